What follows belongs to an exercise in optimizing a design on an open flow for small area, a short achievable clock period and few clock cycles; a production flow would make more cautious choices. In this exercise RTL edits were held to simulation tests only and were not proved equivalent to the original. Runs are listed by start time; runs that overlapped did not see each other's results, and the first one shown may already differ from the original design. Not every run is shown, and edits may drop behaviour that the tests do not exercise. The clock port is modelled as an ideal driver; clocking choices that lean on that would not hold on a real chip. No activity file was given, so power comes from the tool's default toggle rates.

### design.v
module CHIP(clk,
            rst_n,
            mem_wen_D,
            mem_addr_D,
            mem_wdata_D,
            mem_rdata_D,
            mem_addr_I,
            mem_rdata_I
    );
    input         clk, rst_n ;
    output        mem_wen_D  ;
    output [31:0] mem_addr_D ;
    output [31:0] mem_wdata_D;
    input  [31:0] mem_rdata_D;
    output [31:0] mem_addr_I ;
    input  [31:0] mem_rdata_I;
    reg    [31:0] PC          ;              
    reg   [31:0] PC_nxt      ;              
    wire          regWrite    ;              
    wire   [ 4:0] rs1, rs2, rd;              
    wire   [31:0] rs1_data    ;              
    wire   [31:0] rs2_data    ;              
    reg   [31:0] rd_data     ;              
    reg [4:0] state, state_nxt;
    reg [2:0] sub_state, sub_state_nxt;
    reg readInstr,nextReadInstr, updatePC;
    wire branch;
    reg regShouldWrite;
    reg aluValid,mulWaiting;
    reg [1:0] aluMode;
    reg [31:0] in_A,in_B;
    wire aluReady;
    wire [63:0] aluOut;
    reg [11:0] immtest;
    reg [31:0] ex_result;  
    parameter IDLE = 5'd0;
    parameter AUIPC  = 5'd1;
    parameter JAL  = 5'd2;
    parameter JALR = 5'd3;
    parameter BEQ = 5'd4;
    parameter LW  = 5'd5;
    parameter SW  = 5'd6;
    parameter ADDI  = 5'd7;
    parameter SLTI  = 5'd8;
    parameter ADD  = 5'd9;
    parameter SUB  = 5'd10;
    parameter XOR  = 5'd11;
    parameter MUL  = 5'd12;
    parameter ID = 3'd0;
    parameter EX = 3'd1;
    parameter MEM = 3'd2;
    parameter WB = 3'd3;
    parameter BUFFER = 3'd4;
    reg_file reg0(                           
        .clk(clk),                           
        .rst_n(rst_n),                       
        .wen(regWrite),                      
        .a1(rs1),                            
        .a2(rs2),                            
        .aw(rd),                             
        .d(rd_data),                         
        .q1(rs1_data),                       
        .q2(rs2_data));                      
    mulDiv alu0(
        .clk(clk),
        .rst_n(rst_n),
        .valid(aluValid),
        .ready(aluReady),
        .mode(aluMode),
        .in_A(in_A),
        .in_B(in_B),
        .out(aluOut)
    );
    assign rs1 = mem_rdata_I[19:15];
    assign rs2 = mem_rdata_I[24:20];
    assign rd = mem_rdata_I[11:7];
    assign mem_addr_I = PC;
    assign mem_addr_D = (state == LW)? $signed(rs1_data) + $signed(mem_rdata_I[31:20]):$signed(rs1_data) + $signed({mem_rdata_I[31:25],mem_rdata_I[11:7]});
    assign mem_wen_D = (state == SW && sub_state==EX)? 1'd1:1'd0;
    assign mem_wdata_D = rs2_data;
    assign regWrite = regShouldWrite&&(sub_state==WB);
    assign branch = (state==JAL||state==JALR||state==BEQ);
    always @(*)begin
        if(!readInstr)begin
            state_nxt = state;
        end
        else begin
            state_nxt = IDLE;
            case (mem_rdata_I[6:0])
                7'b0010011:begin 
                    case (mem_rdata_I[14:12])
                        3'b000:begin 
                            state_nxt = ADDI;
                        end
                        3'b010:state_nxt = SLTI; 
                    endcase
                end
                7'b0110011:begin 
                    case ({mem_rdata_I[31:25],mem_rdata_I[14:12]})
                        10'd0:state_nxt=ADD; 
                        10'h100:state_nxt=SUB; 
                        10'h4:state_nxt=XOR; 
                        10'h8:state_nxt=MUL; 
                    endcase
                end
                7'b0000011:begin 
                    case (mem_rdata_I[14:12])
                        3'b010:state_nxt=LW; 
                    endcase
                end
                7'b0100011:begin 
                    case (mem_rdata_I[14:12])
                        3'b010:state_nxt=SW; 
                    endcase
                end
                7'b1100011:begin 
                    case (mem_rdata_I[14:12])
                        3'b000:state_nxt=BEQ; 
                    endcase
                end
                7'b0010111:begin 
                    state_nxt=AUIPC;
                end
                7'b1101111:begin
                    state_nxt = JAL;
                end
                7'b1100111:begin
                    state_nxt = JALR;
                end
                default:state_nxt=IDLE;
            endcase
        end
    end
    always @(*)begin
        mulWaiting = 1'd0;
        in_A = 32'd0;
        in_B = 32'd0;
        aluMode = 2'd1;
        aluValid = 1'd0;
        regShouldWrite = 1'd0;
        immtest=12'd0;
        updatePC = 1'd0;
        aluValid = 1'd0;
        sub_state_nxt = ID;
        if(state!=MUL&&sub_state!=EX)begin
            mulWaiting = 1'd0;
            aluMode = 2'd0;
            aluValid = 1'd0;
            in_A = 32'd0;
            in_B = 32'd0;
        end
        case (sub_state)
            ID:begin
                rd_data = 32'd0;
                sub_state_nxt = EX;
                updatePC = 1'd0;
                regShouldWrite = 1'd0;
            end
            EX:begin
                rd_data = 32'd0;
                sub_state_nxt = WB;
                updatePC=1'd0;
                regShouldWrite = 1'd0;
                case (state)
                    ADDI:begin
                        rd_data = $signed(mem_rdata_I[31:20])+$signed(rs1_data);
                    end
                    SLTI:begin
                         rd_data =32'd0;
                         immtest=mem_rdata_I[31:20];
                         if($signed(rs1_data)<$signed(mem_rdata_I[31:20]))begin
                            rd_data = 32'd1;
                         end
                    end
                    ADD: rd_data = $signed(rs1_data)+$signed(rs2_data);
                    SUB: rd_data = $signed(rs1_data)-$signed(rs2_data);
                    XOR: rd_data = rs1_data^rs2_data;
                    MUL:begin
                        if(!mulWaiting)begin
                            aluValid = 1'd1;
                        end
                        else aluValid = 1'd0;
                        in_A = rs1_data;
                        in_B = rs2_data;
                        aluMode = 2'd0;
                        mulWaiting=1'd1;
                        sub_state_nxt = EX;
                        rd_data = aluOut[31:0];
                        if(aluReady)begin
                            sub_state_nxt = WB;
                            mulWaiting = 1'd0;
                        end
                    end
                    LW:begin 
                    end
                    SW:begin
                    end
                    AUIPC:rd_data = {mem_rdata_I[31:12],12'd0} + PC;
                    JAL:rd_data = PC+32'd4;
                    JALR:rd_data = PC+32'd4;
                    BEQ:rd_data = 32'd0;
                endcase
            end
            WB:begin
                regShouldWrite = 1'd0;
                updatePC = 1'd1;
                sub_state_nxt = ID;
                rd_data = ex_result;
                case (state)
                    ADDI:regShouldWrite = 1'd1;
                    SLTI: regShouldWrite = 1'd1;
                    ADD: regShouldWrite = 1'd1;
                    SUB: regShouldWrite = 1'd1;
                    XOR: regShouldWrite = 1'd1;
                    MUL:regShouldWrite = 1'd1;
                    LW: begin
                        regShouldWrite = 1'd1;
                        rd_data = mem_rdata_D;
                    end
                    AUIPC:regShouldWrite = 1'd1;
                    JAL:regShouldWrite = 1'd1;
                    JALR:regShouldWrite = 1'd1;
                endcase
            end
            default: rd_data = 32'd0;
        endcase
    end
    always @(*)begin
        PC_nxt = PC;
        nextReadInstr = 1'd0;
        if(updatePC)begin
            nextReadInstr=1'd1;
            PC_nxt = PC+32'd4;
            if(branch)begin
                if(state==JAL)begin
                    PC_nxt = $signed({mem_rdata_I[31],mem_rdata_I[19:12],mem_rdata_I[20],mem_rdata_I[30:21],1'd0})+$signed(PC);
                end
                else if(state==JALR)begin
                    PC_nxt = $signed(rs1_data)+$signed(mem_rdata_I[31:20]);
                end
                else if(state==BEQ) begin
                    if(rs1_data==rs2_data)begin
                        PC_nxt = $signed({mem_rdata_I[31],mem_rdata_I[7],mem_rdata_I[30:25],mem_rdata_I[11:8],1'd0})+$signed(PC);
                    end
                end            
            end
        end
    end
    always @(posedge clk or negedge rst_n) begin
        if (!rst_n) begin
            PC <= 32'h00400000;  
            state <=IDLE;
            sub_state <=ID;
            readInstr <= 1'd1;
            ex_result <= 32'd0;
        end
        else begin
            PC <= PC_nxt;
            state <= state_nxt;
            sub_state<=sub_state_nxt;
            readInstr <=nextReadInstr;
            if (sub_state == EX) ex_result <= rd_data;
        end
    end
endmodule
module reg_file(clk, rst_n, wen, a1, a2, aw, d, q1, q2);
    parameter BITS = 32;
    parameter word_depth = 32;
    parameter addr_width = 5;  
    input clk, rst_n, wen;  
    input [BITS-1:0] d;
    input [addr_width-1:0] a1, a2, aw;
    output [BITS-1:0] q1, q2;
    reg [BITS-1:0] mem [0:word_depth-1];
    reg [BITS-1:0] mem_nxt [0:word_depth-1];
    integer i;
    assign q1 = mem[a1];
    assign q2 = mem[a2];
    always @(*) begin
        for (i=0; i<word_depth; i=i+1)
            mem_nxt[i] = (wen && (aw == i)) ? d : mem[i];
    end
    always @(posedge clk or negedge rst_n) begin
        if (!rst_n) begin
            mem[0] <= 0;  
            for (i=1; i<word_depth; i=i+1) begin
                case(i)
                    32'd2: mem[i] <= 32'h7fffeffc;  
                    32'd3: mem[i] <= 32'h10008000;  
                    default: mem[i] <= 32'h0;
                endcase
            end
        end
        else begin
            mem[0] <= 0;
            for (i=1; i<word_depth; i=i+1)
                mem[i] <= mem_nxt[i];
        end
    end
endmodule
module mulDiv(clk, rst_n, valid, ready, mode, in_A, in_B, out);
    input         clk, rst_n;
    input         valid;
    input  [1:0]  mode;  
    output        ready;
    input  [31:0] in_A, in_B;
    output [63:0] out;
    parameter IDLE = 3'd0;
    parameter MUL  = 3'd1;
    parameter DIV  = 3'd2;
    parameter SHIFT = 3'd3;
    parameter AVG = 3'd4;
    parameter OUT  = 3'd5;
    reg  [ 2:0] state, state_nxt;
    reg  [ 4:0] counter, counter_nxt;
    reg  [63:0] shreg, shreg_nxt;
    reg  [31:0] alu_in, alu_in_nxt;
    reg  [32:0] alu_out;
    assign ready = (state == OUT);
    assign out = ready? shreg : 64'd0;
    always @(*) begin
        case(state)
            IDLE: begin
                if(!valid)state_nxt = IDLE;
                else begin
                    case(mode)
                        2'd0 : state_nxt = MUL;
                        2'd1 : state_nxt = DIV;
                        2'd2 : state_nxt = SHIFT;
                        2'd3 : state_nxt = AVG;
                        default: state_nxt = IDLE;
                    endcase
                end
            end
            MUL : state_nxt = counter<31 ? MUL:OUT;
            DIV : state_nxt = counter<31 ? DIV:OUT;
            SHIFT : state_nxt = OUT;
            AVG : state_nxt = OUT;
            OUT : state_nxt = IDLE;
            default : state_nxt = IDLE;
        endcase
    end
    always @(*) begin
        if(state == MUL || state == DIV)
            counter_nxt = counter + 5'd1;
        else
            counter_nxt = 5'd0;
    end
    always @(*) begin
        case(state)
            IDLE: begin
                if (valid) alu_in_nxt = in_B;
                else       alu_in_nxt = 0;
            end
            OUT : alu_in_nxt = 0;
            default: alu_in_nxt = alu_in;
        endcase
    end
    always @(*)begin
        case(state)
            MUL : 
                alu_out = shreg[0]? alu_in + shreg[63:32] : shreg[63:32];
            DIV : 
                alu_out = (shreg[62:31] >= alu_in)? {1'd1, shreg[62:31]-alu_in}:{1'd0, shreg[62:31]}; 
            SHIFT :
                alu_out = shreg[31:0]>>alu_in[2:0];
            AVG :  
                alu_out = (shreg[31:0] + alu_in)>>1;
            default:
                alu_out = 33'd0;
        endcase
    end    
    always @(*)begin
        shreg_nxt = shreg; 
        case(state)
            IDLE : begin
                shreg_nxt = 64'd0;
                if(valid) shreg_nxt[31:0] = in_A;
                else ;
            end
            MUL : begin
                shreg_nxt = shreg>>1;
                shreg_nxt[63:31] = alu_out;
            end
            DIV : begin
                shreg_nxt = shreg<<1;
                shreg_nxt[63:32]= alu_out[31:0]; 
                shreg_nxt[0] = alu_out[32];
            end
            SHIFT : 
                shreg_nxt = {32'd0, alu_out[31:0]};
            AVG : 
                shreg_nxt = {32'd0, alu_out[31:0]};
            default:
                shreg_nxt = 64'd0;
        endcase
    end
    always @(posedge clk or negedge rst_n) begin
        if (!rst_n) begin
            state <= IDLE;
            shreg <=64'd0;
            alu_in <=32'd0;
            counter <= 5'd0;
        end
        else begin
            state <= state_nxt;
            shreg <=shreg_nxt;
            alu_in <=alu_in_nxt;
            counter <= counter_nxt;
        end
    end
endmodule
### run.sh
#!/bin/bash
# synth_recipe.tcl (not shown) runs the flow's synth.tcl, then flattens the netlist and writes it again
# the make line also repeats each setting of config.mk as NAME=value (left out here)
make -C /OpenROAD-flow-scripts/flow DESIGN_CONFIG=/design/flow/config.mk WORK_HOME=/design/flow/orfs CLKGATE_MAP_FILE= SYNTH_SCRIPT=/design/flow/synth_recipe.tcl finish
### constraint.sdc
create_clock -name core_clock -period 10.0 [get_ports {clk}]
set_input_delay 2.0000 -clock core_clock [delete_from_list [all_inputs] [get_ports {clk}]]
set_output_delay 2.0000 -clock core_clock [all_outputs]
set_load 0.01 [all_outputs]
### config.mk
export PLATFORM = sky130hd
export DESIGN_NAME = CHIP
export DESIGN_NICKNAME = CHIP
export VERILOG_FILES = /design/flow/design.v
export SDC_FILE = /design/flow/constraint.sdc
export NUM_CORES = 4
export LEC_CHECK = 0
export CAP_MARGIN = 20
export CORE_MARGIN = 2
export CORE_UTILIZATION = 30
export PLACE_DENSITY = 0.45
export SETUP_SLACK_MARGIN = 0.3
export SLEW_MARGIN = 20
==> run summary, run 1 <==
status timing/DRC/antenna clean; IO Pins 163; combinational family with the most area after synthesis compound AO/OA/AOI/OAI gates; Synth top area share 0.3821; skew final 0.08173 ns; total CTS buffers 148; initial antenna violation count 19; hold_buf cts 0; fin. max-slew vios 0; Port Buffer Count 162; Die W 501.7 um; Post-Synth Simple-Gate Area 0.1675; Pleak 38.02 nW; FF/Latch Area 0.02925 mm2; VDD IR max 0.1331 mV; adder-cell area share of the yosys netlist 0.05167; pin count of the biggest net entering global routing 162; CP max stage cell or4b_4; design area 0.08845 mm2; post-DP HPWL 331300 um; DIE AREA 0.2517 mm2; highest clock rate 0.1055 GHz; gr ovfl total 0; Syn Area/Cell 8.467 um2; CP required 8.00 ns; # fillers 25460; type of origin of the critical path input port; EDFF count, synth 0; worst-margin pin slew 1.194 ns; max incr delay on CP 0.54 ns; core box area 0.2462 mm2; Initial Utilization 0.3019; Top FF cell, synth dfrtp_1; Synth Warn # 5; RSZ-0062 raised after global routing false; reg-to-reg startpoint reg0.mem[31][1]; WL per Instance 37.55 um; clock root buffer clkbuf_16; first-pass GRT wire length 637900 um; Netlist Area Pre-Place 0.07432 mm2; hold-critical path depth 1; Logic pwr share 0.322; clock latency on the worst-skew pair 0.85 ns; area grow syn2layout 19.01%; crit path from mem_rdata_I[16]; Via Count 78240; ratio of cells with drive above 1 in the final layout 0.1332; class of the worst hold path register to register; worst r2r path cells 23; Avg Vias per Cell 6.266; # placed instances 12190; critical path fanouts, max 14; crit path time final 9.476 ns; DRT iter0 DRCs 11950; Crit path max-delay family compound AO/OA/AOI/OAI gates; DRC Markers 0; drt total wl 468800 um; most frequent cells in the layout 1131 x dfrtp_1, 1059 x nand2_1, 792 x o21ai_0, 774 x a21oi_1, 746 x nor2_1; Rows 182; Placer Congestion 1.022; Synth async-reset ratio 1.000; Crit path depth 25; Die Y 501.7 um; number of global-route vias before repair 74550; Max-Cap Viols 0; final worst path period share 0.9476; Post-Synthesis Cells 8778; Clock Sinks 1167; switch share 0.3939; CTS tree yes; Flop pwr share 0.332; CP Class input port to primary output; setup TNS 0 ns; commonest non-fill, non-tap cell in the layout dfrtp_1; arrival time worst endpoint 7.48 ns; Cell Pwr Density 184.2 mW/mm2; mux cell area share after synthesis 0.02126; Synth area leader dfrtp_1; Layout Nets 9393; Initial DRT Pass Iterations 10; Rel. slew slack 0.2024; post-synthesis xor/xnor area fraction 0.03273; synth unique cells 117; worst path bufs/invs 6; ANT nets after route 0; CTS max path bufs 3; Seq cells post-synth 1167; GRT Util Overall 0.3632; Critical Path End Type primary output; H-Tree Depth 4; Post-DP Area 0.08324 mm2; top post-synthesis cells by area dfrtp_1 38%, nand2_1 5.4%, o21ai_0 5.4%; clock group share of total power 0.345; switching power 6.416 mW; multi-input combinational cell area 0.04232 mm2; Hold Startpoint ex_result[12]; Compound-Gate Fraction of Synth Area 0.2857; register area share after synthesis 0.3935; Final Core Density 0.3593; final setup violating endpoints 0; CTS clk-pin slew, worst paths 0.05 ns; Hold Violations, Final 0; Internal Power 9.872 mW; Post-Layout Cell Count 12490
==> cell families after synthesis <==
kind of cell,after synthesis
AND/OR/NAND/NOR,2758
XOR/XNOR,276
flip-flops,1167
multiplexers,132
buffers and inverters,898
AO/OA/AOI/OAI,3244
adder cells (fa/ha/maj),303
==> power by group through the flow <==
| stage | clock (mW) | combinational (mW) | sequential [mW] |
|---|---|---|---|
| after floorplan | 0 | 2.75 | 5.29 |
| after global placement | 0 | 5.07 | 5.48 |
| after detailed placement | 0 | 5.08 | 5.48 |
| after CTS | 5.69 | 5.10 | 5.39 |
| after global routing | 5.88 | 5.50 | 5.43 |
| final | 5.62 | 5.25 | 5.42 |
==> per-stage QoR <==
step | worst slack [ns] | total power, mW | hold slack, ns
2_1_floorplan | 1.082 | 8.040 | 0.4080
3_3_place_gp | -0.2634 | 10.55 | 0.4579
3_5_place_dp | -0.2375 | 10.56 | 0.4622
4_1_cts | 0.2134 | 16.19 | 0.4785
5_1_grt | 0.3137 | 16.81 | 0.4916
6_report | 0.5238 | 16.29 | 0.4786
==> layer usage <==
| metal | routed length, um | vias to the layer above | global-route usage |
|---|---|---|---|
| met5 | 110 | - | 0.001158 |
| met3 | 47640 | 1337 | 0.09787 |
| met4 | 31980 | 14 | 0.2067 |
| li1 | - | 32870 | - |
| met2 | 200900 | 5098 | 0.5464 |
| met1 | 188200 | 38910 | 0.4681 |
==> path summary, 6_finish.rpt <==
check                                    to  slack (ns)
min reg2reg                   ex_result[12]        0.48
max reg2reg                 reg0.mem[3][17]        3.26
min                           ex_result[12]        0.48
max in group asynchronous            PC[29]        6.66
max                          mem_addr_D[30]        0.52
min in group asynchronous  reg0.mem[24][14]        1.18
==> repair_timing <==
action / in CTS / in global routing
pin swaps: 8 / 12
endpoints found under the setup margin: 21 / 21
gates resized for setup: 34 / 18
setup buffers: 4 / 2
==> area by class of cell <==
class | count | area share
timing repair buffer | 807 | 0.07821
sequential | 1167 | 0.3307
antenna | 15 | 0.0004244
clock buffer | 229 | 0.04962
multi-input combinational | 6713 | 0.4784
tap | 3312 | 0.04685
clock inverter | 45 | 0.007327
inverter | 198 | 0.008473
==> Yosys cell counts, types with 30 or more instances <==
| cell | number |
|---|---|
| dfrtp_1 | 1135 |
| nand2_1 | 1079 |
| nor2_1 | 822 |
| o21ai_0 | 800 |
| a21oi_1 | 781 |
| clkbuf_1 | 580 |
| a22oi_1 | 510 |
| ha_1 | 282 |
| a221oi_1 | 206 |
| inv_1 | 190 |
| xnor2_1 | 190 |
| nand3_1 | 183 |
| a22o_1 | 181 |
| nand4_1 | 140 |
| a21o_1 | 110 |
| mux2i_1 | 96 |
| and3_1 | 94 |
| xor2_1 | 84 |
| nor3_1 | 82 |
| a31oi_1 | 75 |
| a222oi_1 | 59 |
| o21bai_1 | 58 |
| buf_1 | 55 |
| o21ai_1 | 52 |
| a211oi_1 | 50 |
| o22ai_1 | 49 |
| nor2b_1 | 48 |
| nand2b_1 | 45 |
| nor4_1 | 43 |
| or3_1 | 42 |
| buf_2 | 39 |
| dfstp_2 | 32 |
| o21ai_2 | 32 |
| o221ai_1 | 30 |
==> flip-flops by register name, indices dropped and copies added (netlist names) <==
| name | flops |
|---|---|
| PC | 32 |
| alu0.alu_in | 32 |
| alu0.counter | 5 |
| alu0.state | 3 |
| ex_result | 32 |
| sub_state | 2 |
| reg0.mem | 992 |
| state | 4 |
| readInstr | 1 |
| alu0.shreg | 64 |
Testbench counts, summed over its fixed seeds: cycles 121,836.
==> run 2: changes to the inputs <==
==> design.v (replaced) <==
module CHIP(clk,
            rst_n,
            mem_wen_D,
            mem_addr_D,
            mem_wdata_D,
            mem_rdata_D,
            mem_addr_I,
            mem_rdata_I
    );
    input         clk, rst_n ;
    output        mem_wen_D  ;
    output [31:0] mem_addr_D ;
    output [31:0] mem_wdata_D;
    input  [31:0] mem_rdata_D;
    output [31:0] mem_addr_I ;
    input  [31:0] mem_rdata_I;
    reg  [31:2] pc;
    reg         ex_valid;
    reg  [4:0]  ex_rd;
    reg         ex_wb, ex_inv, ex_ld, ex_sw, ex_beq, ex_jalr, ex_mul, ex_xor, ex_slt, ex_pcx, ex_pred;
    reg  [31:0] opA, opB, sdata;
    reg  [31:2] ex_pcx_v;
    reg  [31:0] mS, mC;
    reg         mul_fin;
    wire [31:0] inst = mem_rdata_I;
    wire [4:0]  rs1 = inst[19:15];
    wire [4:0]  rs2 = inst[24:20];
    wire [4:0]  rd  = inst[11:7];
    wire i_opimm = ~inst[6] & ~inst[5] &  inst[4] & ~inst[2];
    wire i_op    = ~inst[6] &  inst[5] &  inst[4];
    wire i_load  = ~inst[6] & ~inst[5] & ~inst[4];
    wire i_store = ~inst[6] &  inst[5] & ~inst[4];
    wire i_auipc = ~inst[6] &  inst[4] &  inst[2];
    wire i_beq   =  inst[6] & ~inst[2];
    wire i_jalr  =  inst[6] &  inst[2] & ~inst[3];
    wire i_jal   =  inst[6] &  inst[3];
    wire i_slti  = i_opimm & inst[13];
    wire i_mul   = i_op & inst[25];
    wire i_xor   = i_op & inst[14];
    wire i_sub   = i_op & inst[30];
    wire [31:0] immI = {{20{inst[31]}}, inst[31:20]};
    wire [31:0] immS = {{20{inst[31]}}, inst[31:25], inst[11:7]};
    wire [31:2] immBJ = inst[3] ? {{12{inst[31]}}, inst[19:12], inst[20], inst[30:22]}
                                : {{20{inst[31]}}, inst[7], inst[30:25], inst[11:9]};
    wire [31:2] pc4    = pc + 30'd1;
    wire [31:2] tgt_if = pc + immBJ;
    wire [31:2] pcU    = {pc[31:12] + inst[31:12], pc[11:2]};
    wire        pred   = i_jal | (i_beq & (inst[31] | (rs1 == rs2)));
    reg  [31:0] rf [1:31];
    reg  [31:1] rfv;           
    function [31:0] rf_init;
        input [4:0] a;
        begin
            case (a)
                5'd2:    rf_init = 32'h7fffeffc;
                5'd3:    rf_init = 32'h10008000;
                default: rf_init = 32'h0;
            endcase
        end
    endfunction
    wire [31:0] rd1_raw = (rs1 == 5'd0) ? 32'd0 : rf[rs1];
    wire [31:0] rd2_raw = (rs2 == 5'd0) ? 32'd0 : rf[rs2];
    wire        v1 = (rs1 == 5'd0) ? 1'b0 : rfv[rs1];
    wire        v2 = (rs2 == 5'd0) ? 1'b0 : rfv[rs2];
    wire [31:0] rd1 = v1 ? rd1_raw : rf_init(rs1);
    wire [31:0] rd2 = v2 ? rd2_raw : rf_init(rs2);
    wire        stall   = ex_valid & ex_mul & ~mul_fin;
    wire [31:0] sum     = opA + opB + {31'd0, ex_inv};
    wire        slt     = (opA[31] == opB[31]) ? opA[31] : sum[31];
    wire [31:0] result  = ex_ld  ? mem_rdata_D :
                          ex_xor ? (opA ^ opB) :
                          ex_slt ? {31'd0, slt} :
                          ex_pcx ? {ex_pcx_v, 2'b00} : sum;
    wire        we      = ex_valid & ex_wb & ~stall;
    wire        taken   = (opA == opB);
    wire        redirect = ex_valid & (ex_jalr | (ex_beq & (taken != ex_pred)));
    wire [31:2] redir_pc = ex_jalr ? sum[31:2] : ex_pcx_v;
    assign mem_addr_I  = {pc, 2'b00};
    assign mem_addr_D  = sum;
    assign mem_wdata_D = sdata;
    assign mem_wen_D   = ex_valid & ex_sw;
    wire [31:0] rs1v = (we && ex_rd == rs1) ? result : rd1;
    wire [31:0] rs2v = (we && ex_rd == rs2) ? result : rd2;
    wire        use_immI = ~inst[6] & ~inst[5] | (inst[6] & inst[2]);    
    wire        inv_if   = i_sub | i_slti;
    wire [31:0] opB_sel  = i_store ? immS : use_immI ? immI : rs2v;
    function [63:0] csa;    
        input [31:0] a, b, c;
        reg   [31:0] s, k;
        begin
            s = a ^ b ^ c;
            k = (a & b) | (a & c) | (b & c);
            csa = {k[30:0], 1'b0, s};
        end
    endfunction
    wire [31:0] pp0 = opB[0] ? opA        : 32'd0;
    wire [31:0] pp1 = opB[1] ? {opA[30:0], 1'b0} : 32'd0;
    wire [31:0] pp2 = opB[2] ? {opA[29:0], 2'b0} : 32'd0;
    wire [31:0] pp3 = opB[3] ? {opA[28:0], 3'b0} : 32'd0;
    wire [63:0] l1a = csa(mS, mC, pp0);
    wire [63:0] l1b = csa(pp1, pp2, pp3);
    wire [63:0] l2  = csa(l1a[31:0], l1a[63:32], l1b[31:0]);
    wire [63:0] l3  = csa(l2[31:0], l2[63:32], l1b[63:32]);
    wire        mul_last = (opB[31:4] == 28'd0);
    always @(posedge clk or negedge rst_n) begin
        if (!rst_n) begin
            pc       <= 30'h00100000;
            ex_valid <= 1'b0;
            mul_fin  <= 1'b0;
            rfv      <= 31'd0;
        end else begin
            mul_fin <= stall & mul_last;
            if (we) rfv[ex_rd] <= 1'b1;
            if (redirect)       pc <= redir_pc;
            else if (!stall)    pc <= pred ? tgt_if : pc4;
            if (!stall)         ex_valid <= ~redirect;
        end
    end
    always @(posedge clk) begin
        if (we) rf[ex_rd] <= result;
        if (stall) begin
            mS <= mul_last ? 32'd0 : l3[31:0];
            mC <= mul_last ? 32'd0 : l3[63:32];
            opA <= mul_last ? l3[31:0]  : {opA[27:0], 4'd0};
            opB <= mul_last ? l3[63:32] : {4'd0, opB[31:4]};
        end else begin
            mS <= 32'd0;
            mC <= 32'd0;
            opA <= rs1v;
            opB <= inv_if ? ~opB_sel : opB_sel;
            sdata <= rs2v;
            ex_rd   <= rd;
            ex_wb   <= ~(i_store | i_beq) & (rd != 5'd0);
            ex_inv  <= inv_if;
            ex_ld   <= i_load;
            ex_sw   <= i_store;
            ex_beq  <= i_beq;
            ex_jalr <= i_jalr;
            ex_mul  <= i_mul;
            ex_xor  <= i_xor;
            ex_slt  <= i_slti;
            ex_pcx  <= i_auipc | i_jal | i_jalr;
            ex_pred <= pred;
            ex_pcx_v <= i_auipc ? pcU : (pred | ~i_beq) ? pc4 : tgt_if;
        end
    end
endmodule
==> run summary, run 2 <==
setup repair bufs after CTS 0 (was 4); Internal Power 12.54 mW (was 9.872 mW); most frequent cell after synthesis edfxtp_1 (was dfrtp_1); Cell Pwr Density 255.1 mW/mm2 (was 184.2 mW/mm2); Tot Pwr 20.05 mW (was 16.29 mW); WL per Instance 31.33 um (was 37.55 um); largest register by flop count rf (was reg0.mem); RSZ-0062 raised after global routing false (unchanged); layer with the highest usage met2 (unchanged); CTS max path bufs 3 (unchanged); M3 GR Usage 0.02847 (was 0.09787); clock latency on the worst-skew pair 0.82 ns (was 0.85 ns); max reg flops 992 (unchanged); post-DP HPWL 158800 um (was 331300 um); hold-critical path depth 1 (unchanged); Max-Cap Viols 0 (unchanged); Port Buffer Count 158 (was 162); top post-synthesis cells by area edfxtp_1 47%, mux4_2 18%, dfxtp_1 3.6% (was dfrtp_1 38%, nand2_1 5.4%, o21ai_0 5.4%); synth unique cells 108 (was 117); Logic pwr share 0.349 (was 0.322); hold_buf cts 0 (unchanged); FF/Latch Area 0.03621 mm2 (was 0.02925 mm2); CP Class register to primary output (was input port to primary output); Rows 175 (was 182); multi-input combinational cell area 0.03076 mm2 (was 0.04232 mm2); Netlist Area Pre-Place 0.06890 mm2 (was 0.07432 mm2); Synth top area share 0.4663 (was 0.3821); Rel. slew slack 0.1536 (was 0.2024); Critical Path End Type primary output (unchanged); register area share after synthesis 0.5255 (was 0.3935); number of global-route vias before repair 45330 (was 74550); Synth async-reset ratio 0.05008 (was 1.000); setup TNS 0 ns (unchanged); GRT Util Overall 0.2102 (was 0.3632); clock root buffer clkbuf_16 (unchanged); skew final 0.03688 ns (was 0.08173 ns); most frequent cells after synthesis 1070 x edfxtp_1, 564 x mux4_2, 282 x nor2_1 (was 1135 x dfrtp_1, 1079 x nand2_1, 822 x nor2_1); Syn Area/Cell 14.47 um2 (was 8.467 um2); commonest non-fill, non-tap cell in the layout edfxtp_1 (was dfrtp_1); Post-Synthesis Cells 4763 (was 8778); Post-CTS Resized 0 (was 34); EDFF count, synth 1070 (was 0); status timing/DRC/antenna clean (unchanged); CP required 8.00 ns (about the same); DRT iter0 DRCs 4677 (was 11950); most frequent cells in the layout 1070 x edfxtp_1, 564 x mux4_2, 245 x nor2_1, 216 x a21oi_1, 212 x nand2_1 (was 1131 x dfrtp_1, 1059 x nand2_1, 792 x o21ai_0, 774 x a21oi_1, 746 x nor2_1); Top FF cell, synth edfxtp_1 (was dfrtp_1); Flop pwr share 0.392 (was 0.332); met1 track demand over resource 0.2847 (was 0.4681); class of the worst hold path register to register (unchanged); M2 GR Usage 0.3487 (was 0.5464); Seq cells post-synth 1258 (was 1167); Die W 483.2 um (was 501.7 um); DRC Markers 0 (unchanged); switching power 7.507 mW (was 6.416 mW); Initial DRT Pass Iterations 6 (was 10); Clock Sinks 1258 (was 1167); crit path time final 7.443 ns (was 9.476 ns); CTS clk-pin slew, worst paths 0.07 ns (was 0.05 ns); drt total wl 249900 um (was 468800 um); Final Core Density 0.3448 (was 0.3593); Avg Vias per Cell 5.654 (was 6.266); worst r2r path cells 14 (was 23); Synth area leader edfxtp_1 (was dfrtp_1); pin count of the biggest net entering global routing 126 (was 162); area grow syn2layout 14.05% (was 19.01%); Synth Warn # 1 (was 5); Initial Utilization 0.3023 (was 0.3019); initial antenna violation count 11 (was 19); type of origin of the critical path register (was input port); H-Tree Depth 4 (unchanged); ratio of cells with drive above 1 in the final layout 0.2052 (was 0.1332); Placer Congestion 0.9112 (was 1.022); DIE AREA 0.2335 mm2 (was 0.2517 mm2); CTS tree yes (unchanged); Pleak 26.83 nW (was 38.02 nW); worst-margin pin slew 1.260 ns (was 1.194 ns); switch share 0.3744 (was 0.3939); IO Pins 163 (unchanged); VDD IR max 0.1799 mV (was 0.1331 mV); fin. max-slew vios 0 (unchanged); clock group share of total power 0.260 (was 0.345); # fillers 21850 (was 25460); ANT nets after route 0 (unchanged); Die Y 483.2 um (was 501.7 um); Via Count 45100 (was 78240); Hold Violations, Final 0 (unchanged); first-pass GRT wire length 352600 um (was 637900 um); core box area 0.2279 mm2 (was 0.2462 mm2); total CTS buffers 144 (was 148); highest clock rate 0.1343 GHz (was 0.1055 GHz); gr ovfl total 0 (unchanged); critical path fanouts, max 30 (was 14); final worst path period share 0.7443 (was 0.9476); arrival time worst endpoint 5.44 ns (was 7.48 ns); Layout Nets 5143 (was 9393); final setup violating endpoints 0 (unchanged)
run 2: worst paths after layout:
check | start | endpoint | slack, ns
max | opB[2] | mem_addr_D[25] | 2.56
min | rfv[2] | rfv[2] | 0.48
max reg2reg | opB[0] | opB[26] | 4.78
min reg2reg | rfv[2] | rfv[2] | 0.48
max in group asynchronous | rst_n | rfv[25] | 7.98
min in group asynchronous | rst_n | pc[9] | 1.35
run 2: layer usage:
layer,vias up,routed length [um]
li1,18960,-
met1,24040,107100
met2,1700,120800
met3,386,14090
met4,2,7865
met5,-,13
run 2: cell families after synthesis:
kind of cell	after synthesis	synth area share
mux	773	0.2151
fa+ha+maj	223	0.05335
compound gates	869	0.08553
buf+inv	537	0.03407
xor+xnor	131	0.01676
flops	1258	0.5255
other cells	1	0.00005442
simple gates	971	0.06966
run 2: power by group through the flow:
stage                     sequential [mW]  clock (mW)  combinational (mW)
after CTS                            7.84        5.32                6.98
after global placement               7.94           0                6.90
after detailed placement             7.94           0                6.95
after global routing                 7.89        5.50                7.50
after floorplan                      7.64           0                4.02
final                                7.85        5.20                7.00
run 2: worst max-delay path, stage by stage, from the launching register on:
cell and delay [ns]:
dfxtp_1 0.30, buf_4 0.25, ha_1 0.55, o211ai_1 0.16, o21ai_2 0.33, o211ai_1 0.22, o31ai_4 0.53, a21oi_2 0.18
o21bai_1 0.26, a21oi_1 0.12, xnor2_1 1.00, clkdlybuf4s50_1 0.72
run 2: final cells by class:
class / count / area share
diodes: 1 / 0.00003184
clock buffers: 180 / 0.04864
clock inverters: 78 / 0.008868
inverters: 197 / 0.009473
multi-input cells: 2969 / 0.3915
flip-flops and latches: 1258 / 0.4608
well taps: 3009 / 0.04791
repair buffers: 284 / 0.03281
run 2: metrics by stage:
step                hold slack, ns  cells  setup slack, ns  area [um2]
finish                      0.4751   7976            2.557       78590
global route                0.4985   7976            2.428       78590
CTS                         0.4713   7975            2.614       78580
floorplan                   0.4387   4764            4.159       68910
global placement            0.4564   7717            2.947       74060
detailed placement          0.4614   7717            2.888       74060
Testbench counts for the RTL of run 2, summed over its fixed seeds: cycles 38,577.
==> run 3: changes to the inputs <==
--- a/design.v
+++ b/design.v
@@ -23,4 +23,5 @@
     reg  [31:0] mS, mC;
     reg         mul_fin;
+    reg         ex_st;
     wire [31:0] inst = mem_rdata_I;
     wire [4:0]  rs1 = inst[19:15];
@@ -46,5 +47,5 @@
     wire [31:2] tgt_if = pc + immBJ;
     wire [31:2] pcU    = {pc[31:12] + inst[31:12], pc[11:2]};
-    wire        pred   = i_jal | (i_beq & (inst[31] | (rs1 == rs2)));
+    wire        pred_b = i_jal | (i_beq & (inst[31] | (rs1 == rs2)));
     reg  [31:0] rf [1:31];
     reg  [31:1] rfv;           
@@ -59,10 +60,28 @@
         end
     endfunction
-    wire [31:0] rd1_raw = (rs1 == 5'd0) ? 32'd0 : rf[rs1];
-    wire [31:0] rd2_raw = (rs2 == 5'd0) ? 32'd0 : rf[rs2];
-    wire        v1 = (rs1 == 5'd0) ? 1'b0 : rfv[rs1];
-    wire        v2 = (rs2 == 5'd0) ? 1'b0 : rfv[rs2];
+    wire [31:0] dec1 = 32'd1 << rs1;
+    wire [31:0] dec2 = 32'd1 << rs2;
+    reg  [31:0] rd1_raw, rd2_raw;
+    integer k;
+    always @(*) begin
+        rd1_raw = 32'd0;
+        rd2_raw = 32'd0;
+        for (k = 1; k < 32; k = k + 1) begin
+            rd1_raw = rd1_raw | ({32{dec1[k]}} & rf[k]);
+            rd2_raw = rd2_raw | ({32{dec2[k]}} & rf[k]);
+        end
+    end
+    wire        v1  = |(dec1[31:1] & rfv);
+    wire        v2  = |(dec2[31:1] & rfv);
     wire [31:0] rd1 = v1 ? rd1_raw : rf_init(rs1);
     wire [31:0] rd2 = v2 ? rd2_raw : rf_init(rs2);
+    wire        ex_w1   = we && (ex_rd == rs1);
+    wire        jb_ex   = ex_w1 & ex_pcx;
+    wire        jb_x1   = (rs1 == 5'd1) & ~ex_w1;
+    wire        jr_ok   = i_jalr & (jb_ex | jb_x1);
+    wire [31:0] jbase   = jb_ex ? {ex_pcx_v, 2'b00} : (rfv[1] ? rf[1] : 32'd0);
+    wire [31:0] jtgt    = jbase + immI;
+    wire        pred    = pred_b | jr_ok;
+    wire [31:2] pred_pc = i_jalr ? jtgt[31:2] : tgt_if;
     wire        stall   = ex_valid & ex_mul & ~mul_fin;
     wire [31:0] sum     = opA + opB + {31'd0, ex_inv};
@@ -74,10 +93,10 @@
     wire        we      = ex_valid & ex_wb & ~stall;
     wire        taken   = (opA == opB);
-    wire        redirect = ex_valid & (ex_jalr | (ex_beq & (taken != ex_pred)));
+    wire        redirect = ex_valid & ((ex_jalr & ~ex_pred) | (ex_beq & (taken != ex_pred)));
     wire [31:2] redir_pc = ex_jalr ? sum[31:2] : ex_pcx_v;
     assign mem_addr_I  = {pc, 2'b00};
     assign mem_addr_D  = sum;
     assign mem_wdata_D = sdata;
-    assign mem_wen_D   = ex_valid & ex_sw;
+    assign mem_wen_D   = ex_st;
     wire [31:0] rs1v = (we && ex_rd == rs1) ? result : rd1;
     wire [31:0] rs2v = (we && ex_rd == rs2) ? result : rd2;
@@ -109,11 +128,17 @@
             mul_fin  <= 1'b0;
             rfv      <= 31'd0;
+            ex_st    <= 1'b0;
         end else begin
             mul_fin <= stall & mul_last;
             if (we) rfv[ex_rd] <= 1'b1;
             if (redirect)       pc <= redir_pc;
-            else if (!stall)    pc <= pred ? tgt_if : pc4;
+            else if (!stall)    pc <= pred ? pred_pc : pc4;
             if (!stall)         ex_valid <= ~redirect;
+            ex_st <= ~stall & ~redirect & i_store;
         end
+    end
+    always @(posedge clk) begin
+        sdata    <= rs2v;
+        ex_pcx_v <= i_auipc ? pcU : (pred | ~i_beq) ? pc4 : tgt_if;
     end
     always @(posedge clk) begin
@@ -129,5 +154,4 @@
             opA <= rs1v;
             opB <= inv_if ? ~opB_sel : opB_sel;
-            sdata <= rs2v;
             ex_rd   <= rd;
             ex_wb   <= ~(i_store | i_beq) & (rd != 5'd0);
@@ -142,5 +166,4 @@
             ex_pcx  <= i_auipc | i_jal | i_jalr;
             ex_pred <= pred;
-            ex_pcx_v <= i_auipc ? pcU : (pred | ~i_beq) ? pc4 : tgt_if;
         end
     end
==> run summary, run 3 <==
max incr delay on CP 0.90 ns (was 1.00 ns); GRT Util Overall 0.3119 (was 0.2102); Max-Cap Viols 0 (unchanged); Rel. slew slack 0.1532 (was 0.1536); Seq cells post-synth 1258 (unchanged); RSZ-0062 raised after global routing false (unchanged); CP cell instances ha_1 > a211o_1 > a21o_1 > nor3_2 > o21ai_1 > a311oi_2 > nor2_1 > o21a_1 > and2_1 > xnor2_1 > clkdlybuf4s50_1 (was buf_4 > ha_1 > o211ai_1 > o21ai_2 > o211ai_1 > o31ai_4 > a21oi_2 > o21bai_1 > a21oi_1 > xnor2_1 > clkdlybuf4s50_1); IO Pins 163 (unchanged); Cell Pwr Density 280.1 mW/mm2 (was 255.1 mW/mm2); Post-Layout Cell Count 8899 (was 7976); critical path fanouts, max 7 (was 30); fin. max-slew vios 0 (unchanged); Via Count 57860 (was 45100); Hold Violations, Final 0 (unchanged); setup repair bufs after CTS 0 (unchanged); Netlist Area Pre-Place 0.06494 mm2 (was 0.06890 mm2); Synth Warn # 1 (unchanged); commonest non-fill, non-tap cell in the layout edfxtp_1 (unchanged); Pleak 27.10 nW (was 26.83 nW); Synth async-reset ratio 0.05087 (was 0.05008); max reg flops 992 (unchanged); arrival time worst endpoint 5.43 ns (was 5.44 ns); final setup violating endpoints 0 (unchanged); pin count of the biggest net entering global routing 59 (was 126); Tot Pwr 21.16 mW (was 20.05 mW); Rows 170 (was 175); Die Y 469.3 um (was 483.2 um); type of origin of the critical path register (unchanged); ratio of cells with drive above 1 in the final layout 0.09333 (was 0.2052); Critical Path End Type primary output (unchanged); Clock Sinks 1258 (unchanged); CTS max path bufs 3 (unchanged); Syn Area/Cell 11.16 um2 (was 14.47 um2); EDFF count, synth 1007 (was 1070); first-pass GRT wire length 476100 um (was 352600 um); Post-Synthesis Cells 5818 (was 4763); most frequent cells after synthesis 1007 x edfxtp_1, 916 x a22oi_1, 568 x nand2_1 (was 1070 x edfxtp_1, 564 x mux4_2, 282 x nor2_1); register area share after synthesis 0.5480 (was 0.5255); CP required 8.00 ns (about the same); core box area 0.2148 mm2 (was 0.2279 mm2); CTS clk-pin slew, worst paths 0.06 ns (was 0.07 ns); number of global-route vias before repair 54280 (was 45330); CP Class register to primary output (unchanged); DRT iter0 DRCs 10920 (was 4677); worst-margin pin slew 1.257 ns (was 1.260 ns); class of the worst hold path register to register (unchanged); # fillers 21270 (was 21850); clock root buffer clkbuf_16 (unchanged); skew final 0.07662 ns (was 0.03688 ns); Layout Nets 6246 (was 5143); Port Buffer Count 158 (unchanged); crit path time final 7.434 ns (was 7.443 ns); most frequent cells in the layout 1007 x edfxtp_1, 916 x a22oi_1, 566 x nand2_1, 219 x nor2_1, 218 x inv_1 (was 1070 x edfxtp_1, 564 x mux4_2, 245 x nor2_1, 216 x a21oi_1, 212 x nand2_1); Top FF cell, synth edfxtp_1 (unchanged); final worst path period share 0.7434 (was 0.7443); ANT nets after route 0 (unchanged); Placer Congestion 0.9469 (was 0.9112); post-DP HPWL 219400 um (was 158800 um); drt total wl 356600 um (was 249900 um); hold_buf cts 0 (unchanged); highest clock rate 0.1345 GHz (was 0.1343 GHz); Synth top area share 0.4656 (was 0.4663); Die W 469.3 um (was 483.2 um); largest register by flop count rf (unchanged); H-Tree Depth 4 (unchanged); synth unique cells 98 (was 108); status timing/DRC/antenna clean (unchanged); CP max stage cell xnor2_1 (unchanged); setup TNS 0 ns (unchanged); Avg Vias per Cell 6.502 (was 5.654); most frequent cell after synthesis edfxtp_1 (unchanged); design area 0.07554 mm2 (was 0.07859 mm2); gr ovfl total 0 (unchanged); Initial DRT Pass Iterations 9 (was 6); initial antenna violation count 31 (was 11); top post-synthesis cells by area edfxtp_1 47%, a22oi_1 11%, dfxtp_1 5.8% (was edfxtp_1 47%, mux4_2 18%, dfxtp_1 3.6%); # placed instances 8629 (was 7717); Post-DP Area 0.07087 mm2 (was 0.07406 mm2); DIE AREA 0.2202 mm2 (was 0.2335 mm2); Initial Utilization 0.3023 (about the same); clock latency on the worst-skew pair 0.85 ns (was 0.82 ns); VDD IR max 0.1732 mV (was 0.1799 mV); Final Core Density 0.3516 (was 0.3448); WL per Instance 40.07 um (was 31.33 um); area grow syn2layout 16.32% (was 14.05%); total CTS buffers 141 (was 144); Post-CTS Resized 0 (unchanged); CTS tree yes (unchanged); Synth area leader edfxtp_1 (unchanged); DRC Markers 0 (unchanged)
[run 3: report_power, final]
part | leakage, nW | switching (mW) | internal [mW]
logic | 13.4 | 5.37 | 2.49
clock network | 2.25 | 2.39 | 2.93
registers | 11.5 | 0.803 | 7.17
total | 27.1 | 8.56 | 12.6
[run 3: cell type report]
type                    count  area [um2]  share of cell area
diodes                      7       17.52           0.0002319
clock buffers             180        3705             0.04904
clock inverters            82       907.1             0.01201
inverters                 222       833.3             0.01103
multi-input cells        3959       27870              0.3690
flip-flops and latches   1258       35590              0.4711
well taps                2838        3551             0.04701
repair buffers            353        3070             0.04065
[run 3: cells by family after synthesis]
group | count (synthesis) | share of synthesized area
buffers and inverters | 602 | 0.03555
XOR/XNOR | 157 | 0.02117
multiplexers | 65 | 0.01013
flip-flops | 1258 | 0.5480
other | 1 | 0.00005775
AO/OA/AOI/OAI | 1795 | 0.1977
adder cells (fa/ha/maj) | 246 | 0.06102
AND/OR/NAND/NOR | 1694 | 0.1264
[run 3: per-layer routing]
layer | vias up | track usage | routed length (um)
li1 | 22710 | - | -
met1 | 29240 | 0.4015 | 135300
met2 | 4795 | 0.4658 | 151300
met3 | 1090 | 0.1122 | 49040
met4 | 24 | 0.1447 | 20750
met5 | - | 0 | 143
[run 3: worst paths after layout]
kind	from	to	slack, ns	cells past startpoint
min in group asynchronous	rst_n	pc[15]	1.13	1
worst min-delay path	rfv[13]	rfv[13]	0.53	1
worst min register to register	rfv[13]	rfv[13]	0.53	1
max in group asynchronous	rst_n	rfv[18]	7.91	2
worst max-delay path	opA[6]	mem_addr_D[29]	2.57	11
worst max register to register	opB[0]	opA[12]	4.41	15
[run 3: through the flow]
step                setup slack [ns]  hold slack (ns)
floorplan                      3.869           0.4410
global placement               2.557           0.5111
detailed placement             2.499           0.5080
CTS                            2.726           0.5185
global route                   2.549           0.5412
finish                         2.566           0.5291
[run 3: worst max-delay path: cells and delay by family (launching register included)]
family                   cells  cell delay [ns]
buffers and inverters        1             0.72
AO/OA/AOI/OAI                5             1.40
flip-flops                   1             0.62
adder cells (fa/ha/maj)      1             0.41
AND/OR/NAND/NOR              3             0.56
XOR/XNOR                     1             0.90
Testbench counts for the RTL of run 3, summed over its fixed seeds: cycles 37,510.
==> run 4: changes to the inputs <==
==> design.v (replaced) <==
module CHIP(clk,
            rst_n,
            mem_wen_D,
            mem_addr_D,
            mem_wdata_D,
            mem_rdata_D,
            mem_addr_I,
            mem_rdata_I
    );
    input         clk, rst_n ;
    output        mem_wen_D  ;
    output [31:0] mem_addr_D ;
    output [31:0] mem_wdata_D;
    input  [31:0] mem_rdata_D;
    output [31:0] mem_addr_I ;
    input  [31:0] mem_rdata_I;
    reg  [31:2] pc;
    reg         ex_valid;
    reg  [4:0]  ex_rd;
    reg         ex_wb, ex_inv, ex_imm_en, ex_ld, ex_st, ex_beq, ex_jalr, ex_mul, ex_xor, ex_slt, ex_lnk, ex_pred, ex_aui;
    reg  [19:0] ex_imm;
    reg  [31:0] opA, opB;
    reg  [31:2] ex_pcx_v;
    reg  [31:0] mS, mC;
    reg         mul_fin;
    reg         m_wb, m_ld, m_st;
    reg  [4:0]  m_rd;
    reg  [31:0] m_res, m_sdata;
    reg  [31:0] rf [1:31];
    reg  [31:1] rfv;           
    wire [31:0] inst = mem_rdata_I;
    wire [4:0]  rs1 = inst[19:15];
    wire [4:0]  rs2 = inst[24:20];
    wire [4:0]  rd  = inst[11:7];
    wire i_opimm = ~inst[6] & ~inst[5] &  inst[4] & ~inst[2];
    wire i_op    = ~inst[6] &  inst[5] &  inst[4];
    wire i_load  = ~inst[6] & ~inst[5] & ~inst[4];
    wire i_store = ~inst[6] &  inst[5] & ~inst[4];
    wire i_auipc = ~inst[6] &  inst[4] &  inst[2];
    wire i_beq   =  inst[6] & ~inst[2];
    wire i_jalr  =  inst[6] &  inst[2] & ~inst[3];
    wire i_jal   =  inst[6] &  inst[3];
    wire i_slti  = i_opimm & inst[13];
    wire i_mul   = i_op & inst[25];
    wire i_xor   = i_op & inst[14];
    wire i_sub   = i_op & inst[30];
    wire use_rs1 = ~(inst[2] & (inst[3] | inst[4]));
    wire use_rs2 = inst[5] & ~inst[2];
    wire [31:0] immI = {{20{inst[31]}}, inst[31:20]};
    wire [31:2] immBJ = inst[3] ? {{12{inst[31]}}, inst[19:12], inst[20], inst[30:22]}
                                : {{20{inst[31]}}, inst[7], inst[30:25], inst[11:9]};
    wire [31:2] pc4    = pc + 30'd1;
    wire [31:2] tgt_if = pc + immBJ;
    function [31:0] rf_init;
        input [4:0] a;
        begin
            case (a)
                5'd2:    rf_init = 32'h7fffeffc;
                5'd3:    rf_init = 32'h10008000;
                default: rf_init = 32'h0;
            endcase
        end
    endfunction
    wire [31:0] dec1 = 32'd1 << rs1;
    wire [31:0] dec2 = 32'd1 << rs2;
    reg  [31:0] rd1_raw, rd2_raw;
    integer k;
    always @(*) begin
        rd1_raw = 32'd0;
        rd2_raw = 32'd0;
        for (k = 1; k < 32; k = k + 1) begin
            rd1_raw = rd1_raw | ({32{dec1[k]}} & rf[k]);
            rd2_raw = rd2_raw | ({32{dec2[k]}} & rf[k]);
        end
    end
    wire        v1  = |(dec1[31:1] & rfv);
    wire        v2  = |(dec2[31:1] & rfv);
    wire [31:0] rd1 = v1 ? rd1_raw : rf_init(rs1);
    wire [31:0] rd2 = v2 ? rd2_raw : rf_init(rs2);
    wire        stall_ex = ex_valid & ex_mul & ~mul_fin;
    wire [31:0] immx    = ex_aui ? {ex_imm, 12'd0} :
                          ex_imm_en ? {{20{ex_imm[11]}}, ex_imm[11:0]} : opB;
    wire [31:0] bop     = ex_inv ? ~immx : immx;
    wire [31:0] aop     = ex_aui ? {ex_pcx_v, 2'b00} : opA;
    wire [31:0] sum     = aop + bop + {31'd0, ex_inv};
    wire        slt     = (opA[31] == bop[31]) ? opA[31] : sum[31];
    wire [31:0] ex_res  = ex_xor ? (opA ^ opB) :
                          ex_slt ? {31'd0, slt} :
                          ex_lnk ? {ex_pcx_v, 2'b00} : sum;
    wire        e_we    = ex_valid & ex_wb;           
    wire        taken   = (opA == opB);
    wire        redirect = ex_valid & (ex_jalr | (ex_beq & (taken != ex_pred)));
    wire [31:2] redir_pc = ex_jalr ? sum[31:2] : ex_pcx_v;
    wire [31:0] m_result = m_ld ? mem_rdata_D : m_res;
    assign mem_addr_I  = {pc, 2'b00};
    assign mem_addr_D  = m_res;
    assign mem_wdata_D = m_sdata;
    assign mem_wen_D   = m_st;
    wire        f1e = e_we && (ex_rd == rs1);
    wire        f2e = e_we && (ex_rd == rs2);
    wire        f1m = m_wb && (m_rd == rs1);
    wire        f2m = m_wb && (m_rd == rs2);
    wire [31:0] rs1v = f1e ? ex_res : f1m ? m_result : rd1;
    wire [31:0] rs2v = f2e ? ex_res : f2m ? m_result : rd2;
    wire        hazard = ex_ld & ((f1e & use_rs1) | (f2e & use_rs2));
    wire        stall_if = stall_ex | hazard;
    wire        pred_b  = i_jal | (i_beq & (inst[31] | (rs1 == rs2)));
    wire        pred    = pred_b;
    wire [31:2] pred_pc = tgt_if;
    function [63:0] csa;    
        input [31:0] a, b, c;
        reg   [31:0] s, q;
        begin
            s = a ^ b ^ c;
            q = (a & b) | (a & c) | (b & c);
            csa = {q[30:0], 1'b0, s};
        end
    endfunction
    wire [31:0] pp0 = opB[0] ? opA        : 32'd0;
    wire [31:0] pp1 = opB[1] ? {opA[30:0], 1'b0} : 32'd0;
    wire [31:0] pp2 = opB[2] ? {opA[29:0], 2'b0} : 32'd0;
    wire [31:0] pp3 = opB[3] ? {opA[28:0], 3'b0} : 32'd0;
    wire [63:0] l1a = csa(mS, mC, pp0);
    wire [63:0] l1b = csa(pp1, pp2, pp3);
    wire [63:0] l2  = csa(l1a[31:0], l1a[63:32], l1b[31:0]);
    wire [63:0] l3  = csa(l2[31:0], l2[63:32], l1b[63:32]);
    wire        mul_last = (opB[31:4] == 28'd0);
    always @(posedge clk or negedge rst_n) begin
        if (!rst_n) begin
            pc       <= 30'h00100000;
            ex_valid <= 1'b0;
            mul_fin  <= 1'b0;
            m_wb     <= 1'b0;
            m_st     <= 1'b0;
            rfv      <= 31'd0;
        end else begin
            mul_fin <= stall_ex & mul_last;
            if (m_wb) rfv[m_rd] <= 1'b1;
            if (redirect)        pc <= redir_pc;
            else if (!stall_if)  pc <= pred ? pred_pc : pc4;
            if (!stall_ex)       ex_valid <= ~redirect & ~hazard;
            m_wb <= e_we & ~stall_ex;
            m_st <= ex_valid & ex_st & ~stall_ex;
        end
    end
    always @(posedge clk) begin
        if (m_wb) rf[m_rd] <= m_result;
        m_ld    <= ex_ld;
        m_rd    <= ex_rd;
        m_res   <= ex_res;
        m_sdata <= opB;
        ex_pcx_v <= i_auipc ? pc : (pred | ~i_beq) ? pc4 : tgt_if;
        ex_imm  <= i_auipc ? inst[31:12] : {8'd0, i_store ? {inst[31:25], inst[11:7]} : inst[31:20]};
        if (stall_ex) begin
            mS <= mul_last ? 32'd0 : l3[31:0];
            mC <= mul_last ? 32'd0 : l3[63:32];
            opA <= mul_last ? l3[31:0]  : {opA[27:0], 4'd0};
            opB <= mul_last ? l3[63:32] : {4'd0, opB[31:4]};
        end else begin
            mS <= 32'd0;
            mC <= 32'd0;
            opA <= rs1v;
            opB <= rs2v;
            ex_rd     <= rd;
            ex_wb     <= ~(i_store | i_beq) & (rd != 5'd0);
            ex_inv    <= i_sub | i_slti;
            ex_imm_en <= ~i_op & ~i_beq;
            ex_ld     <= i_load;
            ex_st     <= i_store;
            ex_beq    <= i_beq;
            ex_jalr   <= i_jalr;
            ex_mul    <= i_mul;
            ex_xor    <= i_xor;
            ex_slt    <= i_slti;
            ex_lnk    <= i_jal | i_jalr;
            ex_aui    <= i_auipc;
            ex_pred   <= pred;
        end
    end
endmodule
--- a/config.mk
+++ b/config.mk
@@ -8,6 +8,6 @@
 export CAP_MARGIN = 20
 export CORE_MARGIN = 2
-export CORE_UTILIZATION = 30
-export PLACE_DENSITY = 0.45
-export SETUP_SLACK_MARGIN = 0.3
+export CORE_UTILIZATION = 40
+export PLACE_DENSITY = 0.5
+export SETUP_SLACK_MARGIN = 5.0
 export SLEW_MARGIN = 20
==> run summary, run 4 <==
status timing/DRC/antenna clean (unchanged); Via Count 57490 (was 57860); clock root buffer clkbuf_16 (unchanged); Placer Congestion 0.9690 (was 0.9469); # fillers 14840 (was 21270); skew final 0.05288 ns (was 0.07662 ns); # placed instances 7890 (was 8629); crit path time final 5.165 ns (was 7.434 ns); commonest non-fill, non-tap cell in the layout edfxtp_1 (unchanged); DRC Markers 0 (unchanged); Critical Path End Type register (was primary output); class of the worst hold path register to register (unchanged); Layout Nets 6209 (was 6246); most frequent cells after synthesis 1010 x edfxtp_1, 862 x a22oi_1, 453 x nand2_1 (was 1007 x edfxtp_1, 916 x a22oi_1, 568 x nand2_1); WL per Instance 40.48 um (was 40.07 um); DP Worst Slack 2.445 ns (was 2.499 ns); post-DP HPWL 196700 um (was 219400 um); Clock Sinks 1320 (was 1258); Top FF cell, synth edfxtp_1 (unchanged); Initial Utilization 0.4030 (was 0.3023); drt total wl 334100 um (was 356600 um); H-Tree Depth 4 (unchanged); Syn Area/Cell 11.34 um2 (was 11.16 um2); clock latency on the worst-skew pair 0.82 ns (was 0.85 ns); most frequent cell after synthesis edfxtp_1 (unchanged); pin count of the biggest net entering global routing 87 (was 59); worst r2r path cells 16 (was 15); total CTS buffers 145 (was 141); final setup margin 4.835 ns (was 2.566 ns); highest clock rate 0.1936 GHz (was 0.1345 GHz); Setup crit end opA[12] (was mem_addr_D[29]); number of global-route vias before repair 53920 (was 54280); Max-Cap Viols 0 (unchanged); fin. max-slew vios 0 (unchanged); Rows 148 (was 170); Seq cells post-synth 1320 (was 1258); most frequent cells in the layout 1010 x edfxtp_1, 862 x a22oi_1, 449 x nand2_1, 244 x dfxtp_1, 227 x inv_1 (was 1007 x edfxtp_1, 916 x a22oi_1, 566 x nand2_1, 219 x nor2_1, 218 x inv_1); worst-margin pin slew 1.222 ns (was 1.257 ns); CP Class input port to register (was register to primary output); CP required 10.75 ns (was 8.00 ns); CTS clk-pin slew, worst paths 0.06 ns (about the same); setup TNS 0 ns (unchanged); gr ovfl total 0 (unchanged); hold_buf cts 0 (unchanged); largest register by flop count rf (unchanged); initial antenna violation count 23 (was 31); first-pass GRT wire length 448800 um (was 476100 um); Synth async-reset ratio 0.04924 (was 0.05087); r2r setup slk 5.09 ns (was 4.41 ns); Die W 409.0 um (was 469.3 um); CTS tree yes (unchanged); ratio of cells with drive above 1 in the final layout 0.1230 (was 0.09333); DIE AREA 0.1672 mm2 (was 0.2202 mm2); area grow syn2layout 16.69% (was 16.32%); register area share after synthesis 0.5619 (was 0.5480); VDD IR max 0.2548 mV (was 0.1732 mV); final worst path period share 0.5165 (was 0.7434); top post-synthesis cells by area edfxtp_1 46%, a22oi_1 9.9%, dfxtp_1 7.5% (was edfxtp_1 47%, a22oi_1 11%, dfxtp_1 5.8%); Post-Synthesis Cells 5787 (was 5818); Cell Pwr Density 268.8 mW/mm2 (was 280.1 mW/mm2); critical path fanouts, max 20 (was 7); FF-to-FF End opA[21] (was opA[12]); synth unique cells 89 (was 98); Tot Pwr 20.58 mW (was 21.16 mW); DRT iter0 DRCs 10300 (was 10920); Die Y 409.0 um (was 469.3 um); final setup violating endpoints 0 (unchanged); Pleak 27.60 nW (was 27.10 nW); hold-critical path depth 0 (was 1); CTS max path bufs 3 (unchanged); Initial DRT Pass Iterations 11 (was 9); Port Buffer Count 158 (unchanged); RSZ-0062 raised after global routing true (was false); Synth top area share 0.4623 (was 0.4656); reg-to-reg startpoint ex_imm_en (was opB[0]); IO Pins 163 (unchanged); Hold Violations, Final 0 (unchanged); ANT nets after route 0 (unchanged); type of origin of the critical path input port (was register); Synth Warn # 1 (unchanged); core box area 0.1628 mm2 (was 0.2148 mm2); crit path from mem_rdata_I[18] (was opA[6]); arrival time worst endpoint 5.91 ns (was 5.43 ns); Rel. slew slack 0.1623 (was 0.1532); Avg Vias per Cell 6.966 (was 6.502); Synth area leader edfxtp_1 (unchanged); max reg flops 992 (unchanged); GRT Util Overall 0.3869 (was 0.3119); EDFF count, synth 1010 (was 1007); Netlist Area Pre-Place 0.06560 mm2 (was 0.06494 mm2); Post-Layout Cell Count 8253 (was 8899)
-- run 4: where the power goes --
group	internal (mW)	switching, mW	total, mW
Sequential	7.10	0.902	8.01
Combinational	2.25	4.77	7.02
Clock	3.14	2.41	5.55
Total	12.5	8.08	20.6
-- run 4: logic make-up after synthesis --
kind of cell / share of synthesized area
DFF: 0.5619
xor gates and xnor gates: 0.02003
muxes: 0.02129
AOI/OAI and AO/OA: 0.1889
buffers and inverters: 0.03811
adders and majority gates: 0.05085
other: 0.00005717
and+or+nand+nor: 0.1188
-- run 4: stage by stage --
step	instance area, um2	util	hold slack, ns
3_3_place_gp	70420	0.4326	0.4375
4_1_cts	75880	0.4662	0.4521
6_report	76540	0.4703	0.4557
2_1_floorplan	65620	-	0.3665
5_1_grt	76510	0.4701	0.4595
3_5_place_dp	70420	0.4326	0.4329
-- run 4: how the worst min path moves through the flow --
stage,end,start
floorplan,m_sdata[3],opB[3]
global placement,m_ld,ex_ld
detailed placement,m_rd[3],ex_rd[3]
CTS,m_ld,ex_ld
global route,m_ld,ex_ld
finish,m_ld,ex_ld
-- run 4: critical path, cell delays in order --
cell	delay, ns
clkdlybuf4s50_1	0.39
buf_4	0.22
nand3b_1	0.21
buf_4	0.19
nor2_4	0.57
buf_4	0.63
a22oi_1	0.18
nand4_1	0.18
nor2_1	0.07
a21boi_0	0.51
mux2i_1	0.32
mux2i_1	0.23
a21o_1	0.13
-- run 4: layout make-up --
class	instances	area [um2]	share of cell area
multi-input cells	3827	27390	0.3579
clock inverters	87	964.7	0.01260
inverters	231	875.8	0.01144
flip-flops and latches	1320	36860	0.4816
diodes	14	35.03	0.0004577
repair buffers	420	3822	0.04994
clock buffers	178	3865	0.05049
repair inverters	1	5.005	0.00006538
well taps	2175	2721	0.03555
-- run 4: repair_timing --
item                       4_1_cts  5_1_grt
setup endpoints to repair       95       75
gates resized for setup         70       85
buffers inserted                48       34
gates cloned                     0        2
pin swaps                       22       18
-- run 4: metal layers --
| metal | track usage | up-vias | part of all wire |
|---|---|---|---|
| met2 | 0.5896 | 4987 | 0.44 |
| li1 | - | 22660 | - |
| met3 | 0.1359 | 1454 | 0.13 |
| met1 | 0.4640 | 28350 | 0.35 |
| met4 | 0.2495 | 40 | 0.081 |
| met5 | 0.002874 | - | 0.0017 |
Testbench counts for the RTL of run 4, summed over its fixed seeds: cycles 38,827.
==> run 5: changes to the inputs <==
--- a/design.v
+++ b/design.v
@@ -18,8 +18,8 @@
     reg         ex_valid;
     reg  [4:0]  ex_rd;
-    reg         ex_wb, ex_inv, ex_imm_en, ex_ld, ex_st, ex_beq, ex_jalr, ex_mul, ex_xor, ex_slt, ex_lnk, ex_pred, ex_aui;
+    reg         ex_wb, ex_inv, ex_imm_en, ex_ld, ex_st, ex_beq, ex_jalr, ex_mul, ex_xor, ex_slt, ex_lnk, ex_pred, ex_aui, ex_pcs;
     reg  [19:0] ex_imm;
     reg  [31:0] opA, opB;
-    reg  [31:2] ex_pcx_v;
+    reg  [31:2] ex_pc;
     reg  [31:0] mS, mC;
     reg         mul_fin;
@@ -80,16 +80,18 @@
     wire        stall_ex = ex_valid & ex_mul & ~mul_fin;
     wire [31:0] immx    = ex_aui ? {ex_imm, 12'd0} :
+                          ex_beq ? {{19{ex_imm[11]}}, ex_imm[11:0], 1'b0} :
                           ex_imm_en ? {{20{ex_imm[11]}}, ex_imm[11:0]} : opB;
     wire [31:0] bop     = ex_inv ? ~immx : immx;
-    wire [31:0] aop     = ex_aui ? {ex_pcx_v, 2'b00} : opA;
+    wire [31:0] aop     = ex_pcs ? {ex_pc, 2'b00} : opA;
+    wire [31:2] ex_pc4  = ex_pc + 30'd1;
     wire [31:0] sum     = aop + bop + {31'd0, ex_inv};
     wire        slt     = (opA[31] == bop[31]) ? opA[31] : sum[31];
     wire [31:0] ex_res  = ex_xor ? (opA ^ opB) :
                           ex_slt ? {31'd0, slt} :
-                          ex_lnk ? {ex_pcx_v, 2'b00} : sum;
+                          ex_lnk ? {ex_pc4, 2'b00} : sum;
     wire        e_we    = ex_valid & ex_wb;           
     wire        taken   = (opA == opB);
     wire        redirect = ex_valid & (ex_jalr | (ex_beq & (taken != ex_pred)));
-    wire [31:2] redir_pc = ex_jalr ? sum[31:2] : ex_pcx_v;
+    wire [31:2] redir_pc = (ex_beq & ex_pred) ? ex_pc4 : sum[31:2];
     wire [31:0] m_result = m_ld ? mem_rdata_D : m_res;
     assign mem_addr_I  = {pc, 2'b00};
@@ -150,6 +152,8 @@
         m_res   <= ex_res;
         m_sdata <= opB;
-        ex_pcx_v <= i_auipc ? pc : (pred | ~i_beq) ? pc4 : tgt_if;
-        ex_imm  <= i_auipc ? inst[31:12] : {8'd0, i_store ? {inst[31:25], inst[11:7]} : inst[31:20]};
+        ex_pc   <= pc;
+        ex_imm  <= i_auipc ? inst[31:12] :
+                   {8'd0, i_store ? {inst[31:25], inst[11:7]} :
+                          i_beq   ? {inst[31], inst[7], inst[30:25], inst[11:8]} : inst[31:20]};
         if (stall_ex) begin
             mS <= mul_last ? 32'd0 : l3[31:0];
@@ -175,4 +179,5 @@
             ex_lnk    <= i_jal | i_jalr;
             ex_aui    <= i_auipc;
+            ex_pcs    <= i_auipc | i_beq;
             ex_pred   <= pred;
         end
==> flow/run.sh (new file) <==
#!/bin/bash
set -euo pipefail
bash standard.sh SETUP_SLACK_MARGIN=6.0 finish > standard.log 2>&1
==> standard.sh (new file) <==
#!/bin/bash
# synth_recipe.tcl (not shown) runs the flow's synth.tcl, then flattens the netlist and writes it again
# the make line also repeats each setting of config.mk as NAME=value (left out here)
make -C /OpenROAD-flow-scripts/flow DESIGN_CONFIG=/design/flow/config.mk WORK_HOME=/design/flow/orfs CLKGATE_MAP_FILE= SYNTH_SCRIPT=/design/flow/synth_recipe.tcl "${@:-finish}"
removed: run.sh
==> run summary, run 5 <==
status timing/DRC/antenna clean (unchanged); Setup crit end pc[31] (was opA[12]); Logic pwr share 0.395 (was 0.341); most frequent cells in the layout 1011 x edfxtp_1, 868 x a22oi_1, 422 x nand2_1, 310 x buf_4, 242 x dfxtp_1 (was 1010 x edfxtp_1, 862 x a22oi_1, 449 x nand2_1, 244 x dfxtp_1, 227 x inv_1); Synth async-reset ratio 0.04921 (was 0.04924); DIE AREA 0.1651 mm2 (was 0.1672 mm2); final setup margin 5.046 ns (was 4.835 ns); Synth Warn # 1 (unchanged); highest clock rate 0.2019 GHz (was 0.1936 GHz); # fillers 14170 (was 14840); Internal Power 13.66 mW (was 12.50 mW); most frequent cells after synthesis 1011 x edfxtp_1, 875 x a22oi_1, 436 x nand2_1 (was 1010 x edfxtp_1, 862 x a22oi_1, 453 x nand2_1); initial antenna violation count 16 (was 23); Clock Sinks 1321 (was 1320); clock latency on the worst-skew pair 0.80 ns (was 0.82 ns); Post-Synthesis Cells 5597 (was 5787); IO Pins 163 (unchanged); worst-margin pin slew 1.204 ns (was 1.222 ns); Placer Congestion 0.9810 (was 0.9690); ratio of cells with drive above 1 in the final layout 0.2147 (was 0.1230); fin. max-slew vios 0 (unchanged); ANT nets after route 0 (unchanged); register area share after synthesis 0.5697 (was 0.5619); top post-synthesis cells by area edfxtp_1 47%, a22oi_1 10%, dfxtp_1 7.6% (was edfxtp_1 46%, a22oi_1 9.9%, dfxtp_1 7.5%); Via Count 58090 (was 57490); final setup violating endpoints 0 (unchanged); Post-Layout Cell Count 8329 (was 8253); Initial DRT Pass Iterations 13 (was 11); Avg Vias per Cell 6.974 (was 6.966); Post-DP Area 0.06977 mm2 (was 0.07042 mm2); gr ovfl total 0 (unchanged); GRT Util Overall 0.4123 (was 0.3869); synth unique cells 85 (was 89); EDFF count, synth 1011 (was 1010); post-DP HPWL 197900 um (was 196700 um); class of the worst hold path register to register (unchanged); r2r setup slk 5.72 ns (was 5.09 ns); FF-to-FF End pc[31] (was opA[21]); first-pass GRT wire length 463400 um (was 448800 um); H-Tree Depth 4 (unchanged); setup TNS 0 ns (unchanged); multi-input combinational cell area 0.02914 mm2 (was 0.02739 mm2); total CTS buffers 147 (was 145); clock group share of total power 0.250 (was 0.270); arrival time worst endpoint 5.62 ns (was 5.91 ns); DP Worst Slack 2.430 ns (was 2.445 ns); CP required 10.67 ns (was 10.75 ns); Flop pwr share 0.355 (was 0.389); Max-Cap Viols 0 (unchanged); final worst path period share 0.4954 (was 0.5165); Critical Path End Type register (unchanged); Die W 406.4 um (was 409.0 um); switching power 8.765 mW (was 8.080 mW); final hold slack 0.4152 ns (was 0.4557 ns); FF/Latch Area 0.03690 mm2 (was 0.03686 mm2); Final Core Density 0.5094 (was 0.4703); Seq cells post-synth 1321 (was 1320); pin count of the biggest net entering global routing 94 (was 87); # placed instances 7713 (was 7890); most frequent cell after synthesis edfxtp_1 (unchanged); CP Class input port to register (unchanged); Cell Pwr Density 273.8 mW/mm2 (was 268.8 mW/mm2); Top FF cell, synth edfxtp_1 (unchanged); skew final 0.02737 ns (was 0.05288 ns); Netlist Area Pre-Place 0.06476 mm2 (was 0.06560 mm2); crit path from mem_rdata_I[20] (was mem_rdata_I[18]); commonest non-fill, non-tap cell in the layout edfxtp_1 (unchanged); CTS clk-pin slew, worst paths 0.06 ns (about the same); Hold Violations, Final 0 (unchanged); DRC Markers 0 (unchanged); RSZ-0062 raised after global routing true (unchanged); reg-to-reg startpoint opB[3] (was ex_imm_en); Synth top area share 0.4688 (was 0.4623); clock root buffer clkbuf_16 (unchanged); crit path time final 4.954 ns (was 5.165 ns); hold_buf cts 0 (unchanged); Port Buffer Count 158 (unchanged); hold-critical path depth 0 (unchanged); Initial Utilization 0.4029 (was 0.4030); DRT iter0 DRCs 11060 (was 10300); Layout Nets 6303 (was 6209); area grow syn2layout 26.45% (was 16.69%); type of origin of the critical path input port (unchanged); Synth area leader edfxtp_1 (unchanged); Die Y 406.4 um (was 409.0 um); number of global-route vias before repair 54720 (was 53920); core box area 0.1608 mm2 (was 0.1628 mm2); WL per Instance 42.11 um (was 40.48 um); drt total wl 350700 um (was 334100 um); largest register by flop count rf (unchanged); Rel. slew slack 0.1889 (was 0.1623); VDD IR max 0.1854 mV (was 0.2548 mV); CTS max path bufs 3 (unchanged); max reg flops 992 (unchanged); switch share 0.3909 (was 0.3927); Syn Area/Cell 11.57 um2 (was 11.34 um2); worst r2r path cells 13 (was 16); design area 0.08189 mm2 (was 0.07654 mm2); Rows 147 (was 148); CTS tree yes (unchanged); Tot Pwr 22.42 mW (was 20.58 mW); critical path fanouts, max 5 (was 20); Pleak 29.91 nW (was 27.60 nW)
## run 5: cell types whose count changed in the layout (fill, tap and decap cells not counted), moves of 65 or more
cell and change:
buf_4 +86, buf_6 +74, a21oi_1 -79, nand3_1 -92, o21ai_0 -149, buf_12 +65
## run 5: critical path, stage by stage
cell and delay (ns):
buf_6 0.10, buf_12 0.14, xor2_4 0.22, nor3_2 0.06
a31oi_1 0.16, nor2_1 0.06, o21a_2 0.24, nand2_4 0.12
inv_8 0.05, a21oi_4 0.23, a21oi_4 0.07, ha_4 0.33
a21oi_2 0.05, o211a_1 0.22, or3_4 0.36, o2111a_2 0.17
a21o_1 0.19, o21ai_2 0.15, a21oi_2 0.07, xnor2_1 0.14
or3_1 0.31, and3b_1 0.17
## run 5: timing repair
action	CTS	global route
gates cloned	15	6
hold endpoints to repair	0	0
buffers inserted	234	83
pin swaps	183	186
gates resized for setup	661	265
setup endpoints to repair	118	137
## run 5: final cells by class
cell class | count | share of cell area
diodes | 13 | 0.0003973
clock buffers | 182 | 0.04753
clock inverters | 83 | 0.01164
inverters | 216 | 0.01001
multi-input cells | 3677 | 0.3559
flip-flops and latches | 1321 | 0.4505
well taps | 2160 | 0.03300
repair buffers | 677 | 0.09099
## run 5: how the worst min path moves through the flow
| stage | from | endpoint | slack (ns) |
|---|---|---|---|
| 6_report | ex_ld | m_ld | 0.42 |
| 5_1_grt | ex_ld | m_ld | 0.44 |
| 4_1_cts | ex_ld | m_ld | 0.39 |
| 3_5_place_dp | ex_ld | m_ld | 0.38 |
| 3_3_place_gp | ex_ld | m_ld | 0.38 |
| 2_1_floorplan | ex_ld | m_ld | 0.34 |
## run 5: cell families (layout without fill, tap and decap cells)
group                    count (synthesis)  in the layout  share of synthesized area
adder cells (fa/ha/maj)                197            197                    0.05151
multiplexers                           109            109                    0.01754
other                                    1             15                 0.00005791
AND/OR/NAND/NOR                       1554           1558                     0.1186
XOR/XNOR                               180            180                    0.02434
AO/OA/AOI/OAI                         1630           1631                     0.1813
buffers and inverters                  605           1158                    0.03692
flip-flops                            1321           1321                     0.5697
## run 5: power by group through the flow
stage / clock network, mW / registers, mW / logic, mW
CTS: 5.61 / 7.91 / 7.99
global route: 5.84 / 7.96 / 9.22
global placement: 0 / 8.01 / 6.74
detailed placement: 0 / 8.00 / 6.76
floorplan: 0 / 7.62 / 3.78
finish: 5.61 / 7.96 / 8.86
## run 5: per-layer routing
| layer | track usage | vias to the layer above | share of wire |
|---|---|---|---|
| li1 | - | 22470 | - |
| met1 | 0.4815 | 28490 | 0.33 |
| met2 | 0.6153 | 5385 | 0.42 |
| met3 | 0.1503 | 1731 | 0.14 |
| met4 | 0.3192 | 17 | 0.10 |
| met5 | 0 | - | 0.00048 |
Testbench counts for the RTL of run 5, summed over its fixed seeds: cycles 38,827.
==> run 6: changes to the inputs <==
--- a/design.v
+++ b/design.v
@@ -16,5 +16,5 @@
     input  [31:0] mem_rdata_I;
     reg  [31:2] pc;
-    reg         ex_valid;
+    reg         ex_valid, ex_replay;
     reg  [4:0]  ex_rd;
     reg         ex_wb, ex_inv, ex_imm_en, ex_ld, ex_st, ex_beq, ex_jalr, ex_mul, ex_xor, ex_slt, ex_lnk, ex_pred, ex_aui, ex_pcs;
@@ -50,5 +50,14 @@
     wire [31:2] immBJ = inst[3] ? {{12{inst[31]}}, inst[19:12], inst[20], inst[30:22]}
                                 : {{20{inst[31]}}, inst[7], inst[30:25], inst[11:9]};
-    wire [31:2] pc4    = pc + 30'd1;
+    function [29:0] inc30;
+        input [29:0] x;
+        integer j;
+        begin
+            inc30[0] = ~x[0];
+            for (j = 1; j < 30; j = j + 1)
+                inc30[j] = x[j] ^ (&(x | ~((30'd1 << j) - 30'd1)));
+        end
+    endfunction
+    wire [31:2] pc4    = inc30(pc);
     wire [31:2] tgt_if = pc + immBJ;
     function [31:0] rf_init;
@@ -64,18 +73,16 @@
     wire [31:0] dec1 = 32'd1 << rs1;
     wire [31:0] dec2 = 32'd1 << rs2;
-    reg  [31:0] rd1_raw, rd2_raw;
+    wire [31:1] sel1 = dec1[31:1] & rfv;
+    wire [31:1] sel2 = dec2[31:1] & rfv;
+    reg  [31:0] rd1, rd2;
     integer k;
     always @(*) begin
-        rd1_raw = 32'd0;
-        rd2_raw = 32'd0;
+        rd1 = ({32{dec1[2] & ~rfv[2]}} & rf_init(5'd2)) | ({32{dec1[3] & ~rfv[3]}} & rf_init(5'd3));
+        rd2 = ({32{dec2[2] & ~rfv[2]}} & rf_init(5'd2)) | ({32{dec2[3] & ~rfv[3]}} & rf_init(5'd3));
         for (k = 1; k < 32; k = k + 1) begin
-            rd1_raw = rd1_raw | ({32{dec1[k]}} & rf[k]);
-            rd2_raw = rd2_raw | ({32{dec2[k]}} & rf[k]);
+            rd1 = rd1 | ({32{sel1[k]}} & rf[k]);
+            rd2 = rd2 | ({32{sel2[k]}} & rf[k]);
         end
     end
-    wire        v1  = |(dec1[31:1] & rfv);
-    wire        v2  = |(dec2[31:1] & rfv);
-    wire [31:0] rd1 = v1 ? rd1_raw : rf_init(rs1);
-    wire [31:0] rd2 = v2 ? rd2_raw : rf_init(rs2);
     wire        stall_ex = ex_valid & ex_mul & ~mul_fin;
     wire [31:0] immx    = ex_aui ? {ex_imm, 12'd0} :
@@ -92,6 +99,6 @@
     wire        e_we    = ex_valid & ex_wb;           
     wire        taken   = (opA == opB);
-    wire        redirect = ex_valid & (ex_jalr | (ex_beq & (taken != ex_pred)));
-    wire [31:2] redir_pc = (ex_beq & ex_pred) ? ex_pc4 : sum[31:2];
+    wire        redirect = ex_replay | (ex_valid & (ex_jalr | (ex_beq & (taken != ex_pred))));
+    wire [31:2] redir_pc = ex_replay ? ex_pc : (ex_beq & ex_pred) ? ex_pc4 : sum[31:2];
     wire [31:0] m_result = m_ld ? mem_rdata_D : m_res;
     assign mem_addr_I  = {pc, 2'b00};
@@ -106,5 +113,4 @@
     wire [31:0] rs2v = f2e ? ex_res : f2m ? m_result : rd2;
     wire        hazard = ex_ld & ((f1e & use_rs1) | (f2e & use_rs2));
-    wire        stall_if = stall_ex | hazard;
     wire        pred_b  = i_jal | (i_beq & (inst[31] | (rs1 == rs2)));
     wire        pred    = pred_b;
@@ -132,4 +138,5 @@
             pc       <= 30'h00100000;
             ex_valid <= 1'b0;
+            ex_replay <= 1'b0;
             mul_fin  <= 1'b0;
             m_wb     <= 1'b0;
@@ -140,6 +147,9 @@
             if (m_wb) rfv[m_rd] <= 1'b1;
             if (redirect)        pc <= redir_pc;
-            else if (!stall_if)  pc <= pred ? pred_pc : pc4;
-            if (!stall_ex)       ex_valid <= ~redirect & ~hazard;
+            else if (!stall_ex)  pc <= pred ? pred_pc : pc4;
+            if (!stall_ex) begin
+                ex_valid  <= ~redirect & ~hazard;
+                ex_replay <= ~redirect & hazard;
+            end
             m_wb <= e_we & ~stall_ex;
             m_st <= ex_valid & ex_st & ~stall_ex;
==> run.sh (new file) <==
#!/bin/bash
# synth_recipe.tcl (not shown) runs the flow's synth.tcl, then flattens the netlist and writes it again
# the make line also repeats each setting of config.mk as NAME=value (left out here)
make -C /OpenROAD-flow-scripts/flow DESIGN_CONFIG=/design/flow/config.mk WORK_HOME=/design/flow/orfs CLKGATE_MAP_FILE= SYNTH_SCRIPT=/design/flow/synth_recipe.tcl finish
removed: flow/run.sh
removed: standard.sh
==> run summary, run 6 <==
ANT nets after route 0 (unchanged); most frequent cells after synthesis 1011 x edfxtp_1, 406 x a22oi_1, 345 x clkbuf_1 (was 1011 x edfxtp_1, 875 x a22oi_1, 436 x nand2_1); ratio of cells with drive above 1 in the final layout 0.1120 (was 0.2147); Critical Path End Type register (unchanged); post-synthesis xor/xnor area fraction 0.02483 (was 0.02434); multi-input combinational cell area 0.02574 mm2 (was 0.02914 mm2); Synth top area share 0.4728 (was 0.4688); WL per Instance 42.84 um (was 42.11 um); Post-Synthesis Cells 5285 (was 5597); Tot Pwr 20.24 mW (was 22.42 mW); routed wl met2 139200 um (was 147600 um); EDFF count, synth 1011 (unchanged); clock root buffer clkbuf_16 (unchanged); # fillers 14520 (was 14170); Initial Utilization 0.4013 (was 0.4029); combinational family with the most area after synthesis compound AO/OA/AOI/OAI gates (unchanged); commonest non-fill, non-tap cell in the layout edfxtp_1 (unchanged); arrival time worst endpoint 5.87 ns (was 5.62 ns); Layout Nets 5603 (was 6303); CTS clk-pin slew, worst paths 0.06 ns (about the same); highest clock rate 0.1942 GHz (was 0.2019 GHz); mux cell area share after synthesis 0.02013 (was 0.01754); Post-Layout Cell Count 7538 (was 8329); critical path fanouts, max 19 (was 5); number of global-route vias before repair 51080 (was 54720); synth unique cells 83 (was 85); Synth area leader edfxtp_1 (unchanged); Hold Violations, Final 0 (unchanged); GRT Util Overall 0.3843 (was 0.4123); FF/Latch Area 0.03692 mm2 (was 0.03690 mm2); top post-synthesis cells by area edfxtp_1 47%, dfxtp_1 7.6%, a22oi_1 4.7% (was edfxtp_1 47%, a22oi_1 10%, dfxtp_1 7.6%); Netlist Area Pre-Place 0.06421 mm2 (was 0.06476 mm2); final hold slack 0.3866 ns (was 0.4152 ns); Post-Synth Simple-Gate Area 0.09636 (was 0.1186); Clock Sinks 1322 (was 1321); final worst path period share 0.5149 (was 0.4954); Rel. slew slack 0.2117 (was 0.1889); Syn Area/Cell 12.15 um2 (was 11.57 um2); total CTS buffers 145 (was 147); first-pass GRT wire length 432400 um (was 463400 um); pin count of the biggest net entering global routing 75 (was 94); area grow syn2layout 14.58% (was 26.45%); Pleak 26.52 nW (was 29.91 nW); DRC Markers 0 (unchanged); register area share after synthesis 0.5750 (was 0.5697); worst-margin pin slew 1.182 ns (was 1.204 ns); crit path time final 5.149 ns (was 4.954 ns); Die Y 404.7 um (was 406.4 um); Via Count 54340 (was 58090); Cell Pwr Density 275.2 mW/mm2 (was 273.8 mW/mm2); core box area 0.1600 mm2 (was 0.1608 mm2); Placer Congestion 0.9550 (was 0.9810); status timing/DRC/antenna clean (unchanged); hold_buf cts 0 (unchanged); Seq cells post-synth 1322 (was 1321); final setup violating endpoints 0 (unchanged); most frequent cells in the layout 1011 x edfxtp_1, 405 x a22oi_1, 267 x a221oi_1, 264 x a22o_1, 244 x dfxtp_1 (was 1011 x edfxtp_1, 868 x a22oi_1, 422 x nand2_1, 310 x buf_4, 242 x dfxtp_1); initial antenna violation count 17 (was 16); CTS tree yes (unchanged); class of the worst hold path register to register (unchanged); type of origin of the critical path input port (unchanged); H-Tree Depth 4 (unchanged); clock latency on the worst-skew pair 0.81 ns (was 0.80 ns); Avg Vias per Cell 7.209 (was 6.974); most frequent cell after synthesis edfxtp_1 (unchanged); fin. max-slew vios 0 (unchanged); CTS max path bufs 3 (unchanged); DRT iter0 DRCs 10490 (was 11060); final setup margin 4.851 ns (was 5.046 ns); gr ovfl total 0 (unchanged); Synth Warn # 1 (unchanged); CP required 10.72 ns (was 10.67 ns); Metal-1 WL 113800 um (was 116800 um); largest register by flop count rf (unchanged); setup TNS 0 ns (unchanged); IO Pins 163 (unchanged); RSZ-0062 raised after global routing true (unchanged); # placed instances 7266 (was 7713); post-DP HPWL 190400 um (was 197900 um); Rows 147 (unchanged); Max-Cap Viols 0 (unchanged); Initial DRT Pass Iterations 12 (was 13); CP Class input port to register (unchanged); Top FF cell, synth edfxtp_1 (unchanged); Port Buffer Count 158 (unchanged); VDD IR max 0.1992 mV (was 0.1854 mV); adder-cell area share of the yosys netlist 0.05293 (was 0.05151); Die W 404.7 um (was 406.4 um); drt total wl 322900 um (was 350700 um); DR top layer met5 (unchanged); Synth async-reset ratio 0.04992 (was 0.04921); DIE AREA 0.1637 mm2 (was 0.1651 mm2); met3 wire length 44150 um (was 50070 um); max reg flops 992 (unchanged); DP Worst Slack 3.419 ns (was 2.430 ns); Compound-Gate Fraction of Synth Area 0.1933 (was 0.1813); skew final 0.03510 ns (was 0.02737 ns)
==> run 6: kinds of logic (layout without fill, tap and decap cells) <==
logic type / count (synthesis) / in the layout
AO/OA/AOI/OAI: 1634 / 1634
other: 1 / 8
flip-flops: 1322 / 1322
AND/OR/NAND/NOR: 1195 / 1195
XOR/XNOR: 182 / 182
buffers and inverters: 627 / 787
adder cells (fa/ha/maj): 202 / 202
multiplexers: 122 / 122
==> run 6: per-stage QoR <==
stage	cell area, um2	util
3_5_place_dp	68370	0.4273
6_report	73570	0.4597
3_3_place_gp	68340	0.4271
4_1_cts	73200	0.4575
2_1_floorplan	64230	-
5_1_grt	73550	0.4597
==> run 6: per-layer routing <==
layer	track usage	up-vias
met5	0	-
met4	0.2272	16
met3	0.1299	1418
met2	0.5822	4928
met1	0.4761	27040
li1	-	20940
==> run 6: timing repair <==
item	CTS	global route
pin swaps	2	12
endpoints found under the setup margin	79	57
buffers inserted	0	7
resized for setup	61	64
==> run 6: path summary, 6_finish.rpt <==
kind	startpoint	cells past startpoint	to	slack, ns
setup reg to reg	opB[0]	14	opB[16]	5.13
max in group asynchronous	rst_n	1	pc[27]	8.05
setup / recovery	mem_rdata_I[24]	13	opB[14]	4.85
min in group asynchronous	rst_n	1	rfv[8]	1.33
hold / removal	ex_ld	0	m_ld	0.39
hold reg to reg	ex_ld	0	m_ld	0.39
==> run 6: area by class of cell <==
cell class	count	share of cell area
Inverter	209	0.01070
Timing Repair Buffer	320	0.03912
Clock buffer	183	0.05323
Sequential cell	1322	0.5018
Multi-Input combinational cell	3337	0.3499
Antenna cell	6	0.0002041
Tap cell	2086	0.03548
Clock inverter	75	0.009558
==> run 6: power breakdown <==
part	switching (mW)	leakage [nW]	internal, mW
sequential	0.917	12.1	7.11
combinational	4.60	12.2	2.26
clock	2.34	2.25	3.02
total	7.86	26.5	12.4
==> run 6: worst max-delay path: stages <==
cell             delay, ns
clkdlybuf4s50_1       0.39
buf_4                 0.19
nor2_1                0.44
and2_1                0.26
and3_2                0.46
buf_4                 0.62
buf_4                 0.38
a22oi_1               0.12
nand4_1               0.15
nor4_1                0.08
nor3_1                0.47
a21oi_1               0.08
a21oi_1               0.17
Testbench counts for the RTL of run 6, summed over its fixed seeds: cycles 39,029.
==> run 7: changes to the inputs <==
--- a/design.v
+++ b/design.v
@@ -17,4 +17,5 @@
     reg  [31:2] pc;
     reg         ex_valid, ex_replay;
+    reg         ex_fa1, ex_fa2, ex_fb1, ex_fb2;    
     reg  [4:0]  ex_rd;
     reg         ex_wb, ex_inv, ex_imm_en, ex_ld, ex_st, ex_beq, ex_jalr, ex_mul, ex_xor, ex_slt, ex_lnk, ex_pred, ex_aui, ex_pcs;
@@ -27,4 +28,5 @@
     reg  [4:0]  m_rd;
     reg  [31:0] m_res, m_sdata;
+    reg  [31:0] w_res;         
     reg  [31:0] rf [1:31];
     reg  [31:1] rfv;           
@@ -45,6 +47,4 @@
     wire i_xor   = i_op & inst[14];
     wire i_sub   = i_op & inst[30];
-    wire use_rs1 = ~(inst[2] & (inst[3] | inst[4]));
-    wire use_rs2 = inst[5] & ~inst[2];
     wire [31:0] immI = {{20{inst[31]}}, inst[31:20]};
     wire [31:2] immBJ = inst[3] ? {{12{inst[31]}}, inst[19:12], inst[20], inst[30:22]}
@@ -85,21 +85,23 @@
         end
     end
+    wire [31:0] m_result = m_ld ? mem_rdata_D : m_res;
+    wire [31:0] A = ex_fa1 ? m_res : ex_fa2 ? w_res : opA;
+    wire [31:0] B = ex_fb1 ? m_res : ex_fb2 ? w_res : opB;
     wire        stall_ex = ex_valid & ex_mul & ~mul_fin;
     wire [31:0] immx    = ex_aui ? {ex_imm, 12'd0} :
                           ex_beq ? {{19{ex_imm[11]}}, ex_imm[11:0], 1'b0} :
-                          ex_imm_en ? {{20{ex_imm[11]}}, ex_imm[11:0]} : opB;
+                          ex_imm_en ? {{20{ex_imm[11]}}, ex_imm[11:0]} : B;
     wire [31:0] bop     = ex_inv ? ~immx : immx;
-    wire [31:0] aop     = ex_pcs ? {ex_pc, 2'b00} : opA;
+    wire [31:0] aop     = ex_pcs ? {ex_pc, 2'b00} : A;
     wire [31:2] ex_pc4  = ex_pc + 30'd1;
     wire [31:0] sum     = aop + bop + {31'd0, ex_inv};
-    wire        slt     = (opA[31] == bop[31]) ? opA[31] : sum[31];
-    wire [31:0] ex_res  = ex_xor ? (opA ^ opB) :
+    wire        slt     = (A[31] == bop[31]) ? A[31] : sum[31];
+    wire [31:0] ex_res  = ex_xor ? (A ^ B) :
                           ex_slt ? {31'd0, slt} :
                           ex_lnk ? {ex_pc4, 2'b00} : sum;
     wire        e_we    = ex_valid & ex_wb;           
-    wire        taken   = (opA == opB);
+    wire        taken   = (A == B);
     wire        redirect = ex_replay | (ex_valid & (ex_jalr | (ex_beq & (taken != ex_pred))));
     wire [31:2] redir_pc = ex_replay ? ex_pc : (ex_beq & ex_pred) ? ex_pc4 : sum[31:2];
-    wire [31:0] m_result = m_ld ? mem_rdata_D : m_res;
     assign mem_addr_I  = {pc, 2'b00};
     assign mem_addr_D  = m_res;
@@ -110,7 +112,5 @@
     wire        f1m = m_wb && (m_rd == rs1);
     wire        f2m = m_wb && (m_rd == rs2);
-    wire [31:0] rs1v = f1e ? ex_res : f1m ? m_result : rd1;
-    wire [31:0] rs2v = f2e ? ex_res : f2m ? m_result : rd2;
-    wire        hazard = ex_ld & ((f1e & use_rs1) | (f2e & use_rs2));
+    wire        hazard = ex_ld & (f1e | f2e);
     wire        pred_b  = i_jal | (i_beq & (inst[31] | (rs1 == rs2)));
     wire        pred    = pred_b;
@@ -125,13 +125,13 @@
         end
     endfunction
-    wire [31:0] pp0 = opB[0] ? opA        : 32'd0;
-    wire [31:0] pp1 = opB[1] ? {opA[30:0], 1'b0} : 32'd0;
-    wire [31:0] pp2 = opB[2] ? {opA[29:0], 2'b0} : 32'd0;
-    wire [31:0] pp3 = opB[3] ? {opA[28:0], 3'b0} : 32'd0;
+    wire [31:0] pp0 = B[0] ? A               : 32'd0;
+    wire [31:0] pp1 = B[1] ? {A[30:0], 1'b0} : 32'd0;
+    wire [31:0] pp2 = B[2] ? {A[29:0], 2'b0} : 32'd0;
+    wire [31:0] pp3 = B[3] ? {A[28:0], 3'b0} : 32'd0;
     wire [63:0] l1a = csa(mS, mC, pp0);
     wire [63:0] l1b = csa(pp1, pp2, pp3);
     wire [63:0] l2  = csa(l1a[31:0], l1a[63:32], l1b[31:0]);
     wire [63:0] l3  = csa(l2[31:0], l2[63:32], l1b[63:32]);
-    wire        mul_last = (opB[31:4] == 28'd0);
+    wire        mul_last = (B[31:4] == 28'd0);
     always @(posedge clk or negedge rst_n) begin
         if (!rst_n) begin
@@ -161,5 +161,6 @@
         m_rd    <= ex_rd;
         m_res   <= ex_res;
-        m_sdata <= opB;
+        m_sdata <= B;
+        w_res   <= m_result;
         ex_pc   <= pc;
         ex_imm  <= i_auipc ? inst[31:12] :
@@ -169,11 +170,19 @@
             mS <= mul_last ? 32'd0 : l3[31:0];
             mC <= mul_last ? 32'd0 : l3[63:32];
-            opA <= mul_last ? l3[31:0]  : {opA[27:0], 4'd0};
-            opB <= mul_last ? l3[63:32] : {4'd0, opB[31:4]};
+            opA <= mul_last ? l3[31:0]  : {A[27:0], 4'd0};
+            opB <= mul_last ? l3[63:32] : {4'd0, B[31:4]};
+            ex_fa1 <= 1'b0;
+            ex_fa2 <= 1'b0;
+            ex_fb1 <= 1'b0;
+            ex_fb2 <= 1'b0;
         end else begin
             mS <= 32'd0;
             mC <= 32'd0;
-            opA <= rs1v;
-            opB <= rs2v;
+            opA <= rd1;
+            opB <= rd2;
+            ex_fa1 <= f1e;
+            ex_fa2 <= f1m;
+            ex_fb1 <= f2e;
+            ex_fb2 <= f2m;
             ex_rd     <= rd;
             ex_wb     <= ~(i_store | i_beq) & (rd != 5'd0);
==> flow/run.sh (new file) <==
#!/bin/bash
set -euo pipefail
bash standard.sh SETUP_SLACK_MARGIN=6.2 finish > standard.log 2>&1
==> standard.sh (new file) <==
#!/bin/bash
# synth_recipe.tcl (not shown) runs the flow's synth.tcl, then flattens the netlist and writes it again
# the make line also repeats each setting of config.mk as NAME=value (left out here)
make -C /OpenROAD-flow-scripts/flow DESIGN_CONFIG=/design/flow/config.mk WORK_HOME=/design/flow/orfs CLKGATE_MAP_FILE= SYNTH_SCRIPT=/design/flow/synth_recipe.tcl "${@:-finish}"
--- a/config.mk
+++ b/config.mk
@@ -12,2 +12,3 @@
 export SETUP_SLACK_MARGIN = 5.0
 export SLEW_MARGIN = 20
+export TNS_END_PERCENT = 5
removed: run.sh
==> run summary, run 7 <==
status timing/DRC/antenna clean (unchanged); combinational family with the most area after synthesis compound AO/OA/AOI/OAI gates (unchanged); M3 GR Usage 0.1376 (was 0.1299); arrival time worst endpoint 5.09 ns (was 5.87 ns); fin. max-slew vios 0 (unchanged); number of global-route vias before repair 53300 (was 51080); Synth async-reset ratio 0.04860 (was 0.04992); Clock Sinks 1358 (was 1322); Post-Layout Cell Count 8056 (was 7538); synth unique cells 93 (was 83); first-pass GRT wire length 450000 um (was 432400 um); worst-margin pin slew 1.226 ns (was 1.182 ns); Syn Area/Cell 12.03 um2 (was 12.15 um2); final setup violating endpoints 0 (unchanged); clock latency on the worst-skew pair 0.83 ns (was 0.81 ns); Via Count 56720 (was 54340); Placer Congestion 0.9313 (was 0.9550); max incr delay on CP 0.41 ns (was 0.62 ns); final hold slack 0.4540 ns (was 0.3866 ns); area grow syn2layout 21.62% (was 14.58%); core box area 0.1628 mm2 (was 0.1600 mm2); Hold Violations, Final 0 (unchanged); Final Core Density 0.4898 (was 0.4597); M2 GR Usage 0.5834 (was 0.5822); Layout Nets 6016 (was 5603); EDFF count, synth 1011 (unchanged); Max-Cap Viols 0 (unchanged); CTS clk-pin slew, worst paths 0.06 ns (about the same); Post-Synth Simple-Gate Area 0.09357 (was 0.09636); met1 track demand over resource 0.4773 (was 0.4761); most frequent cells after synthesis 1011 x edfxtp_1, 361 x a22oi_1, 353 x nor2_1 (was 1011 x edfxtp_1, 406 x a22oi_1, 345 x clkbuf_1); Die W 408.8 um (was 404.7 um); # placed instances 7554 (was 7266); Avg Vias per Cell 7.041 (was 7.209); top post-synthesis cells by area edfxtp_1 46%, dfxtp_1 8.6%, a22oi_1 4.1% (was edfxtp_1 47%, dfxtp_1 7.6%, a22oi_1 4.7%); gr ovfl total 0 (unchanged); Initial DRT Pass Iterations 7 (was 12); Pleak 28.44 nW (was 26.52 nW); Synth top area share 0.4632 (was 0.4728); highest clock rate 0.2263 GHz (was 0.1942 GHz); Seq cells post-synth 1358 (was 1322); CTS tree yes (unchanged); crit path time final 4.419 ns (was 5.149 ns); initial antenna violation count 23 (was 17); drt total wl 338200 um (was 322900 um); post-synthesis xor/xnor area fraction 0.02539 (was 0.02483); Rel. slew slack 0.1829 (was 0.2117); CTS max path bufs 3 (unchanged); Post-DP Area 0.07018 mm2 (was 0.06837 mm2); Initial Utilization 0.4027 (was 0.4013); RSZ-0062 raised after global routing true (unchanged); post-DP HPWL 194500 um (was 190400 um); H-Tree Depth 4 (unchanged); Top FF cell, synth edfxtp_1 (unchanged); Port Buffer Count 158 (unchanged); skew final 0.04578 ns (was 0.03510 ns); Compound-Gate Fraction of Synth Area 0.1882 (was 0.1933); clock root buffer clkbuf_16 (unchanged); CP required 10.67 ns (was 10.72 ns); DRC Markers 0 (unchanged); critical path fanouts, max 7 (was 19); Critical Path End Type register (unchanged); pin count of the biggest net entering global routing 67 (was 75); ANT nets after route 0 (unchanged); adder-cell area share of the yosys netlist 0.05184 (was 0.05293); WL per Instance 41.98 um (was 42.84 um); Rows 148 (was 147); CP Class register to register (was input port to register); mux cell area share after synthesis 0.02949 (was 0.02013); setup TNS 0 ns (unchanged); Post-Synthesis Cells 5449 (was 5285); most frequent cell after synthesis edfxtp_1 (unchanged); largest register by flop count rf (unchanged); layer with the highest usage met2 (unchanged); Tot Pwr 22.13 mW (was 20.24 mW); DRT iter0 DRCs 10420 (was 10490); VDD IR max 0.2094 mV (was 0.1992 mV); commonest non-fill, non-tap cell in the layout edfxtp_1 (unchanged); Synth Warn # 1 (unchanged); final setup margin 5.581 ns (was 4.851 ns); final worst path period share 0.4419 (was 0.5149); total CTS buffers 147 (was 145); Netlist Area Pre-Place 0.06555 mm2 (was 0.06421 mm2); CP cell instances buf_12 > buf_4 > buf_12 > mux2_2 > mux2i_4 > inv_1 > a21oi_1 > o21ai_0 > xor2_1 > ha_1 > nand3_2 > nand2b_4 > a211oi_4 > o211ai_1 > buf_4 > or2_4 > o211ai_1 > a21oi_2 > xnor2_2 > a221o_1 (was clkdlybuf4s50_1 > buf_4 > nor2_1 > and2_1 > and3_2 > buf_4 > buf_4 > a22oi_1 > nand4_1 > nor4_1 > nor3_1 > a21oi_1 > a21oi_1); type of origin of the critical path register (was input port); GRT Util Overall 0.3903 (was 0.3843); DIE AREA 0.1671 mm2 (was 0.1637 mm2); register area share after synthesis 0.5742 (was 0.5750); DP Worst Slack 3.730 ns (was 3.419 ns); CP max stage cell a221o_1 (was buf_4); ratio of cells with drive above 1 in the final layout 0.1829 (was 0.1120); class of the worst hold path register to register (unchanged); most frequent cells in the layout 1011 x edfxtp_1, 361 x a22oi_1, 320 x nor2_1, 293 x a22o_1, 282 x buf_4 (was 1011 x edfxtp_1, 405 x a22oi_1, 267 x a221oi_1, 264 x a22o_1, 244 x dfxtp_1); Cell Pwr Density 277.6 mW/mm2 (was 275.2 mW/mm2); IO Pins 163 (unchanged); Synth area leader edfxtp_1 (unchanged); max reg flops 992 (unchanged); design area 0.07972 mm2 (was 0.07357 mm2); Die Y 408.8 um (was 404.7 um)
==> run 7: cell count changes in the layout (fill, tap and decap cells not counted), sizes merged, moves of 33 or more <==
cell	change
and3	-66
dfxtp	+36
and2	-50
o221ai	-47
a22oi	-45
a22o	+33
nor3	+34
nor2	+142
buf	+238
a21oi	+50
==> run 7: timing repair <==
item	in CTS	in global routing
cloned	12	5
buffers inserted	148	55
pin swaps	87	59
resized for setup	435	188
setup endpoints to repair	251	256
hold buffers	0	0
==> run 7: report_power, final <==
part	leakage (nW)	internal, mW	total (mW)	switching (mW)
logic	13.7	3.08	8.51	5.42
registers	12.4	7.31	8.03	0.724
clock network	2.36	3.13	5.59	2.47
total	28.4	13.5	22.1	8.61
==> run 7: cells by family (layout without fill, tap and decap cells) <==
group | Yosys count | after routing
AO/OA/AOI/OAI | 1654 | 1654
XOR/XNOR | 190 | 190
adder cells (fa/ha/maj) | 202 | 202
buffers and inverters | 626 | 1040
flip-flops | 1358 | 1358
multiplexers | 170 | 170
other | 1 | 16
AND/OR/NAND/NOR | 1248 | 1251
==> run 7: final timing paths <==
check	start	end	slack [ns]	cells after the start
min in group asynchronous	rst_n	rfv[1]	1.33	1
worst min-delay path	ex_rd[4]	m_rd[4]	0.45	0
worst min register to register	ex_rd[4]	m_rd[4]	0.45	0
worst max-delay path	ex_fb2	m_res[30]	5.58	20
max in group asynchronous	rst_n	pc[21]	8.00	1
worst max register to register	ex_fb2	m_res[30]	5.58	20
==> run 7: routing by layer <==
| metal | wire [um] | vias to the layer above | share of wire |
|---|---|---|---|
| met5 | 181 | - | 0.00054 |
| li1 | - | 21870 | - |
| met4 | 28530 | 18 | 0.084 |
| met1 | 118800 | 28280 | 0.35 |
| met3 | 46660 | 1533 | 0.14 |
| met2 | 144100 | 5018 | 0.43 |
==> run 7: cell type report <==
class | count | area (um2)
clock inverter | 77 | 825.8
inverter | 205 | 770.7
timing repair buffer | 567 | 6010
multi-input combinational | 3469 | 27690
clock buffer | 191 | 4018
tap | 2175 | 2721
sequential | 1358 | 37650
fill | 14500 | 83050
antenna | 14 | 35.03
==> run 7: worst max-delay path: cells and delay by family (launching register included) <==
family	cells	cell delay [ns]
buf+inv	5	0.65
fa+ha+maj	1	0.35
mux	2	0.54
flops	1	0.37
simple gates	3	0.58
xor+xnor	2	0.37
compound gates	7	1.41
Testbench counts for the RTL of run 7, summed over its fixed seeds: cycles 39,055.
==> run 8: changes to the inputs <==
==> run.sh (new file) <==
#!/bin/bash
# synth_recipe.tcl (not shown) runs the flow's synth.tcl, then flattens the netlist and writes it again
# the make line also repeats each setting of config.mk as NAME=value (left out here)
make -C /OpenROAD-flow-scripts/flow DESIGN_CONFIG=/design/flow/config.mk WORK_HOME=/design/flow/orfs CLKGATE_MAP_FILE= SYNTH_SCRIPT=/design/flow/synth_recipe.tcl finish
--- a/config.mk
+++ b/config.mk
@@ -12,3 +12,2 @@
 export SETUP_SLACK_MARGIN = 5.0
 export SLEW_MARGIN = 20
-export TNS_END_PERCENT = 5
removed: flow/run.sh
removed: standard.sh
==> run summary, run 8 <==
post-synthesis xor/xnor area fraction 0.02539 (unchanged); type of origin of the critical path input port (was register); Synth top area share 0.4632 (unchanged); Pleak 26.79 nW (was 28.44 nW); Post-Synthesis Cells 5449 (unchanged); Rel. slew slack 0.1977 (was 0.1829); Internal Power 12.98 mW (was 13.52 mW); area grow syn2layout 15.47% (was 21.62%); worst-margin pin slew 1.204 ns (was 1.226 ns); fin. max-slew vios 0 (unchanged); Netlist Area Pre-Place 0.06555 mm2 (unchanged); number of global-route vias before repair 52020 (was 53300); most frequent cells after synthesis 1011 x edfxtp_1, 361 x a22oi_1, 353 x nor2_1 (unchanged); switching power 8.188 mW (was 8.614 mW); Placer Congestion 0.9638 (was 0.9313); H-Tree Depth 4 (unchanged); top post-synthesis cells by area edfxtp_1 46%, dfxtp_1 8.6%, a22oi_1 4.1% (unchanged); register area share after synthesis 0.5742 (unchanged); Die Y 408.8 um (unchanged); status timing/DRC/antenna clean (unchanged); Avg Vias per Cell 7.044 (was 7.041); CTS clk-pin slew, worst paths 0.07 ns (was 0.06 ns); mux cell area share after synthesis 0.02949 (unchanged); final hold slack 0.4234 ns (was 0.4540 ns); critical path fanouts, max 14 (was 7); CTS tree yes (unchanged); class of the worst hold path register to register (unchanged); Max-Cap Viols 0 (unchanged); final setup violating endpoints 0 (unchanged); Hold Violations, Final 0 (unchanged); most frequent cells in the layout 1011 x edfxtp_1, 361 x a22oi_1, 327 x nor2_1, 297 x a22o_1, 286 x a221oi_1 (was 1011 x edfxtp_1, 361 x a22oi_1, 320 x nor2_1, 293 x a22o_1, 282 x buf_4); max reg flops 992 (unchanged); design area 0.07569 mm2 (was 0.07972 mm2); max incr delay on CP 0.63 ns (was 0.41 ns); hold_buf cts 0 (unchanged); largest register by flop count rf (unchanged); IO Pins 163 (unchanged); commonest non-fill, non-tap cell in the layout edfxtp_1 (unchanged); clock root buffer clkbuf_16 (unchanged); first-pass GRT wire length 438600 um (was 450000 um); Synth area leader edfxtp_1 (unchanged); setup TNS 0 ns (unchanged); skew final 0.02859 ns (was 0.04578 ns); CP cell instances dlygate4sd2_1 > nor2b_1 > nor2b_1 > and3_4 > buf_4 > buf_4 > a221oi_1 > nand4_1 > nor3_1 > a31oi_1 (was buf_12 > buf_4 > buf_12 > mux2_2 > mux2i_4 > inv_1 > a21oi_1 > o21ai_0 > xor2_1 > ha_1 > nand3_2 > nand2b_4 > a211oi_4 > o211ai_1 > buf_4 > or2_4 > o211ai_1 > a21oi_2 > xnor2_2 > a221o_1); pin count of the biggest net entering global routing 67 (unchanged); DRC Markers 0 (unchanged); crit path time final 5.175 ns (was 4.419 ns); final worst path period share 0.5175 (was 0.4419); highest clock rate 0.1932 GHz (was 0.2263 GHz); core box area 0.1628 mm2 (unchanged); Top FF cell, synth edfxtp_1 (unchanged); Post-DP Area 0.07002 mm2 (was 0.07018 mm2); Logic pwr share 0.356 (was 0.384); gr ovfl total 0 (unchanged); synth unique cells 93 (unchanged); Die W 408.8 um (unchanged); CP required 10.61 ns (was 10.67 ns); Compound-Gate Fraction of Synth Area 0.1882 (unchanged); DRT iter0 DRCs 10750 (was 10420); adder-cell area share of the yosys netlist 0.05184 (unchanged); Seq cells post-synth 1358 (unchanged); most frequent cell after synthesis edfxtp_1 (unchanged); Port Buffer Count 158 (unchanged); EDFF count, synth 1011 (unchanged); Initial DRT Pass Iterations 10 (was 7); Synth Warn # 1 (unchanged); post-DP HPWL 193400 um (was 194500 um); Synth async-reset ratio 0.04860 (unchanged); clock latency on the worst-skew pair 0.80 ns (was 0.83 ns); total CTS buffers 147 (unchanged); CTS max path bufs 3 (unchanged); Via Count 55280 (was 56720); VDD IR max 0.2316 mV (was 0.2094 mV); drt total wl 328500 um (was 338200 um); ANT nets after route 0 (unchanged); switch share 0.3868 (was 0.3893); ratio of cells with drive above 1 in the final layout 0.1297 (was 0.1829); Rows 148 (unchanged); Layout Nets 5811 (was 6016); GRT Util Overall 0.3802 (was 0.3903); CP Class input port to register (was register to register); WL per Instance 41.86 um (was 41.98 um); Post-Synth Simple-Gate Area 0.09357 (unchanged); clock group share of total power 0.266 (was 0.253); Clock Sinks 1358 (unchanged); Critical Path End Type register (unchanged); Initial Utilization 0.4027 (unchanged); initial antenna violation count 21 (was 23); combinational family with the most area after synthesis compound AO/OA/AOI/OAI gates (unchanged); arrival time worst endpoint 5.79 ns (was 5.09 ns); RSZ-0062 raised after global routing true (unchanged); CP max stage cell dlygate4sd2_1 (was a221o_1); Flop pwr share 0.378 (was 0.363); Syn Area/Cell 12.03 um2 (unchanged); DIE AREA 0.1671 mm2 (unchanged); Cell Pwr Density 279.7 mW/mm2 (was 277.6 mW/mm2)
## run 8: cell types whose count changed in the layout (fill, tap and decap cells not counted), sizes merged
cell           before  now
diode              14   12
clkinv             57   58
clkdlybuf4s15       0    4
and3               85   84
bufbuf              7    0
buf               402  203
bufinv             10   13
clkbuf            201  186
clkdlybuf4s50     138  150
dlymetal6s2s        4    0
inv               209  210
clkinvlp            6    9
dlygate4sd2         6    2
## run 8: repair_timing
item	4_1_cts	5_1_grt
buffers inserted	9	12
pin swaps	4	5
hold endpoints to repair	0	0
gates cloned	2	1
resized for setup	77	64
setup endpoints to repair	160	57
## run 8: power groups by stage
stage	logic, mW	clock network (mW)	registers, mW
2_1_floorplan	3.99	0	7.83
3_3_place_gp	7.08	0	8.09
3_5_place_dp	7.09	0	8.10
4_1_cts	7.23	5.65	7.99
5_1_grt	7.93	5.86	8.06
6_report	7.53	5.64	8.00
## run 8: routing by layer
layer  track usage  vias up  part of all wire
li1              -    21440                 -
met2        0.5693     4775              0.43
met3        0.1534     1444              0.14
met5      0.004023        -           0.00089
met1        0.4629    27600              0.35
met4        0.2176       22             0.074
## run 8: cell families (layout without fill, tap and decap cells)
group / Yosys count / count (layout)
compound gates: 1654 / 1654
buf+inv: 626 / 835
other cells: 1 / 14
mux: 170 / 170
fa+ha+maj: 202 / 202
simple gates: 1248 / 1250
xor+xnor: 190 / 190
flops: 1358 / 1358
## run 8: path summary, 6_finish.rpt
| kind | start | end | slack, ns | cells after the start |
|---|---|---|---|---|
| worst max-delay path | mem_rdata_I[17] | opA[29] | 4.83 | 10 |
| worst min-delay path | ex_ld | m_ld | 0.42 | 0 |
| worst max register to register | ex_fb2 | opA[13] | 4.99 | 10 |
| worst min register to register | ex_ld | m_ld | 0.42 | 0 |
| max in group asynchronous | rst_n | pc[28] | 8.03 | 1 |
| min in group asynchronous | rst_n | rfv[1] | 1.31 | 1 |
## run 8: through the flow
stage                       util  worst slack, ns  instances  total power, mW
after detailed placement  0.4302            3.461       7545            15.19
after global routing      0.4649            4.930       7837            21.85
after global placement    0.4301            3.489       7545            15.17
after CTS                 0.4623            4.968       7823            20.88
after floorplan                -            5.008       5450            11.83
final                     0.4650            4.825       7848            21.17
## run 8: layout make-up
type / instances / area (um2)
Fill cell: 14640 / 87080
Sequential cell: 1358 / 37650
Multi-Input combinational cell: 3468 / 26420
Clock buffer: 182 / 4028
Timing Repair Buffer: 363 / 3217
Tap cell: 2175 / 2721
Clock inverter: 85 / 857.1
Inverter: 205 / 770.7
Antenna cell: 12 / 30.03
## run 8: critical path: cells and delay by family
family,cells,cell delay (ns)
AND/OR/NAND/NOR,5,1.50
buffers and inverters,3,1.50
AO/OA/AOI/OAI,2,0.73
==> run 9: changes to the inputs <==
--- a/design.v
+++ b/design.v
@@ -48,6 +48,24 @@
     wire i_sub   = i_op & inst[30];
     wire [31:0] immI = {{20{inst[31]}}, inst[31:20]};
-    wire [31:2] immBJ = inst[3] ? {{12{inst[31]}}, inst[19:12], inst[20], inst[30:22]}
-                                : {{20{inst[31]}}, inst[7], inst[30:25], inst[11:9]};
+    wire [31:2] immJ  = {{12{inst[31]}}, inst[19:12], inst[20], inst[30:22]};
+    wire [31:2] immB  = {{20{inst[31]}}, inst[7], inst[30:25], inst[11:9]};
+    function [29:0] ks_add30;
+        input [29:0] x, y;
+        reg   [29:0] g, p, g2, p2;
+        integer j, d;
+        begin
+            g = x & y;
+            p = x ^ y;
+            for (d = 1; d < 30; d = d * 2) begin
+                g2 = g; p2 = p;
+                for (j = d; j < 30; j = j + 1) begin
+                    g2[j] = g[j] | (p[j] & g[j-d]);
+                    p2[j] = p[j] & p[j-d];
+                end
+                g = g2; p = p2;
+            end
+            ks_add30 = (x ^ y) ^ {g[28:0], 1'b0};
+        end
+    endfunction
     function [29:0] inc30;
         input [29:0] x;
@@ -60,5 +78,7 @@
     endfunction
     wire [31:2] pc4    = inc30(pc);
-    wire [31:2] tgt_if = pc + immBJ;
+    wire [31:2] tgt_j  = ks_add30(pc, immJ);
+    wire [31:2] tgt_b  = ks_add30(pc, immB);
+    wire [31:2] tgt_if = inst[3] ? tgt_j : tgt_b;
     function [31:0] rf_init;
         input [4:0] a;
==> flow/run.sh (new file) <==
#!/bin/bash
set -euo pipefail
bash standard.sh 'BUFFER_PORTS_ARGS=-buffer_cell sky130_fd_sc_hd__buf_2' SETUP_SLACK_MARGIN=6.2 finish > standard.log 2>&1
==> standard.sh (new file) <==
#!/bin/bash
# synth_recipe.tcl (not shown) runs the flow's synth.tcl, then flattens the netlist and writes it again
# the make line also repeats each setting of config.mk as NAME=value (left out here)
make -C /OpenROAD-flow-scripts/flow DESIGN_CONFIG=/design/flow/config.mk WORK_HOME=/design/flow/orfs CLKGATE_MAP_FILE= SYNTH_SCRIPT=/design/flow/synth_recipe.tcl "${@:-finish}"
--- a/config.mk
+++ b/config.mk
@@ -12,2 +12,3 @@
 export SETUP_SLACK_MARGIN = 5.0
 export SLEW_MARGIN = 20
+export TNS_END_PERCENT = 5
removed: run.sh
==> run summary, run 9 <==
clock root buffer clkbuf_16 (unchanged); gr ovfl total 0 (unchanged); total CTS buffers 145 (was 147); top post-synthesis cells by area edfxtp_1 46%, dfxtp_1 8.5%, a22o_1 4.1% (was edfxtp_1 46%, dfxtp_1 8.6%, a22oi_1 4.1%); DIE AREA 0.1689 mm2 (was 0.1671 mm2); most frequent cells in the layout 1011 x edfxtp_1, 315 x nand2_1, 312 x a22oi_1, 309 x a22o_1, 307 x nor2_1 (was 1011 x edfxtp_1, 361 x a22oi_1, 327 x nor2_1, 297 x a22o_1, 286 x a221oi_1); register area share after synthesis 0.5680 (was 0.5742); CTS clk-pin slew, worst paths 0.06 ns (was 0.07 ns); Die W 411.0 um (was 408.8 um); setup TNS 0 ns (unchanged); Synth Warn # 1 (unchanged); Rel. slew slack 0.2126 (was 0.1977); Synth area leader edfxtp_1 (unchanged); Rows 149 (was 148); fin. max-slew vios 0 (unchanged); Syn Area/Cell 11.96 um2 (was 12.03 um2); Clock Sinks 1358 (unchanged); switching power 8.859 mW (was 8.188 mW); first-pass GRT wire length 447800 um (was 438600 um); number of global-route vias before repair 53060 (was 52020); Post-DP Area 0.07010 mm2 (was 0.07002 mm2); max incr delay on CP 0.59 ns (was 0.63 ns); status timing/DRC/antenna clean (unchanged); Via Count 56970 (was 55280); CP Class input port to register (unchanged); commonest non-fill, non-tap cell in the layout edfxtp_1 (unchanged); critical path fanouts, max 26 (was 14); final setup margin 5.391 ns (was 4.825 ns); skew final 0.03727 ns (was 0.02859 ns); crit path time final 4.609 ns (was 5.175 ns); final worst path period share 0.4609 (was 0.5175); Placer Congestion 0.9722 (was 0.9638); Netlist Area Pre-Place 0.06626 mm2 (was 0.06555 mm2); Pleak 28.02 nW (was 26.79 nW); arrival time worst endpoint 5.33 ns (was 5.79 ns); multi-input combinational cell area 0.02773 mm2 (was 0.02642 mm2); switch share 0.4008 (was 0.3868); VDD IR max 0.3081 mV (was 0.2316 mV); Port Buffer Count 158 (unchanged); Top FF cell, synth edfxtp_1 (unchanged); Post-Synthesis Cells 5539 (was 5449); Initial Utilization 0.4021 (was 0.4027); clock group share of total power 0.242 (was 0.266); max reg flops 992 (unchanged); Seq cells post-synth 1358 (unchanged); CTS max path bufs 3 (unchanged); EDFF count, synth 1011 (unchanged); ANT nets after route 0 (unchanged); synth unique cells 95 (was 93); DRT iter0 DRCs 11340 (was 10750); class of the worst hold path register to register (unchanged); Internal Power 13.24 mW (was 12.98 mW); design area 0.07694 mm2 (was 0.07569 mm2); hold_buf cts 0 (unchanged); Synth async-reset ratio 0.04860 (unchanged); final setup violating endpoints 0 (unchanged); Flop pwr share 0.365 (was 0.378); FF/Latch Area 0.03765 mm2 (about the same); WL per Instance 42.17 um (was 41.86 um); Logic pwr share 0.392 (was 0.356); worst-margin pin slew 1.181 ns (was 1.204 ns); DP Worst Slack 4.426 ns (was 3.461 ns); most frequent cells after synthesis 1011 x edfxtp_1, 366 x clkbuf_1, 336 x nor2_1 (was 1011 x edfxtp_1, 361 x a22oi_1, 353 x nor2_1); Hold Violations, Final 0 (unchanged); largest register by flop count rf (unchanged); CP max stage cell and3_2 (was dlygate4sd2_1); CTS tree yes (unchanged); Avg Vias per Cell 7.105 (was 7.044); DRC Markers 0 (unchanged); RSZ-0062 raised after global routing true (unchanged); pin count of the biggest net entering global routing 113 (was 67); drt total wl 338100 um (was 328500 um); ratio of cells with drive above 1 in the final layout 0.1737 (was 0.1297); highest clock rate 0.2170 GHz (was 0.1932 GHz); initial antenna violation count 25 (was 21); most frequent cell after synthesis edfxtp_1 (unchanged); Die Y 411.0 um (was 408.8 um); # fillers 15070 (was 14640); Max-Cap Viols 0 (unchanged); CP required 10.72 ns (was 10.61 ns); GRT Util Overall 0.3855 (was 0.3802); area grow syn2layout 16.11% (was 15.47%); Critical Path End Type register (unchanged); IO Pins 163 (unchanged); post-DP HPWL 195200 um (was 193400 um); CP cell instances buf_2 > nand2_1 > nor2_1 > and3_2 > buf_6 > a222oi_1 > nand4_1 > nor3_1 > a21oi_1 > a31o_2 (was dlygate4sd2_1 > nor2b_1 > nor2b_1 > and3_4 > buf_4 > buf_4 > a221oi_1 > nand4_1 > nor3_1 > a31oi_1); Cell Pwr Density 287.3 mW/mm2 (was 279.7 mW/mm2); Layout Nets 5987 (was 5811); type of origin of the critical path input port (unchanged); Initial DRT Pass Iterations 12 (was 10); H-Tree Depth 4 (unchanged); Synth top area share 0.4582 (was 0.4632); clock latency on the worst-skew pair 0.80 ns (about the same); core box area 0.1648 mm2 (was 0.1628 mm2)
## run 9: final cells by class
| type | instances | area share |
|---|---|---|
| well taps | 2189 | 0.03560 |
| inverters | 190 | 0.009302 |
| repair buffers | 444 | 0.04544 |
| flip-flops and latches | 1358 | 0.4893 |
| clock inverters | 69 | 0.007676 |
| diodes | 10 | 0.0003252 |
| multi-input cells | 3567 | 0.3604 |
| clock buffers | 191 | 0.05193 |
## run 9: power groups by stage
stage          sequential (mW)  clock (mW)  combinational [mW]
2_1_floorplan             7.89           0                4.35
3_3_place_gp              8.14           0                7.47
3_5_place_dp              8.15           0                7.49
4_1_cts                   8.05        5.36                8.08
5_1_grt                   8.12        5.55                9.10
6_report                  8.08        5.36                8.67
## run 9: worst max-delay path, delay by kind of cell
family,cells,cell delay (ns)
AND/OR/NAND/NOR,5,1.43
buffers and inverters,2,0.94
AO/OA/AOI/OAI,3,0.87
## run 9: timing repair
item / CTS / global route
gates resized for setup: 172 / 84
pin swaps: 51 / 34
endpoints found under the setup margin: 199 / 157
endpoints found under the hold margin: 0 / 0
gates cloned: 4 / 6
buffers inserted: 60 / 26
## run 9: logic make-up after synthesis
group	Yosys count	share of synthesized area
DFF	1358	0.5680
buffers and inverters	617	0.03656
muxes	164	0.02936
AOI/OAI and AO/OA	1660	0.1875
and+or+nand+nor	1322	0.09800
adders and majority gates	215	0.05385
xor gates and xnor gates	202	0.02670
other	1	0.00005659
## run 9: per-stage QoR
step | util | cells | hold WS (ns) | total power [mW]
floorplan | - | 5540 | 0.3414 | 12.23
detailed placement | 0.4253 | 7651 | 0.4347 | 15.64
finish | 0.4669 | 8018 | 0.4567 | 22.10
global placement | 0.4253 | 7650 | 0.4325 | 15.60
global route | 0.4667 | 8008 | 0.4657 | 22.77
CTS | 0.4622 | 7975 | 0.4589 | 21.48
## run 9: routing by layer
layer / track usage / share of wire / vias up
met5: 0.001696 / 0.00056 / -
met4: 0.2611 / 0.089 / 22
met3: 0.1327 / 0.14 / 1584
met2: 0.5830 / 0.43 / 5071
met1: 0.4640 / 0.35 / 28250
li1: - / - / 22040
## run 9: path summary, 6_finish.rpt
path / end / cells after the start / slack, ns / from
max: opA[0] / 10 / 5.39 / mem_rdata_I[15]
min: m_ld / 0 / 0.46 / ex_ld
max reg2reg: m_res[21] / 21 / 5.56 / ex_fb2
min reg2reg: m_ld / 0 / 0.46 / ex_ld
max in group asynchronous: mul_fin / 1 / 8.03 / rst_n
min in group asynchronous: rfv[1] / 1 / 1.35 / rst_n
Testbench counts for the RTL of run 9, summed over its fixed seeds: cycles 39,055.
==> run 10: changes to the inputs <==
--- a/config.mk
+++ b/config.mk
@@ -9,4 +9,5 @@
 export CORE_MARGIN = 2
 export CORE_UTILIZATION = 40
+export CTS_BUF_LIST = sky130_fd_sc_hd__clkbuf_8
 export PLACE_DENSITY = 0.5
 export SETUP_SLACK_MARGIN = 5.0
==> run summary, run 10 <==
status timing/DRC/antenna clean (unchanged); Pleak 28.37 nW (was 28.02 nW); largest register by flop count rf (unchanged); multi-input combinational cell area 0.02751 mm2 (was 0.02773 mm2); DRC Markers 0 (unchanged); Layout Nets 6074 (was 5987); VDD IR max 0.2999 mV (was 0.3081 mV); class of the worst hold path register to register (unchanged); most frequent cell after synthesis edfxtp_1 (unchanged); most frequent cells in the layout 1011 x edfxtp_1, 317 x nand2_1, 311 x a22oi_1, 310 x a22o_1, 309 x nor2_1 (was 1011 x edfxtp_1, 315 x nand2_1, 312 x a22oi_1, 309 x a22o_1, 307 x nor2_1); arrival time worst endpoint 5.56 ns (was 5.33 ns); Port Buffer Count 158 (unchanged); Rel. slew slack 0.1594 (was 0.2126); RSZ-0062 raised after global routing true (unchanged); top post-synthesis cells by area edfxtp_1 46%, dfxtp_1 8.5%, a22o_1 4.1% (unchanged); switch share 0.4083 (was 0.4008); EDFF count, synth 1011 (unchanged); total CTS buffers 218 (was 145); Synth Warn # 1 (unchanged); CTS max path bufs 3 (unchanged); Initial Utilization 0.4021 (unchanged); Avg Vias per Cell 7.011 (was 7.105); design area 0.07668 mm2 (was 0.07694 mm2); r2r setup slk 5.50 ns (was 5.56 ns); H-Tree Depth 4 (unchanged); Clock Sinks 1358 (unchanged); pin count of the biggest net entering global routing 113 (unchanged); Netlist Area Pre-Place 0.06626 mm2 (unchanged); Rows 149 (unchanged); Synth top area share 0.4582 (unchanged); Post-Synthesis Cells 5539 (unchanged); GRT Util Overall 0.3896 (was 0.3855); core box area 0.1648 mm2 (unchanged); Flop pwr share 0.375 (was 0.365); synth unique cells 95 (unchanged); number of global-route vias before repair 53990 (was 53060); Synth async-reset ratio 0.04860 (unchanged); CTS clk-pin slew, worst paths 0.07 ns (was 0.06 ns); Critical Path End Type register (unchanged); ANT nets after route 0 (unchanged); CTS tree yes (unchanged); # placed instances 7651 (unchanged); max reg flops 992 (unchanged); # fillers 15140 (was 15070); Die Y 411.0 um (unchanged); FF/Latch Area 0.03765 mm2 (unchanged); final setup violating endpoints 0 (unchanged); crit path time final 4.613 ns (was 4.609 ns); Via Count 57330 (was 56970); area grow syn2layout 15.73% (was 16.11%); initial antenna violation count 26 (was 25); final worst path period share 0.4613 (was 0.4609); post-DP HPWL 195200 um (unchanged); hold_buf cts 0 (unchanged); CP Class input port to register (unchanged); Internal Power 12.76 mW (was 13.24 mW); DRT iter0 DRCs 10770 (was 11340); switching power 8.801 mW (was 8.859 mW); Post-Layout Cell Count 8178 (was 8018); Post-DP Area 0.07010 mm2 (unchanged); skew final 0.06732 ns (was 0.03727 ns); Initial DRT Pass Iterations 10 (was 12); Max-Cap Viols 0 (unchanged); type of origin of the critical path input port (unchanged); WL per Instance 41.49 um (was 42.17 um); fin. max-slew vios 0 (unchanged); Synth area leader edfxtp_1 (unchanged); setup TNS 0 ns (unchanged); most frequent cells after synthesis 1011 x edfxtp_1, 366 x clkbuf_1, 336 x nor2_1 (unchanged); ratio of cells with drive above 1 in the final layout 0.1815 (was 0.1737); Hold Violations, Final 0 (unchanged); critical path fanouts, max 19 (was 26); Syn Area/Cell 11.96 um2 (unchanged); IO Pins 163 (unchanged); Die W 411.0 um (unchanged); register area share after synthesis 0.5680 (unchanged); Placer Congestion 0.9722 (unchanged); gr ovfl total 0 (unchanged); commonest non-fill, non-tap cell in the layout edfxtp_1 (unchanged); Logic pwr share 0.399 (was 0.392); worst-margin pin slew 1.251 ns (was 1.181 ns); Top FF cell, synth edfxtp_1 (unchanged); DIE AREA 0.1689 mm2 (unchanged); highest clock rate 0.2168 GHz (was 0.2170 GHz); CP required 10.94 ns (was 10.72 ns); Seq cells post-synth 1358 (unchanged); first-pass GRT wire length 452700 um (was 447800 um); clock latency on the worst-skew pair 1.01 ns (was 0.80 ns); clock root buffer clkbuf_8 (was clkbuf_16); Cell Pwr Density 281.1 mW/mm2 (was 287.3 mW/mm2); drt total wl 339300 um (was 338100 um); clock group share of total power 0.226 (was 0.242)
[run 10: changes by cell type in the layout (fill, tap and decap cells not counted), sizes merged]
cell and delta:
bufbuf +5, and3 +1, clkbuf +59, clkinvlp -3, or4 +1, inv +83
diode +2, bufinv +1, buf +11
[run 10: final cells by class]
type,count,area share
well taps,2189,0.03572
repair buffers,456,0.04828
flip-flops and latches,1358,0.4909
clock buffers,254,0.04559
clock inverters,150,0.01100
diodes,12,0.0003916
inverters,190,0.009333
multi-input cells,3569,0.3587
[run 10: stage by stage]
stage,total power [mW],worst slack (ns),utilization,hold WS [ns]
floorplan,12.23,5.708,-,0.3414
global placement,15.60,4.408,0.4253,0.4325
detailed placement,15.64,4.426,0.4253,0.4347
CTS,21.17,5.575,0.4625,0.4509
global route,22.31,5.514,0.4652,0.4575
finish,21.56,5.387,0.4653,0.4449
[run 10: power by group through the flow]
stage | Combinational, mW | Sequential (mW) | Clock [mW]
after floorplan | 4.35 | 7.89 | 0
after global placement | 7.47 | 8.14 | 0
after detailed placement | 7.49 | 8.15 | 0
after CTS | 8.24 | 8.05 | 4.88
after global routing | 9.07 | 8.13 | 5.11
final | 8.60 | 8.08 | 4.88
[run 10: worst max-delay path, stage by stage]
cell and delay, ns:
buf_2 0.27, inv_4 0.09, nor2_1 0.55, and3_2 0.99, buf_4 0.67, a22o_1 0.25
a221oi_1 0.06, nand4_1 0.16, nor4_2 0.08, buf_4 0.26, a21oi_1 0.12
[run 10: final timing paths]
kind,startpoint,end,cells past startpoint
min,ex_ld,m_ld,0
min reg2reg,ex_ld,m_ld,0
max reg2reg,ex_fa1,opA[12],11
max in group asynchronous,rst_n,pc[25],1
max,mem_rdata_I[23],opB[11],11
min in group asynchronous,rst_n,rfv[1],1
[run 10: repair_timing]
item                                    in CTS  in global routing
endpoints found under the setup margin     206                160
resized for setup                          155                 81
pin swaps                                   43                 24
gates cloned                                11                  2
setup buffers                               83                 15
[run 10: kinds of logic (layout without fill, tap and decap cells)]
group | after synthesis | count (layout) | share of synthesized area
AND/OR/NAND/NOR | 1322 | 1326 | 0.09800
other | 1 | 14 | 0.00005659
buffers and inverters | 617 | 1050 | 0.03656
AO/OA/AOI/OAI | 1660 | 1660 | 0.1875
flip-flops | 1358 | 1358 | 0.5680
XOR/XNOR | 202 | 202 | 0.02670
multiplexers | 164 | 164 | 0.02936
adder cells (fa/ha/maj) | 215 | 215 | 0.05385
[run 10: per-layer routing]
layer,GRT usage,share of wire,vias to the layer above
met5,0.0008479,0.00086,-
met4,0.2700,0.087,30
met3,0.1458,0.14,1645
met2,0.5852,0.43,5042
met1,0.4623,0.35,28360
li1,-,-,22250
==> run 11: changes to the inputs <==
--- a/design.v
+++ b/design.v
@@ -17,8 +17,9 @@
     reg  [31:2] pc;
     reg         ex_valid, ex_replay;
-    reg         ex_fa1, ex_fa2, ex_fb1, ex_fb2;    
+    reg         fa_m, fa_w, fa_r, fb_m, fb_w, fb_r;
+    reg         sa_m, sa_w, sa_r, sa_p, sb_m, sb_w, sb_r, sb_i;
     reg  [4:0]  ex_rd;
-    reg         ex_wb, ex_inv, ex_imm_en, ex_ld, ex_st, ex_beq, ex_jalr, ex_mul, ex_xor, ex_slt, ex_lnk, ex_pred, ex_aui, ex_pcs;
-    reg  [19:0] ex_imm;
+    reg         ex_wb, ex_sub, ex_cin, ex_ld, ex_st, ex_beq, ex_jalr, ex_mul, ex_xor, ex_slt, ex_lnk, ex_pred;
+    reg  [31:0] ex_immv;       
     reg  [31:0] opA, opB;
     reg  [31:2] ex_pc;
@@ -50,4 +51,23 @@
     wire [31:2] immJ  = {{12{inst[31]}}, inst[19:12], inst[20], inst[30:22]};
     wire [31:2] immB  = {{20{inst[31]}}, inst[7], inst[30:25], inst[11:9]};
+    function [31:0] ks_add32;
+        input [31:0] x, y;
+        input        c;
+        reg   [32:0] g, p, g2, p2;
+        integer j, d;
+        begin
+            g = {x & y, c};
+            p = {x ^ y, 1'b0};
+            for (d = 1; d < 33; d = d * 2) begin
+                g2 = g; p2 = p;
+                for (j = d; j < 33; j = j + 1) begin
+                    g2[j] = g[j] | (p[j] & g[j-d]);
+                    p2[j] = p[j] & p[j-d];
+                end
+                g = g2; p = p2;
+            end
+            ks_add32 = (x ^ y) ^ g[31:0];
+        end
+    endfunction
     function [29:0] ks_add30;
         input [29:0] x, y;
@@ -106,14 +126,13 @@
     end
     wire [31:0] m_result = m_ld ? mem_rdata_D : m_res;
-    wire [31:0] A = ex_fa1 ? m_res : ex_fa2 ? w_res : opA;
-    wire [31:0] B = ex_fb1 ? m_res : ex_fb2 ? w_res : opB;
+    wire [31:0] A = ({32{fa_m}} & m_res) | ({32{fa_w}} & w_res) | ({32{fa_r}} & opA);
+    wire [31:0] B = ({32{fb_m}} & m_res) | ({32{fb_w}} & w_res) | ({32{fb_r}} & opB);
     wire        stall_ex = ex_valid & ex_mul & ~mul_fin;
-    wire [31:0] immx    = ex_aui ? {ex_imm, 12'd0} :
-                          ex_beq ? {{19{ex_imm[11]}}, ex_imm[11:0], 1'b0} :
-                          ex_imm_en ? {{20{ex_imm[11]}}, ex_imm[11:0]} : B;
-    wire [31:0] bop     = ex_inv ? ~immx : immx;
-    wire [31:0] aop     = ex_pcs ? {ex_pc, 2'b00} : A;
+    wire [31:0] aop     = ({32{sa_m}} & m_res) | ({32{sa_w}} & w_res) | ({32{sa_r}} & opA) |
+                          ({32{sa_p}} & {ex_pc, 2'b00});
+    wire [31:0] bop     = (({32{sb_m}} & m_res) | ({32{sb_w}} & w_res) | ({32{sb_r}} & opB) |
+                           ({32{sb_i}} & ex_immv)) ^ {32{ex_sub}};
     wire [31:2] ex_pc4  = ex_pc + 30'd1;
-    wire [31:0] sum     = aop + bop + {31'd0, ex_inv};
+    wire [31:0] sum     = ks_add32(aop, bop, ex_cin);
     wire        slt     = (A[31] == bop[31]) ? A[31] : sum[31];
     wire [31:0] ex_res  = ex_xor ? (A ^ B) :
@@ -133,4 +152,6 @@
     wire        f2m = m_wb && (m_rd == rs2);
     wire        hazard = ex_ld & (f1e | f2e);
+    wire        pcs_if = i_auipc | i_beq;    
+    wire        imm_if = ~i_op;              
     wire        pred_b  = i_jal | (i_beq & (inst[31] | (rs1 == rs2)));
     wire        pred    = pred_b;
@@ -184,7 +205,8 @@
         w_res   <= m_result;
         ex_pc   <= pc;
-        ex_imm  <= i_auipc ? inst[31:12] :
-                   {8'd0, i_store ? {inst[31:25], inst[11:7]} :
-                          i_beq   ? {inst[31], inst[7], inst[30:25], inst[11:8]} : inst[31:20]};
+        ex_immv <= i_auipc ? {inst[31:12], 12'd0} :
+                   i_store ? {{20{inst[31]}}, inst[31:25], inst[11:7]} :
+                   i_beq   ? {{19{inst[31]}}, inst[31], inst[7], inst[30:25], inst[11:8], 1'b0} :
+                   i_slti  ? ~immI : immI;
         if (stall_ex) begin
             mS <= mul_last ? 32'd0 : l3[31:0];
@@ -192,8 +214,8 @@
             opA <= mul_last ? l3[31:0]  : {A[27:0], 4'd0};
             opB <= mul_last ? l3[63:32] : {4'd0, B[31:4]};
-            ex_fa1 <= 1'b0;
-            ex_fa2 <= 1'b0;
-            ex_fb1 <= 1'b0;
-            ex_fb2 <= 1'b0;
+            {fa_m, fa_w, fa_r} <= 3'b001;
+            {fb_m, fb_w, fb_r} <= 3'b001;
+            {sa_m, sa_w, sa_r, sa_p} <= 4'b0010;
+            {sb_m, sb_w, sb_r, sb_i} <= 4'b0010;
         end else begin
             mS <= 32'd0;
@@ -201,12 +223,12 @@
             opA <= rd1;
             opB <= rd2;
-            ex_fa1 <= f1e;
-            ex_fa2 <= f1m;
-            ex_fb1 <= f2e;
-            ex_fb2 <= f2m;
+            {fa_m, fa_w, fa_r} <= {f1e, ~f1e & f1m, ~f1e & ~f1m};
+            {fb_m, fb_w, fb_r} <= {f2e, ~f2e & f2m, ~f2e & ~f2m};
+            {sa_m, sa_w, sa_r, sa_p} <= {f1e & ~pcs_if, ~f1e & f1m & ~pcs_if, ~f1e & ~f1m & ~pcs_if, pcs_if};
+            {sb_m, sb_w, sb_r, sb_i} <= {f2e & ~imm_if, ~f2e & f2m & ~imm_if, ~f2e & ~f2m & ~imm_if, imm_if};
             ex_rd     <= rd;
             ex_wb     <= ~(i_store | i_beq) & (rd != 5'd0);
-            ex_inv    <= i_sub | i_slti;
-            ex_imm_en <= ~i_op & ~i_beq;
+            ex_sub    <= i_sub;
+            ex_cin    <= i_sub | i_slti;
             ex_ld     <= i_load;
             ex_st     <= i_store;
@@ -217,6 +239,4 @@
             ex_slt    <= i_slti;
             ex_lnk    <= i_jal | i_jalr;
-            ex_aui    <= i_auipc;
-            ex_pcs    <= i_auipc | i_beq;
             ex_pred   <= pred;
         end
--- a/config.mk
+++ b/config.mk
@@ -9,5 +9,4 @@
 export CORE_MARGIN = 2
 export CORE_UTILIZATION = 40
-export CTS_BUF_LIST = sky130_fd_sc_hd__clkbuf_8
 export PLACE_DENSITY = 0.5
 export SETUP_SLACK_MARGIN = 5.0
==> run summary, run 11 <==
GRT Util Overall 0.4069 (was 0.3896); Placer Congestion 1.040 (was 0.9722); top post-synthesis cells by area edfxtp_1 46%, dfxtp_1 9.2%, a22o_1 4.7% (was edfxtp_1 46%, dfxtp_1 8.5%, a22o_1 4.1%); Crit path max-delay family simple AND/OR/NAND/NOR gates (unchanged); most frequent cells after synthesis 1009 x edfxtp_1, 361 x clkbuf_1, 352 x a22o_1 (was 1011 x edfxtp_1, 366 x clkbuf_1, 336 x nor2_1); CP max stage cell nor2_1 (was and3_2); max incr delay on CP 0.54 ns (was 0.99 ns); WL per Instance 44.57 um (was 41.49 um); drt total wl 353900 um (was 339300 um); setup TNS 0 ns (unchanged); Layout Nets 5897 (was 6074); DIE AREA 0.1681 mm2 (was 0.1689 mm2); pin count of the biggest net entering global routing 142 (was 113); Final Core Density 0.4708 (was 0.4653); DRC Markers 0 (unchanged); CP Class input port to register (unchanged); Hold Violations, Final 0 (unchanged); Rel. slew slack 0.2010 (was 0.1594); clock latency on the worst-skew pair 0.81 ns (was 1.01 ns); Pleak 28.57 nW (was 28.37 nW); ANT nets after route 0 (unchanged); Port Buffer Count 158 (unchanged); Cell Pwr Density 290.1 mW/mm2 (was 281.1 mW/mm2); CP required 10.68 ns (was 10.94 ns); Synth area leader edfxtp_1 (unchanged); Synth async-reset ratio 0.04790 (was 0.04860); Max-Cap Viols 0 (unchanged); max reg flops 992 (unchanged); CP cell instances buf_2 > nor2_1 > nand2_1 > nor2_4 > buf_6 > a222oi_1 > a32oi_1 (was buf_2 > inv_4 > nor2_1 > and3_2 > buf_4 > a22o_1 > a221oi_1 > nand4_1 > nor4_2 > buf_4 > a21oi_1); CTS clk-pin slew, worst paths 0.06 ns (was 0.07 ns); core box area 0.1644 mm2 (was 0.1648 mm2); Via Count 57800 (was 57330); status timing/DRC/antenna clean (unchanged); Top FF cell, synth edfxtp_1 (unchanged); EDFF count, synth 1009 (was 1011); worst-margin pin slew 1.198 ns (was 1.251 ns); post-DP HPWL 205200 um (was 195200 um); final setup violating endpoints 0 (unchanged); initial antenna violation count 22 (was 26); area grow syn2layout 17.38% (was 15.73%); Rows 149 (unchanged); DRT iter0 DRCs 12060 (was 10770); final worst path period share 0.4395 (was 0.4613); skew final 0.03926 ns (was 0.06732 ns); ratio of cells with drive above 1 in the final layout 0.1809 (was 0.1815); first-pass GRT wire length 467400 um (was 452700 um); Synth Warn # 1 (unchanged); largest register by flop count rf (unchanged); number of global-route vias before repair 53490 (was 53990); VDD IR max 0.2609 mV (was 0.2999 mV); fin. max-slew vios 0 (unchanged); synth unique cells 85 (was 95); register area share after synthesis 0.5765 (was 0.5680); Seq cells post-synth 1378 (was 1358); hold_buf cts 0 (unchanged); RSZ-0062 raised after global routing true (unchanged); Clock Sinks 1378 (was 1358); CTS tree yes (unchanged); highest clock rate 0.2275 GHz (was 0.2168 GHz); Initial Utilization 0.4011 (was 0.4021); total CTS buffers 150 (was 218); Initial DRT Pass Iterations 10 (unchanged); IO Pins 163 (unchanged); Die Y 410.0 um (was 411.0 um); Post-Synthesis Cells 5408 (was 5539); Die W 410.0 um (was 411.0 um); commonest non-fill, non-tap cell in the layout edfxtp_1 (unchanged); H-Tree Depth 4 (unchanged); most frequent cell after synthesis edfxtp_1 (unchanged); type of origin of the critical path input port (unchanged); Syn Area/Cell 12.19 um2 (was 11.96 um2); class of the worst hold path register to register (unchanged); most frequent cells in the layout 1009 x edfxtp_1, 352 x a22o_1, 322 x a22oi_1, 320 x a221oi_1, 297 x dfxtp_1 (was 1011 x edfxtp_1, 317 x nand2_1, 311 x a22oi_1, 310 x a22o_1, 309 x nor2_1); gr ovfl total 0 (unchanged); CTS max path bufs 3 (unchanged); critical path fanouts, max 25 (was 19); clock root buffer clkbuf_16 (was clkbuf_8); Synth top area share 0.4594 (was 0.4582); Avg Vias per Cell 7.279 (was 7.011); worst path bufs/invs 2 (was 4); crit path time final 4.395 ns (was 4.613 ns); arrival time worst endpoint 5.07 ns (was 5.56 ns); Netlist Area Pre-Place 0.06595 mm2 (was 0.06626 mm2); Critical Path End Type register (unchanged)
## run 11: cell count changes after synthesis, moves of 37 or more
cell      before  now
a21oi_1      238  143
a222oi_1      66  157
a22o_1       311  352
mux2i_1       69   29
nand2_1      320  270
nor2_1       336  279
o21ai_0      157  120
## run 11: metrics by stage
stage | hold slack, ns | worst slack (ns) | instances | instance area [um2] | power, mW
2_1_floorplan | 0.3479 | 5.420 | 5409 | 66050 | 11.96
3_3_place_gp | 0.3571 | 4.341 | 7526 | 69770 | 15.60
3_5_place_dp | 0.3623 | 4.392 | 7538 | 69870 | 15.60
4_1_cts | 0.3777 | 5.821 | 7877 | 76360 | 21.72
5_1_grt | 0.4159 | 5.742 | 7928 | 77380 | 22.98
6_report | 0.3764 | 5.605 | 7941 | 77410 | 22.45
## run 11: worst paths after layout
| path | slack, ns | depth (start not counted) | endpoint | start |
|---|---|---|---|---|
| max | 5.60 | 7 | opA[21] | mem_rdata_I[17] |
| min | 0.38 | 0 | m_ld | ex_ld |
| max reg2reg | 5.72 | 15 | pc[17] | fb_w |
| min reg2reg | 0.38 | 0 | m_ld | ex_ld |
| max in group asynchronous | 7.99 | 1 | pc[5] | rst_n |
| min in group asynchronous | 1.35 | 1 | rfv[2] | rst_n |
## run 11: area by class of cell
type | count | area [um2]
clock buffers | 196 | 4168
flip-flops and latches | 1378 | 38040
inverters | 220 | 835.8
clock inverters | 81 | 844.6
fillers | 14980 | 87020
repair buffers | 479 | 3780
diodes | 14 | 35.03
well taps | 2189 | 2739
multi-input cells | 3384 | 26970
## run 11: cell families after synthesis
logic type                 share of synthesized area
other                                     0.00005686
buffers and inverters                        0.03794
xor gates and xnor gates                     0.02789
and+or+nand+nor                              0.08769
adders and majority gates                    0.05483
AOI/OAI and AO/OA                             0.2049
muxes                                        0.01021
DFF                                           0.5765
## run 11: what timing repair did
action                     CTS  global route
cloned                       6             4
buffers inserted            56            44
pin swaps                   47            49
setup endpoints to repair  182           219
resized for setup          211           140
## run 11: routing by layer
| metal | GRT usage | vias to the layer above | part of all wire |
|---|---|---|---|
| met4 | 0.2671 | 22 | 0.088 |
| met5 | 0.002011 | - | 0.00067 |
| met2 | 0.5976 | 5402 | 0.42 |
| met1 | 0.4946 | 28850 | 0.35 |
| met3 | 0.1602 | 1561 | 0.15 |
| li1 | - | 21970 | - |
## run 11: where the power goes
part | switching, mW | internal (mW)
clock network | 2.48 | 3.25
logic | 5.51 | 2.68
registers | 1.13 | 7.41
Testbench counts for the RTL of run 11, summed over its fixed seeds: cycles 39,055.
==> run 12: changes to the inputs <==
--- a/design.v
+++ b/design.v
@@ -170,9 +170,17 @@
     wire [31:0] pp2 = B[2] ? {A[29:0], 2'b0} : 32'd0;
     wire [31:0] pp3 = B[3] ? {A[28:0], 3'b0} : 32'd0;
-    wire [63:0] l1a = csa(mS, mC, pp0);
-    wire [63:0] l1b = csa(pp1, pp2, pp3);
-    wire [63:0] l2  = csa(l1a[31:0], l1a[63:32], l1b[31:0]);
-    wire [63:0] l3  = csa(l2[31:0], l2[63:32], l1b[63:32]);
-    wire        mul_last = (B[31:4] == 28'd0);
+    wire [31:0] pp4 = B[4] ? {A[27:0], 4'b0} : 32'd0;
+    wire [31:0] pp5 = B[5] ? {A[26:0], 5'b0} : 32'd0;
+    wire [31:0] pp6 = B[6] ? {A[25:0], 6'b0} : 32'd0;
+    wire [31:0] pp7 = B[7] ? {A[24:0], 7'b0} : 32'd0;
+    wire [63:0] t1a = csa(mS, mC, pp0);
+    wire [63:0] t1b = csa(pp1, pp2, pp3);
+    wire [63:0] t1c = csa(pp4, pp5, pp6);
+    wire [63:0] t2a = csa(t1a[31:0], t1a[63:32], t1b[31:0]);
+    wire [63:0] t2b = csa(t1b[63:32], t1c[31:0], t1c[63:32]);
+    wire [63:0] t3  = csa(t2a[31:0], t2a[63:32], t2b[31:0]);
+    wire [63:0] t4  = csa(t3[31:0], t3[63:32], t2b[63:32]);
+    wire [63:0] l3  = csa(t4[31:0], t4[63:32], pp7);
+    wire        mul_last = (B[31:8] == 24'd0) | (A[23:0] == 24'd0);
     always @(posedge clk or negedge rst_n) begin
         if (!rst_n) begin
@@ -212,6 +220,6 @@
             mS <= mul_last ? 32'd0 : l3[31:0];
             mC <= mul_last ? 32'd0 : l3[63:32];
-            opA <= mul_last ? l3[31:0]  : {A[27:0], 4'd0};
-            opB <= mul_last ? l3[63:32] : {4'd0, B[31:4]};
+            opA <= mul_last ? l3[31:0]  : {A[23:0], 8'd0};
+            opB <= mul_last ? l3[63:32] : {8'd0, B[31:8]};
             {fa_m, fa_w, fa_r} <= 3'b001;
             {fb_m, fb_w, fb_r} <= 3'b001;
==> run summary, run 12 <==
H-Tree Depth 4 (unchanged); adder-cell area share of the yosys netlist 0.08288 (was 0.05483); Layout Nets 6276 (was 5897); arrival time worst endpoint 5.95 ns (was 5.07 ns); FF-to-FF End opA[28] (was pc[17]); ratio of cells with drive above 1 in the final layout 0.1619 (was 0.1809); fin. max-slew vios 0 (unchanged); Seq cells post-synth 1376 (was 1378); Top FF cell, synth edfxtp_1 (unchanged); hold_buf cts 0 (unchanged); Die Y 419.3 um (was 410.0 um); Hold Startpoint ex_ld (unchanged); most frequent cell after synthesis edfxtp_1 (unchanged); hold-critical path depth 0 (unchanged); Syn Area/Cell 12.01 um2 (was 12.19 um2); Logic pwr share 0.396 (was 0.365); reg-to-reg startpoint fb_r (was fb_w); GRT Util Overall 0.3974 (was 0.4069); Clock Sinks 1376 (was 1378); worst-margin pin slew 1.194 ns (was 1.198 ns); core box area 0.1715 mm2 (was 0.1644 mm2); first-pass GRT wire length 476900 um (was 467400 um); DRT iter0 DRCs 11840 (was 12060); Port Buffer Count 158 (unchanged); type of origin of the critical path input port (unchanged); Final Core Density 0.4638 (was 0.4708); skew final 0.06571 ns (was 0.03926 ns); VDD IR max 0.1585 mV (was 0.2609 mV); EDFF count, synth 1009 (unchanged); total CTS buffers 154 (was 150); Internal Power 14.06 mW (was 13.33 mW); status timing/DRC/antenna clean (unchanged); class of the worst hold path register to register (unchanged); highest clock rate 0.1920 GHz (was 0.2275 GHz); Flop pwr share 0.361 (was 0.380); hold endpoint m_ld (unchanged); Critical Path End Type register (unchanged); Initial Utilization 0.4022 (was 0.4011); Netlist Area Pre-Place 0.06899 mm2 (was 0.06595 mm2); Avg Vias per Cell 7.151 (was 7.279); DRC Markers 0 (unchanged); Cell Pwr Density 299.8 mW/mm2 (was 290.1 mW/mm2); CP Class input port to register (unchanged); Hold Violations, Final 0 (unchanged); switching power 9.794 mW (was 9.121 mW); IO Pins 163 (unchanged); CTS tree yes (unchanged); critical path fanouts, max 18 (was 25); crit path time final 5.209 ns (was 4.395 ns); Die W 419.3 um (was 410.0 um); clock latency on the worst-skew pair 0.86 ns (was 0.81 ns); post-DP HPWL 214600 um (was 205200 um); final worst path period share 0.5209 (was 0.4395); Post-Synth Simple-Gate Area 0.09331 (was 0.08769); area grow syn2layout 15.32% (was 17.38%); Post-Layout Cell Count 8336 (was 7941); largest register by flop count rf (unchanged); RSZ-0062 raised after global routing true (unchanged); most frequent cells after synthesis 1009 x edfxtp_1, 409 x clkbuf_1, 373 x nand2_1 (was 1009 x edfxtp_1, 361 x clkbuf_1, 352 x a22o_1); initial antenna violation count 20 (was 22); CP required 10.74 ns (was 10.68 ns); DIE AREA 0.1758 mm2 (was 0.1681 mm2); Pleak 28.64 nW (was 28.57 nW); r2r setup slk 5.02 ns (was 5.72 ns); setup TNS 0 ns (unchanged); Rel. slew slack 0.1980 (was 0.2010); CTS clk-pin slew, worst paths 0.06 ns (about the same); Max-Cap Viols 0 (unchanged); combinational family with the most area after synthesis compound AO/OA/AOI/OAI gates (unchanged); Synth Warn # 1 (unchanged); switch share 0.4106 (was 0.4062); Synth top area share 0.4392 (was 0.4594); max reg flops 992 (unchanged); Initial DRT Pass Iterations 14 (was 10); Via Count 59610 (was 57800); drt total wl 357400 um (was 353900 um); worst r2r path cells 14 (was 15); Post-Synthesis Cells 5744 (was 5408); Placer Congestion 0.9839 (was 1.040); Compound-Gate Fraction of Synth Area 0.1912 (was 0.2049); WL per Instance 42.87 um (was 44.57 um); top post-synthesis cells by area edfxtp_1 44%, dfxtp_1 8.7%, fa_1 6.2% (was edfxtp_1 46%, dfxtp_1 9.2%, a22o_1 4.7%); register area share after synthesis 0.5505 (was 0.5765); # placed instances 7964 (was 7538); Rows 152 (was 149); Synth area leader edfxtp_1 (unchanged); pin count of the biggest net entering global routing 67 (was 142); commonest non-fill, non-tap cell in the layout edfxtp_1 (unchanged); number of global-route vias before repair 56410 (was 53490); CTS max path bufs 3 (unchanged); gr ovfl total 0 (unchanged); clock group share of total power 0.243 (was 0.255); clock root buffer clkbuf_16 (unchanged); most frequent cells in the layout 1009 x edfxtp_1, 371 x nand2_1, 336 x a22o_1, 325 x a221oi_1, 319 x a22oi_1 (was 1009 x edfxtp_1, 352 x a22o_1, 322 x a22oi_1, 320 x a221oi_1, 297 x dfxtp_1); synth unique cells 77 (was 85); final setup violating endpoints 0 (unchanged); mux cell area share after synthesis 0.01462 (was 0.01021); post-synthesis xor/xnor area fraction 0.02869 (was 0.02789); Synth async-reset ratio 0.04797 (was 0.04790); ANT nets after route 0 (unchanged)
## run 12: worst max path at each step
| stage | from | to | slack (ns) | cells past startpoint |
|---|---|---|---|---|
| 2_1_floorplan | fb_r | opA[31] | 5.41 | 19 |
| 3_3_place_gp | fb_r | pc[30] | 4.14 | 17 |
| 3_5_place_dp | fb_r | pc[30] | 4.13 | 17 |
| 4_1_cts | fb_r | opA[31] | 5.07 | 18 |
| 5_1_grt | fb_r | opA[31] | 4.89 | 18 |
| 6_report | mem_rdata_I[20] | opB[24] | 4.79 | 11 |
## run 12: metal layers
layer / GRT usage / wire (um) / vias up / share of wire
met4: 0.2600 / 29670 / 26 / 0.083
met3: 0.1392 / 48640 / 1559 / 0.14
li1: - / - / 22730 / -
met5: 0.008336 / 422 / - / 0.0012
met1: 0.4794 / 124600 / 29750 / 0.35
met2: 0.6008 / 154100 / 5543 / 0.43
## run 12: power groups by stage
| stage | clock (mW) | combinational [mW] | sequential [mW] |
|---|---|---|---|
| after global placement | 0 | 8.50 | 8.66 |
| after global routing | 6.03 | 10.0 | 8.61 |
| after detailed placement | 0 | 8.48 | 8.66 |
| after CTS | 5.80 | 8.97 | 8.55 |
| final | 5.79 | 9.46 | 8.61 |
| after floorplan | 0 | 5.10 | 8.13 |
## run 12: worst max-delay path: stages
cell and delay [ns]:
buf_2 0.34, and2_1 0.29, nor2b_1 0.53, and3_2 1.11, buf_4 0.55, a22o_1 0.22
a221oi_1 0.07, nand4_1 0.16, nor3_1 0.07, and3_1 0.31, o22ai_1 0.21
## run 12: what timing repair did
item,CTS,global route
endpoints found under the hold margin,0,0
pin swaps,19,38
setup endpoints to repair,198,218
setup buffers,50,13
gates cloned,6,3
resized for setup,92,69
## run 12: cell families after synthesis
kind of cell	count (synthesis)
compound gates	1682
xor+xnor	226
fa+ha+maj	328
buf+inv	701
flops	1376
mux	93
other cells	1
simple gates	1337
## run 12: through the flow
stage	instance area (um2)	hold WS, ns	setup WS, ns	power, mW
3_5_place_dp	73020	0.3711	4.130	17.13
5_1_grt	79520	0.3990	4.889	24.65
3_3_place_gp	73010	0.3588	4.137	17.16
6_report	79550	0.3846	4.791	23.85
4_1_cts	79040	0.3874	5.069	23.32
2_1_floorplan	69310	0.3479	5.407	13.23
## run 12: final cells by class
| class | instances | area (um2) |
|---|---|---|
| diodes | 16 | 40.04 |
| inverters | 243 | 924.6 |
| repair buffers | 439 | 3413 |
| well taps | 2310 | 2890 |
| flip-flops and latches | 1376 | 37990 |
| fillers | 15660 | 91990 |
| clock buffers | 204 | 4247 |
| clock inverters | 80 | 814.5 |
| multi-input cells | 3668 | 29240 |
Testbench counts for the RTL of run 12, summed over its fixed seeds: cycles 36,806.
==> run 13: changes to the inputs <==
--- a/design.v
+++ b/design.v
@@ -141,5 +141,5 @@
     wire        e_we    = ex_valid & ex_wb;           
     wire        taken   = (A == B);
-    wire        redirect = ex_replay | (ex_valid & (ex_jalr | (ex_beq & (taken != ex_pred))));
+    wire        redirect = ex_replay | (ex_valid & ((ex_jalr & ~ex_pred) | (ex_beq & (taken != ex_pred))));
     wire [31:2] redir_pc = ex_replay ? ex_pc : (ex_beq & ex_pred) ? ex_pc4 : sum[31:2];
     assign mem_addr_I  = {pc, 2'b00};
@@ -155,6 +155,9 @@
     wire        imm_if = ~i_op;              
     wire        pred_b  = i_jal | (i_beq & (inst[31] | (rs1 == rs2)));
-    wire        pred    = pred_b;
-    wire [31:2] pred_pc = tgt_if;
+    wire        ret_ok  = i_jalr & (rs1 == 5'd1) & (inst[31:20] == 12'd0) &
+                          ~(e_we && ex_rd == 5'd1) & ~(m_wb && m_rd == 5'd1);
+    wire [31:2] x1v     = rfv[1] ? rf[1][31:2] : 30'd0;
+    wire        pred    = pred_b | ret_ok;
+    wire [31:2] pred_pc = ret_ok ? x1v : tgt_if;
     function [63:0] csa;    
         input [31:0] a, b, c;
@@ -170,17 +173,9 @@
     wire [31:0] pp2 = B[2] ? {A[29:0], 2'b0} : 32'd0;
     wire [31:0] pp3 = B[3] ? {A[28:0], 3'b0} : 32'd0;
-    wire [31:0] pp4 = B[4] ? {A[27:0], 4'b0} : 32'd0;
-    wire [31:0] pp5 = B[5] ? {A[26:0], 5'b0} : 32'd0;
-    wire [31:0] pp6 = B[6] ? {A[25:0], 6'b0} : 32'd0;
-    wire [31:0] pp7 = B[7] ? {A[24:0], 7'b0} : 32'd0;
-    wire [63:0] t1a = csa(mS, mC, pp0);
-    wire [63:0] t1b = csa(pp1, pp2, pp3);
-    wire [63:0] t1c = csa(pp4, pp5, pp6);
-    wire [63:0] t2a = csa(t1a[31:0], t1a[63:32], t1b[31:0]);
-    wire [63:0] t2b = csa(t1b[63:32], t1c[31:0], t1c[63:32]);
-    wire [63:0] t3  = csa(t2a[31:0], t2a[63:32], t2b[31:0]);
-    wire [63:0] t4  = csa(t3[31:0], t3[63:32], t2b[63:32]);
-    wire [63:0] l3  = csa(t4[31:0], t4[63:32], pp7);
-    wire        mul_last = (B[31:8] == 24'd0) | (A[23:0] == 24'd0);
+    wire [63:0] l1a = csa(mS, mC, pp0);
+    wire [63:0] l1b = csa(pp1, pp2, pp3);
+    wire [63:0] l2  = csa(l1a[31:0], l1a[63:32], l1b[31:0]);
+    wire [63:0] l3  = csa(l2[31:0], l2[63:32], l1b[63:32]);
+    wire        mul_last = (B[31:4] == 28'd0);
     always @(posedge clk or negedge rst_n) begin
         if (!rst_n) begin
@@ -220,6 +215,6 @@
             mS <= mul_last ? 32'd0 : l3[31:0];
             mC <= mul_last ? 32'd0 : l3[63:32];
-            opA <= mul_last ? l3[31:0]  : {A[23:0], 8'd0};
-            opB <= mul_last ? l3[63:32] : {8'd0, B[31:8]};
+            opA <= mul_last ? l3[31:0]  : {A[27:0], 4'd0};
+            opB <= mul_last ? l3[63:32] : {4'd0, B[31:4]};
             {fa_m, fa_w, fa_r} <= 3'b001;
             {fb_m, fb_w, fb_r} <= 3'b001;
==> run summary, run 13 <==
status timing/DRC/antenna clean (unchanged); number of global-route vias before repair 55970 (was 56410); skew final 0.03453 ns (was 0.06571 ns); Die W 411.8 um (was 419.3 um); most frequent cells in the layout 1009 x edfxtp_1, 368 x a22oi_1, 302 x a22o_1, 300 x buf_4, 295 x a221oi_1 (was 1009 x edfxtp_1, 371 x nand2_1, 336 x a22o_1, 325 x a221oi_1, 319 x a22oi_1); Crit path max-delay family simple AND/OR/NAND/NOR gates (unchanged); CTS tree yes (unchanged); Synth async-reset ratio 0.04790 (was 0.04797); VDD IR max 0.1750 mV (was 0.1585 mV); Final Core Density 0.4755 (was 0.4638); Max-Cap Viols 0 (unchanged); DRT iter0 DRCs 12960 (was 11840); Synth top area share 0.4554 (was 0.4392); IO Pins 163 (unchanged); Cell Pwr Density 289.8 mW/mm2 (was 299.8 mW/mm2); largest register by flop count rf (unchanged); Port Buffer Count 158 (unchanged); Rel. slew slack 0.06909 (was 0.1980); hold_buf cts 0 (unchanged); critical path fanouts, max 14 (was 18); post-DP HPWL 224300 um (was 214600 um); commonest non-fill, non-tap cell in the layout edfxtp_1 (unchanged); arrival time worst endpoint 5.11 ns (was 5.95 ns); Synth Warn # 1 (unchanged); first-pass GRT wire length 487600 um (was 476900 um); drt total wl 368500 um (was 357400 um); Post-Synthesis Cells 5548 (was 5744); worst path bufs/invs 3 (was 2); initial antenna violation count 27 (was 20); gr ovfl total 0 (unchanged); Critical Path End Type register (unchanged); setup TNS 0 ns (unchanged); CP max stage cell and3_2 (unchanged); CTS clk-pin slew, worst paths 0.06 ns (about the same); synth unique cells 78 (was 77); Hold Violations, Final 0 (unchanged); clock latency on the worst-skew pair 0.83 ns (was 0.86 ns); CP required 10.69 ns (was 10.74 ns); Initial Utilization 0.4033 (was 0.4022); RSZ-0062 raised after global routing true (unchanged); most frequent cells after synthesis 1009 x edfxtp_1, 396 x clkbuf_1, 369 x a22oi_1 (was 1009 x edfxtp_1, 409 x clkbuf_1, 373 x nand2_1); Avg Vias per Cell 7.413 (was 7.151); max incr delay on CP 0.53 ns (was 1.11 ns); crit path time final 4.421 ns (was 5.209 ns); DIE AREA 0.1696 mm2 (was 0.1758 mm2); DRC Markers 0 (unchanged); final worst path period share 0.4421 (was 0.5209); class of the worst hold path register to register (unchanged); WL per Instance 45.37 um (was 42.87 um); Seq cells post-synth 1378 (was 1376); most frequent cell after synthesis edfxtp_1 (unchanged); fin. max-slew vios 0 (unchanged); Initial DRT Pass Iterations 13 (was 14); worst-margin pin slew 1.396 ns (was 1.194 ns); Via Count 60210 (was 59610); type of origin of the critical path input port (unchanged); CP Class input port to register (unchanged); pin count of the biggest net entering global routing 77 (was 67); clock root buffer clkbuf_16 (unchanged); Synth area leader edfxtp_1 (unchanged); ANT nets after route 0 (unchanged); H-Tree Depth 4 (unchanged); ratio of cells with drive above 1 in the final layout 0.1826 (was 0.1619); Die Y 411.8 um (was 419.3 um); area grow syn2layout 17.92% (was 15.32%); EDFF count, synth 1009 (unchanged); Placer Congestion 0.9829 (was 0.9839); CTS max path bufs 3 (unchanged); Layout Nets 6070 (was 6276); final setup violating endpoints 0 (unchanged); highest clock rate 0.2262 GHz (was 0.1920 GHz); Rows 149 (was 152); total CTS buffers 149 (was 154); core box area 0.1650 mm2 (was 0.1715 mm2); Top FF cell, synth edfxtp_1 (unchanged); final hold slack 0.3838 ns (was 0.3846 ns); Clock Sinks 1378 (was 1376); top post-synthesis cells by area edfxtp_1 46%, dfxtp_1 9.1%, a22oi_1 4.2% (was edfxtp_1 44%, dfxtp_1 8.7%, fa_1 6.2%); GRT Util Overall 0.4215 (was 0.3974); register area share after synthesis 0.5714 (was 0.5505); max reg flops 992 (unchanged); CP most frequent cell buf_4; CP cell instances buf_4 > nor2b_2 > and2_1 > and3_2 > buf_6 > buf_4 > a22o_1 > a221oi_1 > nand4_1 > nor3_2 > a31oi_2 (was buf_2 > and2_1 > nor2b_1 > and3_2 > buf_4 > a22o_1 > a221oi_1 > nand4_1 > nor3_1 > and3_1 > o22ai_1); Netlist Area Pre-Place 0.06653 mm2 (was 0.06899 mm2); Syn Area/Cell 11.99 um2 (was 12.01 um2); Pleak 28.65 nW (was 28.64 nW)
==> run 13: worst paths after layout <==
| path | start | endpoint | slack, ns | cells after the start |
|---|---|---|---|---|
| worst max-delay path | mem_rdata_I[19] | opA[25] | 5.58 | 11 |
| worst min-delay path | ex_ld | m_ld | 0.38 | 0 |
| worst max register to register | fb_m | opA[9] | 5.64 | 19 |
| worst min register to register | ex_ld | m_ld | 0.38 | 0 |
| max in group asynchronous | rst_n | rfv[19] | 7.96 | 1 |
| min in group asynchronous | rst_n | pc[19] | 1.35 | 1 |
==> run 13: cell type report <==
| cell class | count | area [um2] |
|---|---|---|
| fill | 14930 | 86530 |
| sequential | 1378 | 38050 |
| multi-input combinational | 3511 | 27470 |
| timing repair buffer | 533 | 4348 |
| clock buffer | 189 | 3971 |
| tap | 2189 | 2739 |
| clock inverter | 87 | 1001 |
| inverter | 215 | 825.8 |
| antenna | 20 | 50.05 |
==> run 13: timing repair <==
action / in CTS / in global routing
setup buffers: 78 / 41
gates resized for setup: 188 / 180
pin swaps: 41 / 49
setup endpoints to repair: 198 / 172
cloned: 7 / 4
==> run 13: per-stage QoR <==
step | setup WS (ns) | instance area (um2) | cells | total power, mW
after floorplan | 5.408 | 66690 | 5549 | 12.32
after global placement | 4.123 | 70750 | 7691 | 16.02
after detailed placement | 4.076 | 70770 | 7694 | 16.02
after CTS | 5.706 | 77330 | 8055 | 22.17
after global routing | 5.659 | 78410 | 8104 | 23.30
final | 5.579 | 78460 | 8122 | 22.74
==> run 13: metal layers <==
metal | up-vias | wire [um] | track usage
met3 | 1773 | 54070 | 0.1595
met1 | 29990 | 126000 | 0.5066
met4 | 24 | 33620 | 0.2932
met5 | - | 279 | 0.009893
li1 | 22530 | - | -
met2 | 5881 | 154500 | 0.6222
==> run 13: power by group <==
part           internal [mW]  leakage [nW]  switching [mW]  total (mW)
clock                   3.24          2.40            2.52        5.76
combinational           2.85          13.7            5.59        8.43
sequential              7.42          12.5            1.12        8.55
total                   13.5          28.6            9.23        22.7
==> run 13: kinds of logic after synthesis <==
family / count (synthesis) / synth area share
AO/OA/AOI/OAI: 1799 / 0.2087
XOR/XNOR: 219 / 0.02883
adder cells (fa/ha/maj): 216 / 0.05382
buffers and inverters: 662 / 0.03765
flip-flops: 1378 / 0.5714
multiplexers: 55 / 0.008914
other: 1 / 0.00005636
AND/OR/NAND/NOR: 1218 / 0.09061
Testbench counts for the RTL of run 13, summed over its fixed seeds: cycles 38,303.
==> run 14: changes to the inputs <==
==> flow/run.sh (replaced) <==
#!/bin/bash
set -euo pipefail
bash standard.sh 'BUFFER_PORTS_ARGS=-buffer_cell sky130_fd_sc_hd__buf_4' SETUP_SLACK_MARGIN=6.2 finish > standard.log 2>&1
==> run summary, run 14 <==
DIE AREA 0.1696 mm2 (unchanged); Initial Utilization 0.4033 (unchanged); WL per Instance 45.96 um (was 45.37 um); CTS tree yes (unchanged); CP Class input port to register (unchanged); ratio of cells with drive above 1 in the final layout 0.1790 (was 0.1826); worst-margin pin slew 1.209 ns (was 1.396 ns); first-pass GRT wire length 489800 um (was 487600 um); ANT nets after route 0 (unchanged); Flop pwr share 0.370 (was 0.376); status timing/DRC/antenna clean (unchanged); initial antenna violation count 31 (was 27); most frequent cells after synthesis 1009 x edfxtp_1, 396 x clkbuf_1, 369 x a22oi_1 (unchanged); synth unique cells 78 (unchanged); Logic pwr share 0.373 (was 0.371); Crit path max-delay family compound AO/OA/AOI/OAI gates (was simple AND/OR/NAND/NOR gates); CP cell instances buf_4 > and2_0 > and3_2 > buf_4 > a22o_1 > a221oi_1 > nand4_1 > a2111oi_4 > a21oi_1 (was buf_4 > nor2b_2 > and2_1 > and3_2 > buf_6 > buf_4 > a22o_1 > a221oi_1 > nand4_1 > nor3_2 > a31oi_2); switching power 9.383 mW (was 9.229 mW); Hold Violations, Final 0 (unchanged); critical path fanouts, max 22 (was 14); Top FF cell, synth edfxtp_1 (unchanged); Post-Synth Simple-Gate Area 0.09060 (unchanged); most frequent cell after synthesis edfxtp_1 (unchanged); Synth async-reset ratio 0.04790 (unchanged); register area share after synthesis 0.5714 (unchanged); commonest non-fill, non-tap cell in the layout edfxtp_1 (unchanged); CTS max path bufs 3 (unchanged); pin count of the biggest net entering global routing 128 (was 77); IO Pins 163 (unchanged); drt total wl 372000 um (was 368500 um); Seq cells post-synth 1378 (unchanged); CP required 10.65 ns (was 10.69 ns); gr ovfl total 0 (unchanged); most frequent cells in the layout 1009 x edfxtp_1, 422 x buf_4, 368 x a22oi_1, 302 x a22o_1, 296 x nor2_1 (was 1009 x edfxtp_1, 368 x a22oi_1, 302 x a22o_1, 300 x buf_4, 295 x a221oi_1); type of origin of the critical path input port (unchanged); CP max stage cell a2111oi_4 (was and3_2); clock latency on the worst-skew pair 0.83 ns (about the same); Clock Sinks 1378 (unchanged); Port Buffer Count 158 (unchanged); mux cell area share after synthesis 0.008914 (unchanged); post-synthesis xor/xnor area fraction 0.02883 (unchanged); # placed instances 7669 (was 7694); DRC Markers 0 (unchanged); post-DP HPWL 222900 um (was 224300 um); Synth Warn # 1 (unchanged); max reg flops 992 (unchanged); Layout Nets 6034 (was 6070); Post-Synthesis Cells 5548 (unchanged); final worst path period share 0.4496 (was 0.4421); switch share 0.4042 (was 0.4059); total CTS buffers 156 (was 149); class of the worst hold path register to register (unchanged); hold_buf cts 0 (unchanged); DRT iter0 DRCs 12440 (was 12960); Critical Path End Type register (unchanged); skew final 0.04208 ns (was 0.03453 ns); max incr delay on CP 0.71 ns (was 0.53 ns); clock root buffer clkbuf_16 (unchanged); Avg Vias per Cell 7.358 (was 7.413); Synth top area share 0.4554 (unchanged); EDFF count, synth 1009 (unchanged); Netlist Area Pre-Place 0.06653 mm2 (unchanged); final setup violating endpoints 0 (unchanged); core box area 0.1650 mm2 (unchanged); highest clock rate 0.2224 GHz (was 0.2262 GHz); adder-cell area share of the yosys netlist 0.05382 (unchanged); Synth area leader edfxtp_1 (unchanged); Initial DRT Pass Iterations 8 (was 13); RSZ-0062 raised after global routing true (unchanged); worst path bufs/invs 2 (was 3); Cell Pwr Density 295.3 mW/mm2 (was 289.8 mW/mm2); Internal Power 13.83 mW (was 13.51 mW); VDD IR max 0.1977 mV (was 0.1750 mV); number of global-route vias before repair 55600 (was 55970); arrival time worst endpoint 5.14 ns (was 5.11 ns); final hold slack 0.3904 ns (was 0.3838 ns); Post-Layout Cell Count 8094 (was 8122); largest register by flop count rf (unchanged); Rows 149 (unchanged); Compound-Gate Fraction of Synth Area 0.2087 (unchanged); Die Y 411.8 um (unchanged); top post-synthesis cells by area edfxtp_1 46%, dfxtp_1 9.1%, a22oi_1 4.2% (unchanged); Pleak 28.61 nW (was 28.65 nW); crit path time final 4.496 ns (was 4.421 ns); Via Count 59550 (was 60210); GRT Util Overall 0.4251 (was 0.4215); CTS clk-pin slew, worst paths 0.06 ns (about the same); Die W 411.8 um (unchanged); CP most frequent cell buf_4 (unchanged); H-Tree Depth 4 (unchanged); clock group share of total power 0.257 (was 0.253); Placer Congestion 0.9757 (was 0.9829); Rel. slew slack 0.1858 (was 0.06909); Max-Cap Viols 0 (unchanged); setup TNS 0 ns (unchanged); combinational family with the most area after synthesis compound AO/OA/AOI/OAI gates (unchanged); Syn Area/Cell 11.99 um2 (unchanged); fin. max-slew vios 0 (unchanged); area grow syn2layout 18.14% (was 17.92%)
## run 14: cell count changes in the layout (fill, tap and decap cells not counted), moves of 6 or more
cell / delta
buf_2: -144
buf_4: +122
buf_12: -10
ha_1: -9
nor3_1: +8
clkbuf_16: +7
clkinvlp_4: -7
nor3_2: -6
## run 14: layout make-up
type	count	area, um2
clock buffers	203	4277
repair buffers	487	4076
well taps	2189	2739
fillers	14830	86390
flip-flops and latches	1378	38040
multi-input cells	3514	27620
clock inverters	86	970.9
diodes	22	55.05
inverters	215	822.0
## run 14: final timing paths
check                                 from       to  slack [ns]  cells after the start
setup / recovery           mem_rdata_I[21]  opB[23]        5.50                      9
hold / removal                       ex_ld     m_ld        0.39                      0
setup reg to reg                      fa_w  opA[21]        5.68                     13
hold reg to reg                      ex_ld     m_ld        0.39                      0
max in group asynchronous            rst_n   rfv[9]        7.83                      2
min in group asynchronous            rst_n     m_st        0.98                      1
## run 14: cells by family after synthesis
logic type                 after synthesis
other                                    1
buffers and inverters                  662
adders and majority gates              216
and+or+nand+nor                       1218
xor gates and xnor gates               219
DFF                                   1378
AOI/OAI and AO/OA                     1799
muxes                                   55
## run 14: stage by stage
step           cell area, um2  power [mW]  utilization  worst slack [ns]
2_1_floorplan           66690       12.32            -             5.408
3_3_place_gp            70970       16.22       0.4302             3.845
3_5_place_dp            70990       16.21       0.4303             3.791
4_1_cts                 77760       22.65       0.4713             5.674
5_1_grt                 78550       23.81       0.4761             5.615
6_report                78600       23.21       0.4764             5.504
## run 14: routing by layer
| layer | track usage | wire, um | vias up |
|---|---|---|---|
| met1 | 0.5081 | 125800 | 29540 |
| met3 | 0.1562 | 53990 | 1717 |
| li1 | - | - | 22520 |
| met5 | 0.005088 | 279 | - |
| met2 | 0.6278 | 156200 | 5755 |
| met4 | 0.3114 | 35690 | 26 |
## run 14: power by group through the flow
stage	clock network (mW)	logic (mW)	registers, mW
2_1_floorplan	0	4.27	8.05
3_3_place_gp	0	7.62	8.61
3_5_place_dp	0	7.60	8.61
4_1_cts	5.96	8.19	8.51
5_1_grt	6.17	9.05	8.59
6_report	5.97	8.66	8.59
## run 14: worst register-to-register path, delay by kind of cell, from the launching register on
kind,cells,cell delay (ns)
and+or+nand+nor,3,0.38
buffers and inverters,4,0.59
AOI/OAI and AO/OA,3,1.41
DFF,1,0.31
adders and majority gates,3,1.59
## run 14: what timing repair did
item                                    4_1_cts  5_1_grt
resized for setup                           185      136
pin swaps                                    55       38
cloned                                        5        2
setup buffers                                71       36
endpoints found under the hold margin         0        0
endpoints found under the setup margin      202      165
==> run 15: changes to the inputs <==
==> flow/run.sh (replaced) <==
#!/bin/bash
set -euo pipefail
bash standard.sh 'BUFFER_PORTS_ARGS=-buffer_cell sky130_fd_sc_hd__buf_2' SETUP_SLACK_MARGIN=6.2 finish > standard.log 2>&1
--- a/config.mk
+++ b/config.mk
@@ -12,3 +12,3 @@
 export SETUP_SLACK_MARGIN = 5.0
 export SLEW_MARGIN = 20
-export TNS_END_PERCENT = 5
+export TNS_END_PERCENT = 25
==> run summary, run 15 <==
clock group share of total power 0.240 (was 0.257); synth unique cells 78 (unchanged); ANT nets after route 0 (unchanged); most frequent cells after synthesis 1009 x edfxtp_1, 396 x clkbuf_1, 369 x a22oi_1 (unchanged); Rows 149 (unchanged); VDD IR max 0.1908 mV (was 0.1977 mV); arrival time worst endpoint 5.06 ns (was 5.14 ns); Flop pwr share 0.366 (was 0.370); Syn Area/Cell 11.99 um2 (unchanged); area grow syn2layout 22.35% (was 18.14%); critical path fanouts, max 23 (was 22); # placed instances 7677 (was 7669); reg-to-reg startpoint fb_r (was fa_w); Seq cells post-synth 1378 (unchanged); status timing/DRC/antenna clean (unchanged); max incr delay on CP 0.70 ns (was 0.71 ns); IO Pins 163 (unchanged); crit path time final 4.424 ns (was 4.496 ns); CP cell instances buf_4 > nor2b_1 > and2_1 > and3_2 > buf_6 > a22o_1 > a221oi_1 > nand4_1 > nor3_1 > a31oi_1 (was buf_4 > and2_0 > and3_2 > buf_4 > a22o_1 > a221oi_1 > nand4_1 > a2111oi_4 > a21oi_1); Logic pwr share 0.394 (was 0.373); GRT Util Overall 0.4203 (was 0.4251); Synth Warn # 1 (unchanged); H-Tree Depth 4 (unchanged); Post-Layout Cell Count 8259 (was 8094); Max-Cap Viols 0 (unchanged); switching power 9.471 mW (was 9.383 mW); Die Y 411.8 um (unchanged); skew final 0.03621 ns (was 0.04208 ns); core box area 0.1650 mm2 (unchanged); Clock Sinks 1378 (unchanged); Top FF cell, synth edfxtp_1 (unchanged); Cell Pwr Density 287.2 mW/mm2 (was 295.3 mW/mm2); Synth area leader edfxtp_1 (unchanged); EDFF count, synth 1009 (unchanged); setup TNS 0 ns (unchanged); pin count of the biggest net entering global routing 82 (was 128); CTS clk-pin slew, worst paths 0.06 ns (about the same); RSZ-0062 raised after global routing true (unchanged); Hold Startpoint ex_ld (unchanged); ratio of cells with drive above 1 in the final layout 0.2249 (was 0.1790); Tot Pwr 23.38 mW (was 23.21 mW); clock root buffer clkbuf_16 (unchanged); CP max stage cell and3_2 (was a2111oi_4); top post-synthesis cells by area edfxtp_1 46%, dfxtp_1 9.1%, a22oi_1 4.2% (unchanged); Avg Vias per Cell 7.385 (was 7.358); CTS max path bufs 3 (unchanged); hold-critical path depth 0 (unchanged); number of global-route vias before repair 56110 (was 55600); # fillers 14650 (was 14830); final hold slack 0.3877 ns (was 0.3904 ns); crit path from mem_rdata_I[18] (was mem_rdata_I[21]); Port Buffer Count 158 (unchanged); CTS tree yes (unchanged); Post-Synthesis Cells 5548 (unchanged); Critical Path End Type register (unchanged); clock latency on the worst-skew pair 0.81 ns (was 0.83 ns); register area share after synthesis 0.5714 (unchanged); Via Count 60990 (was 59550); Placer Congestion 0.9720 (was 0.9757); gr ovfl total 0 (unchanged); DRT iter0 DRCs 13240 (was 12440); drt total wl 376900 um (was 372000 um); Final Core Density 0.4934 (was 0.4764); switch share 0.4051 (was 0.4042); hold_buf cts 0 (unchanged); Rel. slew slack 0.1816 (was 0.1858); total CTS buffers 149 (was 156); class of the worst hold path register to register (unchanged); largest register by flop count rf (unchanged); CP Class input port to register (unchanged); highest clock rate 0.2261 GHz (was 0.2224 GHz); Die W 411.8 um (unchanged); max reg flops 992 (unchanged); worst-margin pin slew 1.228 ns (was 1.209 ns); Layout Nets 6203 (was 6034); fin. max-slew vios 0 (unchanged); commonest non-fill, non-tap cell in the layout edfxtp_1 (unchanged); WL per Instance 45.64 um (was 45.96 um); Initial Utilization 0.4033 (unchanged); CP required 10.63 ns (was 10.65 ns); DIE AREA 0.1696 mm2 (unchanged); first-pass GRT wire length 484700 um (was 489800 um); initial antenna violation count 23 (was 31); most frequent cell after synthesis edfxtp_1 (unchanged); Synth async-reset ratio 0.04790 (unchanged); type of origin of the critical path input port (unchanged); worst r2r path cells 15 (was 13); final worst path period share 0.4424 (was 0.4496); Pleak 29.82 nW (was 28.61 nW); post-DP HPWL 219100 um (was 222900 um); Hold Violations, Final 0 (unchanged); Initial DRT Pass Iterations 13 (was 8); Synth top area share 0.4554 (unchanged); Netlist Area Pre-Place 0.06653 mm2 (unchanged); final setup violating endpoints 0 (unchanged); DRC Markers 0 (unchanged); Internal Power 13.91 mW (was 13.83 mW); most frequent cells in the layout 1009 x edfxtp_1, 374 x buf_4, 366 x a22oi_1, 302 x a22o_1, 288 x dfxtp_1 (was 1009 x edfxtp_1, 422 x buf_4, 368 x a22oi_1, 302 x a22o_1, 296 x nor2_1)
[run 15: worst paths after layout]
kind,to,slack (ns)
hold reg to reg,m_ld,0.39
min in group asynchronous,pc[19],1.34
setup / recovery,opA[14],5.58
setup reg to reg,opA[13],5.67
hold / removal,m_ld,0.39
max in group asynchronous,rfv[26],7.92
[run 15: cell families after synthesis]
family          share of synthesized area
compound gates                     0.2087
xor+xnor                          0.02883
fa+ha+maj                         0.05382
buf+inv                           0.03765
flops                              0.5714
mux                              0.008914
other cells                    0.00005636
simple gates                      0.09061
[run 15: area by class of cell]
cell class | count | area [um2] | share of cell area
diodes | 27 | 67.56 | 0.0008300
clock buffers | 202 | 4199 | 0.05158
clock inverters | 71 | 641.9 | 0.007885
inverters | 215 | 825.8 | 0.01014
multi-input cells | 3511 | 28530 | 0.3504
flip-flops and latches | 1378 | 38050 | 0.4674
well taps | 2189 | 2739 | 0.03364
repair buffers | 666 | 6355 | 0.07806
[run 15: per-stage QoR]
step / cell area (um2) / worst slack [ns]
floorplan: 67400 / 5.408
global placement: 70900 / 4.404
detailed placement: 70910 / 4.357
CTS: 78510 / 5.815
global route: 81340 / 5.678
finish: 81410 / 5.576
[run 15: per-layer routing]
layer / part of all wire / vias to the layer above / global-route usage
li1: - / 22870 / -
met1: 0.33 / 30090 / 0.4925
met2: 0.41 / 6151 / 0.6163
met3: 0.15 / 1848 / 0.1710
met4: 0.098 / 26 / 0.3136
met5: 0.0013 / - / 0.01215
[run 15: power groups by stage]
stage / Sequential, mW / Combinational [mW] / Clock (mW)
final: 8.55 / 9.21 / 5.62
after global routing: 8.54 / 9.58 / 5.82
after global placement: 8.55 / 7.52 / 0
after CTS: 8.46 / 8.53 / 5.60
after detailed placement: 8.55 / 7.52 / 0
after floorplan: 8.06 / 4.33 / 0
[run 15: timing repair]
item	in CTS	in global routing
endpoints found under the setup margin	139	159
resized for setup	337	306
setup buffers	120	128
cloned	13	19
pin swaps	106	126
[run 15: worst max-delay path, delay by kind of cell]
kind | cells | cell delay, ns
buffers and inverters | 2 | 0.78
AO/OA/AOI/OAI | 3 | 0.68
AND/OR/NAND/NOR | 5 | 1.54
==> run 16: changes to the inputs <==
--- a/config.mk
+++ b/config.mk
@@ -9,6 +9,8 @@
 export CORE_MARGIN = 2
 export CORE_UTILIZATION = 40
+export CTS_CLUSTER_DIAMETER = 80
+export CTS_CLUSTER_SIZE = 20
 export PLACE_DENSITY = 0.5
 export SETUP_SLACK_MARGIN = 5.0
 export SLEW_MARGIN = 20
-export TNS_END_PERCENT = 25
+export TNS_END_PERCENT = 5
==> run summary, run 16 <==
status timing/DRC/antenna clean (unchanged); arrival time worst endpoint 5.06 ns (about the same); hold_buf cts 0 (unchanged); RSZ-0062 raised after global routing true (unchanged); Netlist Area Pre-Place 0.06653 mm2 (unchanged); number of global-route vias before repair 55410 (was 56110); max reg flops 992 (unchanged); Seq cells post-synth 1378 (unchanged); Port Buffer Count 158 (unchanged); Pleak 27.95 nW (was 29.82 nW); type of origin of the critical path input port (unchanged); gr ovfl total 0 (unchanged); CP required 10.55 ns (was 10.63 ns); final hold slack 0.3847 ns (was 0.3877 ns); # fillers 15010 (was 14650); setup TNS 0 ns (unchanged); Post-DP Area 0.07077 mm2 (was 0.07091 mm2); CTS tree yes (unchanged); DIE AREA 0.1696 mm2 (unchanged); Die Y 411.8 um (unchanged); Initial Utilization 0.4033 (unchanged); Rel. slew slack 0.09840 (was 0.1816); Cell Pwr Density 275.2 mW/mm2 (was 287.2 mW/mm2); GRT Util Overall 0.4202 (was 0.4203); most frequent cells in the layout 1009 x edfxtp_1, 368 x a22oi_1, 315 x buf_4, 301 x a22o_1, 291 x a221oi_1 (was 1009 x edfxtp_1, 374 x buf_4, 366 x a22oi_1, 302 x a22o_1, 288 x dfxtp_1); WL per Instance 45.93 um (was 45.64 um); drt total wl 369500 um (was 376900 um); Synth async-reset ratio 0.04790 (unchanged); total CTS buffers 91 (was 149); fin. max-slew vios 0 (unchanged); VDD IR max 0.1673 mV (was 0.1908 mV); class of the worst hold path register to register (unchanged); Syn Area/Cell 11.99 um2 (unchanged); clock root buffer clkbuf_16 (unchanged); area grow syn2layout 15.96% (was 22.35%); Max-Cap Viols 0 (unchanged); post-DP HPWL 224300 um (was 219100 um); Die W 411.8 um (unchanged); first-pass GRT wire length 486100 um (was 484700 um); IO Pins 163 (unchanged); ratio of cells with drive above 1 in the final layout 0.1805 (was 0.2249); EDFF count, synth 1009 (unchanged); Rows 149 (unchanged); Synth Warn # 1 (unchanged); DRT iter0 DRCs 12960 (was 13240); Post-Synthesis Cells 5548 (unchanged); Via Count 59650 (was 60990); top post-synthesis cells by area edfxtp_1 46%, dfxtp_1 9.1%, a22oi_1 4.2% (unchanged); DRC Markers 0 (unchanged); Clock Sinks 1378 (unchanged); initial antenna violation count 27 (was 23); CP Class input port to register (unchanged); final setup violating endpoints 0 (unchanged); worst-margin pin slew 1.352 ns (was 1.228 ns); synth unique cells 78 (unchanged); Layout Nets 6046 (was 6203); commonest non-fill, non-tap cell in the layout edfxtp_1 (unchanged); ANT nets after route 0 (unchanged); Placer Congestion 0.9829 (was 0.9720); largest register by flop count rf (unchanged); skew final 0.03360 ns (was 0.03621 ns); pin count of the biggest net entering global routing 77 (was 82); Critical Path End Type register (unchanged); core box area 0.1650 mm2 (unchanged); most frequent cell after synthesis edfxtp_1 (unchanged); Hold Violations, Final 0 (unchanged); critical path fanouts, max 18 (was 23); CTS max path bufs 3 (unchanged); H-Tree Depth 3 (was 4); CTS clk-pin slew, worst paths 0.08 ns (was 0.06 ns); Tot Pwr 21.23 mW (was 23.38 mW); Synth top area share 0.4554 (unchanged); design area 0.07716 mm2 (was 0.08141 mm2); highest clock rate 0.2216 GHz (was 0.2261 GHz); Synth area leader edfxtp_1 (unchanged); crit path time final 4.512 ns (was 4.424 ns); Top FF cell, synth edfxtp_1 (unchanged); Avg Vias per Cell 7.416 (was 7.385); final worst path period share 0.4512 (was 0.4424); clock latency on the worst-skew pair 0.76 ns (was 0.81 ns); register area share after synthesis 0.5714 (unchanged); Initial DRT Pass Iterations 12 (was 13); most frequent cells after synthesis 1009 x edfxtp_1, 396 x clkbuf_1, 369 x a22oi_1 (unchanged)
==> run 16: cell counts after synthesis <==
Identical to the previous run, type by type.
==> run 16: cell type report <==
cell class                 count  area, um2  share of cell area
sequential                  1378      38050              0.4932
tap                         2189       2739             0.03550
inverter                     215      829.5             0.01075
timing repair buffer         566       4831             0.06261
multi-input combinational   3512      27700              0.3590
antenna                       25      62.56           0.0008108
clock buffer                 122       2489             0.03225
clock inverter                36      456.7            0.005919
==> run 16: per-layer routing <==
metal | up-vias | part of all wire | track usage
li1 | 22480 | - | -
met1 | 29590 | 0.34 | 0.5043
met2 | 5910 | 0.42 | 0.6198
met3 | 1650 | 0.15 | 0.1589
met4 | 20 | 0.094 | 0.2967
met5 | - | 0.0010 | 0.002261
==> run 16: worst paths after layout <==
path | startpoint | endpoint | slack, ns | depth (start not counted)
worst max-delay path | mem_rdata_I[18] | opA[20] | 5.49 | 10
worst min-delay path | ex_ld | m_ld | 0.38 | 0
worst max register to register | fb_r | opA[9] | 5.57 | 19
worst min register to register | ex_ld | m_ld | 0.38 | 0
max in group asynchronous | rst_n | rfv[31] | 7.92 | 1
min in group asynchronous | rst_n | pc[8] | 1.40 | 1
==> run 16: power breakdown <==
part / total [mW] / switching (mW) / internal (mW) / leakage, nW
registers: 8.53 / 1.12 / 7.41 / 12.5
clock network: 4.09 / 2.20 / 1.89 / 1.42
logic: 8.61 / 5.65 / 2.96 / 14.0
==> run 16: metrics by stage <==
stage | instances | setup slack, ns | util
6_report | 8043 | 5.488 | 0.4676
5_1_grt | 8018 | 5.603 | 0.4673
4_1_cts | 7938 | 5.688 | 0.4567
3_5_place_dp | 7694 | 4.076 | 0.4289
3_3_place_gp | 7691 | 4.123 | 0.4288
2_1_floorplan | 5549 | 5.408 | -
==> run 16: worst max-delay path: stages <==
cell,delay [ns]
buf_4,0.20
nor2b_2,0.23
and2_1,0.22
and3_2,0.42
buf_6,0.30
buf_4,0.29
a222oi_1,0.55
nand4_1,0.18
nor3_1,0.34
a31oi_1,0.23
==> run 16: timing repair <==
action | 4_1_cts | 5_1_grt
buffers inserted | 79 | 67
pin swaps | 48 | 85
hold endpoints to repair | 0 | 0
gates cloned | 7 | 11
endpoints found under the setup margin | 208 | 189
resized for setup | 202 | 247
==> run 16: logic make-up after synthesis <==
group                      count (synthesis)  share of synthesized area
DFF                                     1378                     0.5714
xor gates and xnor gates                 219                    0.02883
and+or+nand+nor                         1218                    0.09061
buffers and inverters                    662                    0.03765
muxes                                     55                   0.008914
adders and majority gates                216                    0.05382
other                                      1                 0.00005636
AOI/OAI and AO/OA                       1799                     0.2087
==> run 17: changes to the inputs <==
--- a/config.mk
+++ b/config.mk
@@ -8,8 +8,6 @@
 export CAP_MARGIN = 20
 export CORE_MARGIN = 2
-export CORE_UTILIZATION = 40
-export CTS_CLUSTER_DIAMETER = 80
-export CTS_CLUSTER_SIZE = 20
-export PLACE_DENSITY = 0.5
+export CORE_UTILIZATION = 45
+export PLACE_DENSITY = 0.55
 export SETUP_SLACK_MARGIN = 5.0
 export SLEW_MARGIN = 20
==> run summary, run 17 <==
VDD IR max 0.1852 mV (was 0.1673 mV); Initial Utilization 0.4517 (was 0.4033); synth unique cells 78 (unchanged); Internal Power 13.85 mW (was 12.26 mW); setup TNS 0 ns (unchanged); clock latency on the worst-skew pair 0.83 ns (was 0.76 ns); clock group share of total power 0.253 (was 0.193); Top FF cell, synth edfxtp_1 (unchanged); most frequent cell after synthesis edfxtp_1 (unchanged); crit path from mem_rdata_I[15] (was mem_rdata_I[18]); Cell Pwr Density 297.1 mW/mm2 (was 275.2 mW/mm2); CP required 10.63 ns (was 10.55 ns); most frequent cells after synthesis 1009 x edfxtp_1, 396 x clkbuf_1, 369 x a22oi_1 (unchanged); Hold Startpoint ex_ld (unchanged); commonest non-fill, non-tap cell in the layout edfxtp_1 (unchanged); Hold Violations, Final 0 (unchanged); critical path fanouts, max 13 (was 18); Synth Warn # 1 (unchanged); worst-margin pin slew 1.338 ns (was 1.352 ns); most frequent cells in the layout 1009 x edfxtp_1, 368 x a22oi_1, 302 x a22o_1, 298 x dfxtp_1, 293 x a221oi_1 (was 1009 x edfxtp_1, 368 x a22oi_1, 315 x buf_4, 301 x a22o_1, 291 x a221oi_1); Post-Layout Cell Count 7847 (was 8043); largest register by flop count rf (unchanged); Netlist Area Pre-Place 0.06653 mm2 (unchanged); GRT Util Overall 0.4655 (was 0.4202); switching power 9.458 mW (was 8.968 mW); Port Buffer Count 158 (unchanged); ratio of cells with drive above 1 in the final layout 0.1824 (was 0.1805); DRC Markers 0 (unchanged); DIE AREA 0.1509 mm2 (was 0.1696 mm2); Die Y 388.5 um (was 411.8 um); final setup violating endpoints 0 (unchanged); skew final 0.03292 ns (was 0.03360 ns); Layout Nets 6054 (was 6046); Logic pwr share 0.382 (was 0.405); # placed instances 7412 (was 7694); max reg flops 992 (unchanged); Synth async-reset ratio 0.04790 (unchanged); Clock Sinks 1378 (unchanged); register area share after synthesis 0.5714 (unchanged); Syn Area/Cell 11.99 um2 (unchanged); top post-synthesis cells by area edfxtp_1 46%, dfxtp_1 9.1%, a22oi_1 4.2% (unchanged); Pleak 28.71 nW (was 27.95 nW); first-pass GRT wire length 479300 um (was 486100 um); core box area 0.1473 mm2 (was 0.1650 mm2); gr ovfl total 0 (unchanged); Via Count 60680 (was 59650); Rows 141 (was 149); total CTS buffers 152 (was 91); CP Class input port to register (unchanged); fin. max-slew vios 0 (unchanged); Critical Path End Type register (unchanged); Placer Congestion 1.025 (was 0.9829); switch share 0.4059 (was 0.4224); CTS tree yes (unchanged); crit path time final 4.562 ns (was 4.512 ns); Metal-1 WL 117400 um (was 125500 um); H-Tree Depth 4 (was 3); EDFF count, synth 1009 (unchanged); Synth area leader edfxtp_1 (unchanged); Post-Synthesis Cells 5548 (unchanged); Synth top area share 0.4554 (unchanged); Initial DRT Pass Iterations 13 (was 12); initial antenna violation count 29 (was 27); DR top layer met5 (unchanged); area grow syn2layout 17.88% (was 15.96%); IO Pins 163 (unchanged); type of origin of the critical path input port (unchanged); Max-Cap Viols 0 (unchanged); reg-to-reg startpoint fa_w (was fb_r); number of global-route vias before repair 56030 (was 55410); Avg Vias per Cell 7.733 (was 7.416); CTS clk-pin slew, worst paths 0.07 ns (was 0.08 ns); CTS max path bufs 3 (unchanged); WL per Instance 46.08 um (was 45.93 um); DRT iter0 DRCs 13720 (was 12960); Rel. slew slack 0.1077 (was 0.09840); routed wl met2 146000 um (was 154800 um); Seq cells post-synth 1378 (unchanged); ANT nets after route 0 (unchanged); clock root buffer clkbuf_16 (unchanged); post-DP HPWL 212800 um (was 224300 um); final worst path period share 0.4562 (was 0.4512); Die W 388.5 um (was 411.8 um); RSZ-0062 raised after global routing true (unchanged); status timing/DRC/antenna clean (unchanged); Tot Pwr 23.30 mW (was 21.23 mW); arrival time worst endpoint 5.20 ns (was 5.06 ns); highest clock rate 0.2192 GHz (was 0.2216 GHz); met3 wire length 59030 um (was 54020 um); Flop pwr share 0.365 (was 0.402); class of the worst hold path register to register (unchanged); pin count of the biggest net entering global routing 75 (was 77); drt total wl 361600 um (was 369500 um)
run 17: worst paths after layout:
check,slack (ns),end,cells after the start
setup / recovery,5.44,opA[23],10
hold / removal,0.43,m_ld,0
setup reg to reg,5.55,opA[25],13
hold reg to reg,0.43,m_ld,0
max in group asynchronous,8.00,pc[18],1
min in group asynchronous,1.32,rfv[31],1
run 17: what timing repair did:
item | CTS | global route
gates resized for setup | 218 | 122
pin swaps | 54 | 53
endpoints found under the setup margin | 141 | 164
hold buffers | 0 | 0
gates cloned | 15 | 2
setup buffers | 87 | 28
run 17: power groups by stage:
stage	registers, mW	clock network, mW	logic (mW)
after floorplan	8.05	0	4.27
after detailed placement	8.52	0	7.53
after global placement	8.51	0	7.51
after CTS	8.42	5.87	8.22
final	8.51	5.90	8.89
after global routing	8.51	6.11	9.19
run 17: per-layer routing:
layer	global-route usage	vias up
met4	0.3755	20
met2	0.6570	6517
met5	0.01754	-
met3	0.2066	1965
li1	-	22540
met1	0.5461	29640
run 17: cell type report:
type,count,area (um2)
antenna,19,47.55
clock buffer,190,4163
clock inverter,90,996.0
fill,12610,68880
inverter,215,825.8
multi-input combinational,3513,27770
sequential,1378,38030
tap,1930,2415
timing repair buffer,512,4183
run 17: worst max-delay path: stages:
cell and delay (ns):
buf_2 0.35, and3b_1 0.41, and3_4 0.44, buf_4 0.39, buf_4 0.49, a22o_1 0.22
a221oi_1 0.05, nand4_1 0.12, nor3_1 0.08, a31oi_2 0.55
run 17: per-stage QoR:
| stage | setup WS [ns] | hold slack, ns | cell area (um2) | utilization |
|---|---|---|---|---|
| final | 5.438 | 0.4307 | 78430 | 0.5324 |
| after global routing | 5.588 | 0.4340 | 78380 | 0.5321 |
| after CTS | 5.681 | 0.4270 | 77550 | 0.5265 |
| after detailed placement | 3.988 | 0.4022 | 70310 | 0.4773 |
| after global placement | 4.085 | 0.3868 | 70290 | 0.4772 |
| after floorplan | 5.408 | 0.3479 | 66690 | - |
run 17: kinds of logic (layout without fill, tap and decap cells):
logic type,count (synthesis),after routing,share of synthesized area
DFF,1378,1378,0.5714
AOI/OAI and AO/OA,1799,1800,0.2087
and+or+nand+nor,1218,1221,0.09061
xor gates and xnor gates,219,219,0.02883
other,1,21,0.00005636
buffers and inverters,662,1007,0.03765
adders and majority gates,216,216,0.05382
muxes,55,55,0.008914
==> run 18: changes to the inputs <==
==> flow/run.sh (replaced) <==
#!/bin/bash
set -euo pipefail
bash standard.sh 'BUFFER_PORTS_ARGS=-buffer_cell sky130_fd_sc_hd__buf_2' SETUP_SLACK_MARGIN=6.2 \
  "PRE_GLOBAL_ROUTE_TCL=$PWD/flow/rc.tcl" finish > standard.log 2>&1
==> flow/rc.tcl (new file) <==
set k 1.2
set_layer_rc -layer li1  -capacitance [expr {$k*1.499e-04}]   -resistance [expr {$k*7.176e-02}]
set_layer_rc -layer met1 -capacitance [expr {$k*1.72375E-04}] -resistance [expr {$k*8.929e-04}]
set_layer_rc -layer met2 -capacitance [expr {$k*1.36233E-04}] -resistance [expr {$k*8.929e-04}]
set_layer_rc -layer met3 -capacitance [expr {$k*2.14962E-04}] -resistance [expr {$k*1.567e-04}]
set_layer_rc -layer met4 -capacitance [expr {$k*1.48128E-04}] -resistance [expr {$k*1.567e-04}]
set_layer_rc -layer met5 -capacitance [expr {$k*1.54087E-04}] -resistance [expr {$k*1.781e-05}]
set_wire_rc -signal -layer met1
set_wire_rc -clock -layer met3
--- a/config.mk
+++ b/config.mk
@@ -8,6 +8,6 @@
 export CAP_MARGIN = 20
 export CORE_MARGIN = 2
-export CORE_UTILIZATION = 45
-export PLACE_DENSITY = 0.55
+export CORE_UTILIZATION = 40
+export PLACE_DENSITY = 0.5
 export SETUP_SLACK_MARGIN = 5.0
 export SLEW_MARGIN = 20
==> run summary, run 18 <==
ANT nets after route 0 (unchanged); CP required 10.61 ns (was 10.63 ns); final setup violating endpoints 0 (unchanged); Hold Violations, Final 0 (unchanged); post-synthesis xor/xnor area fraction 0.02883 (unchanged); Clock Sinks 1378 (unchanged); fin. max-slew vios 0 (unchanged); class of the worst hold path register to register (unchanged); initial antenna violation count 27 (was 29); Crit path depth 19 (was 10); Post-Synth Simple-Gate Area 0.09060 (unchanged); DIE AREA 0.1696 mm2 (was 0.1509 mm2); commonest non-fill, non-tap cell in the layout edfxtp_1 (unchanged); Cell Pwr Density 286.9 mW/mm2 (was 297.1 mW/mm2); RSZ-0062 raised after global routing true (unchanged); M2 GR Usage 0.6216 (was 0.6570); register area share after synthesis 0.5714 (unchanged); Initial DRT Pass Iterations 13 (unchanged); mux cell area share after synthesis 0.008914 (unchanged); DRT iter0 DRCs 13480 (was 13720); type of origin of the critical path register (was input port); CTS tree yes (unchanged); critical path fanouts, max 11 (was 13); worst r2r path cells 19 (was 13); most frequent cells after synthesis 1009 x edfxtp_1, 396 x clkbuf_1, 369 x a22oi_1 (unchanged); top post-synthesis cells by area edfxtp_1 46%, dfxtp_1 9.1%, a22oi_1 4.2% (unchanged); Pleak 29.41 nW (was 28.71 nW); Syn Area/Cell 11.99 um2 (unchanged); final worst path period share 0.4341 (was 0.4562); first-pass GRT wire length 487400 um (was 479300 um); combinational family with the most area after synthesis compound AO/OA/AOI/OAI gates (unchanged); met1 track demand over resource 0.5056 (was 0.5461); max incr delay on CP 0.48 ns (was 0.55 ns); Max-Cap Viols 0 (unchanged); CP Class register to register (was input port to register); Post-Synthesis Cells 5548 (unchanged); worst path bufs/invs 10 (was 3); Synth area leader edfxtp_1 (unchanged); area grow syn2layout 20.78% (was 17.88%); Rel. slew slack 0.2162 (was 0.1077); WL per Instance 45.53 um (was 46.08 um); worst-margin pin slew 1.176 ns (was 1.338 ns); drt total wl 374100 um (was 361600 um); post-DP HPWL 224300 um (was 212800 um); Synth top area share 0.4554 (unchanged); adder-cell area share of the yosys netlist 0.05382 (unchanged); CTS clk-pin slew, worst paths 0.06 ns (was 0.07 ns); Rows 149 (was 141); Layout Nets 6165 (was 6054); final hold slack 0.3846 ns (was 0.4307 ns); VDD IR max 0.1750 mV (was 0.1852 mV); largest register by flop count rf (unchanged); setup TNS 0 ns (unchanged); H-Tree Depth 4 (unchanged); Via Count 60640 (was 60680); ratio of cells with drive above 1 in the final layout 0.2034 (was 0.1824); Compound-Gate Fraction of Synth Area 0.2087 (unchanged); max reg flops 992 (unchanged); crit path time final 4.341 ns (was 4.562 ns); Seq cells post-synth 1378 (unchanged); EDFF count, synth 1009 (unchanged); number of global-route vias before repair 56020 (was 56030); Port Buffer Count 158 (unchanged); CP most frequent cell buf_4 (unchanged); IO Pins 163 (unchanged); gr ovfl total 0 (unchanged); arrival time worst endpoint 4.95 ns (was 5.20 ns); Crit path max-delay family adder cells (was buffers and inverters); Avg Vias per Cell 7.380 (was 7.733); hold-critical path depth 0 (unchanged); Tot Pwr 23.05 mW (was 23.30 mW); clock latency on the worst-skew pair 0.84 ns (was 0.83 ns); synth unique cells 78 (unchanged); GRT Util Overall 0.4213 (was 0.4655); Placer Congestion 0.9829 (was 1.025); highest clock rate 0.2304 GHz (was 0.2192 GHz); Die W 411.8 um (was 388.5 um); clock root buffer clkbuf_16 (unchanged); Die Y 411.8 um (was 388.5 um); most frequent cells in the layout 1009 x edfxtp_1, 368 x a22oi_1, 333 x buf_4, 300 x a22o_1, 290 x a221oi_1 (was 1009 x edfxtp_1, 368 x a22oi_1, 302 x a22o_1, 298 x dfxtp_1, 293 x a221oi_1); core box area 0.1650 mm2 (was 0.1473 mm2); total CTS buffers 149 (was 152); Top FF cell, synth edfxtp_1 (unchanged); CP cell instances buf_12 > a222oi_1 > buf_4 > buf_4 > buf_4 > buf_4 > buf_4 > buf_4 > buf_6 > nor2_1 > fa_1 > inv_1 > fa_1 > inv_1 > fa_1 > nor2_1 > a21oi_4 > nor2_1 > a31oi_2 (was buf_2 > and3b_1 > and3_4 > buf_4 > buf_4 > a22o_1 > a221oi_1 > nand4_1 > nor3_1 > a31oi_2); CTS max path bufs 3 (unchanged); CP max stage cell fa_1 (was a31oi_2); most frequent cell after synthesis edfxtp_1 (unchanged); layer with the highest usage met2 (unchanged); pin count of the biggest net entering global routing 77 (was 75); Synth Warn # 1 (unchanged); Initial Utilization 0.4033 (was 0.4517); DRC Markers 0 (unchanged); Synth async-reset ratio 0.04790 (unchanged); Critical Path End Type register (unchanged); M3 GR Usage 0.1597 (was 0.2066); skew final 0.03779 ns (was 0.03292 ns); status timing/DRC/antenna clean (unchanged); hold_buf cts 0 (unchanged); Final Core Density 0.4871 (was 0.5324); Netlist Area Pre-Place 0.06653 mm2 (unchanged)
==> run 18: changes by cell type in the layout (fill, tap and decap cells not counted), moves of 9 or more <==
cell / delta
clkbuf_1: +11
dfxtp_1: -9
buf_12: +14
buf_6: +23
buf_4: +51
and3_2: -13
clkinv_1: -15
and3_4: +17
buf_16: +9
buf_8: +10
==> run 18: what timing repair did <==
action | in CTS | in global routing
pin swaps | 41 | 102
endpoints found under the setup margin | 198 | 211
gates resized for setup | 188 | 377
buffers inserted | 78 | 120
gates cloned | 7 | 17
==> run 18: cell type report <==
cell class                      count  area, um2
Antenna cell                       20      50.05
Clock buffer                      189       3971
Clock inverter                     87       1001
Fill cell                       14730      84630
Inverter                          215      825.8
Multi-Input combinational cell   3512      27970
Sequential cell                  1378      38050
Tap cell                         2189       2739
Timing Repair Buffer              627       5748
==> run 18: logic make-up after synthesis <==
logic type | count (synthesis)
xor+xnor | 219
compound gates | 1799
simple gates | 1218
fa+ha+maj | 216
other cells | 1
mux | 55
flops | 1378
buf+inv | 662
==> run 18: report_power, final <==
part	internal (mW)	leakage [nW]	switching, mW
logic	3.04	14.5	5.71
clock network	3.24	2.40	2.52
registers	7.42	12.5	1.12
==> run 18: path summary, 6_finish.rpt <==
kind | from | to | slack, ns
worst max-delay path | fb_r | opA[21] | 5.66
max in group asynchronous | rst_n | rfv[11] | 8.26
worst max register to register | fb_r | opA[21] | 5.66
min in group asynchronous | rst_n | pc[19] | 1.23
worst min register to register | ex_ld | m_ld | 0.38
worst min-delay path | ex_ld | m_ld | 0.38
==> run 18: per-layer routing <==
metal,vias to the layer above,share of wire
met1,30010,0.34
met5,-,0.0016
li1,22770,-
met4,24,0.096
met3,1800,0.15
met2,6043,0.42
==> run 18: through the flow <==
stage	worst slack [ns]	instance area, um2	instances
6_report	5.659	80360	8217
4_1_cts	5.706	77330	8055
3_5_place_dp	4.076	70770	7694
5_1_grt	5.477	80310	8199
3_3_place_gp	4.123	70750	7691
2_1_floorplan	5.408	66690	5549
==> run 19: changes to the inputs <==
==> flow/run.sh (replaced) <==
#!/bin/bash
set -euo pipefail
bash standard.sh 'BUFFER_PORTS_ARGS=-buffer_cell sky130_fd_sc_hd__buf_2' SETUP_SLACK_MARGIN=6.2 \
  "PRE_GLOBAL_ROUTE_TCL=$PWD/flow/rc.tcl" "PRE_CTS_TCL=$PWD/flow/rc.tcl" finish > standard.log 2>&1
==> run summary, run 19 <==
status timing/DRC/antenna clean (unchanged); setup TNS 0 ns (unchanged); crit path time final 4.386 ns (was 4.341 ns); final setup margin 5.614 ns (was 5.659 ns); Avg Vias per Cell 7.408 (was 7.380); Pleak 29.89 nW (was 29.41 nW); Netlist Area Pre-Place 0.06653 mm2 (unchanged); DRC Markers 0 (unchanged); Rows 149 (unchanged); RSZ-0062 raised after global routing true (unchanged); Synth area leader edfxtp_1 (unchanged); initial antenna violation count 26 (was 27); drt total wl 377000 um (was 374100 um); Critical Path End Type register (unchanged); Synth async-reset ratio 0.04790 (unchanged); worst path bufs/invs 3 (was 10); CP max stage cell nor3_2 (was fa_1); first-pass GRT wire length 490200 um (was 487400 um); class of the worst hold path register to register (unchanged); Die W 411.8 um (unchanged); total CTS buffers 165 (was 149); most frequent cell after synthesis edfxtp_1 (unchanged); final setup violating endpoints 0 (unchanged); highest clock rate 0.2280 GHz (was 0.2304 GHz); most frequent cells in the layout 1009 x edfxtp_1, 375 x buf_4, 367 x a22oi_1, 302 x a22o_1, 290 x dfxtp_1 (was 1009 x edfxtp_1, 368 x a22oi_1, 333 x buf_4, 300 x a22o_1, 290 x a221oi_1); Rel. slew slack 0.2188 (was 0.2162); Max-Cap Viols 0 (unchanged); Top FF cell, synth edfxtp_1 (unchanged); VDD IR max 0.1717 mV (was 0.1750 mV); type of origin of the critical path input port (was register); Hold Violations, Final 0 (unchanged); synth unique cells 78 (unchanged); gr ovfl total 0 (unchanged); Synth top area share 0.4554 (unchanged); core box area 0.1650 mm2 (unchanged); Initial Utilization 0.4033 (unchanged); Clock Sinks 1378 (unchanged); fin. max-slew vios 0 (unchanged); register area share after synthesis 0.5714 (unchanged); Seq cells post-synth 1378 (unchanged); top post-synthesis cells by area edfxtp_1 46%, dfxtp_1 9.1%, a22oi_1 4.2% (unchanged); Synth Warn # 1 (unchanged); Post-Synthesis Cells 5548 (unchanged); Crit path max-delay family simple AND/OR/NAND/NOR gates (was adder cells); CP cell instances buf_4 > nor2b_2 > nor2b_2 > nand2_1 > nor2_4 > buf_12 > buf_4 > a222oi_1 > nand4_1 > nor3_2 > a31oi_1 (was buf_12 > a222oi_1 > buf_4 > buf_4 > buf_4 > buf_4 > buf_4 > buf_4 > buf_6 > nor2_1 > fa_1 > inv_1 > fa_1 > inv_1 > fa_1 > nor2_1 > a21oi_4 > nor2_1 > a31oi_2); clock latency on the worst-skew pair 0.84 ns (about the same); DIE AREA 0.1696 mm2 (unchanged); CTS clk-pin slew, worst paths 0.06 ns (about the same); WL per Instance 45.45 um (was 45.53 um); DP Worst Slack 4.076 ns (unchanged); Tot Pwr 23.38 mW (was 23.05 mW); ANT nets after route 0 (unchanged); Syn Area/Cell 11.99 um2 (unchanged); EDFF count, synth 1009 (unchanged); IO Pins 163 (unchanged); arrival time worst endpoint 5.04 ns (was 4.95 ns); area grow syn2layout 22.11% (was 20.78%); final worst path period share 0.4386 (was 0.4341); CP Class input port to register (was register to register); critical path fanouts, max 13 (was 11); CP required 10.65 ns (was 10.61 ns); Via Count 61440 (was 60640); max reg flops 992 (unchanged); # fillers 14650 (was 14730); max incr delay on CP 0.82 ns (was 0.48 ns); Cell Pwr Density 287.8 mW/mm2 (was 286.9 mW/mm2); Layout Nets 6221 (was 6165); largest register by flop count rf (unchanged); GRT Util Overall 0.4241 (was 0.4213); Initial DRT Pass Iterations 14 (was 13); ratio of cells with drive above 1 in the final layout 0.2127 (was 0.2034); most frequent cells after synthesis 1009 x edfxtp_1, 396 x clkbuf_1, 369 x a22oi_1 (unchanged); pin count of the biggest net entering global routing 77 (unchanged); number of global-route vias before repair 56330 (was 56020); Die Y 411.8 um (unchanged); CTS tree yes (unchanged); Port Buffer Count 158 (unchanged); skew final 0.04761 ns (was 0.03779 ns); DRT iter0 DRCs 12870 (was 13480); Placer Congestion 0.9829 (unchanged); commonest non-fill, non-tap cell in the layout edfxtp_1 (unchanged); post-DP HPWL 224300 um (unchanged); hold_buf cts 0 (unchanged); worst-margin pin slew 1.172 ns (was 1.176 ns)
run 19: cell count changes in the layout (fill, tap and decap cells not counted), sizes merged:
cell,change
buf,+41
clkbuf,+25
clkinv,+7
bufinv,-5
diode,+5
inv,+3
and2,+2
a21oi,+1
bufbuf,-1
clkinvlp,-1
run 19: timing repair:
item | 4_1_cts | 5_1_grt
setup endpoints to repair | 233 | 189
pin swaps | 45 | 113
setup buffers | 92 | 145
gates resized for setup | 239 | 343
cloned | 11 | 15
run 19: cell type report:
cell class / count / area (um2) / area share
sequential: 1378 / 38050 / 0.4684
multi-input combinational: 3515 / 27990 / 0.3445
timing repair buffer: 664 / 6148 / 0.07568
clock buffer: 217 / 4541 / 0.05589
tap: 2189 / 2739 / 0.03371
clock inverter: 91 / 882.1 / 0.01086
inverter: 215 / 832.0 / 0.01024
antenna: 25 / 62.56 / 0.0007700
run 19: routing by layer:
layer	part of all wire	vias up	track usage
li1	-	22930	-
met1	0.33	30450	0.5025
met2	0.41	6166	0.6196
met3	0.15	1877	0.1720
met4	0.10	29	0.3075
met5	0.0016	-	0.01215
run 19: final timing paths:
kind	from	endpoint	slack, ns	depth (start not counted)
max in group asynchronous	rst_n	rfv[1]	8.24	1
max	mem_rdata_I[16]	opA[6]	5.61	11
max reg2reg	sb_r	pc[31]	5.71	16
min	ex_ld	m_ld	0.39	0
min in group asynchronous	rst_n	pc[23]	1.21	1
min reg2reg	ex_ld	m_ld	0.39	0
run 19: stage by stage:
stage | util | cells | hold WS (ns) | cell area, um2
finish | 0.4924 | 8294 | 0.3858 | 81240
global route | 0.4920 | 8269 | 0.4107 | 81180
CTS | 0.4738 | 8105 | 0.3862 | 78170
detailed placement | 0.4289 | 7694 | 0.3676 | 70770
global placement | 0.4288 | 7691 | 0.3644 | 70750
floorplan | - | 5549 | 0.3479 | 66690
run 19: logic make-up after synthesis:
| logic type | after synthesis | share of synthesized area |
|---|---|---|
| buf+inv | 662 | 0.03765 |
| compound gates | 1799 | 0.2087 |
| simple gates | 1218 | 0.09061 |
| fa+ha+maj | 216 | 0.05382 |
| mux | 55 | 0.008914 |
| other cells | 1 | 0.00005636 |
| flops | 1378 | 0.5714 |
| xor+xnor | 219 | 0.02883 |
run 19: power breakdown:
group,total (mW),switching [mW],internal (mW)
logic,8.74,5.72,3.02
registers,8.55,1.12,7.43
clock network,6.09,2.61,3.48
==> run 20: changes to the inputs <==
==> flow/run.sh (replaced) <==
#!/bin/bash
set -euo pipefail
bash standard.sh 'BUFFER_PORTS_ARGS=-buffer_cell sky130_fd_sc_hd__buf_2' SETUP_SLACK_MARGIN=6.2 \
  "PRE_GLOBAL_ROUTE_TCL=$PWD/flow/rc.tcl" finish > standard.log 2>&1
--- a/flow/rc.tcl
+++ b/flow/rc.tcl
@@ -1,3 +1,3 @@
-set k 1.2
+set k 1.3
 set_layer_rc -layer li1  -capacitance [expr {$k*1.499e-04}]   -resistance [expr {$k*7.176e-02}]
 set_layer_rc -layer met1 -capacitance [expr {$k*1.72375E-04}] -resistance [expr {$k*8.929e-04}]
==> run summary, run 20 <==
status timing/DRC/antenna clean (unchanged); most frequent cell after synthesis edfxtp_1 (unchanged); final worst path period share 0.4361 (was 0.4386); DP Worst Slack 4.076 ns (unchanged); reg-to-reg startpoint fb_r (was sb_r); highest clock rate 0.2293 GHz (was 0.2280 GHz); max incr delay on CP 0.61 ns (was 0.82 ns); Post-Synthesis Cells 5548 (unchanged); initial antenna violation count 24 (was 26); Syn Area/Cell 11.99 um2 (unchanged); hold-critical path depth 0 (unchanged); Rows 149 (unchanged); EDFF count, synth 1009 (unchanged); Cell Pwr Density 286.8 mW/mm2 (was 287.8 mW/mm2); CTS max path bufs 3; Rel. slew slack 0.2420 (was 0.2188); Synth Warn # 1 (unchanged); Clock Sinks 1378 (unchanged); area grow syn2layout 20.67% (was 22.11%); Hold Violations, Final 0 (unchanged); DRC Markers 0 (unchanged); DRT iter0 DRCs 12940 (was 12870); design area 0.08029 mm2 (was 0.08124 mm2); FF-to-FF End opA[9] (was pc[31]); Layout Nets 6167 (was 6221); core box area 0.1650 mm2 (unchanged); r2r setup slk 5.64 ns (was 5.71 ns); Pleak 29.39 nW (was 29.89 nW); first-pass GRT wire length 487400 um (was 490200 um); CP Class register to register (was input port to register); class of the worst hold path register to register (unchanged); CTS tree yes (unchanged); final setup violating endpoints 0 (unchanged); IO Pins 163 (unchanged); Final Core Density 0.4866 (was 0.4924); Synth top area share 0.4554 (unchanged); setup TNS 0 ns (unchanged); final hold slack 0.3830 ns (was 0.3858 ns); Post-DP Area 0.07077 mm2 (unchanged); skew final 0.03671 ns (was 0.04761 ns); Synth area leader edfxtp_1 (unchanged); Die W 411.8 um (unchanged); WL per Instance 45.22 um (was 45.45 um); commonest non-fill, non-tap cell in the layout edfxtp_1 (unchanged); Initial DRT Pass Iterations 14 (unchanged); max reg flops 992 (unchanged); most frequent cells after synthesis 1009 x edfxtp_1, 396 x clkbuf_1, 369 x a22oi_1 (unchanged); critical path fanouts, max 8 (was 13); VDD IR max 0.1748 mV (was 0.1717 mV); CP cell instances buf_12 > a222oi_1 > buf_4 > buf_6 > buf_4 > buf_4 > buf_6 > buf_6 > buf_12 > nor2_4 > fa_1 > inv_2 > fa_1 > inv_2 > fa_2 > nor2_4 > a21oi_4 > nor2_4 > a31oi_4 (was buf_4 > nor2b_2 > nor2b_2 > nand2_1 > nor2_4 > buf_12 > buf_4 > a222oi_1 > nand4_1 > nor3_2 > a31oi_1); Placer Congestion 0.9829 (unchanged); Top FF cell, synth edfxtp_1 (unchanged); hold endpoint m_ld (unchanged); clock latency on the worst-skew pair 0.83 ns (was 0.84 ns); total CTS buffers 149 (was 165); CP max stage cell fa_2 (was nor3_2); Critical Path End Type register (unchanged); Die Y 411.8 um (unchanged); worst-margin pin slew 1.137 ns (was 1.172 ns); GRT Util Overall 0.4214 (was 0.4241); H-Tree Depth 4; drt total wl 371700 um (was 377000 um); most frequent cells in the layout 1009 x edfxtp_1, 368 x a22oi_1, 336 x buf_4, 302 x a22o_1, 289 x a221oi_1 (was 1009 x edfxtp_1, 375 x buf_4, 367 x a22oi_1, 302 x a22o_1, 290 x dfxtp_1); Via Count 60740 (was 61440); clock root buffer clkbuf_16; RSZ-0062 raised after global routing true (unchanged); gr ovfl total 0 (unchanged); Port Buffer Count 158 (unchanged); number of global-route vias before repair 56010 (was 56330); DIE AREA 0.1696 mm2 (unchanged); register area share after synthesis 0.5714 (unchanged); ANT nets after route 0 (unchanged); post-DP HPWL 224300 um (unchanged); CTS clk-pin slew, worst paths 0.06 ns (about the same); crit path time final 4.361 ns (was 4.386 ns); Avg Vias per Cell 7.389 (was 7.408); Max-Cap Viols 0 (unchanged); type of origin of the critical path register (was input port); Synth async-reset ratio 0.04790 (unchanged); Seq cells post-synth 1378 (unchanged); synth unique cells 78 (unchanged); final setup margin 5.639 ns (was 5.614 ns); CP required 10.69 ns (was 10.65 ns); largest register by flop count rf (unchanged); Initial Utilization 0.4033 (unchanged); arrival time worst endpoint 5.05 ns (was 5.04 ns); worst r2r path cells 19 (was 16); top post-synthesis cells by area edfxtp_1 46%, dfxtp_1 9.1%, a22oi_1 4.2% (unchanged); Netlist Area Pre-Place 0.06653 mm2 (unchanged); fin. max-slew vios 0 (unchanged); Hold Startpoint ex_ld (unchanged); ratio of cells with drive above 1 in the final layout 0.2043 (was 0.2127); pin count of the biggest net entering global routing 77 (unchanged)
run 20: where the power goes:
| group | leakage (nW) | internal (mW) | total, mW | switching, mW |
|---|---|---|---|---|
| logic | 14.5 | 3.02 | 8.72 | 5.70 |
| registers | 12.5 | 7.42 | 8.55 | 1.13 |
| clock network | 2.40 | 3.24 | 5.75 | 2.51 |
| total | 29.4 | 13.7 | 23.0 | 9.34 |
run 20: worst max-delay path, delay by kind of cell, from the launching register on:
kind / cells / cell delay [ns]
adders and majority gates: 3 / 1.61
AOI/OAI and AO/OA: 3 / 1.03
buffers and inverters: 10 / 1.04
DFF: 1 / 0.35
and+or+nand+nor: 3 / 0.17
run 20: cells by family (layout without fill, tap and decap cells):
| kind of cell | count (synthesis) | count (layout) | share of synthesized area |
|---|---|---|---|
| AO/OA/AOI/OAI | 1799 | 1800 | 0.2087 |
| XOR/XNOR | 219 | 219 | 0.02883 |
| flip-flops | 1378 | 1378 | 0.5714 |
| adder cells (fa/ha/maj) | 216 | 216 | 0.05382 |
| other | 1 | 23 | 0.00005636 |
| multiplexers | 55 | 55 | 0.008914 |
| buffers and inverters | 662 | 1119 | 0.03765 |
| AND/OR/NAND/NOR | 1218 | 1221 | 0.09061 |
run 20: final cells by class:
cell class / count / area [um2]
repair buffers: 628 / 5683
multi-input cells: 3513 / 27950
inverters: 215 / 829.5
well taps: 2189 / 2739
flip-flops and latches: 1378 / 38060
fillers: 14760 / 84700
clock inverters: 87 / 1001
diodes: 21 / 52.55
clock buffers: 189 / 3971
run 20: worst max path at each step:
stage	startpoint	end	slack, ns	depth (start not counted)
CTS	sb_r	pc[31]	5.71	16
detailed placement	sb_m	m_res[0]	4.08	14
global placement	sb_m	m_res[0]	4.12	14
floorplan	mem_rdata_I[23]	pc[30]	5.41	13
finish	fb_r	opA[9]	5.64	19
global route	fb_w	opA[26]	5.36	19
run 20: timing repair:
item	CTS	global route
setup endpoints to repair	198	246
hold buffers	0	0
buffers inserted	78	119
pin swaps	41	90
cloned	7	12
resized for setup	188	361
run 20: layer usage:
layer,global-route usage,part of all wire,vias up
li1,-,-,22780
met1,0.5062,0.34,30250
met2,0.6208,0.42,5914
met3,0.1597,0.15,1768
met5,0.009893,0.0014,-
met4,0.2961,0.093,26
run 20: metrics by stage:
step	instances	total power [mW]
2_1_floorplan	5549	12.32
3_3_place_gp	7691	16.02
3_5_place_dp	7694	16.02
4_1_cts	8055	22.17
5_1_grt	8201	25.23
6_report	8220	23.03
==> run 21: changes to the inputs <==
--- a/flow/rc.tcl
+++ b/flow/rc.tcl
@@ -1,3 +1,3 @@
-set k 1.3
+set k 1.1
 set_layer_rc -layer li1  -capacitance [expr {$k*1.499e-04}]   -resistance [expr {$k*7.176e-02}]
 set_layer_rc -layer met1 -capacitance [expr {$k*1.72375E-04}] -resistance [expr {$k*8.929e-04}]
==> run summary, run 21 <==
status timing/DRC/antenna clean (unchanged); Tot Pwr 22.97 mW (was 23.03 mW); class of the worst hold path register to register (unchanged); Via Count 60900 (was 60740); ratio of cells with drive above 1 in the final layout 0.2036 (was 0.2043); Critical Path End Type register (unchanged); IO Pins 163 (unchanged); largest register by flop count rf (unchanged); CTS max path bufs 3 (unchanged); Synth area leader edfxtp_1 (unchanged); DIE AREA 0.1696 mm2 (unchanged); worst-margin pin slew 1.395 ns (was 1.137 ns); first-pass GRT wire length 487600 um (was 487400 um); final worst path period share 0.4329 (was 0.4361); CP required 10.65 ns (was 10.69 ns); clock latency on the worst-skew pair 0.84 ns (was 0.83 ns); DRT iter0 DRCs 13180 (was 12940); register area share after synthesis 0.5714 (unchanged); Cell Pwr Density 285.5 mW/mm2 (was 286.8 mW/mm2); Post-DP Area 0.07077 mm2 (unchanged); area grow syn2layout 20.93% (was 20.67%); gr ovfl total 0 (unchanged); total CTS buffers 149 (unchanged); DRC Markers 0 (unchanged); VDD IR max 0.1759 mV (was 0.1748 mV); most frequent cells after synthesis 1009 x edfxtp_1, 396 x clkbuf_1, 369 x a22oi_1 (unchanged); Seq cells post-synth 1378 (unchanged); Netlist Area Pre-Place 0.06653 mm2 (unchanged); core box area 0.1650 mm2 (unchanged); Initial Utilization 0.4033 (unchanged); Placer Congestion 0.9829 (unchanged); final setup violating endpoints 0 (unchanged); Initial DRT Pass Iterations 13 (was 14); Die Y 411.8 um (unchanged); Avg Vias per Cell 7.417 (was 7.389); Clock Sinks 1378 (unchanged); Die W 411.8 um (unchanged); top post-synthesis cells by area edfxtp_1 46%, dfxtp_1 9.1%, a22oi_1 4.2% (unchanged); most frequent cell after synthesis edfxtp_1 (unchanged); Port Buffer Count 158 (unchanged); Final Core Density 0.4877 (was 0.4866); RSZ-0062 raised after global routing true (unchanged); Synth Warn # 1 (unchanged); arrival time worst endpoint 4.97 ns (was 5.05 ns); Post-Layout Cell Count 8211 (was 8220); most frequent cells in the layout 1009 x edfxtp_1, 368 x a22oi_1, 341 x buf_4, 301 x a22o_1, 289 x dfxtp_1 (was 1009 x edfxtp_1, 368 x a22oi_1, 336 x buf_4, 302 x a22o_1, 289 x a221oi_1); hold_buf cts 0 (unchanged); synth unique cells 78 (unchanged); EDFF count, synth 1009 (unchanged); commonest non-fill, non-tap cell in the layout edfxtp_1 (unchanged); initial antenna violation count 23 (was 24); clock root buffer clkbuf_16 (unchanged); crit path time final 4.329 ns (was 4.361 ns); GRT Util Overall 0.4215 (was 0.4214); Synth async-reset ratio 0.04790 (unchanged); drt total wl 376000 um (was 371700 um); max reg flops 992 (unchanged); setup TNS 0 ns (unchanged); Post-Synthesis Cells 5548 (unchanged); Rel. slew slack 0.06990 (was 0.2420); CTS tree yes (unchanged); Rows 149 (unchanged); skew final 0.04049 ns (was 0.03671 ns); post-DP HPWL 224300 um (unchanged); number of global-route vias before repair 56000 (was 56010); ANT nets after route 0 (unchanged); Layout Nets 6169 (was 6167); design area 0.08046 mm2 (was 0.08029 mm2); CTS clk-pin slew, worst paths 0.06 ns (about the same); Synth top area share 0.4554 (unchanged); CP Class register to register (unchanged); Top FF cell, synth edfxtp_1 (unchanged); WL per Instance 45.79 um (was 45.22 um); Hold Violations, Final 0 (unchanged); Max-Cap Viols 0 (unchanged); # placed instances 7694 (unchanged); Pleak 29.48 nW (was 29.39 nW); pin count of the biggest net entering global routing 77 (unchanged); type of origin of the critical path register (unchanged); critical path fanouts, max 9 (was 8); Syn Area/Cell 11.99 um2 (unchanged); H-Tree Depth 4 (unchanged); highest clock rate 0.2310 GHz (was 0.2293 GHz); fin. max-slew vios 0 (unchanged)
[run 21: final timing paths]
check | from | to | slack, ns | cells past startpoint
hold / removal | ex_ld | m_ld | 0.38 | 0
max in group asynchronous | rst_n | rfv[19] | 8.24 | 1
setup / recovery | fb_r | opA[11] | 5.67 | 15
setup reg to reg | fb_r | opA[11] | 5.67 | 15
hold reg to reg | ex_ld | m_ld | 0.38 | 0
min in group asynchronous | rst_n | pc[19] | 1.21 | 1
[run 21: cells by family (layout without fill, tap and decap cells)]
family                   Yosys count  in the layout  share of synthesized area
AO/OA/AOI/OAI                   1799           1800                     0.2087
flip-flops                      1378           1378                     0.5714
AND/OR/NAND/NOR                 1218           1222                    0.09061
buffers and inverters            662           1120                    0.03765
XOR/XNOR                         219            219                    0.02883
adder cells (fa/ha/maj)          216            216                    0.05382
multiplexers                      55             55                   0.008914
other                              1             12                 0.00005636
[run 21: final cells by class]
cell class | instances | area (um2)
Inverter | 215 | 825.8
Sequential cell | 1378 | 38050
Fill cell | 14750 | 84530
Multi-Input combinational cell | 3514 | 27950
Clock inverter | 87 | 1001
Antenna cell | 10 | 25.02
Tap cell | 2189 | 2739
Clock buffer | 189 | 3971
Timing Repair Buffer | 629 | 5889
[run 21: repair_timing]
action                     CTS  global route
gates resized for setup    188           384
setup buffers               78           123
pin swaps                   41            91
cloned                       7            21
setup endpoints to repair  198           187
[run 21: layer usage]
metal  GRT usage  wire, um  vias to the layer above
li1            -         -                    22760
met1      0.5064    126300                    30070
met2      0.6218    155300                     6201
met3      0.1592     57380                     1852
met4      0.2952     36730                       20
met5    0.009893       311                        -
[run 21: where the power goes]
group          total, mW  leakage (nW)  internal, mW  switching (mW)
logic               8.65          14.6          2.98            5.68
registers           8.55          12.5          7.42            1.13
clock network       5.77          2.40          3.24            2.53
total               23.0          29.5          13.6            9.33
[run 21: critical path: stages (launching register included)]
cell       delay, ns
dfxtp_4         0.36
buf_12          0.14
a222oi_1        0.38
buf_4           0.20
bufbuf_16       0.26
buf_12          0.13
nor2_1          0.06
fa_1            0.47
inv_1           0.05
fa_1            0.55
inv_1           0.05
fa_1            0.52
nor2_1          0.07
a21oi_2         0.33
nor2_1          0.12
a31oi_2         0.47
[run 21: stage by stage]
| step | setup WS (ns) | hold slack, ns |
|---|---|---|
| after floorplan | 5.408 | 0.3479 |
| after detailed placement | 4.076 | 0.3676 |
| after global placement | 4.123 | 0.3644 |
| after global routing | 5.560 | 0.4083 |
| final | 5.671 | 0.3825 |
| after CTS | 5.706 | 0.3825 |

[what the ideal ports hide]
Ports are ideal in the flow. The routed layouts listed here were re-timed in OpenROAD.
Step 1: set_driving_cell puts a clkbuf_16 on clk and a buf_2 on each other input, an assumption about the parent block.
Step 2, shift: input delay + t, output delay - t, t = (earliest + latest rising clock arrival at the registers) / 2. This alone moves slack from input paths to output paths.
a / b / c = ideal / step 1 / step 2; a / b = the first two.
run	t, ns	setup WS [ns]	hold WS [ns]	pins driven straight from the clock port
run 1	0.904	0.524 / 0.489 / 0.084	0.479 / 0.479 / 0.479	1
run 2	0.897	2.557 / 2.462 / 2.902	0.475 / 0.475 / 0.475	1
run 3	0.897	2.566 / 2.476 / 2.330	0.529 / 0.529 / 0.529	1
run 4	0.873	4.835 / 4.896 / 4.023	0.456 / 0.456 / 0.456	1
run 5	0.869	5.046 / 5.086 / 4.217	0.415 / 0.415 / 0.415	1
run 6	0.876	4.851 / 4.910 / 4.034	0.387 / 0.387 / 0.387	1
run 7	0.879	5.581 / 5.581 / 4.835	0.454 / 0.454 / 0.454	1
run 8	0.874	4.825 / 4.899 / 4.025	0.423 / 0.423 / 0.423	1
run 9	0.860	5.391 / 5.453 / 4.593	0.457 / 0.457 / 0.457	1
run 10	1.050	5.387 / 5.438 / 4.387	0.445 / 0.445 / 0.445	1
run 11	0.879	5.605 / 5.673 / 4.794	0.376 / 0.376 / 0.376	1
run 12	0.910	4.791 / 4.855 / 3.945	0.385 / 0.385 / 0.385	1
run 13	0.901	5.579 / 5.642 / 4.743	0.384 / 0.384 / 0.384	1
run 14	0.892	5.504 / 5.568 / 4.676	0.390 / 0.390 / 0.390	1
run 15	0.882	5.576 / 5.634 / 4.752	0.388 / 0.388 / 0.388	1
run 16	0.839	5.488 / 5.550 / 4.710	0.385 / 0.385 / 0.385	1
run 17	0.895	5.438 / 5.501 / 4.607	0.431 / 0.431 / 0.431	1
run 18	0.907	5.659 / 5.659 / 4.894	0.385 / 0.385 / 0.385	1
run 19	0.909	5.614 / 5.684 / 4.775	0.386 / 0.386 / 0.386	1
run 20	0.903	5.639 / 5.639 / 4.871	0.383 / 0.383 / 0.383	1
run 21	0.909	5.671 / 5.671 / 4.895	0.382 / 0.382 / 0.382	1
After both steps setup and hold are still met in every run listed. The setup slack of run 10, which loses most, moves by +0.051 ns with the drivers and by -1.000 ns with both steps.
